Background: an optimization exercise with open tools, aiming at small area. Do not read the settings as production practice.
RTL that was checked went through simulation tests only; none was proved equivalent to the original.
The runs stand in the order in which they began. Some may have run side by side, so a run need not build on the results above it, and the first need not be the original design.
Not every run is shown, and edits may drop behaviour that the tests do not exercise.
Function not checked in runs 3 and 4: the RTL went through the layout flow alone.
No activity file was given, so power comes from the tool's default toggle rates. The clock port is modelled as an ideal driver; clocking choices that lean on that would not hold on a real chip.

==> flow/design.v <==
`timescale 1ns / 1ps
module myfifo
(
    input clk,
    input srst,
    input [7 : 0] din,
    input wr_en,
    input rd_en,
    output [7 : 0] dout,
    output full,
    output empty
);
    reg [7:0] mem [63:0];
    reg [5:0] wptr;
    reg [5:0] rptr;
    reg [6:0] count;
    reg [7:0] dout_reg;
    wire do_wr = wr_en && (count != 7'd64);
    wire do_rd = rd_en && (count != 7'd0);
    assign dout = dout_reg;
    assign full = (count == 7'd64);
    assign empty = (count == 7'd0);
    always @ (posedge clk) begin
        if(do_wr)
            mem[wptr] <= din;
    end
    always @ (posedge clk) begin
        if(srst) begin
            wptr <= 6'd0;
            rptr <= 6'd0;
            count <= 7'd0;
            dout_reg <= 8'd0;
        end
        else begin
            if(do_wr)
                wptr <= wptr + 6'd1;
            if(do_rd) begin
                dout_reg <= mem[rptr];
                rptr <= rptr + 6'd1;
            end
            count <= count + {6'd0, do_wr} - {6'd0, do_rd};
        end
    end
endmodule
`timescale 1 ns / 1 ns
module spi_slave_r
(
	input rst,
	input clk,
	input fifo_full,
	output [7:0] fifo_d,
	output fifo_w_en,
	input sclk,
	input sdin
);
	reg [1:0] sclk_edge;
	always @ (posedge clk) begin
		if(!rst) begin
			sclk_edge <= 2'b00;
		end
		else begin
			sclk_edge <= {sclk_edge[0],sclk};
		end
	end
	reg w_en_reg;
	reg [7:0] d_reg;
	assign fifo_w_en = w_en_reg;
	assign fifo_d = d_reg;
	reg [4:0] bit_index;
	reg [4:0] sta_cur;
	always @ (posedge clk) begin
		if(!rst) begin
			w_en_reg <= 1'b0;
			d_reg <= 8'd0;
			bit_index <= 5'd0;
			sta_cur <= 0;
		end
		else begin
			case(sta_cur)
				0 : begin
					d_reg <= 8'd0;
					bit_index <= 5'd0;
					sta_cur <= 1;
				end
				1 : begin
					if(sclk_edge == 2'b01) begin
						d_reg[0] <= sdin;
						sta_cur <= 2;
					end
				end
				2 : begin
					bit_index <= bit_index + 1;
					sta_cur <= 3;
				end	
				3 : begin
					if(bit_index == 8) begin
						if(fifo_full != 1)
							w_en_reg <= 1;
						sta_cur <= 4;
					end
					else begin
						d_reg <= {d_reg[6:0],1'b0};
						sta_cur <= 1;
					end
				end
				4 : begin
					w_en_reg <= 0;
					sta_cur <= 0;
				end
			endcase
		end
	end
endmodule
`timescale 1ns / 1ps
module depack
(
    input clk,
    input rst,
    input spi_sclk,
    input spi_din,
    input load,
    output crc_err,
    output ready,
    output [31:0] ftw_lower_1,
    output [31:0] ftw_upper_1,
    output [31:0] ftw_lower_2,
    output [31:0] ftw_upper_2,
    output [31:0] sweep_step,
    output [15:0] sweep_rate,
    output [31:0] resweep_period,
    output [2:0] mode,
    output rf_switch,
    output [7:0] tx_att,
    output [2:0] rx_ch_pwr_ctrl,
    output [7:0] rx_ch1_att,
    output [7:0] rx_ch2_att,
    output [7:0] rx_ch3_att,
    output [7:0] rx_ch1_pha,
    output [7:0] rx_ch2_pha,
    output [7:0] rx_ch3_pha,
    output [31:0] ct_period
);
    wire fifo_rst = ~rst;
    wire fifo_wr_en;
    wire fifo_rd_en;
    wire [7:0] fifo_din;
    wire [7:0] fifo_dout;
    wire fifo_full;
    wire fifo_empty;
    reg fifo_rd_en_reg;
    assign fifo_rd_en = fifo_rd_en_reg;
    myfifo rx_fifo_inst
    (
        .clk(clk),  
        .srst(fifo_rst),  
        .din(fifo_din),  
        .wr_en(fifo_wr_en),  
        .rd_en(fifo_rd_en),  
        .dout(fifo_dout),  
        .full(fifo_full),  
        .empty(fifo_empty)  
    );
    spi_slave_r spi_slave_r_inst
    (
        .rst(rst),
        .clk(clk),
        .fifo_full(fifo_full),
        .fifo_d(fifo_din),
        .fifo_w_en(fifo_wr_en),
        .sclk(spi_sclk),
        .sdin(spi_din)
    );
    reg [7:0] cmd [41:0];
    assign ftw_lower_1 = {cmd[2],cmd[3],cmd[4],cmd[5]};
    assign ftw_upper_1 = {cmd[6],cmd[7],cmd[8],cmd[9]};
    assign ftw_lower_2 = {cmd[10],cmd[11],cmd[12],cmd[13]};
    assign ftw_upper_2 = {cmd[14],cmd[15],cmd[16],cmd[17]};
    assign sweep_step = {cmd[18],cmd[19],cmd[20],cmd[21]};
    assign sweep_rate = {cmd[22],cmd[23]};
    assign resweep_period = {cmd[24],cmd[25],cmd[26],cmd[27]};
    assign mode = cmd[29][2:0];
    assign rf_switch = cmd[29][3];
    assign tx_att = cmd[28];
    assign rx_ch_pwr_ctrl = cmd[30][2:0];
    assign rx_ch1_att = cmd[31];
    assign rx_ch2_att = cmd[32];
    assign rx_ch3_att = cmd[33];
    assign rx_ch1_pha = cmd[34];
    assign rx_ch2_pha = cmd[35];
    assign rx_ch3_pha = cmd[36];
    assign ct_period = {cmd[37],cmd[38],cmd[39],cmd[40]};
    reg crc_err_reg;
    reg ready_reg;
    assign crc_err = crc_err_reg;
    assign ready = ready_reg;
    reg [4:0] sta_cur;
    reg [7:0] acc_res;
    reg [5:0] byte_index;
    integer k;
    always @ (posedge clk) begin
        if(!rst) begin
            crc_err_reg <= 0;
            ready_reg <= 0;
            fifo_rd_en_reg <= 0;
            for(k=0;k<42;k=k+1)
                cmd[k] <= 8'd0;
            sta_cur <= 0;
        end
        else begin
            case (sta_cur)
                0 : begin
                    byte_index <= 0;
                    acc_res <= 0;
                    sta_cur <= 1;
                end
                1 : begin
                    if(fifo_empty == 0)
                        sta_cur <=2;
                end
                2 : begin
                    fifo_rd_en_reg <= 1;
                    sta_cur <= 3;
                end
                3 : begin
                    fifo_rd_en_reg <= 0;
                    sta_cur <= 4;
                end
                4 : begin
                    cmd[byte_index] <= fifo_dout;
                    byte_index <= byte_index + 1;
                    sta_cur <= 5;
                end
                5 : begin
                    if(byte_index != 6'h2a) 
                        sta_cur <= 1;
                    else begin
                        byte_index <= 0;
                        if((cmd[0] == 8'heb) && (cmd[1] == 8'h90)) begin
                            acc_res <= 0;
                            sta_cur <= 6;
                        end
                        else sta_cur <= 9;
                    end
                end
                6 : begin 
                    acc_res <= acc_res + cmd[byte_index];
                    sta_cur <= 7;
                end
                7 : begin
                    byte_index <= byte_index + 1;
                    sta_cur <= 8;
                end
                8 : begin
                    if(byte_index != 6'h29)
                        sta_cur <= 6;
                    else begin
                        if(acc_res != cmd[41]) begin
                            crc_err_reg <= 1;
                            byte_index <= 0;
                            sta_cur <= 9;
                        end
                        else begin
                            crc_err_reg <= 0;
                            sta_cur <= 12;
                        end
                    end
                end
                9 : begin 
                    cmd[byte_index] <= cmd[byte_index+1];
                    sta_cur <= 10;
                end
                10 : begin
                    byte_index <= byte_index + 1;
                    sta_cur <= 11;
                end
                11 : begin
                    if(byte_index != 8'h29) 
                        sta_cur <= 9;
                    else sta_cur <= 1;
                end
                12 : begin
                    ready_reg <= 1;
                    sta_cur <= 13;
                end
                13 : begin
                    if(load) begin
                        ready_reg <= 0;  
                        sta_cur <= 0;
                    end
                end
            endcase
        end
    end
endmodule
`timescale 1ns / 1ps
module parallel_wr
    #(
		parameter [15 : 0] MAIN_CLOCK_PERIOD = 7,
        parameter [15 : 0] RD_DELAY_CLOCK_PERIOD = 40,
        parameter [15 : 0] WR_DELAY_CLOCK_PERIOD = 20,
		parameter [3 : 0] ADDR_WIDTH = 8,
		parameter [5 : 0] DATA_WIDTH = 8
	)
    (
        input rst,
		input clk,
		input load,
        input wr_cmd, 
		input [ADDR_WIDTH - 1 : 0] addr,
		input [DATA_WIDTH - 1 : 0] wdata,
        output [DATA_WIDTH - 1 : 0] rdata,
        output busy,
		output finish,
        output pwd, 
        output wr,
        output rd,
        output [ADDR_WIDTH - 1 : 0] p_addr,
		output [DATA_WIDTH - 1 : 0] p_wdata,
        input [DATA_WIDTH - 1 : 0] p_rdata,
        output data_tri_select
    );
    localparam [15 : 0] RD_DELAY_CLOCK_NUM = RD_DELAY_CLOCK_PERIOD / MAIN_CLOCK_PERIOD;
    localparam [15 : 0] WR_DELAY_CLOCK_NUM = WR_DELAY_CLOCK_PERIOD / MAIN_CLOCK_PERIOD;
    reg busy_reg;
	reg finish_reg;
    assign busy = busy_reg;
	assign finish = finish_reg;
    assign pwd = 0;
    reg wr_reg;
    reg rd_reg;
    assign wr = wr_reg;
    assign rd = rd_reg;
    reg [ADDR_WIDTH - 1 : 0] p_addr_reg;
    reg [DATA_WIDTH - 1 : 0] p_wdata_reg;
    reg data_tri_select_reg;
    assign p_addr = p_addr_reg;
    assign p_wdata = p_wdata_reg;
    assign data_tri_select = data_tri_select_reg;
    reg [DATA_WIDTH - 1 : 0] rdata_reg;
    assign rdata = rdata_reg;
    reg wr_cmd_reg;
    reg [15 : 0] delay_count;
    reg [7 : 0] fsm_state_cur;
    always @ (posedge clk) begin
        if(!rst) begin
            busy_reg <= 1'b0;
	        finish_reg <= 1'b1;
            wr_reg <= 1;
            rd_reg <= 1;
            p_addr_reg <= 0;
            p_wdata_reg <= 0;
            rdata_reg <= 0;
            data_tri_select_reg <= 0;
            fsm_state_cur <= 0;
        end
        else begin
            case(fsm_state_cur)
                0 : begin
                    delay_count <= 16'd0;
                    fsm_state_cur <= 1;
                end
                1 : begin
                    if(load) begin
                        wr_cmd_reg <= wr_cmd;
                        p_addr_reg <= addr;
                        p_wdata_reg <= wdata;
                        busy_reg <= 1;
                        finish_reg <= 0;
                        fsm_state_cur <= 2;
                    end
                end
                2 : begin
                    delay_count <= 16'd0;
                    data_tri_select_reg <= wr_cmd_reg;
                    if(wr_cmd_reg) begin
                        rd_reg <= 0;
                        fsm_state_cur <= 3;
                    end
                    else begin
                        wr_reg <= 0;
                        fsm_state_cur <= 6;
                    end         
                end
                3 : begin
                    delay_count <= delay_count + 16'd1;
                    if(delay_count == RD_DELAY_CLOCK_NUM) begin
                        rdata_reg <= p_rdata;
                        fsm_state_cur <= 4;
                    end
                end
                4 : begin
                    rd_reg <= 1; 
                    delay_count <= 0;
                    fsm_state_cur <= 5;
                end
                5 : begin
                    delay_count <= delay_count + 16'd1;
                    if(delay_count == RD_DELAY_CLOCK_NUM) begin
                        busy_reg <= 1'b0;
	                    finish_reg <= 1'b1;
                        fsm_state_cur <= 0;
                    end
                end
                6 : begin
                    delay_count <= delay_count + 16'd1;
                    if(delay_count == WR_DELAY_CLOCK_NUM)
                        fsm_state_cur <= 7;
                end 
                7 : begin
                    wr_reg <= 1; 
                    delay_count <= 0;
                    fsm_state_cur <= 8;
                end
                8 : begin
                    delay_count <= delay_count + 16'd1;
                    if(delay_count == WR_DELAY_CLOCK_NUM) begin
                        busy_reg <= 1'b0;
	                    finish_reg <= 1'b1;
                        fsm_state_cur <= 0;
                    end
                end
            endcase
        end
    end
endmodule
`timescale 1ns / 1ps
module ad9914_reg_wr
    #(
        parameter IO_UPDATE_DELAY_NUM = 2
    )
    (
		input clk,
        input rst,
        input load,
        input [7:0] reg_base_addr,
        input [31:0] reg_wvar,
        output [31:0] reg_rvar,
        input [3:0] reg_byte_num,
        output res,
        output busy,
        output finish,
        output io_update,
        output p_pwd, 
        output p_wr,
        output p_rd,
		output [7 : 0] p_addr,
		output [7 : 0] p_wdata,
        input [7 : 0] p_rdata,
        output data_tri_select
    );
    wire p_load;
    wire p_wr_cmd;
    wire [7 : 0] addr;
    wire [7 : 0] wdata;
    wire [7 : 0] rdata;
    wire p_busy;
    wire p_finish;
    reg p_load_reg;
    reg p_wr_cmd_reg;
    reg [7 : 0] addr_reg;
    reg [7 : 0] wdata_reg;
    assign p_load = p_load_reg;
    assign p_wr_cmd = p_wr_cmd_reg;
    assign addr = addr_reg;
    assign wdata = wdata_reg;
    parallel_wr parallel_wr_inst
    (
        .rst(rst),
		.clk(clk),
		.load(p_load),
        .wr_cmd(p_wr_cmd), 
		.addr(addr),
		.wdata(wdata),
        .rdata(rdata),
        .busy(p_busy),
		.finish(p_finish),
        .pwd(p_pwd), 
        .wr(p_wr),
        .rd(p_rd),
        .p_addr(p_addr),
		.p_wdata(p_wdata),
        .p_rdata(p_rdata),
        .data_tri_select(data_tri_select)
    );
    reg [7:0] reg_base_addr_reg;
    reg [7:0] reg_wvar_reg [3:0];
    reg [7:0] reg_rvar_reg [3:0];
    reg [3:0] reg_byte_num_reg;
    reg res_reg;
    reg busy_reg;
    reg finish_reg;
    reg io_update_reg;
    assign reg_rvar = {reg_rvar_reg[3],reg_rvar_reg[2],reg_rvar_reg[1],reg_rvar_reg[0]};
    assign res = res_reg;
    assign busy =busy_reg;
    assign finish = finish_reg;
    assign io_update = io_update_reg;
	reg [7 : 0] fsm_state_cur;
	reg [15 : 0] delay_count;
	reg [7 : 0] reg_index;
    always @ (posedge clk) begin
		if(!rst) begin
			p_load_reg <= 0;
			p_wr_cmd_reg <= 0;
            addr_reg <= 0;
            wdata_reg <= 0;
            reg_rvar_reg[0] <= 0;
            reg_rvar_reg[1] <= 0;
            reg_rvar_reg[2] <= 0;
            reg_rvar_reg[3] <= 0;
            res_reg <= 0;
            busy_reg <= 0;
            finish_reg <= 1;
            reg_index <= 0;
			io_update_reg <= 0;
			fsm_state_cur <= 0;
		end
		else begin
            case(fsm_state_cur)
                0:	begin
				    fsm_state_cur <= 1;
                end
                1 : begin
                    if(load) begin
                        reg_wvar_reg[0] <= reg_wvar[7:0];
					    reg_wvar_reg[1] <= reg_wvar[15:8];
					    reg_wvar_reg[2] <= reg_wvar[23:16];
					    reg_wvar_reg[3] <= reg_wvar[31:24];
                        reg_base_addr_reg <= (reg_base_addr << 2);
                        reg_byte_num_reg <= reg_byte_num - 1;
                        busy_reg <= 1;
                        finish_reg <= 0;
                        reg_index <= 0;
                        fsm_state_cur <= 2;
                    end
                end
                2 : begin 
                    if(p_finish) begin
                        wdata_reg <= reg_wvar_reg[reg_index];
                        addr_reg <= reg_base_addr_reg + reg_index;
                        p_wr_cmd_reg <= 0;
                        p_load_reg <= 1;
                        fsm_state_cur <= 3;
                    end
                end
                3 : begin
                    if(p_busy) begin
                        p_load_reg <= 0;
                        reg_index <= reg_index + 1;
                        if(reg_index == reg_byte_num_reg)
                            fsm_state_cur <= 4;
                        else fsm_state_cur <= 2;
                    end
                end
                4 : begin
                    if(p_finish) begin
                        delay_count <= 16'd0;
                        io_update_reg <= 1;
                        fsm_state_cur <= 5;
                    end
                end
                5 : begin
                    delay_count <= delay_count + 16'd1;
                    if(delay_count == IO_UPDATE_DELAY_NUM) begin
                        io_update_reg <= 0;
                        reg_index <= 0;
                        fsm_state_cur <= 6;
                    end
                end
                6 : begin
                    if(p_finish) begin
                        addr_reg <= reg_base_addr_reg + reg_index;
                        p_wr_cmd_reg <= 1;
                        p_load_reg <= 1;
                        fsm_state_cur <= 7;
                    end
                end
                7 : begin
                    if(p_busy) begin
                        p_load_reg <= 0;
                        fsm_state_cur <= 8;
                    end
                end
                8 : begin
                     if(p_finish) begin
                        reg_rvar_reg[reg_index] <= rdata;
                        reg_index <= reg_index + 1;
                        if(reg_index == reg_byte_num_reg)
                            fsm_state_cur <= 9;
                        else fsm_state_cur <= 6;
                     end
                end
                9 : begin
                    busy_reg <= 0;
                    finish_reg <= 1;
                    if((reg_wvar_reg[0] == reg_rvar_reg[0])
                        && (reg_wvar_reg[1] == reg_rvar_reg[1])
                        && (reg_wvar_reg[2] == reg_rvar_reg[2])
                        && (reg_wvar_reg[3] == reg_rvar_reg[3]))
                        res_reg <= 0;
                    else res_reg <= 1;
                    reg_index <= 0;
                    fsm_state_cur <= 0;
                end   
            endcase
        end
    end
endmodule
`timescale 1ns / 1ps
module ad9914_ctrl
#(
	parameter [7 : 0] MASTER_RESET_DELAY_NUM = 10
)
(
	input clk,
	input rst,
	input update,
	input [31 : 0] lower_limit,
	input [31 : 0] upper_limit,
	input [31 : 0] positive_step,
	input [15 : 0] positive_rate,
	input [31 : 0] resweep_period,
	output busy,
	output finish,
	output trig,
	output pre_trig,
	output resweep,
	output osk,
	input dover,
	output dhold,
	output io_update,
	output master_reset,
	output dctrl,
	output [2 : 0] profile_select,
	output [3 : 0] function_select,
	output p_pwd,
	output p_rd,
	output p_wr,
	output [7 : 0] p_addr,
	input [7 : 0] p_data_in,
	output [7 : 0] p_data_out,
	output p_data_tri_select
);
	wire p_load;
	wire [7:0] reg_base_addr;
	wire [31:0] reg_wvar;
	wire [31:0] reg_rvar;
	wire [3:0] reg_byte_num;
	wire p_res;
	wire p_busy;
	wire p_finish;
	reg p_load_reg;
	reg [7:0] reg_base_addr_reg;
	reg [31:0] reg_wvar_reg;
	reg [3:0] reg_byte_num_reg;
	assign p_load = p_load_reg;
	assign reg_base_addr = reg_base_addr_reg;
	assign reg_wvar = reg_wvar_reg;
	assign reg_byte_num = reg_byte_num_reg;
	ad9914_reg_wr ad9914_reg_wr_inst
    (
		.clk(clk),
        .rst(rst),
        .load(p_load),
        .reg_base_addr(reg_base_addr),
        .reg_wvar(reg_wvar),
        .reg_rvar(reg_rvar),
        .reg_byte_num(reg_byte_num),
        .res(p_res),
        .busy(p_busy),
        .finish(p_finish),
        .io_update(io_update),
        .p_pwd(p_pwd), 
        .p_wr(p_wr),
        .p_rd(p_rd),
		.p_addr(p_addr),
		.p_wdata(p_data_out),
        .p_rdata(p_data_in),
        .data_tri_select(p_data_tri_select)
    );
	assign function_select = 4'b0000;
	assign profile_select = 3'b000;
	assign dhold = 0;
	reg dctrl_reg;
	assign dctrl = dctrl_reg;
	reg pre_trig_reg;
	assign pre_trig = pre_trig_reg;
	assign master_reset = 1'b0;
	reg resweep_state;
	assign resweep = resweep_state;
	reg busy_reg;
	reg finish_reg;
	assign busy = busy_reg;
	assign finish = finish_reg;
	wire [31 : 0] sfr [3 : 0]; 
	assign sfr[3] = 32'h00_05_31_20;
	assign sfr[2] = 32'h00_00_19_1c;
	assign sfr[1] = 32'h00_04_29_00;
	assign sfr[0] = 32'h00_01_03_00;
	reg [31 : 0] lower_limit_reg;
	reg [31 : 0] upper_limit_reg;
	reg [31 : 0] positive_step_reg;
	reg [15 : 0] positive_rate_reg;
	reg [31 : 0] resweep_period_reg;
	reg [7 : 0] fsm_state_cur;
	reg [31 : 0] delay_count;
	reg [7 : 0] reg_index;
	reg fixed_freq_enable;
	reg osk_trig_enable;
	always @ (posedge clk) begin
		if(!rst) begin
			busy_reg <= 0;
			finish_reg <= 1;
			p_load_reg <= 0;
			reg_base_addr_reg <= 0;
			reg_wvar_reg <= 0;
			reg_byte_num_reg <= 0;	
			reg_index <= 0;	
			dctrl_reg <= 0;
			pre_trig_reg <= 0;
			fixed_freq_enable <= 0;
			osk_trig_enable <= 0;
			resweep_state <= 0;
			fsm_state_cur <= 0;
		end
		else case(fsm_state_cur)
			0 : begin
				dctrl_reg <= 0;
				pre_trig_reg <= 0;
				osk_trig_enable <= 0;
				resweep_state <= 0;
				reg_index <= 0;
				fsm_state_cur <= 1;
			end
			1 : begin
				if(update) begin
					lower_limit_reg <= lower_limit;
					upper_limit_reg <= upper_limit;
					positive_step_reg <= positive_step;
					positive_rate_reg <= positive_rate;
					resweep_period_reg <= resweep_period;
					busy_reg <= 1;
					finish_reg <= 0;
					fixed_freq_enable <= (positive_step == 0) ? 1 : 0;
					fsm_state_cur <= 3;
				end
			end
			3 : begin 
				if(p_finish) begin
					reg_wvar_reg <= sfr[reg_index];
					reg_base_addr_reg <= reg_index;
					reg_byte_num_reg <= 4;
					p_load_reg <= 1;
					fsm_state_cur <= 4;
				end	
			end
			4 : begin
				if(p_busy) begin
					p_load_reg <= 0;
					reg_index <= reg_index + 1;
					if(reg_index == 3)
						fsm_state_cur <= 5;
					else fsm_state_cur <= 3;	
				end
			end
			5 : begin 
				if(p_finish) begin
					reg_wvar_reg <= lower_limit_reg;
					reg_base_addr_reg <= reg_index;
					reg_byte_num_reg <= 4;
					p_load_reg <= 1;
					fsm_state_cur <= 6;
				end
			end
			6 : begin
				if(p_busy) begin
					p_load_reg <= 0;
					reg_index <= reg_index + 1;
					fsm_state_cur <= 7;
				end
			end
			7 : begin 
				if(p_finish) begin
					reg_wvar_reg <= upper_limit_reg;
					reg_base_addr_reg <= reg_index;
					reg_byte_num_reg <= 4;
					p_load_reg <= 1;
					fsm_state_cur <= 8;
				end
			end
			8 : begin
				if(p_busy) begin
					p_load_reg <= 0;
					reg_index <= reg_index + 1;
					fsm_state_cur <= 9;
				end
			end
			9 : begin 
				if(p_finish) begin
					reg_wvar_reg <= positive_step_reg;
					reg_base_addr_reg <= reg_index;
					reg_byte_num_reg <= 4;
					p_load_reg <= 1;
					fsm_state_cur <= 10;
				end
			end
			10 : begin
				if(p_busy) begin
					p_load_reg <= 0;
					reg_index <= reg_index + 2;
					fsm_state_cur <= 11;
				end
			end
			11 : begin 
				if(p_finish) begin
					reg_wvar_reg <= positive_rate_reg;
					reg_base_addr_reg <= reg_index;
					reg_byte_num_reg <= 4;
					p_load_reg <= 1;
					fsm_state_cur <= 12;
				end
			end
			12 : begin
				if(p_busy) begin
					p_load_reg <= 0;
					fsm_state_cur <= 13;
				end
			end
			13 : begin 
				if(p_finish) begin
					reg_wvar_reg <= 32'h0f_ff_00_00;
					reg_base_addr_reg <= 8'h0c;
					reg_byte_num_reg <= 4;
					p_load_reg <= 1;
					fsm_state_cur <= 14;
				end
			end
			14 : begin
				if(p_busy) begin
					p_load_reg <= 0;
					fsm_state_cur <= 15;
				end
			end
			15 : begin
				if(p_finish && (!p_res)) begin
					osk_trig_enable <= 1;
					fsm_state_cur <= 16;
				end
			end
			16 : begin
				pre_trig_reg <= 0; 
				if(p_finish) begin
					dctrl_reg <= 1;
					reg_wvar_reg <= sfr[1] | 32'h00_08_00_00;
					reg_base_addr_reg <= 8'h01;
					reg_byte_num_reg <= 4;
					p_load_reg <= 1;
					fsm_state_cur <= 17;
				end
			end
			17 : begin
				if(p_busy) begin
					p_load_reg <= 0;
					fsm_state_cur <= 18;
				end
			end
			18 : begin
				if(p_finish) begin
					busy_reg <= 0;
					finish_reg <= 1;
					dctrl_reg <= 0;
					delay_count <= 0;
					fsm_state_cur <= 19;
				end
			end
			19 : begin
				delay_count <= delay_count + 1;
				if(update)
					fsm_state_cur <= 0;
				else if((delay_count > resweep_period_reg) && (!fixed_freq_enable)) begin
					resweep_state <= 1;
					fsm_state_cur <= 16;
				end
				else if(delay_count > resweep_period_reg - 32'd40)
					pre_trig_reg <= 1;
			end
		endcase
	end
	wire resweep_osk_trig;
	assign resweep_osk_trig = resweep_state ? ~dover : 0;
	wire initsweep_osk_trig;
	reg initsweep_osk_trig_enable;
	reg [7:0] initsweep_osk_trig_delay_count;
	reg [3:0] initsweep_osk_trig_sta;
	always @ (posedge clk) begin
		if(!rst) begin
			initsweep_osk_trig_delay_count <= 0;
			initsweep_osk_trig_enable <= 0;
			initsweep_osk_trig_sta <= 0;
		end
		else case (initsweep_osk_trig_sta)
			0 : begin
				if(update) begin
					initsweep_osk_trig_enable <= 0;
					initsweep_osk_trig_delay_count <= 0;
					initsweep_osk_trig_sta <= 1;
				end
			end
			1 : begin
				initsweep_osk_trig_delay_count <= initsweep_osk_trig_delay_count + 1;
				if(initsweep_osk_trig_delay_count == 5) begin
					initsweep_osk_trig_sta <= 2;	
				end
			end
			2 : begin
				if(osk_trig_enable)
					initsweep_osk_trig_sta <= 3;
			end
			3 : begin
				if(io_update) begin
					initsweep_osk_trig_delay_count <= 0;
					initsweep_osk_trig_sta <= 4;
				end
			end
			4 : begin
				initsweep_osk_trig_delay_count <= initsweep_osk_trig_delay_count + 1;
				if(initsweep_osk_trig_delay_count == 5) begin
					initsweep_osk_trig_enable <= 1;
					initsweep_osk_trig_sta <= 0;	
				end
			end
		endcase
	end
	assign initsweep_osk_trig = initsweep_osk_trig_enable ? ~dover : 0;
	assign osk = (resweep_state ? resweep_osk_trig : initsweep_osk_trig) | fixed_freq_enable;
	assign trig = osk;
endmodule
`timescale 1ns / 1ps
module ds3502
(
    input clk,
    input rst,
    input load,
    input [7:0] reg_addr,
    input [7:0] reg_var,
    output reg busy,
    output [1:0] a,
    output reg scl,
    input sda_i,
    output reg sda_o,
    output reg sda_io_ctrl 
);
    assign a = 2'b00;
    reg [7:0] reg_addr_temp;
    reg [7:0] reg_var_temp;
    reg [7:0] fsm_state_cur;
    reg [15:0] delay_count;
    reg [7:0] i2c_addr_temp;
    reg [7:0] bit_temp;
    always @ (posedge clk) begin
        if(!rst) begin
            busy <= 1'b0;
            sda_io_ctrl <= 1'b0;
            scl <= 1'b1;
            sda_o <= 1'b1;
            delay_count <= 16'd0;
            fsm_state_cur <= 8'd0;
        end
        else begin
            case(fsm_state_cur)
                0 : begin
                    if(load) begin
                        reg_addr_temp <= reg_addr;
                        reg_var_temp <= reg_var;
                        busy <= 1'b1;
                        fsm_state_cur <= 8'd1;
                    end
                end
                1 : begin
                    sda_o <= 1'b0;
                    delay_count <= 16'd0;
                    fsm_state_cur <= 8'd2;
                end
                2 : begin
                    delay_count <= delay_count + 16'd1;
                    if(delay_count == 1410) begin
                        scl <= 1'b0;
                        delay_count <= 16'd0;
                        fsm_state_cur <= 8'd3;
                    end
                end
                3 : begin
                    delay_count <= delay_count + 16'd1;
                    if(delay_count == 1410) begin
                        i2c_addr_temp <= 8'h50;
                        bit_temp <= 8'd0;
                        fsm_state_cur <= 8'd4;
                    end
                end
                4 : begin
                    sda_o <= i2c_addr_temp[7];
                    bit_temp <= bit_temp + 8'd1;
                    delay_count <= 16'd0;
                    fsm_state_cur <= 8'd5;
                end
                5 : begin
                    delay_count <= delay_count + 16'd1;
                    if(delay_count == 1410) begin
                        scl <= 1'b1;
                        delay_count <= 16'd0;
                        fsm_state_cur <= 8'd6;
                    end
                end
                6 : begin
                    delay_count <= delay_count + 16'd1;
                    if(delay_count == 1410) begin
                        scl <= 1'b0;
                        delay_count <= 16'd0;
                        fsm_state_cur <= 8'd7;
                    end
                end
                7 : begin
                    delay_count <= delay_count + 16'd1;
                    if(delay_count == 1410) begin
                        if(bit_temp == 8'd8) begin
                            sda_io_ctrl <= 1'b1;
                            fsm_state_cur <= 8'd8;
                        end
                        else begin
                            i2c_addr_temp <= {i2c_addr_temp[6:0],1'b0};
                            fsm_state_cur <= 8'd4;
                        end
                    end
                end
                8 : begin
                    if(sda_i == 1'b0)
                        fsm_state_cur <= 8'd9;
                    else fsm_state_cur <= 8'd28;
                end
                9 : begin
                    scl <= 1'b1;
                    delay_count <= 16'd0;
                    fsm_state_cur <= 8'd10;
                end
                10 : begin
                    delay_count <= delay_count + 16'd1;
                    if(delay_count == 1410) begin
                        scl <= 1'b0;
                        sda_io_ctrl <= 1'b0;
                        delay_count <= 16'd0;
                        fsm_state_cur <= 8'd11;
                    end 
                end
                11 : begin
                    delay_count <= delay_count + 16'd1;
                    if(delay_count == 1410) begin
                        bit_temp <= 8'd0;
                        fsm_state_cur <= 8'd12;
                    end 
                end
                12 : begin
                    sda_o <= reg_addr_temp[7];
                    bit_temp <= bit_temp + 8'd1;
                    delay_count <= 16'd0;
                    fsm_state_cur <= 8'd13;
                end
                13: begin
                    delay_count <= delay_count + 16'd1;
                    if(delay_count == 1410) begin
                        scl <= 1'b1;
                        delay_count <= 16'd0;
                        fsm_state_cur <= 8'd14;
                    end
                end
                14 : begin
                    delay_count <= delay_count + 16'd1;
                    if(delay_count == 2820) begin
                        scl <= 1'b0;
                        delay_count <= 16'd0;
                        fsm_state_cur <= 8'd15;
                    end
                end
                15 : begin
                    delay_count <= delay_count + 16'd1;
                    if(delay_count == 1410) begin
                        if(bit_temp == 8'd8) begin
                            sda_io_ctrl <= 1'b1;
                            fsm_state_cur <= 8'd16;
                        end
                        else begin
                            reg_addr_temp <= {reg_addr_temp[6:0],1'b0};
                            fsm_state_cur <= 8'd12;
                        end
                    end
                end
                16 : begin
                    if(sda_i == 1'b0)
                        fsm_state_cur <= 8'd17;
                    else  fsm_state_cur <= 8'd28;
                end
                17 : begin
                    scl <= 1'b1;
                    delay_count <= 16'd0;
                    fsm_state_cur <= 8'd18;
                end
                18 : begin
                    delay_count <= delay_count + 16'd1;
                    if(delay_count == 1410) begin
                        scl <= 1'b0;
                        sda_io_ctrl <= 1'b0;
                        delay_count <= 16'd0;
                        fsm_state_cur <= 8'd19;
                    end 
                end
                19 : begin
                    delay_count <= delay_count + 16'd1;
                    if(delay_count == 1410) begin
                        bit_temp <= 8'd0;
                        fsm_state_cur <= 8'd20;
                    end 
                end
                20 : begin
                    sda_o <= reg_var_temp[7];
                    bit_temp <= bit_temp + 8'd1;
                    delay_count <= 16'd0;
                    fsm_state_cur <= 8'd21;
                end
                21: begin
                    delay_count <= delay_count + 16'd1;
                    if(delay_count == 1410) begin
                        scl <= 1'b1;
                        delay_count <= 16'd0;
                        fsm_state_cur <= 8'd22;
                    end
                end
                22 : begin
                    delay_count <= delay_count + 16'd1;
                    if(delay_count == 2820) begin
                        scl <= 1'b0;
                        delay_count <= 16'd0;
                        fsm_state_cur <= 8'd23;
                    end
                end
                23 : begin
                    delay_count <= delay_count + 16'd1;
                    if(delay_count == 1410) begin
                        if(bit_temp == 8'd8) begin
                            sda_io_ctrl <= 1'b1;
                            fsm_state_cur <= 8'd24;
                        end
                        else begin
                            reg_var_temp <= {reg_var_temp[6:0],1'b0};
                            fsm_state_cur <= 8'd20;
                        end
                    end
                end
                24 : begin
                    if(sda_i == 1'b0)
                        fsm_state_cur <= 8'd25;
                    else fsm_state_cur <= 8'd28;
                end
                25 : begin
                    scl <= 1'b1;
                    delay_count <= 16'd0;
                    fsm_state_cur <= 8'd26;
                end
                26 : begin
                    delay_count <= delay_count + 16'd1;
                    if(delay_count == 1410) begin
                        scl <= 1'b0;
                        sda_io_ctrl <= 1'b0;
                        delay_count <= 16'd0;
                        fsm_state_cur <= 8'd27;
                    end 
                end
                27 : begin
                    delay_count <= delay_count + 16'd1;
                    if(delay_count == 1410)
                        fsm_state_cur <= 8'd28;
                end
                28 : begin
                    sda_io_ctrl <= 1'b0;
                    sda_o <= 1'b0;
                    delay_count <= 16'd0;
                    fsm_state_cur <= 8'd29;
                end
                29 : begin
                    delay_count <= delay_count + 16'd1;
                    if(delay_count == 1410) begin
                        scl <= 1'b1;
                        delay_count <= 16'd0;
                        fsm_state_cur <= 8'd30;
                    end 
                end
                30 : begin
                    delay_count <= delay_count + 16'd1;
                    if(delay_count == 1410) begin
                        sda_o <= 1'b1;
                        busy <= 1'b0;
                        fsm_state_cur <= 8'd0;
                    end
                end
            endcase
        end
    end
endmodule
`timescale 1ns / 1ps
module work_flow
(
    input clk,
    input rst,
    input [31:0] ct_period,
    input [1:0] tv_mode,
    input ad9914_update_1,
    input ad9914_update_2,
    input ad9914_osk_2_temp,
    input ad9914_trig_1,
    input ad9914_pre_trig_1,
    input [2:0] rx_ch_pwr_ctrl,
    output ad9914_osk_2,
    output tr,
    output tr_pwr,
    output lo,
    output tv,
    output [2:0] rx_ch_ctrl
);
    reg [1:0] ad9914_update_1_edge;
    reg [1:0] ad9914_update_2_edge;
    reg [1:0] ad9914_trig_1_edge;
    reg [1:0] ad9914_pre_trig_1_edge;
    always @ (posedge clk) begin
        if(!rst) begin
            ad9914_update_1_edge <= 2'b00;
            ad9914_update_2_edge <= 2'b00;
            ad9914_trig_1_edge <= 2'b00;
            ad9914_pre_trig_1_edge <= 2'b00;
        end
        else begin
        ad9914_update_1_edge <= {ad9914_update_1_edge[0],ad9914_update_1};
        ad9914_update_2_edge <= {ad9914_update_2_edge[0],ad9914_update_2};
        ad9914_trig_1_edge <= {ad9914_trig_1_edge[0],ad9914_trig_1};
        ad9914_pre_trig_1_edge <= {ad9914_pre_trig_1_edge[0],ad9914_pre_trig_1};
        end
    end
    reg ct_enable;
    reg [31:0] ct_delay_count;
    reg [31:0] ct_period_reg;
    reg [5:0] ct_fsm_sta;
    always @ (posedge clk) begin
        if(!rst) begin
            ct_delay_count <= 32'd0;
            ct_enable <= 1'b0;
            ct_period_reg <= 32'd0;
            ct_fsm_sta <= 0;
        end
        else if(ad9914_update_2_edge == 2'b01) begin
            ct_enable <= 1'b1;
            ct_period_reg <= ct_period;
            ct_delay_count <= 0;
        end
        else if(ct_delay_count > ct_period_reg) begin
            ct_enable <= 1'b0;
        end
        else if(ct_enable) begin
            ct_delay_count <= ct_delay_count + 8'd1;
        end
    end
    reg [7:0] tv_sw_count;
    reg tv_sw;
    reg tv_sw_enable;
    reg tr_sw;
    always @ (posedge clk) begin
        if(!rst) begin
            tv_sw_count <= 8'd0;
            tv_sw <= 1'b1;
            tv_sw_enable <= 1'b0;
            tr_sw <= 1'b0;
        end
        else if(ad9914_update_1_edge == 2'b01) begin
            tv_sw_count <= 8'd0;
            tv_sw <= 1'b1;
            tv_sw_enable <= 1'b1;
        end
        else if(ad9914_pre_trig_1_edge == 2'b01) begin
            tv_sw_count <= 8'd0;
            tv_sw_enable <= 1'b1;
        end
        else if(tv_sw_count > 8'd10) begin
            if(tv_mode == 2'b11)
                tv_sw <= ~tv_sw;
            else tv_sw <= 1'b0;
            tv_sw_enable <= 1'b0;
            tv_sw_count <= 8'd0;
            tr_sw <= ct_enable ? 1'b1 : 1'b0;
        end
        else if(tv_sw_enable) begin
            tv_sw_count <= tv_sw_count + 8'd1;
        end
    end
    reg [7:0] tr_pwr_off_count;
    reg tr_pwr_on;
    reg tr_pwr_enable;
    always @ (posedge clk) begin
        if(!rst) begin
            tr_pwr_off_count <= 8'd0;
            tr_pwr_on <= 1'b0;
            tr_pwr_enable <= 1'b0;
        end
        else if((ad9914_update_1_edge == 2'b01) || (ad9914_pre_trig_1_edge == 2'b01)) begin
            tr_pwr_off_count <= 8'd0;
            tr_pwr_on <= 1'b0;
            tr_pwr_enable <= 1'b1;
        end
        else if(ad9914_trig_1_edge == 2'b10) begin
            tr_pwr_on <= 1'b0;
            tr_pwr_enable <= 1'b0;
            tr_pwr_off_count <= 8'd0;
        end
        else if(tr_pwr_off_count > 8'd20) begin
            tr_pwr_on <= 1'b1;
            tr_pwr_enable <= 1'b0;
        end
        else if(tr_pwr_enable) begin
            tr_pwr_off_count <= tr_pwr_off_count + 8'd1;
        end
    end
    assign tv = tv_sw;
    assign tr_pwr = tr_pwr_on;
    assign tr = tr_sw;
    assign lo = tr;
    assign ad9914_osk_2 = ct_enable ? ad9914_osk_2_temp : 1'b0;
    assign rx_ch_ctrl = ct_enable ? {~rx_ch_pwr_ctrl[2], ~rx_ch_pwr_ctrl[1],~rx_ch_pwr_ctrl[0]}: 3'b111;
endmodule
`timescale 1ns / 1ps
module top
(
    input clk,
    input rst_n,
    input spi_sclk,
    input spi_din,
    output tr_pwr_p,
    output tr_pwr_n,
    output tr,
    output lo,
    output t_bite,
    output [5:0] tx_att,
    output tv,
    output [2:0] rx_ch_pwr_ctrl,
    output [2:0] rx_ch_ctrl,
    output [2:0] scl,
    input [2:0] sda_i,
    output [2:0] sda_o,
    output [2:0] sda_t,
    output [2:0] a0,
    output [2:0] a1,
    output [5:0] rx_ch1_pha,
    output [5:0] rx_ch2_pha,
    output [5:0] rx_ch3_pha,
    output trig,
    output osk_1,
    input dover_1,
    output dhold_1,
    output io_update_1,
    output master_reset_1,
    output dctrl_1,
    output [2 : 0] profile_select_1,
    output [3 : 0] function_select_1,
    output p_pwd_1,
    output p_rd_1,
    output p_wr_1,
    output [7 : 0] p_addr_1,
    input [7 : 0] p_data_in_1,
    output [7 : 0] p_data_out_1,
    output p_data_t_1,
    output osk_2,
    input dover_2,
    output dhold_2,
    output io_update_2,
    output master_reset_2,
    output dctrl_2,
    output [2 : 0] profile_select_2,
    output [3 : 0] function_select_2,
    output p_pwd_2,
    output p_rd_2,
    output p_wr_2,
    output [7 : 0] p_addr_2,
    input [7 : 0] p_data_in_2,
    output [7 : 0] p_data_out_2,
    output p_data_t_2
);
	wire rst;
    assign rst = rst_n;
    wire depack_load;
    wire depack_ready;
    wire depack_crc_err;
    wire [31:0] depack_ftw_lower_1;
    wire [31:0] depack_ftw_upper_1;
    wire [31:0] depack_ftw_lower_2;
    wire [31:0] depack_ftw_upper_2;
    wire [31:0] depack_sweep_step;
    wire [15:0] depack_sweep_rate;
    wire [31:0] depack_resweep_period;
    wire [2:0] depack_mode;
    wire depack_rf_switch;
    wire [7:0] depack_tx_att;
    wire [2:0] depack_rx_ch_pwr_ctrl;
    wire [7:0] depack_rx_ch1_att;
    wire [7:0] depack_rx_ch2_att;
    wire [7:0] depack_rx_ch3_att;
    wire [7:0] depack_rx_ch1_pha;
    wire [7:0] depack_rx_ch2_pha;
    wire [7:0] depack_rx_ch3_pha;
    wire [31:0] depack_ct_period;
    depack depack_inst
    (
        .clk(clk),
        .rst(rst),
        .spi_sclk(spi_sclk),
        .spi_din(spi_din),
        .load(depack_load),
        .crc_err(depack_crc_err),
        .ready(depack_ready),
        .ftw_lower_1(depack_ftw_lower_1),
        .ftw_upper_1(depack_ftw_upper_1),
        .ftw_lower_2(depack_ftw_lower_2),
        .ftw_upper_2(depack_ftw_upper_2),
        .sweep_step(depack_sweep_step),
        .sweep_rate(depack_sweep_rate),
        .resweep_period(depack_resweep_period),
        .mode(depack_mode),
        .rf_switch(depack_rf_switch),
        .tx_att(depack_tx_att),
        .rx_ch_pwr_ctrl(depack_rx_ch_pwr_ctrl),
        .rx_ch1_att(depack_rx_ch1_att),
        .rx_ch2_att(depack_rx_ch2_att),
        .rx_ch3_att(depack_rx_ch3_att),
        .rx_ch1_pha(depack_rx_ch1_pha),
        .rx_ch2_pha(depack_rx_ch2_pha),
        .rx_ch3_pha(depack_rx_ch3_pha),
        .ct_period(depack_ct_period)
    );
    assign tx_att = depack_tx_att[5:0];
    assign rx_ch_pwr_ctrl = depack_rx_ch_pwr_ctrl;
    wire [2:0] ds3502_load;
    wire [2:0] ds3502_busy;
    wire [2:0] ds3502_sda_i;
    wire [2:0] ds3502_sda_o;
    wire [2:0] sda_io_ctrl;
    assign ds3502_sda_i = sda_i;
    assign sda_o = ds3502_sda_o;
    assign sda_t = sda_io_ctrl;
    ds3502 ds3502_inst_0
    (
        .clk(clk),
        .rst(rst),
        .load(depack_ready),
        .reg_addr(8'd0),
        .reg_var(depack_rx_ch1_att),
        .busy(ds3502_busy[0]),
        .a({a1[0],a0[0]}),
        .scl(scl[0]),
        .sda_i(ds3502_sda_i[0]),
        .sda_o(ds3502_sda_o[0]),
        .sda_io_ctrl(sda_io_ctrl[0]) 
    );
    ds3502 ds3502_inst_1
    (
        .clk(clk),
        .rst(rst),
        .load(depack_ready),
        .reg_addr(8'd0),
        .reg_var(depack_rx_ch2_att),
        .busy(ds3502_busy[1]),
        .a({a1[1],a0[1]}),
        .scl(scl[1]),
        .sda_i(ds3502_sda_i[1]),
        .sda_o(ds3502_sda_o[1]),
        .sda_io_ctrl(sda_io_ctrl[1]) 
    );
    ds3502 ds3502_inst_2
    (
        .clk(clk),
        .rst(rst),
        .load(depack_ready),
        .reg_addr(8'd0),
        .reg_var(depack_rx_ch3_att),
        .busy(ds3502_busy[2]),
        .a({a1[2],a0[2]}),
        .scl(scl[2]),
        .sda_i(ds3502_sda_i[2]),
        .sda_o(ds3502_sda_o[2]),
        .sda_io_ctrl(sda_io_ctrl[2]) 
    );
    assign rx_ch1_pha = depack_rx_ch1_pha[5:0];
    assign rx_ch2_pha = depack_rx_ch2_pha[5:0];
    assign rx_ch3_pha = depack_rx_ch3_pha[5:0];
    wire ad9914_update_1;
    wire ad9914_busy_1;
    wire ad9914_finish_1;
    wire ad9914_trig_1;
    wire ad9914_pre_trig_1;
    wire p_data_tri_select_1;
    assign p_data_t_1 = p_data_tri_select_1;
    wire resweep_1;
    ad9914_ctrl ad9914_ctrl_inst1
	(
		.clk(clk),
		.rst(rst),
		.update(ad9914_update_1),
		.lower_limit(depack_ftw_lower_1),
		.upper_limit(depack_ftw_upper_1),
		.positive_step(depack_sweep_step),
		.positive_rate(depack_sweep_rate),
		.resweep_period(depack_resweep_period),
		.busy(ad9914_busy_1),
		.finish(ad9914_finish_1),
		.trig(ad9914_trig_1),
        .pre_trig(ad9914_pre_trig_1),
        .resweep(resweep_1),
		.osk(osk_1),
		.dover(dover_1),
		.dhold(dhold_1),
		.io_update(io_update_1),
		.master_reset(master_reset_1),
		.dctrl(dctrl_1),
		.profile_select(profile_select_1),
		.function_select(function_select_1),
		.p_pwd(p_pwd_1),
		.p_rd(p_rd_1),
		.p_wr(p_wr_1),
		.p_addr(p_addr_1),
		.p_data_in(p_data_in_1),
		.p_data_out(p_data_out_1),
		.p_data_tri_select(p_data_tri_select_1)
	);
    wire ad9914_update_2;
    wire ad9914_busy_2;
    wire ad9914_finish_2;
    wire ad9914_trig_2;
    wire p_data_tri_select_2;
    assign p_data_t_2 = p_data_tri_select_2;
    wire osk_2_temp;
    ad9914_ctrl ad9914_ctrl_inst2
	(
		.clk(clk),
		.rst(rst),
		.update(ad9914_update_2),
		.lower_limit(depack_ftw_lower_2),
		.upper_limit(depack_ftw_upper_2),
		.positive_step(depack_sweep_step),
		.positive_rate(depack_sweep_rate),
		.resweep_period(depack_resweep_period),
		.busy(ad9914_busy_2),
		.finish(ad9914_finish_2),
		.trig(ad9914_trig_2),
        .pre_trig(),
        .resweep(),
		.osk(osk_2_temp),
		.dover(dover_2),
		.dhold(dhold_2),
		.io_update(io_update_2),
		.master_reset(master_reset_2),
		.dctrl(dctrl_2),
		.profile_select(profile_select_2),
		.function_select(function_select_2),
		.p_pwd(p_pwd_2),
		.p_rd(p_rd_2),
		.p_wr(p_wr_2),
		.p_addr(p_addr_2),
		.p_data_in(p_data_in_2),
		.p_data_out(p_data_out_2),
		.p_data_tri_select(p_data_tri_select_2)
	);
    wire tr_pwr;
    work_flow work_flow_inst
    (
        .clk(clk),
        .rst(rst),
        .ct_period(depack_ct_period),
        .tv_mode(depack_mode[1:0]),
        .ad9914_update_1(ad9914_update_1),
        .ad9914_update_2(ad9914_update_2),
        .ad9914_osk_2_temp(osk_2_temp),
        .ad9914_trig_1(ad9914_trig_1),
        .ad9914_pre_trig_1(ad9914_pre_trig_1),
        .rx_ch_pwr_ctrl(depack_rx_ch_pwr_ctrl),
        .ad9914_osk_2(osk_2),
        .tr(tr),
        .tr_pwr(tr_pwr),
        .lo(lo),
        .tv(tv),
        .rx_ch_ctrl(rx_ch_ctrl)
    );
    assign tr_pwr_p = tr_pwr & depack_rf_switch;
    assign tr_pwr_n = ~tr_pwr_p;
    assign t_bite = ~tr;
    assign trig = ad9914_trig_1;
    reg depack_load_reg;
    reg ad9914_update_1_reg;
    reg ad9914_update_2_reg;
    assign depack_load = depack_load_reg;
    assign ad9914_update_1 = ad9914_update_1_reg;
    assign ad9914_update_2 = ad9914_update_2_reg;
    reg [3:0] main_proc_sta;
    always @ (posedge clk) begin
        if(!rst) begin 
            depack_load_reg <= 0;
            ad9914_update_1_reg <= 0;
            ad9914_update_2_reg <= 0;
            main_proc_sta <= 0;
        end
        else begin
            case (main_proc_sta)
                0 : begin
                    if(depack_ready)
                        main_proc_sta <= 1;
                end
                1 : begin
                    if(ad9914_finish_1 && ad9914_finish_2)
                        main_proc_sta <= 2;
                end
                2 : begin
                    ad9914_update_1_reg <= 1;
                    if(depack_mode[2] == 1'b1)
                        ad9914_update_2_reg <= 1;
                    main_proc_sta <= 3;
                end
                3 : begin
                    if(ad9914_busy_1 && (ad9914_busy_2 || (~depack_mode[2]))) begin
                        ad9914_update_1_reg <= 0;
                        ad9914_update_2_reg <= 0;
                        main_proc_sta <= 4;
                    end
                end
                4 : begin
                    if(ad9914_finish_1 && ad9914_finish_2)
                        main_proc_sta <= 5;
                end
                5 : begin
                    depack_load_reg <= 1;
                    main_proc_sta <= 6;
                end
                6 : begin
                    if(!depack_ready) begin
                        depack_load_reg <= 0;
                        main_proc_sta <= 0;
                    end
                end
            endcase
        end
    end
endmodule
==> flow/run.sh <==
#!/bin/bash
# synth_recipe.tcl (not shown) runs the flow's synth.tcl, then flattens the netlist and writes it again
# the make line also repeats each setting of config.mk as NAME=value (left out here)
make -C /OpenROAD-flow-scripts/flow DESIGN_CONFIG=/design/flow/config.mk WORK_HOME=/design/flow/orfs CLKGATE_MAP_FILE= SYNTH_SCRIPT=/design/flow/synth_recipe.tcl finish
==> flow/config.mk <==
export PLATFORM = sky130hd
export DESIGN_NAME = top
export DESIGN_NICKNAME = top
export VERILOG_FILES = /design/flow/design.v
export SDC_FILE = /design/flow/constraint.sdc
export NUM_CORES = 4
export LEC_CHECK = 0
export CAP_MARGIN = 20
export CORE_MARGIN = 2
export CORE_UTILIZATION = 40
export PLACE_DENSITY = 0.6
export SLEW_MARGIN = 20
==> flow/constraint.sdc <==
create_clock -name core_clock -period 10.0 [get_ports {clk}]
set_input_delay 2.0000 -clock core_clock [delete_from_list [all_inputs] [get_ports {clk}]]
set_output_delay 2.0000 -clock core_clock [all_outputs]
set_load 0.01 [all_outputs]
==> results of run 1 <==
per-layer routing:
layer  part of all wire, %  wire length [microns]
met1                    41                 113000
met2                    45                 123000
met3                   9.6                  26200
met4                   4.1                  11300
met5                 0.024                     65
how the worst max path moves through the flow:
stage                     slack, ns                                   end  depth (start not counted)
after floorplan                2.47  ad9914_ctrl_inst2.lower_limit_reg[0]                          4
after global placement         4.21                                  trig                          4
after detailed placement       4.22                                  trig                          4
after CTS                      4.21                                  trig                          4
after global routing           4.22                                 osk_1                          4
final                          4.26                                  trig                          4
cell usage in the layout (no fill, tap or decap), types with 22 or more instances in the layout:
master           Yosys  routed
a21oi_1            420     419
and2_1             102     101
nor4_1              59      55
nand2b_1            61      61
buf_4               77     100
clkinv_2             0      42
dfxtp_1            507     492
and4_1              23      23
clkinv_1             0      35
a222oi_1            32      32
nand2_1            707     707
mux4_2             448     448
o22ai_1             26      26
clkbuf_16            0     238
mux2_2              24      24
nand3_1            206     206
nor3_1             111      99
or3_1               38      38
nand4_1             76      76
edfxtp_1          1658    1658
xnor2_1            132     130
ha_1               213     212
nor2b_1             47      45
o211ai_1            30      30
inv_1              229     228
and3_1              89      89
a211oi_1            34      32
a31oi_1             52      52
a311oi_1            26      26
nor2_1            1095    1087
a22oi_1             81      81
clkbuf_1           279      38
conb_1               1      30
a21o_1              36      36
clkdlybuf4s50_1      0     113
o21ai_0            186     185
bufinv_16            0      22
mux2i_1             45      45
xor2_1             229     228
per-stage QoR:
step                utilization [%]  instance area (sq um)  hold slack, ns
finish                         45.0                 112000           0.427
global route                   45.0                 112000           0.435
CTS                            44.9                 112000           0.419
detailed placement             41.8                 104000           0.410
global placement               41.7                 104000           0.414
floorplan                         -                  99900           0.403
cells by family (layout without fill, tap and decap cells):
family                   after synthesis  after routing  share of synthesized area (%)
other                                  1             39                        0.00376
XOR/XNOR                             363            363                           3.20
AND/OR/NAND/NOR                     2723           2723                           12.4
AO/OA/AOI/OAI                       1112           1112                           7.18
buffers and inverters                736            886                           3.46
multiplexers                         520            520                           10.9
adder cells (fa/ha/maj)              219            219                           2.77
flip-flops                          2165           2165                           60.0
layout make-up:
| cell class | instances | area [sq um] |
|---|---|---|
| Clock buffer | 291 | 6300 |
| Antenna cell | 9 | 22.5 |
| Clock inverter | 138 | 1590 |
| Fill cell | 22190 | 137000 |
| Tap cell | 3330 | 4170 |
| Timing Repair Buffer | 219 | 1970 |
| Inverter | 238 | 901 |
| Sequential cell | 2165 | 60000 |
| Multi-Input combinational cell | 4967 | 36800 |
synthesized netlist by cell type, drive strengths merged, types with 60 or more instances:
cell type / number
edfxtp: 1658
nor2: 1095
nand2: 707
dfxtp: 507
mux4: 451
a21oi: 421
clkbuf: 279
inv: 238
xor2: 229
buf: 219
ha: 213
nand3: 206
o21ai: 192
xnor2: 134
nor3: 114
and2: 104
and3: 90
a22oi: 81
nand4: 77
nand2b: 61
nor4: 60
power groups by stage:
stage	combinational (mW)	sequential, mW	clock [mW]
2_1_floorplan	3.53	10.5	0
4_1_cts	4.46	10.8	8.90
3_3_place_gp	4.38	11.0	0
5_1_grt	4.82	10.9	9.26
3_5_place_dp	4.43	11.0	0
6_report	4.51	10.8	8.76
critical path, delay by kind of cell:
kind	cells	cell delay, ns
AOI/OAI and AO/OA	1	0.38
buffers and inverters	3	1.35
==> summary.txt, run 1 <==
- VDD IR max: 0.167 mV
- Initial antenna violation count: 16
- Gpl congestion: 0.952
- RSZ-0062 raised after global routing: no
- Min-Delay Path Class: flip-flop to flip-flop
- CTS tree: done
- Clock slew at reported path FFs: 0.06 ns
- Mapped cell area: 99800 sq um
- Achievable Freq: 174 MHz
- Worst-Margin Slew: 1.18 ns
- Root buffer cell: clkbuf_16
- Post-Layout Cell Count: 11357
- Layout cells sized above 1: 13.0%
- Min-Delay Startpoint: ad9914_ctrl_inst2.reg_base_addr_reg[4]
- Crit end category: primary output
- Pin count of the biggest net entering global routing: 94
- Sequential share of power: 44.9%
- Final Power: 24.1 mW
- Final hold viol count: 0
- Largest cells by area after synthesis: edfxtp_1 50%, dfxtp_1 10%, mux4_2 10%, nor2_1 4.1%, ha_1 2.7%
- # rows: 183
- Post-synthesis sequential element count: 2165
- Crit path launch: dover_1
- Top Ports: 141
- Combinational group share of total power: 18.8%
- Leak: 37.1 nW
- Minimum clock period: 5.74 ns
- ANT nets after route: 0
- PD cells: 215 nW/um^2
- GR Util met2: 32.4%
- Post-CTS Setup Repair Bufs: 0
- Chip Width: 504 microns
- Syn. warnings: 10
- Total GRT Usage: 21.2%
- Inst Count DP: 10918
- Syn Inst Count: 7839
- Worst clock skew: 0.103 ns
- DR vias/cell: 5.73
- Crit-path max FO: 3
- Finish-stage setup viols: 0
- Int Pwr: 17.1 mW
- Critical path class: input pin to primary output
- Inserted Clock Buffers: 226
- Clock insertion delay at the later pin of the skew report: 0.93 ns
- Synthesized area per cell: 12.7 sq um
- WL final: 273000 microns
- Die height: 504 microns
- Clk buf depth: 3
- Hold path depth: 0
- HPWL Detailed: 188000 microns
- Layout area overhead: 11.9%
- NetSw: 7.02 mW
- Vias in the first global route: 62393
- Met3 Track Usage GR: 4.77%
- Post-synthesis async set-or-reset flop share: 0%
- Global-route wire length before repair: 405000 microns
- DRC: 0
- Avg WL per Cell: 24.1 microns
- Data required, critical path: 8.00 ns
- Reg2reg path depth: 10
- Initial Utilization: 40.2%
- Cell taking the most area after synthesis: edfxtp_1
- First DRT Iteration DRCs: 7897
- Number of distinct library cells after synthesis: 95
- CTS resizes: 0
- Status: timing/DRC/antenna clean
- Nets@finish: 8059
- Total negative slack: 0 ns
- Worst slack, placed: 4.22 ns
- Rel. slew slack: 21.2%
- R2R Setup Slk: 4.56 ns
- Crit-path max cell delay: 0.56 ns
- CP cell instances: clkdlybuf4s50_1 > o21bai_1 > buf_4 > clkdlybuf4s50_1
- Seq/Total Area, Yosys: 60.0%
- CP most frequent cell: clkdlybuf4s50_1
- Met1 usage: 29.3%
- Global routing's busiest layer: met2
- Crit path max-delay cell type: clkdlybuf4s50_1
- Pre-antenna DRT Iters: 9
- Area share of the largest cell type after synthesis: 49.9%
- Worst Setup Slack, final: 4.26 ns
- PortBufs: 114
- Period utilisation layout: 57.4%
- Max Cap Violations: 0
- Via count: 65121
- Die area: 254000 sq um
- Worst Setup Start Kind: input pin
- Congestion Overflow GR: 0
- Pins Over Slew Limit: 0
- Switching share of total power: 29.2%
- Worst r2r src: depack_inst.byte_index[1]
- Crit path arrival time: 3.74 ns
- Reg-to-Reg End: depack_inst.cmd[53][4]
- Core Region: 248000 sq um
- CTS Sinks: 2165
- Post-synth top flop: edfxtp_1
- H-tree depth reported by CTS: 4
- Top flop regs: depack_inst.cmd x512, depack_inst.rx_fifo_inst.mem x512
- Hold-fix buffers, CTS: 0
- EDFF count, synth: 1658
- Clk pwr share: 36.4%
==> run 2: changes to the inputs <==
==> flow/design.v (replaced) <==
`timescale 1 ns / 1 ns
module spi_slave_r
(
	input rst,
	input clk,
	input fifo_full,
	output [7:0] fifo_d,
	output fifo_w_en,
	input sclk,
	input sdin
);
	reg [1:0] sclk_edge;
	always @ (posedge clk) begin
		if(!rst)
			sclk_edge <= 2'b00;
		else
			sclk_edge <= {sclk_edge[0],sclk};
	end
	reg w_en_reg;
	reg [7:0] d_reg;
	reg [3:0] bit_index;
	reg [2:0] sta_cur;
	assign fifo_w_en = w_en_reg;
	assign fifo_d = d_reg;
	always @ (posedge clk) begin
		if(sta_cur == 3'd1 && sclk_edge == 2'b01)
			d_reg <= {d_reg[6:0],sdin};
	end
	always @ (posedge clk) begin
		if(!rst) begin
			w_en_reg <= 1'b0;
			sta_cur <= 3'd0;
		end
		else begin
			case(sta_cur)
				3'd0 : begin
					bit_index <= 4'd0;
					sta_cur <= 3'd1;
				end
				3'd1 : begin
					if(sclk_edge == 2'b01)
						sta_cur <= 3'd2;
				end
				3'd2 : begin
					bit_index <= bit_index + 4'd1;
					sta_cur <= 3'd3;
				end
				3'd3 : begin
					if(bit_index == 4'd8) begin
						if(!fifo_full)
							w_en_reg <= 1'b1;
						sta_cur <= 3'd4;
					end
					else
						sta_cur <= 3'd1;
				end
				default : begin
					w_en_reg <= 1'b0;
					sta_cur <= 3'd0;
				end
			endcase
		end
	end
endmodule
`timescale 1ns / 1ps
module depack
(
    input clk,
    input rst,
    input spi_sclk,
    input spi_din,
    input load,
    output ready,
    output [31:0] ftw_lower_1,
    output [31:0] ftw_upper_1,
    output [31:0] ftw_lower_2,
    output [31:0] ftw_upper_2,
    output [31:0] sweep_step,
    output [15:0] sweep_rate,
    output [31:0] resweep_period,
    output [2:0] mode,
    output rf_switch,
    output [7:0] tx_att,
    output [2:0] rx_ch_pwr_ctrl,
    output [7:0] rx_ch1_att,
    output [7:0] rx_ch2_att,
    output [7:0] rx_ch3_att,
    output [7:0] rx_ch1_pha,
    output [7:0] rx_ch2_pha,
    output [7:0] rx_ch3_pha,
    output [31:0] ct_period
);
    reg [3:0] sta_cur;
    wire fifo_wr_en;
    wire [7:0] fifo_din;
    reg [7:0] mem [0:63];
    reg [5:0] wptr;
    reg [5:0] rptr;
    reg [6:0] count;
    wire fifo_full = count[6];
    wire fifo_empty = (count == 7'd0);
    wire do_wr = fifo_wr_en & ~fifo_full;
    wire do_rd = (sta_cur == 4'd3);
    always @ (posedge clk) begin
        if(do_wr)
            mem[wptr] <= fifo_din;
    end
    always @ (posedge clk) begin
        if(!rst) begin
            wptr <= 6'd0;
            count <= 7'd0;
        end
        else begin
            if(do_wr)
                wptr <= wptr + 6'd1;
            count <= count + {6'd0, do_wr} - {6'd0, do_rd};
        end
    end
    spi_slave_r spi_slave_r_inst
    (
        .rst(rst),
        .clk(clk),
        .fifo_full(fifo_full),
        .fifo_d(fifo_din),
        .fifo_w_en(fifo_wr_en),
        .sclk(spi_sclk),
        .sdin(spi_din)
    );
    wire [7:0] cmd [0:41];
    reg [5:0] byte_index;
    reg [7:0] acc_sum;
    reg ready_reg;
    assign ready = ready_reg;
    assign ftw_lower_1 = {cmd[2],cmd[3],cmd[4],cmd[5]};
    assign ftw_upper_1 = {cmd[6],cmd[7],cmd[8],cmd[9]};
    assign ftw_lower_2 = {cmd[10],cmd[11],cmd[12],cmd[13]};
    assign ftw_upper_2 = {cmd[14],cmd[15],cmd[16],cmd[17]};
    assign sweep_step = {cmd[18],cmd[19],cmd[20],cmd[21]};
    assign sweep_rate = {cmd[22],cmd[23]};
    assign resweep_period = {cmd[24],cmd[25],cmd[26],cmd[27]};
    assign mode = cmd[29][2:0];
    assign rf_switch = cmd[29][3];
    assign tx_att = cmd[28];
    assign rx_ch_pwr_ctrl = cmd[30][2:0];
    assign rx_ch1_att = cmd[31];
    assign rx_ch2_att = cmd[32];
    assign rx_ch3_att = cmd[33];
    assign rx_ch1_pha = cmd[34];
    assign rx_ch2_pha = cmd[35];
    assign rx_ch3_pha = cmd[36];
    assign ct_period = {cmd[37],cmd[38],cmd[39],cmd[40]};
    wire fill = (sta_cur == 4'd4);
    wire slide = (sta_cur == 4'd9);
    wire [7:0] fifo_byte = mem[rptr];
    wire [7:0] next_byte = cmd[byte_index + 6'd1];
    wire [7:0] wbyte = fill ? fifo_byte : next_byte;
    function [7:0] rmask(input integer k);
        case(k)
            28, 34, 35, 36 : rmask = 8'h3f;
            29 : rmask = 8'h0f;
            30 : rmask = 8'h07;
            default : rmask = 8'h00;
        endcase
    endfunction
    genvar gk;
    generate
        for(gk = 0; gk < 42; gk = gk + 1) begin : g_cmd
            wire we = (fill | slide) && (byte_index == gk);
            reg [7:0] r;
            assign cmd[gk] = r;
            always @ (posedge clk) begin
                if(!rst)
                    r <= r & ~rmask(gk);
                else if(we)
                    r <= wbyte;
            end
        end
    endgenerate
    wire [7:0] slide_delta = cmd[41] - cmd[0];
    wire header_ok = (cmd[0] == 8'heb) && (cmd[1] == 8'h90);
    always @ (posedge clk) begin
        if(!rst) begin
            ready_reg <= 1'b0;
            sta_cur <= 4'd0;
        end
        else begin
            case (sta_cur)
                4'd0 : begin
                    byte_index <= 6'd0;
                    acc_sum <= 8'd0;
                    sta_cur <= 4'd1;
                end
                4'd1 : begin
                    if(!fifo_empty)
                        sta_cur <= 4'd2;
                end
                4'd2 : sta_cur <= 4'd3;
                4'd3 : sta_cur <= 4'd4;
                4'd4 : begin
                    byte_index <= byte_index + 6'd1;
                    if(byte_index != 6'd41)
                        acc_sum <= acc_sum + fifo_byte;
                    sta_cur <= 4'd5;
                end
                4'd5 : begin
                    if(byte_index != 6'd42)
                        sta_cur <= 4'd1;
                    else begin
                        byte_index <= 6'd0;
                        if(header_ok)
                            sta_cur <= 4'd6;
                        else begin
                            acc_sum <= acc_sum + slide_delta;
                            sta_cur <= 4'd9;
                        end
                    end
                end
                4'd6 : sta_cur <= 4'd7;
                4'd7 : begin
                    byte_index <= byte_index + 6'd1;
                    sta_cur <= 4'd8;
                end
                4'd8 : begin
                    if(byte_index != 6'd41)
                        sta_cur <= 4'd6;
                    else if(acc_sum != cmd[41]) begin
                        byte_index <= 6'd0;
                        acc_sum <= acc_sum + slide_delta;
                        sta_cur <= 4'd9;
                    end
                    else
                        sta_cur <= 4'd12;
                end
                4'd9 : sta_cur <= 4'd10;
                4'd10 : begin
                    byte_index <= byte_index + 6'd1;
                    sta_cur <= 4'd11;
                end
                4'd11 : begin
                    if(byte_index != 6'd41)
                        sta_cur <= 4'd9;
                    else
                        sta_cur <= 4'd1;
                end
                4'd12 : begin
                    ready_reg <= 1'b1;
                    sta_cur <= 4'd13;
                end
                4'd13 : begin
                    if(load) begin
                        ready_reg <= 1'b0;
                        sta_cur <= 4'd0;
                    end
                end
                default : ;
            endcase
        end
    end
    always @ (posedge clk) begin
        if(!rst)
            rptr <= 6'd0;
        else if(fill)
            rptr <= rptr + 6'd1;
    end
endmodule
`timescale 1ns / 1ps
module ad9914_ctrl
(
	input clk,
	input rst,
	input update,
	input [31 : 0] lower_limit,
	input [31 : 0] upper_limit,
	input [31 : 0] positive_step,
	input [15 : 0] positive_rate,
	input [31 : 0] resweep_period,
	output busy,
	output finish,
	output trig,
	output pre_trig,
	output osk,
	input dover,
	output io_update,
	output dctrl,
	output p_rd,
	output p_wr,
	output [7 : 0] p_addr,
	input [7 : 0] p_data_in,
	output [7 : 0] p_data_out,
	output p_data_tri_select
);
	reg c_busy;
	reg c_load;
	reg [3:0] base;           
	reg [1:0] sfr_index;
	reg dctrl_reg;
	reg pre_trig_reg;
	reg fixed_freq_enable;
	reg osk_trig_enable;
	reg resweep_state;
	reg [4:0] c_sta;
	reg [31:0] resweep_period_reg;
	reg [31:0] delay_count;
	reg r_busy;
	reg r_load;
	reg r_wr_cmd;
	reg r_res;
	reg r_io_update;
	reg [3:0] r_sta;
	reg [1:0] r_delay;
	reg [1:0] r_index;
	reg r_mismatch;
	reg p_busy;
	reg wr_reg;
	reg rd_reg;
	reg [5:0] p_addr_reg;
	reg [7:0] p_wdata_reg;
	reg tri_reg;
	reg p_wr_cmd;
	reg [2:0] p_delay;
	reg [3:0] p_sta;
	assign busy = c_busy;
	assign finish = ~c_busy;
	assign dctrl = dctrl_reg;
	assign pre_trig = pre_trig_reg;
	assign io_update = r_io_update;
	assign p_rd = rd_reg;
	assign p_wr = wr_reg;
	assign p_addr = {2'b00, p_addr_reg};
	assign p_data_out = p_wdata_reg;
	assign p_data_tri_select = tri_reg;
	reg [31:0] reg_value;
	always @ (*) begin
		case(base)
			4'd0 : reg_value = 32'h00_01_03_00;
			4'd1 : reg_value = dctrl_reg ? 32'h00_0c_29_00 : 32'h00_04_29_00;
			4'd2 : reg_value = 32'h00_00_19_1c;
			4'd3 : reg_value = 32'h00_05_31_20;
			4'd4 : reg_value = lower_limit;
			4'd5 : reg_value = upper_limit;
			4'd6 : reg_value = positive_step;
			4'd8 : reg_value = {16'd0, positive_rate};
			default : reg_value = 32'h0f_ff_00_00;
		endcase
	end
	wire [7:0] reg_byte = reg_value[{r_index, 3'b000} +: 8];
	always @ (posedge clk) begin
		if(!rst) begin
			c_busy <= 1'b0;
			c_load <= 1'b0;
			dctrl_reg <= 1'b0;
			pre_trig_reg <= 1'b0;
			fixed_freq_enable <= 1'b0;
			osk_trig_enable <= 1'b0;
			resweep_state <= 1'b0;
			c_sta <= 5'd0;
		end
		else case(c_sta)
			5'd0 : begin
				dctrl_reg <= 1'b0;
				pre_trig_reg <= 1'b0;
				osk_trig_enable <= 1'b0;
				resweep_state <= 1'b0;
				sfr_index <= 2'd0;
				c_sta <= 5'd1;
			end
			5'd1 : begin
				if(update) begin
					resweep_period_reg <= resweep_period;
					c_busy <= 1'b1;
					fixed_freq_enable <= (positive_step == 32'd0);
					c_sta <= 5'd3;
				end
			end
			5'd3 : begin
				if(!r_busy) begin
					base <= {2'b00, sfr_index};
					c_load <= 1'b1;
					c_sta <= 5'd4;
				end
			end
			5'd4 : begin
				if(r_busy) begin
					c_load <= 1'b0;
					sfr_index <= sfr_index + 2'd1;
					if(sfr_index == 2'd3)
						c_sta <= 5'd5;
					else
						c_sta <= 5'd3;
				end
			end
			5'd5 : begin
				if(!r_busy) begin
					base <= 4'd4;
					c_load <= 1'b1;
					c_sta <= 5'd6;
				end
			end
			5'd6 : begin
				if(r_busy) begin
					c_load <= 1'b0;
					c_sta <= 5'd7;
				end
			end
			5'd7 : begin
				if(!r_busy) begin
					base <= 4'd5;
					c_load <= 1'b1;
					c_sta <= 5'd8;
				end
			end
			5'd8 : begin
				if(r_busy) begin
					c_load <= 1'b0;
					c_sta <= 5'd9;
				end
			end
			5'd9 : begin
				if(!r_busy) begin
					base <= 4'd6;
					c_load <= 1'b1;
					c_sta <= 5'd10;
				end
			end
			5'd10 : begin
				if(r_busy) begin
					c_load <= 1'b0;
					c_sta <= 5'd11;
				end
			end
			5'd11 : begin
				if(!r_busy) begin
					base <= 4'd8;
					c_load <= 1'b1;
					c_sta <= 5'd12;
				end
			end
			5'd12 : begin
				if(r_busy) begin
					c_load <= 1'b0;
					c_sta <= 5'd13;
				end
			end
			5'd13 : begin
				if(!r_busy) begin
					base <= 4'd12;
					c_load <= 1'b1;
					c_sta <= 5'd14;
				end
			end
			5'd14 : begin
				if(r_busy) begin
					c_load <= 1'b0;
					c_sta <= 5'd15;
				end
			end
			5'd15 : begin
				if(!r_busy && !r_res) begin
					osk_trig_enable <= 1'b1;
					c_sta <= 5'd16;
				end
			end
			5'd16 : begin
				pre_trig_reg <= 1'b0;
				if(!r_busy) begin
					dctrl_reg <= 1'b1;
					base <= 4'd1;
					c_load <= 1'b1;
					c_sta <= 5'd17;
				end
			end
			5'd17 : begin
				if(r_busy) begin
					c_load <= 1'b0;
					c_sta <= 5'd18;
				end
			end
			5'd18 : begin
				if(!r_busy) begin
					c_busy <= 1'b0;
					dctrl_reg <= 1'b0;
					delay_count <= 32'd0;
					c_sta <= 5'd19;
				end
			end
			5'd19 : begin
				delay_count <= delay_count + 32'd1;
				if(update)
					c_sta <= 5'd0;
				else if((delay_count > resweep_period_reg) && (!fixed_freq_enable)) begin
					resweep_state <= 1'b1;
					c_sta <= 5'd16;
				end
				else if(delay_count > resweep_period_reg - 32'd40)
					pre_trig_reg <= 1'b1;
			end
			default : ;
		endcase
	end
	always @ (posedge clk) begin
		if(!rst) begin
			r_busy <= 1'b0;
			r_load <= 1'b0;
			r_io_update <= 1'b0;
			r_sta <= 4'd0;
		end
		else begin
			case(r_sta)
				4'd0 : r_sta <= 4'd1;
				4'd1 : begin
					if(c_load) begin
						r_busy <= 1'b1;
						r_index <= 2'd0;
						r_sta <= 4'd2;
					end
				end
				4'd2 : begin
					if(!p_busy) begin
						r_wr_cmd <= 1'b0;
						r_load <= 1'b1;
						r_sta <= 4'd3;
					end
				end
				4'd3 : begin
					if(p_busy) begin
						r_load <= 1'b0;
						r_index <= r_index + 2'd1;
						if(r_index == 2'd3)
							r_sta <= 4'd4;
						else
							r_sta <= 4'd2;
					end
				end
				4'd4 : begin
					if(!p_busy) begin
						r_delay <= 2'd0;
						r_io_update <= 1'b1;
						r_sta <= 4'd5;
					end
				end
				4'd5 : begin
					r_delay <= r_delay + 2'd1;
					if(r_delay == 2'd2) begin
						r_io_update <= 1'b0;
						r_index <= 2'd0;
						r_sta <= 4'd6;
					end
				end
				4'd6 : begin
					if(!p_busy) begin
						r_wr_cmd <= 1'b1;
						r_load <= 1'b1;
						r_sta <= 4'd7;
					end
				end
				4'd7 : begin
					if(p_busy) begin
						r_load <= 1'b0;
						r_sta <= 4'd8;
					end
				end
				4'd8 : begin
					if(!p_busy) begin
						r_index <= r_index + 2'd1;
						if(r_index == 2'd3)
							r_sta <= 4'd9;
						else
							r_sta <= 4'd6;
					end
				end
				4'd9 : begin
					r_busy <= 1'b0;
					r_res <= r_mismatch;
					r_sta <= 4'd0;
				end
				default : ;
			endcase
		end
	end
	wire p_sample = (p_sta == 4'd3) && (p_delay == 3'd5);
	always @ (posedge clk) begin
		if(r_sta == 4'd1)
			r_mismatch <= 1'b0;
		else if(p_sample && (p_data_in != reg_byte))
			r_mismatch <= 1'b1;
	end
	always @ (posedge clk) begin
		if(!rst) begin
			p_busy <= 1'b0;
			wr_reg <= 1'b1;
			rd_reg <= 1'b1;
			p_addr_reg <= 6'd0;
			p_wdata_reg <= 8'd0;
			tri_reg <= 1'b0;
			p_sta <= 4'd0;
		end
		else begin
			case(p_sta)
				4'd0 : begin
					p_delay <= 3'd0;
					p_sta <= 4'd1;
				end
				4'd1 : begin
					if(r_load) begin
						p_wr_cmd <= r_wr_cmd;
						p_addr_reg <= {base, r_index};
						if(!r_wr_cmd)
							p_wdata_reg <= reg_byte;
						p_busy <= 1'b1;
						p_sta <= 4'd2;
					end
				end
				4'd2 : begin
					p_delay <= 3'd0;
					tri_reg <= p_wr_cmd;
					if(p_wr_cmd) begin
						rd_reg <= 1'b0;
						p_sta <= 4'd3;
					end
					else begin
						wr_reg <= 1'b0;
						p_sta <= 4'd6;
					end
				end
				4'd3 : begin
					p_delay <= p_delay + 3'd1;
					if(p_delay == 3'd5)
						p_sta <= 4'd4;
				end
				4'd4 : begin
					rd_reg <= 1'b1;
					p_delay <= 3'd0;
					p_sta <= 4'd5;
				end
				4'd5 : begin
					p_delay <= p_delay + 3'd1;
					if(p_delay == 3'd5) begin
						p_busy <= 1'b0;
						p_sta <= 4'd0;
					end
				end
				4'd6 : begin
					p_delay <= p_delay + 3'd1;
					if(p_delay == 3'd2)
						p_sta <= 4'd7;
				end
				4'd7 : begin
					wr_reg <= 1'b1;
					p_delay <= 3'd0;
					p_sta <= 4'd8;
				end
				4'd8 : begin
					p_delay <= p_delay + 3'd1;
					if(p_delay == 3'd2) begin
						p_busy <= 1'b0;
						p_sta <= 4'd0;
					end
				end
				default : ;
			endcase
		end
	end
	reg initsweep_osk_trig_enable;
	reg [2:0] initsweep_delay_count;
	reg [2:0] initsweep_sta;
	always @ (posedge clk) begin
		if(!rst) begin
			initsweep_osk_trig_enable <= 1'b0;
			initsweep_sta <= 3'd0;
		end
		else case (initsweep_sta)
			3'd0 : begin
				if(update) begin
					initsweep_osk_trig_enable <= 1'b0;
					initsweep_delay_count <= 3'd0;
					initsweep_sta <= 3'd1;
				end
			end
			3'd1 : begin
				initsweep_delay_count <= initsweep_delay_count + 3'd1;
				if(initsweep_delay_count == 3'd5)
					initsweep_sta <= 3'd2;
			end
			3'd2 : begin
				if(osk_trig_enable)
					initsweep_sta <= 3'd3;
			end
			3'd3 : begin
				if(r_io_update) begin
					initsweep_delay_count <= 3'd0;
					initsweep_sta <= 3'd4;
				end
			end
			3'd4 : begin
				initsweep_delay_count <= initsweep_delay_count + 3'd1;
				if(initsweep_delay_count == 3'd5) begin
					initsweep_osk_trig_enable <= 1'b1;
					initsweep_sta <= 3'd0;
				end
			end
			default : ;
		endcase
	end
	assign osk = ((resweep_state | initsweep_osk_trig_enable) & ~dover) | fixed_freq_enable;
	assign trig = osk;
endmodule
`timescale 1ns / 1ps
module ds3502
(
    input clk,
    input rst,
    input load,
    input [7:0] reg_var,
    output reg scl,
    input sda_i,
    output reg sda_o,
    output reg sda_io_ctrl 
);
    reg [7:0] reg_var_temp;
    reg [4:0] fsm_state_cur;
    reg [11:0] delay_count;
    reg [3:0] bit_temp;
    wire q = (delay_count == 12'd1410);
    wire h = (delay_count == 12'd2820);
    wire [11:0] delay_inc = delay_count + 12'd1;
    wire addr_bit = (bit_temp == 4'd1) || (bit_temp == 4'd3);
    wire var_bit = reg_var_temp[3'd7 - bit_temp[2:0]];
    always @ (posedge clk) begin
        if(!rst) begin
            sda_io_ctrl <= 1'b0;
            scl <= 1'b1;
            sda_o <= 1'b1;
            fsm_state_cur <= 5'd0;
        end
        else begin
            case(fsm_state_cur)
                5'd0 : begin
                    if(load) begin
                        reg_var_temp <= reg_var;
                        fsm_state_cur <= 5'd1;
                    end
                end
                5'd1 : begin
                    sda_o <= 1'b0;
                    delay_count <= 12'd0;
                    fsm_state_cur <= 5'd2;
                end
                5'd2 : begin
                    delay_count <= delay_inc;
                    if(q) begin
                        scl <= 1'b0;
                        delay_count <= 12'd0;
                        fsm_state_cur <= 5'd3;
                    end
                end
                5'd3 : begin
                    delay_count <= delay_inc;
                    if(q) begin
                        bit_temp <= 4'd0;
                        fsm_state_cur <= 5'd4;
                    end
                end
                5'd4 : begin
                    sda_o <= addr_bit;
                    bit_temp <= bit_temp + 4'd1;
                    delay_count <= 12'd0;
                    fsm_state_cur <= 5'd5;
                end
                5'd5 : begin
                    delay_count <= delay_inc;
                    if(q) begin
                        scl <= 1'b1;
                        delay_count <= 12'd0;
                        fsm_state_cur <= 5'd6;
                    end
                end
                5'd6 : begin
                    delay_count <= delay_inc;
                    if(q) begin
                        scl <= 1'b0;
                        delay_count <= 12'd0;
                        fsm_state_cur <= 5'd7;
                    end
                end
                5'd7 : begin
                    delay_count <= delay_inc;
                    if(q) begin
                        if(bit_temp == 4'd8) begin
                            sda_io_ctrl <= 1'b1;
                            fsm_state_cur <= 5'd8;
                        end
                        else
                            fsm_state_cur <= 5'd4;
                    end
                end
                5'd8 : begin
                    if(sda_i == 1'b0)
                        fsm_state_cur <= 5'd9;
                    else
                        fsm_state_cur <= 5'd28;
                end
                5'd9 : begin
                    scl <= 1'b1;
                    delay_count <= 12'd0;
                    fsm_state_cur <= 5'd10;
                end
                5'd10 : begin
                    delay_count <= delay_inc;
                    if(q) begin
                        scl <= 1'b0;
                        sda_io_ctrl <= 1'b0;
                        delay_count <= 12'd0;
                        fsm_state_cur <= 5'd11;
                    end
                end
                5'd11 : begin
                    delay_count <= delay_inc;
                    if(q) begin
                        bit_temp <= 4'd0;
                        fsm_state_cur <= 5'd12;
                    end
                end
                5'd12 : begin
                    sda_o <= 1'b0;
                    bit_temp <= bit_temp + 4'd1;
                    delay_count <= 12'd0;
                    fsm_state_cur <= 5'd13;
                end
                5'd13 : begin
                    delay_count <= delay_inc;
                    if(q) begin
                        scl <= 1'b1;
                        delay_count <= 12'd0;
                        fsm_state_cur <= 5'd14;
                    end
                end
                5'd14 : begin
                    delay_count <= delay_inc;
                    if(h) begin
                        scl <= 1'b0;
                        delay_count <= 12'd0;
                        fsm_state_cur <= 5'd15;
                    end
                end
                5'd15 : begin
                    delay_count <= delay_inc;
                    if(q) begin
                        if(bit_temp == 4'd8) begin
                            sda_io_ctrl <= 1'b1;
                            fsm_state_cur <= 5'd16;
                        end
                        else
                            fsm_state_cur <= 5'd12;
                    end
                end
                5'd16 : begin
                    if(sda_i == 1'b0)
                        fsm_state_cur <= 5'd17;
                    else
                        fsm_state_cur <= 5'd28;
                end
                5'd17 : begin
                    scl <= 1'b1;
                    delay_count <= 12'd0;
                    fsm_state_cur <= 5'd18;
                end
                5'd18 : begin
                    delay_count <= delay_inc;
                    if(q) begin
                        scl <= 1'b0;
                        sda_io_ctrl <= 1'b0;
                        delay_count <= 12'd0;
                        fsm_state_cur <= 5'd19;
                    end
                end
                5'd19 : begin
                    delay_count <= delay_inc;
                    if(q) begin
                        bit_temp <= 4'd0;
                        fsm_state_cur <= 5'd20;
                    end
                end
                5'd20 : begin
                    sda_o <= var_bit;
                    bit_temp <= bit_temp + 4'd1;
                    delay_count <= 12'd0;
                    fsm_state_cur <= 5'd21;
                end
                5'd21 : begin
                    delay_count <= delay_inc;
                    if(q) begin
                        scl <= 1'b1;
                        delay_count <= 12'd0;
                        fsm_state_cur <= 5'd22;
                    end
                end
                5'd22 : begin
                    delay_count <= delay_inc;
                    if(h) begin
                        scl <= 1'b0;
                        delay_count <= 12'd0;
                        fsm_state_cur <= 5'd23;
                    end
                end
                5'd23 : begin
                    delay_count <= delay_inc;
                    if(q) begin
                        if(bit_temp == 4'd8) begin
                            sda_io_ctrl <= 1'b1;
                            fsm_state_cur <= 5'd24;
                        end
                        else
                            fsm_state_cur <= 5'd20;
                    end
                end
                5'd24 : begin
                    if(sda_i == 1'b0)
                        fsm_state_cur <= 5'd25;
                    else
                        fsm_state_cur <= 5'd28;
                end
                5'd25 : begin
                    scl <= 1'b1;
                    delay_count <= 12'd0;
                    fsm_state_cur <= 5'd26;
                end
                5'd26 : begin
                    delay_count <= delay_inc;
                    if(q) begin
                        scl <= 1'b0;
                        sda_io_ctrl <= 1'b0;
                        delay_count <= 12'd0;
                        fsm_state_cur <= 5'd27;
                    end
                end
                5'd27 : begin
                    delay_count <= delay_inc;
                    if(q)
                        fsm_state_cur <= 5'd28;
                end
                5'd28 : begin
                    sda_io_ctrl <= 1'b0;
                    sda_o <= 1'b0;
                    delay_count <= 12'd0;
                    fsm_state_cur <= 5'd29;
                end
                5'd29 : begin
                    delay_count <= delay_inc;
                    if(q) begin
                        scl <= 1'b1;
                        delay_count <= 12'd0;
                        fsm_state_cur <= 5'd30;
                    end
                end
                5'd30 : begin
                    delay_count <= delay_inc;
                    if(q) begin
                        sda_o <= 1'b1;
                        fsm_state_cur <= 5'd0;
                    end
                end
                default : ;
            endcase
        end
    end
endmodule
`timescale 1ns / 1ps
module work_flow
(
    input clk,
    input rst,
    input [31:0] ct_period,
    input [1:0] tv_mode,
    input ad9914_update_1,
    input ad9914_update_2,
    input ad9914_osk_2_temp,
    input ad9914_trig_1,
    input ad9914_pre_trig_1,
    input [2:0] rx_ch_pwr_ctrl,
    output ad9914_osk_2,
    output tr,
    output tr_pwr,
    output lo,
    output tv,
    output [2:0] rx_ch_ctrl
);
    reg [1:0] ad9914_update_1_edge;
    reg [1:0] ad9914_update_2_edge;
    reg [1:0] ad9914_trig_1_edge;
    reg [1:0] ad9914_pre_trig_1_edge;
    always @ (posedge clk) begin
        if(!rst) begin
            ad9914_update_1_edge <= 2'b00;
            ad9914_update_2_edge <= 2'b00;
            ad9914_trig_1_edge <= 2'b00;
            ad9914_pre_trig_1_edge <= 2'b00;
        end
        else begin
            ad9914_update_1_edge <= {ad9914_update_1_edge[0],ad9914_update_1};
            ad9914_update_2_edge <= {ad9914_update_2_edge[0],ad9914_update_2};
            ad9914_trig_1_edge <= {ad9914_trig_1_edge[0],ad9914_trig_1};
            ad9914_pre_trig_1_edge <= {ad9914_pre_trig_1_edge[0],ad9914_pre_trig_1};
        end
    end
    wire update_1_rise = (ad9914_update_1_edge == 2'b01);
    wire update_2_rise = (ad9914_update_2_edge == 2'b01);
    wire pre_trig_1_rise = (ad9914_pre_trig_1_edge == 2'b01);
    wire trig_1_fall = (ad9914_trig_1_edge == 2'b10);
    reg ct_enable;
    reg [31:0] ct_left;
    reg ct_forever;
    wire ct_over = (&ct_left) & ~ct_forever;
    always @ (posedge clk) begin
        if(!rst)
            ct_enable <= 1'b0;
        else if(update_2_rise) begin
            ct_enable <= 1'b1;
            ct_left <= ct_period;
            ct_forever <= &ct_period;
        end
        else if(ct_over)
            ct_enable <= 1'b0;
        else if(ct_enable)
            ct_left <= ct_left - 32'd1;
    end
    reg [3:0] tv_sw_count;
    reg tv_sw;
    reg tv_sw_enable;
    reg tr_sw;
    always @ (posedge clk) begin
        if(!rst) begin
            tv_sw_count <= 4'd0;
            tv_sw <= 1'b1;
            tv_sw_enable <= 1'b0;
            tr_sw <= 1'b0;
        end
        else if(update_1_rise) begin
            tv_sw_count <= 4'd0;
            tv_sw <= 1'b1;
            tv_sw_enable <= 1'b1;
        end
        else if(pre_trig_1_rise) begin
            tv_sw_count <= 4'd0;
            tv_sw_enable <= 1'b1;
        end
        else if(tv_sw_count > 4'd10) begin
            if(tv_mode == 2'b11)
                tv_sw <= ~tv_sw;
            else
                tv_sw <= 1'b0;
            tv_sw_enable <= 1'b0;
            tv_sw_count <= 4'd0;
            tr_sw <= ct_enable;
        end
        else if(tv_sw_enable) begin
            tv_sw_count <= tv_sw_count + 4'd1;
        end
    end
    reg [4:0] tr_pwr_off_count;
    reg tr_pwr_on;
    reg tr_pwr_enable;
    always @ (posedge clk) begin
        if(!rst) begin
            tr_pwr_off_count <= 5'd0;
            tr_pwr_on <= 1'b0;
            tr_pwr_enable <= 1'b0;
        end
        else if(update_1_rise || pre_trig_1_rise) begin
            tr_pwr_off_count <= 5'd0;
            tr_pwr_on <= 1'b0;
            tr_pwr_enable <= 1'b1;
        end
        else if(trig_1_fall) begin
            tr_pwr_on <= 1'b0;
            tr_pwr_enable <= 1'b0;
            tr_pwr_off_count <= 5'd0;
        end
        else if(tr_pwr_off_count > 5'd20) begin
            tr_pwr_on <= 1'b1;
            tr_pwr_enable <= 1'b0;
        end
        else if(tr_pwr_enable) begin
            tr_pwr_off_count <= tr_pwr_off_count + 5'd1;
        end
    end
    assign tv = tv_sw;
    assign tr_pwr = tr_pwr_on;
    assign tr = tr_sw;
    assign lo = tr;
    assign ad9914_osk_2 = ct_enable & ad9914_osk_2_temp;
    assign rx_ch_ctrl = ct_enable ? ~rx_ch_pwr_ctrl : 3'b111;
endmodule
`timescale 1ns / 1ps
module top
(
    input clk,
    input rst_n,
    input spi_sclk,
    input spi_din,
    output tr_pwr_p,
    output tr_pwr_n,
    output tr,
    output lo,
    output t_bite,
    output [5:0] tx_att,
    output tv,
    output [2:0] rx_ch_pwr_ctrl,
    output [2:0] rx_ch_ctrl,
    output [2:0] scl,
    input [2:0] sda_i,
    output [2:0] sda_o,
    output [2:0] sda_t,
    output [2:0] a0,
    output [2:0] a1,
    output [5:0] rx_ch1_pha,
    output [5:0] rx_ch2_pha,
    output [5:0] rx_ch3_pha,
    output trig,
    output osk_1,
    input dover_1,
    output dhold_1,
    output io_update_1,
    output master_reset_1,
    output dctrl_1,
    output [2 : 0] profile_select_1,
    output [3 : 0] function_select_1,
    output p_pwd_1,
    output p_rd_1,
    output p_wr_1,
    output [7 : 0] p_addr_1,
    input [7 : 0] p_data_in_1,
    output [7 : 0] p_data_out_1,
    output p_data_t_1,
    output osk_2,
    input dover_2,
    output dhold_2,
    output io_update_2,
    output master_reset_2,
    output dctrl_2,
    output [2 : 0] profile_select_2,
    output [3 : 0] function_select_2,
    output p_pwd_2,
    output p_rd_2,
    output p_wr_2,
    output [7 : 0] p_addr_2,
    input [7 : 0] p_data_in_2,
    output [7 : 0] p_data_out_2,
    output p_data_t_2
);
    wire rst = rst_n;
    wire depack_load;
    wire depack_ready;
    wire [31:0] depack_ftw_lower_1;
    wire [31:0] depack_ftw_upper_1;
    wire [31:0] depack_ftw_lower_2;
    wire [31:0] depack_ftw_upper_2;
    wire [31:0] depack_sweep_step;
    wire [15:0] depack_sweep_rate;
    wire [31:0] depack_resweep_period;
    wire [2:0] depack_mode;
    wire depack_rf_switch;
    wire [7:0] depack_tx_att;
    wire [2:0] depack_rx_ch_pwr_ctrl;
    wire [7:0] depack_rx_ch1_att;
    wire [7:0] depack_rx_ch2_att;
    wire [7:0] depack_rx_ch3_att;
    wire [7:0] depack_rx_ch1_pha;
    wire [7:0] depack_rx_ch2_pha;
    wire [7:0] depack_rx_ch3_pha;
    wire [31:0] depack_ct_period;
    depack depack_inst
    (
        .clk(clk),
        .rst(rst),
        .spi_sclk(spi_sclk),
        .spi_din(spi_din),
        .load(depack_load),
        .ready(depack_ready),
        .ftw_lower_1(depack_ftw_lower_1),
        .ftw_upper_1(depack_ftw_upper_1),
        .ftw_lower_2(depack_ftw_lower_2),
        .ftw_upper_2(depack_ftw_upper_2),
        .sweep_step(depack_sweep_step),
        .sweep_rate(depack_sweep_rate),
        .resweep_period(depack_resweep_period),
        .mode(depack_mode),
        .rf_switch(depack_rf_switch),
        .tx_att(depack_tx_att),
        .rx_ch_pwr_ctrl(depack_rx_ch_pwr_ctrl),
        .rx_ch1_att(depack_rx_ch1_att),
        .rx_ch2_att(depack_rx_ch2_att),
        .rx_ch3_att(depack_rx_ch3_att),
        .rx_ch1_pha(depack_rx_ch1_pha),
        .rx_ch2_pha(depack_rx_ch2_pha),
        .rx_ch3_pha(depack_rx_ch3_pha),
        .ct_period(depack_ct_period)
    );
    assign tx_att = depack_tx_att[5:0];
    assign rx_ch_pwr_ctrl = depack_rx_ch_pwr_ctrl;
    assign rx_ch1_pha = depack_rx_ch1_pha[5:0];
    assign rx_ch2_pha = depack_rx_ch2_pha[5:0];
    assign rx_ch3_pha = depack_rx_ch3_pha[5:0];
    assign a0 = 3'b000;
    assign a1 = 3'b000;
    ds3502 ds3502_inst_0
    (
        .clk(clk), .rst(rst), .load(depack_ready), .reg_var(depack_rx_ch1_att),
        .scl(scl[0]), .sda_i(sda_i[0]), .sda_o(sda_o[0]), .sda_io_ctrl(sda_t[0])
    );
    ds3502 ds3502_inst_1
    (
        .clk(clk), .rst(rst), .load(depack_ready), .reg_var(depack_rx_ch2_att),
        .scl(scl[1]), .sda_i(sda_i[1]), .sda_o(sda_o[1]), .sda_io_ctrl(sda_t[1])
    );
    ds3502 ds3502_inst_2
    (
        .clk(clk), .rst(rst), .load(depack_ready), .reg_var(depack_rx_ch3_att),
        .scl(scl[2]), .sda_i(sda_i[2]), .sda_o(sda_o[2]), .sda_io_ctrl(sda_t[2])
    );
    reg ad9914_update_1_reg;
    reg ad9914_update_2_reg;
    wire ad9914_busy_1;
    wire ad9914_finish_1;
    wire ad9914_trig_1;
    wire ad9914_pre_trig_1;
    assign dhold_1 = 1'b0;
    assign master_reset_1 = 1'b0;
    assign profile_select_1 = 3'b000;
    assign function_select_1 = 4'b0000;
    assign p_pwd_1 = 1'b0;
    ad9914_ctrl ad9914_ctrl_inst1
    (
        .clk(clk),
        .rst(rst),
        .update(ad9914_update_1_reg),
        .lower_limit(depack_ftw_lower_1),
        .upper_limit(depack_ftw_upper_1),
        .positive_step(depack_sweep_step),
        .positive_rate(depack_sweep_rate),
        .resweep_period(depack_resweep_period),
        .busy(ad9914_busy_1),
        .finish(ad9914_finish_1),
        .trig(ad9914_trig_1),
        .pre_trig(ad9914_pre_trig_1),
        .osk(osk_1),
        .dover(dover_1),
        .io_update(io_update_1),
        .dctrl(dctrl_1),
        .p_rd(p_rd_1),
        .p_wr(p_wr_1),
        .p_addr(p_addr_1),
        .p_data_in(p_data_in_1),
        .p_data_out(p_data_out_1),
        .p_data_tri_select(p_data_t_1)
    );
    wire ad9914_busy_2;
    wire ad9914_finish_2;
    wire osk_2_temp;
    assign dhold_2 = 1'b0;
    assign master_reset_2 = 1'b0;
    assign profile_select_2 = 3'b000;
    assign function_select_2 = 4'b0000;
    assign p_pwd_2 = 1'b0;
    ad9914_ctrl ad9914_ctrl_inst2
    (
        .clk(clk),
        .rst(rst),
        .update(ad9914_update_2_reg),
        .lower_limit(depack_ftw_lower_2),
        .upper_limit(depack_ftw_upper_2),
        .positive_step(depack_sweep_step),
        .positive_rate(depack_sweep_rate),
        .resweep_period(depack_resweep_period),
        .busy(ad9914_busy_2),
        .finish(ad9914_finish_2),
        .trig(),
        .pre_trig(),
        .osk(osk_2_temp),
        .dover(dover_2),
        .io_update(io_update_2),
        .dctrl(dctrl_2),
        .p_rd(p_rd_2),
        .p_wr(p_wr_2),
        .p_addr(p_addr_2),
        .p_data_in(p_data_in_2),
        .p_data_out(p_data_out_2),
        .p_data_tri_select(p_data_t_2)
    );
    wire tr_pwr;
    work_flow work_flow_inst
    (
        .clk(clk),
        .rst(rst),
        .ct_period(depack_ct_period),
        .tv_mode(depack_mode[1:0]),
        .ad9914_update_1(ad9914_update_1_reg),
        .ad9914_update_2(ad9914_update_2_reg),
        .ad9914_osk_2_temp(osk_2_temp),
        .ad9914_trig_1(ad9914_trig_1),
        .ad9914_pre_trig_1(ad9914_pre_trig_1),
        .rx_ch_pwr_ctrl(depack_rx_ch_pwr_ctrl),
        .ad9914_osk_2(osk_2),
        .tr(tr),
        .tr_pwr(tr_pwr),
        .lo(lo),
        .tv(tv),
        .rx_ch_ctrl(rx_ch_ctrl)
    );
    assign tr_pwr_p = tr_pwr & depack_rf_switch;
    assign tr_pwr_n = ~tr_pwr_p;
    assign t_bite = ~tr;
    assign trig = ad9914_trig_1;
    reg depack_load_reg;
    assign depack_load = depack_load_reg;
    reg [2:0] main_proc_sta;
    always @ (posedge clk) begin
        if(!rst) begin
            depack_load_reg <= 1'b0;
            ad9914_update_1_reg <= 1'b0;
            ad9914_update_2_reg <= 1'b0;
            main_proc_sta <= 3'd0;
        end
        else begin
            case (main_proc_sta)
                3'd0 : begin
                    if(depack_ready)
                        main_proc_sta <= 3'd1;
                end
                3'd1 : begin
                    if(ad9914_finish_1 && ad9914_finish_2)
                        main_proc_sta <= 3'd2;
                end
                3'd2 : begin
                    ad9914_update_1_reg <= 1'b1;
                    if(depack_mode[2] == 1'b1)
                        ad9914_update_2_reg <= 1'b1;
                    main_proc_sta <= 3'd3;
                end
                3'd3 : begin
                    if(ad9914_busy_1 && (ad9914_busy_2 || (~depack_mode[2]))) begin
                        ad9914_update_1_reg <= 1'b0;
                        ad9914_update_2_reg <= 1'b0;
                        main_proc_sta <= 3'd4;
                    end
                end
                3'd4 : begin
                    if(ad9914_finish_1 && ad9914_finish_2)
                        main_proc_sta <= 3'd5;
                end
                3'd5 : begin
                    depack_load_reg <= 1'b1;
                    main_proc_sta <= 3'd6;
                end
                3'd6 : begin
                    if(!depack_ready) begin
                        depack_load_reg <= 1'b0;
                        main_proc_sta <= 3'd0;
                    end
                end
                default : ;
            endcase
        end
    end
endmodule
==> summary.txt, run 2 <==
- Reg2reg path depth: 11 (+1)
- Fin util: 45.2% (+0.22 points)
- Crit path arrival time: 6.53 ns (+2.79 ns)
- Crit path max-delay cell type: a2111oi_0
- Crit path depth: 11 (+7)
- Inst Count DP: 7350 (-33%)
- Post-CTS Setup Repair Bufs: 0 (unchanged)
- Crit-path max FO: 25 (+22)
- # rows: 147 (-20%)
- Placed cell areas: 67900 sq um (-35%)
- Top Ports: 141 (unchanged)
- Clk buf depth: 3 (unchanged)
- Leak: 23.8 nW (-36%)
- Worst r2r src: depack_inst.byte_index[0]
- Root buffer cell: clkbuf_16
- Chip Width: 407 microns (-19%)
- Max Cap Violations: 0 (unchanged)
- Number of distinct library cells after synthesis: 103 (+8.4%)
- Top flop regs: depack_inst.mem x512, depack_inst.g_cmd.r x336
- Period utilisation layout: 60.0% (+2.6 points)
- DRC: 0 (unchanged)
- Finish-stage setup viols: 0 (unchanged)
- Congestion Overflow GR: 0 (unchanged)
- Worst clock skew: 0.0606 ns (-0.0420 ns)
- CTS resizes: 0 (unchanged)
- RSZ-0062 raised after global routing: no
- Via count: 45504 (-30%)
- Syn. warnings: 6 (-4)
- H-tree depth reported by CTS: 4 (unchanged)
- CTS Sinks: 1325 (-39%)
- Seq/Total Area, Yosys: 58.0% (-2.0 points)
- Total negative slack: 0 ns (unchanged)
- Count leader, synth: edfxtp_1
- First DRT Iteration DRCs: 5582 (-29%)
- Post-synthesis sequential element count: 1325 (-39%)
- Worst-Margin Slew: 1.19 ns (+0.0151 ns)
- Most frequent cells after synthesis: 1114 x edfxtp_1, 542 x nor2_1, 345 x nand2_1
- Status: timing/DRC/antenna clean
- Post-synthesis async set-or-reset flop share: 0% (unchanged)
- Area share of the largest cell type after synthesis: 51.5% (+1.6 points)
- Most flop-heavy register: depack_inst.mem
- Post-synth top flop: edfxtp_1
- Rel. slew slack: 18.5% (-2.8 points)
- Final Power: 14.6 mW (-39%)
- Pins Over Slew Limit: 0 (unchanged)
- Hold-fix buffers, CTS: 0 (unchanged)
- Post-Layout Cell Count: 7618 (-33%)
- DR vias/cell: 5.97 (+4.2%)
- Die area: 166000 sq um (-35%)
- Clock insertion delay at the later pin of the skew report: 0.83 ns (-0.10 ns)
- Crit-path max cell delay: 0.75 ns (+0.19 ns)
- Vias in the first global route: 43164 (-31%)
- Clock slew at reported path FFs: 0.06 ns (about the same)
- Cell taking the most area after synthesis: edfxtp_1
- PortBufs: 110 (-3.5%)
- Critical Path Sink: depack_inst.g_cmd[18].r[6]
- WL final: 212000 microns (-22%)
- Min-Delay Path Class: flip-flop to flip-flop
- Data required, critical path: 10.53 ns (+2.53 ns)
- Nets@finish: 5541 (-31%)
- Core Region: 161000 sq um (-35%)
- Inserted Clock Buffers: 144 (-36%)
- Crit-path leading delay family: simple AND/OR/NAND/NOR gates
- Mapped cell area: 64900 sq um (-35%)
- Post-route cell area: 72700 sq um (-35%)
- Largest register FFs: 512
- PD cells: 201 nW/um^2 (-6.8%)
- Crit end category: flip-flop
- Commonest non-fill, non-tap cell in the layout: edfxtp_1
- Layout area overhead: 12.0% (about the same)
- Global-route wire length before repair: 305000 microns (-25%)
- VDD IR max: 0.182 mV (+9.2%)
- HPWL Detailed: 151000 microns (-20%)
- Die height: 407 microns (-19%)
- Gpl congestion: 1.04 (+9.5%)
- Final hold viol count: 0 (unchanged)
- Commonest cells after routing, fill and taps aside: 1114 x edfxtp_1, 541 x nor2_1, 344 x nand2_1
- Layout cells sized above 1: 10.9% (-2.2 points)
- Avg WL per Cell: 27.8 microns (+16%)
- Synthesized area per cell: 12.1 sq um (-4.8%)
- Reg-to-Reg End: depack_inst.g_cmd[18].r[6]
- Minimum clock period: 6.00 ns (+0.256 ns)
- Largest cells by area after synthesis: edfxtp_1 52%, dfxtp_1 6.5%, mux4_2 6.1%, ha_1 3.3%, nor2_1 3.1%
- Pre-antenna DRT Iters: 8 (-1)
- Pin count of the biggest net entering global routing: 107 (+14%)
- Initial Utilization: 40.3% (+0.16 points)
- Worst Setup Start Kind: flip-flop
- Achievable Freq: 167 MHz (-4.3%)
- CTS tree: done
- Crit path launch: depack_inst.byte_index[0]
- Initial antenna violation count: 8 (-8)
- ANT nets after route: 0 (unchanged)
- Total GRT Usage: 25.4% (+4.1 points)
- CP cell instances: ha_1 > and3_1 > xnor2_4 > buf_4 > and3_1 > a222oi_1 > a2111oi_0 > nand3_1 > and4_1 > o31ai_4 > buf_4
- Worst Path Buf+Inv: 2 (-1)
- EDFF count, synth: 1114 (-33%)
- R2R Setup Slk: 4.00 ns (-0.56 ns)
- Critical path class: flip-flop to flip-flop
- Syn Inst Count: 5354 (-32%)
[run 2: changes by cell type after synthesis, moves of 39 or more]
cell      previous run  this run
edfxtp_1          1658      1114
dfxtp_1            507       211
nand2_1            707       345
ha_1               213       169
mux4_2             448       175
and2_1             102        37
buf_2               71        32
xor2_1             229       102
nor2_1            1095       542
buf_6               42         3
nand3_1            206       155
a21oi_1            420       267
[run 2: how the worst min path moves through the flow]
stage                                                from                              end  slack, ns  cells past startpoint
after CTS                      depack_inst.g_cmd[31].r[4]    ds3502_inst_0.reg_var_temp[4]       0.44                      0
final                            work_flow_inst.tr_pwr_on         work_flow_inst.tr_pwr_on       0.45                      2
after floorplan           ad9914_ctrl_inst2.resweep_state  ad9914_ctrl_inst2.resweep_state       0.42                      2
after global placement    ad9914_ctrl_inst2.resweep_state  ad9914_ctrl_inst2.resweep_state       0.44                      2
after global routing           depack_inst.g_cmd[31].r[4]    ds3502_inst_0.reg_var_temp[4]       0.45                      0
after detailed placement         work_flow_inst.tr_pwr_on         work_flow_inst.tr_pwr_on       0.44                      2
[run 2: per-stage QoR]
stage | worst slack (ns) | hold WS, ns
3_3_place_gp | 4.47 | 0.436
4_1_cts | 4.19 | 0.440
3_5_place_dp | 4.21 | 0.439
2_1_floorplan | 4.87 | 0.421
5_1_grt | 3.88 | 0.449
6_report | 4.00 | 0.448
[run 2: area by class of cell]
| type | instances | area, sq um |
|---|---|---|
| Clock inverter | 85 | 880 |
| Sequential cell | 1325 | 37700 |
| Antenna cell | 3 | 7.51 |
| Timing Repair Buffer | 192 | 1760 |
| Tap cell | 2160 | 2700 |
| Clock buffer | 178 | 3850 |
| Inverter | 216 | 816 |
| Multi-Input combinational cell | 3459 | 25000 |
| Fill cell | 14505 | 88200 |
[run 2: per-layer routing]
| layer | vias to the layer above | routed length [microns] | track usage [%] |
|---|---|---|---|
| met3 | 484 | 17400 | 5.40 |
| met4 | 8 | 12100 | 13.1 |
| met1 | 22597 | 84200 | 32.9 |
| met2 | 2125 | 98200 | 40.0 |
| li1 | 20290 | - | - |
| met5 | - | 57 | 0 |
[run 2: tightest hold or removal path, cell delays in order (launching register included)]
cell and delay, ns:
dfxtp_1 0.31, inv_1 0.05, a21oi_1 0.05
[run 2: cells by family (layout without fill, tap and decap cells)]
family / Yosys count / in the layout / share of synthesized area, %
multiplexers: 239 / 239 / 7.09
other: 1 / 33 / 0.00578
XOR/XNOR: 227 / 227 / 3.10
buffers and inverters: 599 / 671 / 4.00
flip-flops: 1325 / 1325 / 58.0
adder cells (fa/ha/maj): 179 / 179 / 3.55
AND/OR/NAND/NOR: 1654 / 1654 / 12.4
AO/OA/AOI/OAI: 1130 / 1130 / 11.8
[run 2: where the power goes]
| part | total, mW | internal [mW] | switching (mW) | leakage, nW |
|---|---|---|---|---|
| clock | 5.34 | 3.03 | 2.31 | 2.29 |
| sequential | 6.80 | 6.46 | 0.340 | 11.8 |
| combinational | 2.47 | 0.795 | 1.67 | 9.71 |
| total | 14.6 | 10.3 | 4.32 | 23.8 |
==> run 3: changes to the inputs <==
--- a/flow/design.v
+++ b/flow/design.v
@@ -93,27 +93,64 @@
     reg [3:0] sta_cur;
     wire fifo_wr_en;
     wire [7:0] fifo_din;
-    reg [7:0] mem [0:63];
-    reg [5:0] wptr;
-    reg [5:0] rptr;
+    reg [7:0] ring [0:63];
+    reg [7:0] wbuf;
+    reg wbuf_valid;
+    reg [5:0] wslot;
+    reg [7:0] head;
+    reg head_valid;
     reg [6:0] count;
     wire fifo_full = count[6];
     wire fifo_empty = (count == 7'd0);
     wire do_wr = fifo_wr_en & ~fifo_full;
     wire do_rd = (sta_cur == 4'd3);
+    wire put = wbuf_valid && (wslot[3:0] == 4'd2);
+    integer m;
     always @ (posedge clk) begin
+        for(m = 0; m < 64; m = m + 1) begin
+            if(m % 16 == 0)
+                ring[m] <= (put && (wslot[5:4] == m / 16)) ? wbuf : ring[(m + 1) % 64];
+            else
+                ring[m] <= ring[(m + 1) % 64];
+        end
+    end
+    always @ (posedge clk) begin
+        if(!rst)
+            wslot <= 6'd0;
+        else
+            wslot <= wslot - {5'd0, ~do_wr};
         if(do_wr)
-            mem[wptr] <= fifo_din;
+            wbuf <= fifo_din;
+    end
+    wire [5:0] oslot = wslot - count[5:0];
+    wire [7:0] tap = ring[{oslot[5:2], 2'b00}];
+    wire oldest_waiting = wbuf_valid && (count == 7'd1);
+    wire fetch_ring = !head_valid && (count != 7'd0) && !oldest_waiting && (oslot[1:0] == 2'd0);
+    wire fetch_wbuf = !head_valid && oldest_waiting;
+    always @ (posedge clk) begin
+        if(do_wr && fifo_empty)
+            head <= fifo_din;
+        else if(fetch_wbuf)
+            head <= wbuf;
+        else if(fetch_ring)
+            head <= tap;
     end
     always @ (posedge clk) begin
         if(!rst) begin
-            wptr <= 6'd0;
             count <= 7'd0;
+            wbuf_valid <= 1'b0;
+            head_valid <= 1'b0;
         end
         else begin
-            if(do_wr)
-                wptr <= wptr + 6'd1;
             count <= count + {6'd0, do_wr} - {6'd0, do_rd};
+            if(do_wr)
+                wbuf_valid <= 1'b1;
+            else if(put)
+                wbuf_valid <= 1'b0;
+            if(do_rd)
+                head_valid <= 1'b0;
+            else if((do_wr && fifo_empty) || fetch_wbuf || fetch_ring)
+                head_valid <= 1'b1;
         end
     end
     spi_slave_r spi_slave_r_inst
@@ -126,11 +163,65 @@
         .sclk(spi_sclk),
         .sdin(spi_din)
     );
+    reg [7:0] win [0:41];
     wire [7:0] cmd [0:41];
     reg [5:0] byte_index;
     reg [7:0] acc_sum;
     reg ready_reg;
     assign ready = ready_reg;
+    wire fill = (sta_cur == 4'd4);
+    wire slide = (sta_cur == 4'd9);
+    wire [7:0] fifo_byte = head;
+    integer w;
+    always @ (posedge clk) begin
+        if(fill) begin
+            win[41] <= fifo_byte;
+            for(w = 0; w < 41; w = w + 1)
+                win[w] <= win[w + 1];
+        end
+    end
+    genvar gk;
+    generate
+        for(gk = 0; gk < 42; gk = gk + 1) begin : g_win
+            assign cmd[gk] = win[gk];
+        end
+    endgenerate
+    reg [5:0] out28;
+    reg [3:0] out29;
+    reg [2:0] out30;
+    reg [5:0] out34;
+    reg [5:0] out35;
+    reg [5:0] out36;
+    wire at28 = (byte_index == 6'd28);
+    wire at29 = (byte_index == 6'd29);
+    wire at30 = (byte_index == 6'd30);
+    wire at34 = (byte_index == 6'd34);
+    wire at35 = (byte_index == 6'd35);
+    wire at36 = (byte_index == 6'd36);
+    always @ (posedge clk) begin
+        if(!rst) begin
+            out28 <= 6'd0;
+            out29 <= 4'd0;
+            out30 <= 3'd0;
+            out34 <= 6'd0;
+            out35 <= 6'd0;
+            out36 <= 6'd0;
+        end
+        else begin
+            if(at28 && fill) out28 <= fifo_byte[5:0];
+            if(at28 && slide) out28 <= win[29][5:0];
+            if(at29 && fill) out29 <= fifo_byte[3:0];
+            if(at29 && slide) out29 <= win[30][3:0];
+            if(at30 && fill) out30 <= fifo_byte[2:0];
+            if(at30 && slide) out30 <= win[31][2:0];
+            if(at34 && fill) out34 <= fifo_byte[5:0];
+            if(at34 && slide) out34 <= win[35][5:0];
+            if(at35 && fill) out35 <= fifo_byte[5:0];
+            if(at35 && slide) out35 <= win[36][5:0];
+            if(at36 && fill) out36 <= fifo_byte[5:0];
+            if(at36 && slide) out36 <= win[37][5:0];
+        end
+    end
     assign ftw_lower_1 = {cmd[2],cmd[3],cmd[4],cmd[5]};
     assign ftw_upper_1 = {cmd[6],cmd[7],cmd[8],cmd[9]};
     assign ftw_lower_2 = {cmd[10],cmd[11],cmd[12],cmd[13]};
@@ -138,44 +229,17 @@
     assign sweep_step = {cmd[18],cmd[19],cmd[20],cmd[21]};
     assign sweep_rate = {cmd[22],cmd[23]};
     assign resweep_period = {cmd[24],cmd[25],cmd[26],cmd[27]};
-    assign mode = cmd[29][2:0];
-    assign rf_switch = cmd[29][3];
-    assign tx_att = cmd[28];
-    assign rx_ch_pwr_ctrl = cmd[30][2:0];
+    assign mode = out29[2:0];
+    assign rf_switch = out29[3];
+    assign tx_att = {2'b00, out28};
+    assign rx_ch_pwr_ctrl = out30;
     assign rx_ch1_att = cmd[31];
     assign rx_ch2_att = cmd[32];
     assign rx_ch3_att = cmd[33];
-    assign rx_ch1_pha = cmd[34];
-    assign rx_ch2_pha = cmd[35];
-    assign rx_ch3_pha = cmd[36];
+    assign rx_ch1_pha = {2'b00, out34};
+    assign rx_ch2_pha = {2'b00, out35};
+    assign rx_ch3_pha = {2'b00, out36};
     assign ct_period = {cmd[37],cmd[38],cmd[39],cmd[40]};
-    wire fill = (sta_cur == 4'd4);
-    wire slide = (sta_cur == 4'd9);
-    wire [7:0] fifo_byte = mem[rptr];
-    wire [7:0] next_byte = cmd[byte_index + 6'd1];
-    wire [7:0] wbyte = fill ? fifo_byte : next_byte;
-    function [7:0] rmask(input integer k);
-        case(k)
-            28, 34, 35, 36 : rmask = 8'h3f;
-            29 : rmask = 8'h0f;
-            30 : rmask = 8'h07;
-            default : rmask = 8'h00;
-        endcase
-    endfunction
-    genvar gk;
-    generate
-        for(gk = 0; gk < 42; gk = gk + 1) begin : g_cmd
-            wire we = (fill | slide) && (byte_index == gk);
-            reg [7:0] r;
-            assign cmd[gk] = r;
-            always @ (posedge clk) begin
-                if(!rst)
-                    r <= r & ~rmask(gk);
-                else if(we)
-                    r <= wbyte;
-            end
-        end
-    endgenerate
     wire [7:0] slide_delta = cmd[41] - cmd[0];
     wire header_ok = (cmd[0] == 8'heb) && (cmd[1] == 8'h90);
     always @ (posedge clk) begin
@@ -256,12 +320,6 @@
             endcase
         end
     end
-    always @ (posedge clk) begin
-        if(!rst)
-            rptr <= 6'd0;
-        else if(fill)
-            rptr <= rptr + 6'd1;
-    end
 endmodule
 `timescale 1ns / 1ps
 module ad9914_ctrl
@@ -291,7 +349,6 @@
 );
 	reg c_busy;
 	reg c_load;
-	reg [3:0] base;           
 	reg [1:0] sfr_index;
 	reg dctrl_reg;
 	reg pre_trig_reg;
@@ -300,38 +357,42 @@
 	reg resweep_state;
 	reg [4:0] c_sta;
 	reg [31:0] resweep_period_reg;
-	reg [31:0] delay_count;
+	reg [31:0] delay_left;     
 	reg r_busy;
-	reg r_load;
-	reg r_wr_cmd;
+	reg [6:0] t;
 	reg r_res;
-	reg r_io_update;
-	reg [3:0] r_sta;
-	reg [1:0] r_delay;
-	reg [1:0] r_index;
 	reg r_mismatch;
-	reg p_busy;
-	reg wr_reg;
-	reg rd_reg;
 	reg [5:0] p_addr_reg;
-	reg [7:0] p_wdata_reg;
+	reg p_wr_cmd;             
 	reg tri_reg;
-	reg p_wr_cmd;
-	reg [2:0] p_delay;
-	reg [3:0] p_sta;
 	assign busy = c_busy;
 	assign finish = ~c_busy;
 	assign dctrl = dctrl_reg;
 	assign pre_trig = pre_trig_reg;
-	assign io_update = r_io_update;
-	assign p_rd = rd_reg;
-	assign p_wr = wr_reg;
+	assign io_update = r_busy & (t >= 7'd42) & (t <= 7'd44);
+	assign p_rd = ~(r_busy & rd_low);
+	assign p_wr = ~(r_busy & wr_low);
 	assign p_addr = {2'b00, p_addr_reg};
-	assign p_data_out = p_wdata_reg;
+	assign p_data_out = reg_byte;
 	assign p_data_tri_select = tri_reg;
+	reg [3:0] base;
+	always @ (*) begin
+		case(c_sta)
+			5'd5 : base = 4'd3;
+			5'd7 : base = 4'd4;
+			5'd9 : base = 4'd5;
+			5'd11 : base = 4'd6;
+			5'd13 : base = 4'd8;
+			5'd15 : base = 4'd12;
+			5'd18 : base = 4'd1;
+			default : base = {2'b00, sfr_index - 2'd1};
+		endcase
+	end
+	wire [3:0] out_reg = p_addr_reg[5:2];
+	wire [1:0] out_byte = p_wr_cmd ? 2'd3 : p_addr_reg[1:0];
 	reg [31:0] reg_value;
 	always @ (*) begin
-		case(base)
+		case(out_reg)
 			4'd0 : reg_value = 32'h00_01_03_00;
 			4'd1 : reg_value = dctrl_reg ? 32'h00_0c_29_00 : 32'h00_04_29_00;
 			4'd2 : reg_value = 32'h00_00_19_1c;
@@ -343,7 +404,11 @@
 			default : reg_value = 32'h0f_ff_00_00;
 		endcase
 	end
-	wire [7:0] reg_byte = reg_value[{r_index, 3'b000} +: 8];
+	wire [7:0] reg_byte = reg_value[{out_byte, 3'b000} +: 8];
+	wire [7:0] amp_byte = (p_addr_reg[1:0] == 2'd3) ? 8'h0f :
+	                      (p_addr_reg[1:0] == 2'd2) ? 8'hff : 8'h00;
+	wire period_over = (&delay_left) & ~(&resweep_period_reg);
+	wire pre_trig_start = (delay_left == 32'd39) & (resweep_period_reg != 32'd39);
 	always @ (posedge clk) begin
 		if(!rst) begin
 			c_busy <= 1'b0;
@@ -374,7 +439,6 @@
 			end
 			5'd3 : begin
 				if(!r_busy) begin
-					base <= {2'b00, sfr_index};
 					c_load <= 1'b1;
 					c_sta <= 5'd4;
 				end
@@ -391,7 +455,6 @@
 			end
 			5'd5 : begin
 				if(!r_busy) begin
-					base <= 4'd4;
 					c_load <= 1'b1;
 					c_sta <= 5'd6;
 				end
@@ -404,7 +467,6 @@
 			end
 			5'd7 : begin
 				if(!r_busy) begin
-					base <= 4'd5;
 					c_load <= 1'b1;
 					c_sta <= 5'd8;
 				end
@@ -417,7 +479,6 @@
 			end
 			5'd9 : begin
 				if(!r_busy) begin
-					base <= 4'd6;
 					c_load <= 1'b1;
 					c_sta <= 5'd10;
 				end
@@ -430,7 +491,6 @@
 			end
 			5'd11 : begin
 				if(!r_busy) begin
-					base <= 4'd8;
 					c_load <= 1'b1;
 					c_sta <= 5'd12;
 				end
@@ -443,7 +503,6 @@
 			end
 			5'd13 : begin
 				if(!r_busy) begin
-					base <= 4'd12;
 					c_load <= 1'b1;
 					c_sta <= 5'd14;
 				end
@@ -464,7 +523,6 @@
 				pre_trig_reg <= 1'b0;
 				if(!r_busy) begin
 					dctrl_reg <= 1'b1;
-					base <= 4'd1;
 					c_load <= 1'b1;
 					c_sta <= 5'd17;
 				end
@@ -479,185 +537,98 @@
 				if(!r_busy) begin
 					c_busy <= 1'b0;
 					dctrl_reg <= 1'b0;
-					delay_count <= 32'd0;
 					c_sta <= 5'd19;
 				end
 			end
 			5'd19 : begin
-				delay_count <= delay_count + 32'd1;
 				if(update)
 					c_sta <= 5'd0;
-				else if((delay_count > resweep_period_reg) && (!fixed_freq_enable)) begin
+				else if(period_over && (!fixed_freq_enable)) begin
 					resweep_state <= 1'b1;
 					c_sta <= 5'd16;
 				end
-				else if(delay_count > resweep_period_reg - 32'd40)
+				else if(pre_trig_start)
 					pre_trig_reg <= 1'b1;
 			end
 			default : ;
 		endcase
 	end
 	always @ (posedge clk) begin
-		if(!rst) begin
+		if((c_sta == 5'd18) && !r_busy)
+			delay_left <= resweep_period_reg;
+		else
+			delay_left <= delay_left - 32'd1;
+	end
+	reg wr_low;
+	reg rd_low;
+	reg sample;
+	reg set_addr;
+	reg set_rd;
+	reg [1:0] byte_k;
+	always @ (*) begin
+		wr_low = 1'b0;
+		rd_low = 1'b0;
+		sample = 1'b0;
+		set_addr = 1'b0;
+		set_rd = 1'b0;
+		byte_k = 2'd0;
+		case(t)
+			7'd4, 7'd5, 7'd6, 7'd7, 7'd14, 7'd15, 7'd16, 7'd17,
+			7'd24, 7'd25, 7'd26, 7'd27, 7'd34, 7'd35, 7'd36, 7'd37 : wr_low = 1'b1;
+			7'd48, 7'd49, 7'd50, 7'd51, 7'd52, 7'd54,
+			7'd65, 7'd66, 7'd67, 7'd68, 7'd69, 7'd71,
+			7'd82, 7'd83, 7'd84, 7'd85, 7'd86, 7'd88,
+			7'd99, 7'd100, 7'd101, 7'd102, 7'd103, 7'd105 : rd_low = 1'b1;
+			7'd53, 7'd70, 7'd87, 7'd104 : begin rd_low = 1'b1; sample = 1'b1; end
+			7'd2 : begin set_addr = 1'b1; byte_k = 2'd0; end
+			7'd12 : begin set_addr = 1'b1; byte_k = 2'd1; end
+			7'd22 : begin set_addr = 1'b1; byte_k = 2'd2; end
+			7'd32 : begin set_addr = 1'b1; byte_k = 2'd3; end
+			7'd46 : begin set_addr = 1'b1; set_rd = 1'b1; byte_k = 2'd0; end
+			7'd63 : begin set_addr = 1'b1; set_rd = 1'b1; byte_k = 2'd1; end
+			7'd80 : begin set_addr = 1'b1; set_rd = 1'b1; byte_k = 2'd2; end
+			7'd97 : begin set_addr = 1'b1; set_rd = 1'b1; byte_k = 2'd3; end
+			default : ;
+		endcase
+	end
+	always @ (posedge clk) begin
+		if(!rst)
 			r_busy <= 1'b0;
-			r_load <= 1'b0;
-			r_io_update <= 1'b0;
-			r_sta <= 4'd0;
-		end
-		else begin
-			case(r_sta)
-				4'd0 : r_sta <= 4'd1;
-				4'd1 : begin
-					if(c_load) begin
-						r_busy <= 1'b1;
-						r_index <= 2'd0;
-						r_sta <= 4'd2;
-					end
-				end
-				4'd2 : begin
-					if(!p_busy) begin
-						r_wr_cmd <= 1'b0;
-						r_load <= 1'b1;
-						r_sta <= 4'd3;
-					end
-				end
-				4'd3 : begin
-					if(p_busy) begin
-						r_load <= 1'b0;
-						r_index <= r_index + 2'd1;
-						if(r_index == 2'd3)
-							r_sta <= 4'd4;
-						else
-							r_sta <= 4'd2;
-					end
-				end
-				4'd4 : begin
-					if(!p_busy) begin
-						r_delay <= 2'd0;
-						r_io_update <= 1'b1;
-						r_sta <= 4'd5;
-					end
-				end
-				4'd5 : begin
-					r_delay <= r_delay + 2'd1;
-					if(r_delay == 2'd2) begin
-						r_io_update <= 1'b0;
-						r_index <= 2'd0;
-						r_sta <= 4'd6;
-					end
-				end
-				4'd6 : begin
-					if(!p_busy) begin
-						r_wr_cmd <= 1'b1;
-						r_load <= 1'b1;
-						r_sta <= 4'd7;
-					end
-				end
-				4'd7 : begin
-					if(p_busy) begin
-						r_load <= 1'b0;
-						r_sta <= 4'd8;
-					end
-				end
-				4'd8 : begin
-					if(!p_busy) begin
-						r_index <= r_index + 2'd1;
-						if(r_index == 2'd3)
-							r_sta <= 4'd9;
-						else
-							r_sta <= 4'd6;
-					end
-				end
-				4'd9 : begin
-					r_busy <= 1'b0;
-					r_res <= r_mismatch;
-					r_sta <= 4'd0;
-				end
-				default : ;
-			endcase
+		else if(!r_busy) begin
+			if(c_load)
+				r_busy <= 1'b1;
 		end
+		else if(t == 7'd113)
+			r_busy <= 1'b0;
 	end
-	wire p_sample = (p_sta == 4'd3) && (p_delay == 3'd5);
 	always @ (posedge clk) begin
-		if(r_sta == 4'd1)
+		if(!r_busy)
+			t <= 7'd1;
+		else
+			t <= t + 7'd1;
+	end
+	always @ (posedge clk) begin
+		if(!r_busy)
 			r_mismatch <= 1'b0;
-		else if(p_sample && (p_data_in != reg_byte))
+		else if(sample && (p_data_in != amp_byte))
 			r_mismatch <= 1'b1;
 	end
 	always @ (posedge clk) begin
+		if(r_busy && (t == 7'd113))
+			r_res <= r_mismatch;
+	end
+	always @ (posedge clk) begin
 		if(!rst) begin
-			p_busy <= 1'b0;
-			wr_reg <= 1'b1;
-			rd_reg <= 1'b1;
 			p_addr_reg <= 6'd0;
-			p_wdata_reg <= 8'd0;
+			p_wr_cmd <= 1'b0;
 			tri_reg <= 1'b0;
-			p_sta <= 4'd0;
 		end
 		else begin
-			case(p_sta)
-				4'd0 : begin
-					p_delay <= 3'd0;
-					p_sta <= 4'd1;
-				end
-				4'd1 : begin
-					if(r_load) begin
-						p_wr_cmd <= r_wr_cmd;
-						p_addr_reg <= {base, r_index};
-						if(!r_wr_cmd)
-							p_wdata_reg <= reg_byte;
-						p_busy <= 1'b1;
-						p_sta <= 4'd2;
-					end
-				end
-				4'd2 : begin
-					p_delay <= 3'd0;
-					tri_reg <= p_wr_cmd;
-					if(p_wr_cmd) begin
-						rd_reg <= 1'b0;
-						p_sta <= 4'd3;
-					end
-					else begin
-						wr_reg <= 1'b0;
-						p_sta <= 4'd6;
-					end
-				end
-				4'd3 : begin
-					p_delay <= p_delay + 3'd1;
-					if(p_delay == 3'd5)
-						p_sta <= 4'd4;
-				end
-				4'd4 : begin
-					rd_reg <= 1'b1;
-					p_delay <= 3'd0;
-					p_sta <= 4'd5;
-				end
-				4'd5 : begin
-					p_delay <= p_delay + 3'd1;
-					if(p_delay == 3'd5) begin
-						p_busy <= 1'b0;
-						p_sta <= 4'd0;
-					end
-				end
-				4'd6 : begin
-					p_delay <= p_delay + 3'd1;
-					if(p_delay == 3'd2)
-						p_sta <= 4'd7;
-				end
-				4'd7 : begin
-					wr_reg <= 1'b1;
-					p_delay <= 3'd0;
-					p_sta <= 4'd8;
-				end
-				4'd8 : begin
-					p_delay <= p_delay + 3'd1;
-					if(p_delay == 3'd2) begin
-						p_busy <= 1'b0;
-						p_sta <= 4'd0;
-					end
-				end
-				default : ;
-			endcase
+			if(r_busy && set_addr) begin
+				p_addr_reg <= {base, byte_k};
+				p_wr_cmd <= set_rd;
+			end
+			tri_reg <= p_wr_cmd;
 		end
 	end
 	reg initsweep_osk_trig_enable;
@@ -686,7 +657,7 @@
 					initsweep_sta <= 3'd3;
 			end
 			3'd3 : begin
-				if(r_io_update) begin
+				if(io_update) begin
 					initsweep_delay_count <= 3'd0;
 					initsweep_sta <= 3'd4;
 				end
@@ -716,247 +687,153 @@
     output reg sda_o,
     output reg sda_io_ctrl 
 );
+    localparam [2:0] S_IDLE  = 3'd0;
+    localparam [2:0] S_START = 3'd1;    
+    localparam [2:0] S_BIT   = 3'd2;    
+    localparam [2:0] S_BITW  = 3'd3;    
+    localparam [2:0] S_ACK   = 3'd4;    
+    localparam [2:0] S_ACKH  = 3'd5;    
+    localparam [2:0] S_STOP  = 3'd6;    
     reg [7:0] reg_var_temp;
-    reg [4:0] fsm_state_cur;
-    reg [11:0] delay_count;
+    reg [2:0] step;
+    reg [1:0] phase;         
+    reg [1:0] byte_no;       
     reg [3:0] bit_temp;
-    wire q = (delay_count == 12'd1410);
-    wire h = (delay_count == 12'd2820);
-    wire [11:0] delay_inc = delay_count + 12'd1;
+    reg [11:0] delay_count;
+    wire q = (delay_count == 12'hb79);
+    wire h = (delay_count == 12'h9a3);
+    wire [11:0] delay_inc = {delay_count[10:0],
+        delay_count[11] ^ delay_count[10] ^ delay_count[9] ^ delay_count[3]};
+    wire long_low = (byte_no != 2'd0) && (phase == 2'd1);
+    wire done = long_low ? h : q;
     wire addr_bit = (bit_temp == 4'd1) || (bit_temp == 4'd3);
     wire var_bit = reg_var_temp[3'd7 - bit_temp[2:0]];
+    wire bit_val = (byte_no == 2'd0) ? addr_bit :
+                   (byte_no == 2'd1) ? 1'b0 : var_bit;
     always @ (posedge clk) begin
+        if(step == S_IDLE) begin
+            if(load)
+                reg_var_temp <= reg_var;
+        end
+    end
+    always @ (posedge clk) begin
+        delay_count <= delay_inc;
         if(!rst) begin
             sda_io_ctrl <= 1'b0;
             scl <= 1'b1;
             sda_o <= 1'b1;
-            fsm_state_cur <= 5'd0;
+            step <= S_IDLE;
         end
         else begin
-            case(fsm_state_cur)
-                5'd0 : begin
+            case(step)
+                S_IDLE : begin
                     if(load) begin
-                        reg_var_temp <= reg_var;
-                        fsm_state_cur <= 5'd1;
-                    end
-                end
-                5'd1 : begin
-                    sda_o <= 1'b0;
-                    delay_count <= 12'd0;
-                    fsm_state_cur <= 5'd2;
-                end
-                5'd2 : begin
-                    delay_count <= delay_inc;
-                    if(q) begin
-                        scl <= 1'b0;
-                        delay_count <= 12'd0;
-                        fsm_state_cur <= 5'd3;
-                    end
-                end
-                5'd3 : begin
-                    delay_count <= delay_inc;
-                    if(q) begin
+                        step <= S_START;
+                        phase <= 2'd3;
+                        byte_no <= 2'd0;
                         bit_temp <= 4'd0;
-                        fsm_state_cur <= 5'd4;
                     end
                 end
-                5'd4 : begin
-                    sda_o <= addr_bit;
-                    bit_temp <= bit_temp + 4'd1;
-                    delay_count <= 12'd0;
-                    fsm_state_cur <= 5'd5;
-                end
-                5'd5 : begin
-                    delay_count <= delay_inc;
-                    if(q) begin
-                        scl <= 1'b1;
-                        delay_count <= 12'd0;
-                        fsm_state_cur <= 5'd6;
+                S_START : begin
+                    if(phase == 2'd3) begin
+                        sda_o <= 1'b0;
+                        phase <= 2'd0;
+                        delay_count <= 12'd1;
                     end
-                end
-                5'd6 : begin
-                    delay_count <= delay_inc;
-                    if(q) begin
-                        scl <= 1'b0;
-                        delay_count <= 12'd0;
-                        fsm_state_cur <= 5'd7;
-                    end
-                end
-                5'd7 : begin
-                    delay_count <= delay_inc;
-                    if(q) begin
-                        if(bit_temp == 4'd8) begin
-                            sda_io_ctrl <= 1'b1;
-                            fsm_state_cur <= 5'd8;
+                    else begin
+                        if(q) begin
+                            delay_count <= 12'd1;
+                            if(phase == 2'd0) begin
+                                scl <= 1'b0;
+                                phase <= 2'd1;
+                            end
+                            else
+                                step <= S_BIT;
                         end
-                        else
-                            fsm_state_cur <= 5'd4;
-                    end
-                end
-                5'd8 : begin
-                    if(sda_i == 1'b0)
-                        fsm_state_cur <= 5'd9;
-                    else
-                        fsm_state_cur <= 5'd28;
-                end
-                5'd9 : begin
-                    scl <= 1'b1;
-                    delay_count <= 12'd0;
-                    fsm_state_cur <= 5'd10;
-                end
-                5'd10 : begin
-                    delay_count <= delay_inc;
-                    if(q) begin
-                        scl <= 1'b0;
-                        sda_io_ctrl <= 1'b0;
-                        delay_count <= 12'd0;
-                        fsm_state_cur <= 5'd11;
                     end
                 end
-                5'd11 : begin
-                    delay_count <= delay_inc;
-                    if(q) begin
-                        bit_temp <= 4'd0;
-                        fsm_state_cur <= 5'd12;
-                    end
-                end
-                5'd12 : begin
-                    sda_o <= 1'b0;
+                S_BIT : begin
+                    sda_o <= bit_val;
                     bit_temp <= bit_temp + 4'd1;
-                    delay_count <= 12'd0;
-                    fsm_state_cur <= 5'd13;
-                end
-                5'd13 : begin
-                    delay_count <= delay_inc;
-                    if(q) begin
-                        scl <= 1'b1;
-                        delay_count <= 12'd0;
-                        fsm_state_cur <= 5'd14;
-                    end
-                end
-                5'd14 : begin
-                    delay_count <= delay_inc;
-                    if(h) begin
-                        scl <= 1'b0;
-                        delay_count <= 12'd0;
-                        fsm_state_cur <= 5'd15;
-                    end
-                end
-                5'd15 : begin
-                    delay_count <= delay_inc;
-                    if(q) begin
-                        if(bit_temp == 4'd8) begin
-                            sda_io_ctrl <= 1'b1;
-                            fsm_state_cur <= 5'd16;
-                        end
-                        else
-                            fsm_state_cur <= 5'd12;
+                    delay_count <= 12'd1;
+                    phase <= 2'd0;
+                    step <= S_BITW;
+                end
+                S_BITW : begin
+                    if(done) begin
+                        delay_count <= 12'd1;
+                        case(phase)
+                            2'd0 : begin
+                                scl <= 1'b1;
+                                phase <= 2'd1;
+                            end
+                            2'd1 : begin
+                                scl <= 1'b0;
+                                phase <= 2'd2;
+                            end
+                            default : begin
+                                if(bit_temp == 4'd8) begin
+                                    sda_io_ctrl <= 1'b1;
+                                    step <= S_ACK;
+                                end
+                                else
+                                    step <= S_BIT;
+                            end
+                        endcase
                     end
                 end
-                5'd16 : begin
+                S_ACK : begin
                     if(sda_i == 1'b0)
-                        fsm_state_cur <= 5'd17;
+                        step <= S_ACKH;
                     else
-                        fsm_state_cur <= 5'd28;
+                        step <= S_STOP;
+                    phase <= 2'd3;
                 end
-                5'd17 : begin
-                    scl <= 1'b1;
-                    delay_count <= 12'd0;
-                    fsm_state_cur <= 5'd18;
-                end
-                5'd18 : begin
-                    delay_count <= delay_inc;
-                    if(q) begin
-                        scl <= 1'b0;
-                        sda_io_ctrl <= 1'b0;
-                        delay_count <= 12'd0;
-                        fsm_state_cur <= 5'd19;
-                    end
-                end
-                5'd19 : begin
-                    delay_count <= delay_inc;
-                    if(q) begin
-                        bit_temp <= 4'd0;
-                        fsm_state_cur <= 5'd20;
-                    end
-                end
-                5'd20 : begin
-                    sda_o <= var_bit;
-                    bit_temp <= bit_temp + 4'd1;
-                    delay_count <= 12'd0;
-                    fsm_state_cur <= 5'd21;
-                end
-                5'd21 : begin
-                    delay_count <= delay_inc;
-                    if(q) begin
+                S_ACKH : begin
+                    if(phase == 2'd3) begin
                         scl <= 1'b1;
-                        delay_count <= 12'd0;
-                        fsm_state_cur <= 5'd22;
+                        delay_count <= 12'd1;
+                        phase <= 2'd0;
                     end
-                end
-                5'd22 : begin
-                    delay_count <= delay_inc;
-                    if(h) begin
-                        scl <= 1'b0;
-                        delay_count <= 12'd0;
-                        fsm_state_cur <= 5'd23;
-                    end
-                end
-                5'd23 : begin
-                    delay_count <= delay_inc;
-                    if(q) begin
-                        if(bit_temp == 4'd8) begin
-                            sda_io_ctrl <= 1'b1;
-                            fsm_state_cur <= 5'd24;
+                    else begin
+                        if(q) begin
+                            delay_count <= 12'd1;
+                            if(phase == 2'd0) begin
+                                scl <= 1'b0;
+                                sda_io_ctrl <= 1'b0;
+                                phase <= 2'd1;
+                            end
+                            else begin
+                                bit_temp <= 4'd0;
+                                byte_no <= byte_no + 2'd1;
+                                if(byte_no == 2'd2)
+                                    step <= S_STOP;
+                                else
+                                    step <= S_BIT;
+                                phase <= 2'd3;
+                            end
                         end
-                        else
-                            fsm_state_cur <= 5'd20;
                     end
                 end
-                5'd24 : begin
-                    if(sda_i == 1'b0)
-                        fsm_state_cur <= 5'd25;
-                    else
-                        fsm_state_cur <= 5'd28;
-                end
-                5'd25 : begin
-                    scl <= 1'b1;
-                    delay_count <= 12'd0;
-                    fsm_state_cur <= 5'd26;
-                end
-                5'd26 : begin
-                    delay_count <= delay_inc;
-                    if(q) begin
-                        scl <= 1'b0;
+                S_STOP : begin
+                    if(phase == 2'd3) begin
                         sda_io_ctrl <= 1'b0;
-                        delay_count <= 12'd0;
-                        fsm_state_cur <= 5'd27;
+                        sda_o <= 1'b0;
+                        delay_count <= 12'd1;
+                        phase <= 2'd0;
                     end
-                end
-                5'd27 : begin
-                    delay_count <= delay_inc;
-                    if(q)
-                        fsm_state_cur <= 5'd28;
-                end
-                5'd28 : begin
-                    sda_io_ctrl <= 1'b0;
-                    sda_o <= 1'b0;
-                    delay_count <= 12'd0;
-                    fsm_state_cur <= 5'd29;
-                end
-                5'd29 : begin
-                    delay_count <= delay_inc;
-                    if(q) begin
-                        scl <= 1'b1;
-                        delay_count <= 12'd0;
-                        fsm_state_cur <= 5'd30;
-                    end
-                end
-                5'd30 : begin
-                    delay_count <= delay_inc;
-                    if(q) begin
-                        sda_o <= 1'b1;
-                        fsm_state_cur <= 5'd0;
+                    else begin
+                        if(q) begin
+                            delay_count <= 12'd1;
+                            if(phase == 2'd0) begin
+                                scl <= 1'b1;
+                                phase <= 2'd1;
+                            end
+                            else begin
+                                sda_o <= 1'b1;
+                                step <= S_IDLE;
+                            end
+                        end
                     end
                 end
                 default : ;
@@ -1013,14 +890,17 @@
     always @ (posedge clk) begin
         if(!rst)
             ct_enable <= 1'b0;
-        else if(update_2_rise) begin
+        else if(update_2_rise)
             ct_enable <= 1'b1;
+        else if(ct_over)
+            ct_enable <= 1'b0;
+    end
+    always @ (posedge clk) begin
+        if(update_2_rise) begin
             ct_left <= ct_period;
             ct_forever <= &ct_period;
         end
-        else if(ct_over)
-            ct_enable <= 1'b0;
-        else if(ct_enable)
+        else
             ct_left <= ct_left - 32'd1;
     end
     reg [3:0] tv_sw_count;
--- a/flow/config.mk
+++ b/flow/config.mk
@@ -7,6 +7,9 @@
 export LEC_CHECK = 0
 export CAP_MARGIN = 20
 export CORE_MARGIN = 2
-export CORE_UTILIZATION = 40
-export PLACE_DENSITY = 0.6
+export CORE_UTILIZATION = 45
+export CTS_BUF_LIST = sky130_fd_sc_hd__clkbuf_16
+export CTS_CLUSTER_DIAMETER = 60
+export CTS_CLUSTER_SIZE = 24
+export PLACE_DENSITY = 0.65
 export SLEW_MARGIN = 20
==> summary.txt, run 3 <==
- CTS resizes: 0 (unchanged)
- Worst r2r src: depack_inst.count[0]
- Largest cells by area after synthesis: dfxtp_1 34%, edfxtp_1 31%, nand2_1 2.6%, nor2_1 2.5%, ha_1 2.4%
- Cell taking the most area after synthesis: dfxtp_1
- Congestion Overflow GR: 0 (unchanged)
- Clk buf depth: 3 (unchanged)
- Min-Delay Path Class: flip-flop to flip-flop
- Int Pwr: 9.10 mW (-12%)
- Crit path launch: ad9914_ctrl_inst1.p_addr_reg[4]
- Syn Inst Count: 4236 (-21%)
- Crit-path leading delay family: simple AND/OR/NAND/NOR gates
- Clk pwr share: 31.8% (-4.8 points)
- Crit path arrival time: 4.22 ns (-2.31 ns)
- Final hold viol count: 0 (unchanged)
- Met1 WL: 52800 microns (-37%)
- Top Ports: 141 (unchanged)
- Root buffer cell: clkbuf_16
- Finish-stage setup viols: 0 (unchanged)
- Area share of the largest cell type after synthesis: 33.6% (-18 points)
- Crit end category: primary output
- Seq/Total Area, Yosys: 64.3% (+6.2 points)
- Worst slack, placed: 4.57 ns (+0.365 ns)
- ANT nets after route: 0 (unchanged)
- Pins Over Slew Limit: 0 (unchanged)
- Layout area overhead: 11.8%
- Critical path class: flip-flop to primary output
- Global-route wire length before repair: 173000 microns (-43%)
- Worst Path Buf+Inv: 2 (unchanged)
- Max Cap Violations: 0 (unchanged)
- Sequential share of power: 49.6% (+3.1 points)
- Layout cells sized above 1: 7.33% (-3.5 points)
- Crit-path max cell delay: 0.84 ns (+0.09 ns)
- Worst Setup Start Kind: flip-flop
- DRC: 0 (unchanged)
- Met3 WL: 6950 microns (-60%)
- Crit path max-delay cell type: dfxtp_1
- Initial Utilization: 45.3% (+5.0 points)
- Die height: 335 microns (-18%)
- CTS Sinks: 1330 (+0.38%)
- Nets@finish: 4407 (-20%)
- Worst Setup Slack, final: 3.78 ns (-0.216 ns)
- Data required, critical path: 8.00 ns (-2.53 ns)
- Leak: 19.4 nW (-19%)
- Vias in the first global route: 30204 (-30%)
- RSZ-0062 raised after global routing: no
- Total negative slack: 0 ns (unchanged)
- Commonest cells after routing, fill and taps aside: 827 x dfxtp_1, 503 x edfxtp_1, 334 x nand2_1
- Gpl congestion: 0.889 (-15%)
- Total GRT Usage: 19.5% (-5.9 points)
- Achievable Freq: 161 MHz (-3.5%)
- Synthesized area per cell: 11.6 sq um (-4.1%)
- PortBufs: 110 (unchanged)
- Worst clock skew: 0.0339 ns (-0.0267 ns)
- Post-CTS Setup Repair Bufs: 0 (unchanged)
- Initial antenna violation count: 0 (-8)
- # rows: 121 (-18%)
- Count leader, synth: dfxtp_1
- Post-synth top flop: dfxtp_1
- Pin count of the biggest net entering global routing: 176 (+64%)
- Most frequent cells after synthesis: 827 x dfxtp_1, 503 x edfxtp_1, 335 x nand2_1
- Rel. slew slack: 27.4% (+8.9 points)
- Switching share of total power: 31.9% (+2.4 points)
- Top Metal Used: met4
- DR vias/cell: 5.55 (-7.0%)
- CP cell instances: nand2b_1 > nor3_2 > buf_4 > a22oi_1 > a21oi_1 > nor3_1 > o21ai_0 > clkdlybuf4s50_1
- H-tree depth reported by CTS: 3 (-1)
- Sequential cell area: 31700 sq um (-16%)
- Avg WL per Cell: 19.2 microns (-31%)
- Metal2 WL: 48600 microns (-51%)
- Number of distinct library cells after synthesis: 108 (+4.9%)
- Area of the multi-input gates: 16200 sq um (-35%)
- Minimum clock period: 6.22 ns (+0.216 ns)
- First DRT Iteration DRCs: 3176 (-43%)
- Worst-Margin Slew: 1.09 ns (-0.105 ns)
- Top flop regs: depack_inst.ring x512, depack_inst.win x336
- HPWL Detailed: 74200 microns (-51%)
- Status: timing/DRC/antenna clean
- CTS tree: done
- Post-synthesis sequential element count: 1330 (+0.38%)
- PD cells: 243 nW/um^2 (+21%)
- Commonest non-fill, non-tap cell in the layout: dfxtp_1
- Clock slew at reported path FFs: 0.08 ns (+0.02 ns)
- Fill count: 9417 (-35%)
- Via count: 32048 (-30%)
- Largest register FFs: 512 (unchanged)
- Min-Delay Startpoint: depack_inst.ring[22][2]
- Mapped cell area: 49300 sq um (-24%)
- Combinational group share of total power: 18.6% (+1.7 points)
- NetSw: 4.27 mW (-1.2%)
- Hold-fix buffers, CTS: 0 (unchanged)
- Chip Width: 335 microns (-18%)
- Most flop-heavy register: depack_inst.ring
- Period utilisation layout: 62.2% (+2.2 points)
- EDFF count, synth: 503 (-55%)
- Pre-antenna DRT Iters: 6 (-2)
- Clock insertion delay at the later pin of the skew report: 0.71 ns (-0.12 ns)
- Syn. warnings: 8 (+2)
- VDD IR max: 0.203 mV (+11%)
- Crit-path max FO: 24 (-4.0%)
- Die area: 112000 sq um (-32%)
- Post-synthesis async set-or-reset flop share: 0% (unchanged)
- Core Region: 109000 sq um (-32%)
- Inserted Clock Buffers: 97 (-33%)
- WL final: 111000 microns (-48%)
## run 3: cell types whose count changed after synthesis, moves of 63 or more
| cell | previous run | this run |
|---|---|---|
| nor2_1 | 542 | 326 |
| inv_1 | 210 | 147 |
| clkbuf_1 | 248 | 164 |
| edfxtp_1 | 1114 | 503 |
| dfxtp_1 | 211 | 827 |
| mux4_2 | 175 | 6 |
| ha_1 | 169 | 95 |
## run 3: final timing paths
| kind | end | slack [ns] | cells past startpoint |
|---|---|---|---|
| worst min register to register | depack_inst.ring[21][2] | 0.32 | 0 |
| worst min-delay path | depack_inst.ring[21][2] | 0.32 | 0 |
| worst max-delay path | p_data_out_1[0] | 3.78 | 8 |
| worst max register to register | depack_inst.head[0] | 5.93 | 10 |
## run 3: metal layers
layer  track usage, %  up-vias
met5                0        -
met4             5.01        0
met3             3.16      163
met2             29.6      973
met1             29.0    15562
li1                 -    15350
## run 3: final cells by class
class / count / area share, %
multi-input combinational: 2551 / 29.4
timing repair buffer: 144 / 2.48
antenna: 2 / 0.00909
clock buffer: 101 / 4.59
sequential: 1330 / 57.5
inverter: 153 / 1.06
clock inverter: 75 / 1.75
tap: 1414 / 3.21
## run 3: worst register-to-register path, cell delays in order (launching register included)
cell       delay [ns]
dfxtp_1          0.40
ha_1             0.19
inv_1            0.06
fa_1             0.60
a211oi_1         0.48
o21bai_1         0.20
and2_2           0.43
a2111oi_4        0.63
nand2_1          0.30
o221a_2          0.32
o32a_1           0.23
## run 3: logic make-up (layout without fill, tap and decap cells)
family | count (synthesis) | after routing | synth area share (%)
xor+xnor | 155 | 155 | 2.79
fa+ha+maj | 106 | 106 | 2.84
mux | 82 | 82 | 1.93
simple gates | 1321 | 1321 | 13.4
other cells | 1 | 32 | 0.00761
buf+inv | 384 | 473 | 3.29
compound gates | 857 | 857 | 11.4
flops | 1330 | 1330 | 64.3
## run 3: stage by stage
stage,cell area [sq um],util (%),hold slack (ns),power [mW],std cells
floorplan,49400,-,0.310,8.40,4265
global placement,51600,47.4,0.310,9.18,5592
detailed placement,51600,47.4,0.312,9.21,5592
CTS,55100,50.6,0.318,13.4,5768
global route,55100,50.6,0.322,14.0,5768
finish,55100,50.6,0.320,13.4,5770
## run 3: power groups by stage
stage / sequential, mW / combinational (mW) / clock, mW
5_1_grt: 6.70 / 2.74 / 4.54
6_report: 6.63 / 2.48 / 4.25
3_5_place_dp: 6.74 / 2.47 / 0
4_1_cts: 6.63 / 2.48 / 4.33
3_3_place_gp: 6.74 / 2.44 / 0
2_1_floorplan: 6.50 / 1.90 / 0
==> run 4: changes to the inputs <==
==> flow/flow/run.sh (new file) <==
#!/bin/bash
set -o pipefail
cp standard.sh standard_sh.txt
export CTS_ARGS="-sink_clustering_enable -repair_clock_nets -sink_clustering_size 24 -sink_clustering_max_diameter 60 -buf_list sky130_fd_sc_hd__clkbuf_16 -dont_use_dummy_load"
bash standard.sh > standard.log 2>&1
==> flow/standard.sh (new file) <==
#!/bin/bash
# synth_recipe.tcl (not shown) runs the flow's synth.tcl, then flattens the netlist and writes it again
# the make line also repeats each setting of config.mk as NAME=value (left out here)
make -C /OpenROAD-flow-scripts/flow DESIGN_CONFIG=/design/flow/config.mk WORK_HOME=/design/flow/orfs CLKGATE_MAP_FILE= SYNTH_SCRIPT=/design/flow/synth_recipe.tcl "${@:-finish}"
removed: flow/run.sh
==> summary.txt, run 4 <==
- Top Ports: 141 (unchanged)
- Final Power: 12.5 mW (-6.2%)
- Congestion Overflow GR: 0 (unchanged)
- Gpl congestion: 0.889 (unchanged)
- Pins Over Slew Limit: 0 (unchanged)
- CTS Sinks: 1330 (unchanged)
- Crit end category: primary output
- H-tree depth reported by CTS: 3 (unchanged)
- Total GRT Usage: 19.4% (-0.094 points)
- Commonest cells after routing, fill and taps aside: 827 x dfxtp_1, 503 x edfxtp_1, 334 x nand2_1
- Critical path class: flip-flop to primary output
- Fill count: 9538 (+1.3%)
- Reg2reg path depth: 11 (+1)
- Final hold viol count: 0 (unchanged)
- Die area: 112000 sq um (unchanged)
- DRC: 0 (unchanged)
- Worst Setup Slack, final: 3.83 ns (+0.0453 ns)
- PortBufs: 110 (unchanged)
- Fin util: 49.7% (-0.98 points)
- Nets@finish: 4407 (unchanged)
- Core Region: 109000 sq um (unchanged)
- Max Cap Violations: 0 (unchanged)
- Period utilisation layout: 61.7% (-0.45 points)
- Data required, critical path: 8.00 ns (about the same)
- Pre-antenna DRT Iters: 9 (+3)
- Clk buf depth: 3 (unchanged)
- Initial Utilization: 45.3% (unchanged)
- Layout cells sized above 1: 5.89% (-1.4 points)
- Most flop-heavy register: depack_inst.ring
- Crit path arrival time: 4.17 ns (-0.05 ns)
- R2R Setup Slk: 5.96 ns (+0.03 ns)
- DR vias/cell: 5.59 (+0.58%)
- Achievable Freq: 162 MHz (+0.73%)
- Area share of the largest cell type after synthesis: 33.6% (unchanged)
- Mapped cell area: 49300 sq um (unchanged)
- Chip Width: 335 microns (unchanged)
- RSZ-0062 raised after global routing: no
- Worst-Margin Slew: 1.04 ns (-0.0424 ns)
- Worst slack, placed: 4.57 ns (unchanged)
- Finish-stage setup viols: 0 (unchanged)
- WL final: 110000 microns (-0.55%)
- VDD IR max: 0.204 mV (+0.79%)
- Largest register FFs: 512 (unchanged)
- Count leader, synth: dfxtp_1
- Synthesized area per cell: 11.6 sq um (unchanged)
- Minimum clock period: 6.17 ns (-0.0453 ns)
- Avg WL per Cell: 19.4 microns (+0.86%)
- CTS tree: done
- Inserted Clock Buffers: 97 (unchanged)
- Leak: 18.8 nW (-2.7%)
- Post-synth top flop: dfxtp_1
- ANT nets after route: 0 (unchanged)
- Most frequent cells after synthesis: 827 x dfxtp_1, 503 x edfxtp_1, 335 x nand2_1
- Clock slew at reported path FFs: 0.07 ns (about the same)
- Number of distinct library cells after synthesis: 108 (unchanged)
- Commonest non-fill, non-tap cell in the layout: dfxtp_1
- Vias in the first global route: 29960 (-0.81%)
- Via count: 31782 (-0.83%)
- Die height: 335 microns (unchanged)
- Seq/Total Area, Yosys: 64.3% (unchanged)
- PD cells: 232 nW/um^2 (-4.3%)
- Pin count of the biggest net entering global routing: 176 (unchanged)
- CTS resizes: 0 (unchanged)
- Total negative slack: 0 ns (unchanged)
- Status: timing/DRC/antenna clean
- Largest cells by area after synthesis: dfxtp_1 34%, edfxtp_1 31%, nand2_1 2.6%, nor2_1 2.5%, ha_1 2.4%
- Worst Setup Start Kind: flip-flop
- CP cell instances: nand2b_1 > nor3_2 > buf_4 > a22oi_1 > a21oi_1 > nor3_1 > o21ai_0 > clkdlybuf4s50_1
- Top flop regs: depack_inst.ring x512, depack_inst.win x336
- Hold path depth: 0 (unchanged)
- Syn. warnings: 8 (unchanged)
- HPWL Detailed: 74200 microns (unchanged)
- First DRT Iteration DRCs: 3302 (+4.0%)
- Crit-path max FO: 24 (unchanged)
- Cell taking the most area after synthesis: dfxtp_1
- # rows: 121 (unchanged)
- Post-synthesis async set-or-reset flop share: 0% (unchanged)
- Crit-path max cell delay: 0.83 ns (about the same)
- Initial antenna violation count: 0 (unchanged)
- Crit path max-delay cell type: dfxtp_1
- Rel. slew slack: 29.8% (+2.4 points)
- EDFF count, synth: 503 (unchanged)
- Clock insertion delay at the later pin of the skew report: 0.69 ns (-0.02 ns)
- Post-CTS Setup Repair Bufs: 0 (unchanged)
- Root buffer cell: clkbuf_16
- Min-Delay Path Class: flip-flop to flip-flop
- Layout area overhead: 9.61%
- Hold-fix buffers, CTS: 0 (unchanged)
- Antenna diodes: 0 (-2)
- Worst clock skew: 0.0784 ns (+0.0445 ns)
- Global-route wire length before repair: 172000 microns (-0.63%)
- Post-synthesis sequential element count: 1330 (unchanged)
- Syn Inst Count: 4236 (unchanged)
[run 4: cell counts after synthesis]
Identical to the previous run, type by type.
[run 4: layer usage]
layer | up-vias | global-route usage (%) | part of all wire [%]
met5 | - | 0 | 0
met4 | 0 | 5.09 | 2.3
met3 | 160 | 3.26 | 6.2
met2 | 980 | 29.3 | 44
met1 | 15380 | 28.9 | 48
li1 | 15262 | - | -
[run 4: critical path: cells and delay by family, from the launching register on]
kind | cells | cell delay [ns]
AOI/OAI and AO/OA | 3 | 0.69
DFF | 1 | 0.83
buffers and inverters | 2 | 0.96
and+or+nand+nor | 3 | 1.03
[run 4: final cells by class]
type	instances	area, sq um	area share (%)
clock buffer	97	2430	4.50
inverter	153	584	1.08
multi-input combinational	2551	16200	30.0
timing repair buffer	144	1360	2.53
sequential	1330	31700	58.6
tap	1414	1770	3.28
[run 4: worst paths after layout]
check,end,startpoint
setup / recovery,p_data_out_1[0],ad9914_ctrl_inst1.p_addr_reg[4]
hold reg to reg,depack_inst.ring[21][2],depack_inst.ring[22][2]
setup reg to reg,depack_inst.head[0],depack_inst.wslot[0]
hold / removal,depack_inst.ring[21][2],depack_inst.ring[22][2]
[run 4: kinds of logic (layout without fill, tap and decap cells)]
group | Yosys count | in the layout | share of synthesized area (%)
other | 1 | 30 | 0.00761
buffers and inverters | 384 | 394 | 3.29
DFF | 1330 | 1330 | 64.3
adders and majority gates | 106 | 106 | 2.84
AOI/OAI and AO/OA | 857 | 857 | 11.4
xor gates and xnor gates | 155 | 155 | 2.79
muxes | 82 | 82 | 1.93
and+or+nand+nor | 1321 | 1321 | 13.4
[run 4: power breakdown]
group	leakage [nW]	internal, mW	switching [mW]
logic	6.36	0.920	1.56
registers	11.3	6.11	0.527
clock network	1.20	1.70	1.73
[run 4: metrics by stage]
stage | area, sq um | hold WS (ns) | cells
finish | 54000 | 0.291 | 5689
global route | 54000 | 0.293 | 5689
CTS | 54000 | 0.291 | 5689
detailed placement | 51600 | 0.312 | 5592
global placement | 51600 | 0.310 | 5592
floorplan | 49400 | 0.310 | 4265
==> run 5: changes to the inputs <==
--- a/flow/design.v
+++ b/flow/design.v
@@ -348,14 +348,13 @@
 	output p_data_tri_select
 );
 	reg c_busy;
-	reg c_load;
 	reg [1:0] sfr_index;
 	reg dctrl_reg;
 	reg pre_trig_reg;
 	reg fixed_freq_enable;
 	reg osk_trig_enable;
 	reg resweep_state;
-	reg [4:0] c_sta;
+	reg [3:0] c_sta;
 	reg [31:0] resweep_period_reg;
 	reg [31:0] delay_left;     
 	reg r_busy;
@@ -378,13 +377,13 @@
 	reg [3:0] base;
 	always @ (*) begin
 		case(c_sta)
-			5'd5 : base = 4'd3;
-			5'd7 : base = 4'd4;
-			5'd9 : base = 4'd5;
-			5'd11 : base = 4'd6;
-			5'd13 : base = 4'd8;
-			5'd15 : base = 4'd12;
-			5'd18 : base = 4'd1;
+			4'd5 : base = 4'd3;
+			4'd7 : base = 4'd4;
+			4'd9 : base = 4'd5;
+			4'd11 : base = 4'd6;
+			4'd13 : base = 4'd8;
+			4'd15 : base = 4'd12;
+			4'd8 : base = 4'd1;
 			default : base = {2'b00, sfr_index - 2'd1};
 		endcase
 	end
@@ -409,143 +408,74 @@
 	                      (p_addr_reg[1:0] == 2'd2) ? 8'hff : 8'h00;
 	wire period_over = (&delay_left) & ~(&resweep_period_reg);
 	wire pre_trig_start = (delay_left == 32'd39) & (resweep_period_reg != 32'd39);
+	wire c_start = !r_busy && ((c_sta == 4'd3) || (c_sta == 4'd5) || (c_sta == 4'd7) ||
+	                           (c_sta == 4'd9) || (c_sta == 4'd11) || (c_sta == 4'd13) ||
+	                           (c_sta == 4'd6));
 	always @ (posedge clk) begin
 		if(!rst) begin
 			c_busy <= 1'b0;
-			c_load <= 1'b0;
 			dctrl_reg <= 1'b0;
 			pre_trig_reg <= 1'b0;
 			fixed_freq_enable <= 1'b0;
 			osk_trig_enable <= 1'b0;
 			resweep_state <= 1'b0;
-			c_sta <= 5'd0;
+			c_sta <= 4'd0;
 		end
 		else case(c_sta)
-			5'd0 : begin
+			4'd0 : begin
 				dctrl_reg <= 1'b0;
 				pre_trig_reg <= 1'b0;
 				osk_trig_enable <= 1'b0;
 				resweep_state <= 1'b0;
 				sfr_index <= 2'd0;
-				c_sta <= 5'd1;
+				c_sta <= 4'd1;
 			end
-			5'd1 : begin
+			4'd1 : begin
 				if(update) begin
 					resweep_period_reg <= resweep_period;
 					c_busy <= 1'b1;
 					fixed_freq_enable <= (positive_step == 32'd0);
-					c_sta <= 5'd3;
+					c_sta <= 4'd3;
 				end
 			end
-			5'd3 : begin
+			4'd3 : begin
 				if(!r_busy) begin
-					c_load <= 1'b1;
-					c_sta <= 5'd4;
-				end
-			end
-			5'd4 : begin
-				if(r_busy) begin
-					c_load <= 1'b0;
 					sfr_index <= sfr_index + 2'd1;
 					if(sfr_index == 2'd3)
-						c_sta <= 5'd5;
-					else
-						c_sta <= 5'd3;
-				end
-			end
-			5'd5 : begin
-				if(!r_busy) begin
-					c_load <= 1'b1;
-					c_sta <= 5'd6;
-				end
-			end
-			5'd6 : begin
-				if(r_busy) begin
-					c_load <= 1'b0;
-					c_sta <= 5'd7;
-				end
-			end
-			5'd7 : begin
-				if(!r_busy) begin
-					c_load <= 1'b1;
-					c_sta <= 5'd8;
-				end
-			end
-			5'd8 : begin
-				if(r_busy) begin
-					c_load <= 1'b0;
-					c_sta <= 5'd9;
-				end
-			end
-			5'd9 : begin
-				if(!r_busy) begin
-					c_load <= 1'b1;
-					c_sta <= 5'd10;
+						c_sta <= 4'd5;
 				end
 			end
-			5'd10 : begin
-				if(r_busy) begin
-					c_load <= 1'b0;
-					c_sta <= 5'd11;
-				end
-			end
-			5'd11 : begin
-				if(!r_busy) begin
-					c_load <= 1'b1;
-					c_sta <= 5'd12;
-				end
-			end
-			5'd12 : begin
-				if(r_busy) begin
-					c_load <= 1'b0;
-					c_sta <= 5'd13;
-				end
-			end
-			5'd13 : begin
-				if(!r_busy) begin
-					c_load <= 1'b1;
-					c_sta <= 5'd14;
-				end
-			end
-			5'd14 : begin
-				if(r_busy) begin
-					c_load <= 1'b0;
-					c_sta <= 5'd15;
-				end
-			end
-			5'd15 : begin
+			4'd5 : if(!r_busy) c_sta <= 4'd7;
+			4'd7 : if(!r_busy) c_sta <= 4'd9;
+			4'd9 : if(!r_busy) c_sta <= 4'd11;
+			4'd11 : if(!r_busy) c_sta <= 4'd13;
+			4'd13 : if(!r_busy) c_sta <= 4'd15;
+			4'd15 : begin
 				if(!r_busy && !r_res) begin
 					osk_trig_enable <= 1'b1;
-					c_sta <= 5'd16;
+					c_sta <= 4'd6;
 				end
 			end
-			5'd16 : begin
+			4'd6 : begin
 				pre_trig_reg <= 1'b0;
 				if(!r_busy) begin
 					dctrl_reg <= 1'b1;
-					c_load <= 1'b1;
-					c_sta <= 5'd17;
+					c_sta <= 4'd8;
 				end
 			end
-			5'd17 : begin
-				if(r_busy) begin
-					c_load <= 1'b0;
-					c_sta <= 5'd18;
-				end
-			end
-			5'd18 : begin
+			4'd8 : begin
 				if(!r_busy) begin
 					c_busy <= 1'b0;
 					dctrl_reg <= 1'b0;
-					c_sta <= 5'd19;
+					c_sta <= 4'd10;
 				end
 			end
-			5'd19 : begin
+			4'd10 : begin
 				if(update)
-					c_sta <= 5'd0;
+					c_sta <= 4'd0;
 				else if(period_over && (!fixed_freq_enable)) begin
 					resweep_state <= 1'b1;
-					c_sta <= 5'd16;
+					c_sta <= 4'd6;
 				end
 				else if(pre_trig_start)
 					pre_trig_reg <= 1'b1;
@@ -554,7 +484,7 @@
 		endcase
 	end
 	always @ (posedge clk) begin
-		if((c_sta == 5'd18) && !r_busy)
+		if((c_sta == 4'd8) && !r_busy)
 			delay_left <= resweep_period_reg;
 		else
 			delay_left <= delay_left - 32'd1;
@@ -594,16 +524,14 @@
 	always @ (posedge clk) begin
 		if(!rst)
 			r_busy <= 1'b0;
-		else if(!r_busy) begin
-			if(c_load)
-				r_busy <= 1'b1;
-		end
+		else if(c_start)
+			r_busy <= 1'b1;
 		else if(t == 7'd113)
 			r_busy <= 1'b0;
 	end
 	always @ (posedge clk) begin
 		if(!r_busy)
-			t <= 7'd1;
+			t <= 7'd0;
 		else
 			t <= t + 7'd1;
 	end
==> flow/run.sh (new file) <==
#!/bin/bash
# synth_recipe.tcl (not shown) runs the flow's synth.tcl, then flattens the netlist and writes it again
# the make line also repeats each setting of config.mk as NAME=value (left out here)
make -C /OpenROAD-flow-scripts/flow DESIGN_CONFIG=/design/flow/config.mk WORK_HOME=/design/flow/orfs CLKGATE_MAP_FILE= SYNTH_SCRIPT=/design/flow/synth_recipe.tcl finish
removed: flow/flow/run.sh
removed: flow/standard.sh
==> summary.txt, run 5 <==
- R2R Setup Slk: 5.88 ns (-0.08 ns)
- Worst Setup Start Kind: flip-flop
- Pin count of the biggest net entering global routing: 195 (+11%)
- Leak: 19.3 nW (+2.8%)
- Mapped cell area: 48700 sq um (-1.2%)
- Achievable Freq: 183 MHz (+13%)
- Inst Count DP: 5536 (-1.0%)
- Clk buf depth: 3 (unchanged)
- Post-synthesis sequential element count: 1326 (-0.30%)
- ANT nets after route: 0 (unchanged)
- DRC: 0 (unchanged)
- EDFF count, synth: 503 (unchanged)
- Core Region: 107000 sq um (-1.4%)
- WL final: 110000 microns (-0.47%)
- Largest register FFs: 512 (unchanged)
- Final Power: 13.9 mW (+11%)
- Pins Over Slew Limit: 0 (unchanged)
- Most frequent cells after synthesis: 823 x dfxtp_1, 503 x edfxtp_1, 368 x nor2_1
- Antenna diodes: 0 (unchanged)
- Inserted Clock Buffers: 101 (+4.1%)
- Congestion Overflow GR: 0 (unchanged)
- Pre-antenna DRT Iters: 8 (-1)
- Hold-fix buffers, CTS: 0 (unchanged)
- Root buffer cell: clkbuf_16
- CTS tree: done
- GR Util met2: 28.8% (-0.44 points)
- Cell taking the most area after synthesis: dfxtp_1
- Initial Utilization: 45.4% (+0.086 points)
- Period utilisation layout: 54.7% (-7.0 points)
- Post-Layout Cell Count: 5721 (+0.56%)
- # rows: 120 (-0.83%)
- Status: timing/DRC/antenna clean
- Rel. slew slack: 23.5% (-6.3 points)
- Syn. warnings: 8 (unchanged)
- Clock insertion delay at the later pin of the skew report: 0.72 ns (+0.03 ns)
- Crit path arrival time: 3.47 ns (-0.70 ns)
- PortBufs: 110 (unchanged)
- H-tree depth reported by CTS: 3 (unchanged)
- Nets@finish: 4366 (-0.93%)
- Post-synthesis async set-or-reset flop share: 0% (unchanged)
- Post-synth top flop: dfxtp_1
- Most flop-heavy register: depack_inst.ring
- Top Ports: 141 (unchanged)
- CTS Sinks: 1326 (-0.30%)
- Global-route wire length before repair: 171000 microns (-0.87%)
- Data required, critical path: 8.00 ns (about the same)
- Seq/Total Area, Yosys: 64.9% (+0.61 points)
- Min-Delay Path Class: flip-flop to flip-flop
- DR vias/cell: 5.53 (-1.0%)
- Via count: 31641 (-0.44%)
- Global routing's busiest layer: met1
- Avg WL per Cell: 19.2 microns (-1.0%)
- PD cells: 255 nW/um^2 (+9.6%)
- Chip Width: 333 microns (-0.59%)
- Total GRT Usage: 19.4% (-0.029 points)
- Syn Inst Count: 4176 (-1.4%)
- Die height: 333 microns (-0.59%)
- Max Cap Violations: 0 (unchanged)
- Crit end category: primary output
- Met3 Track Usage GR: 2.94% (-0.31 points)
- Met1 usage: 29.1% (+0.23 points)
- CTS resizes: 0 (unchanged)
- HPWL Detailed: 73800 microns (-0.58%)
- Layout cells sized above 1: 7.46% (+1.6 points)
- Gpl congestion: 0.869 (-2.2%)
- Final hold viol count: 0 (unchanged)
- Synthesized area per cell: 11.7 sq um (+0.23%)
- Initial antenna violation count: 1 (+1)
- Total negative slack: 0 ns (unchanged)
- RSZ-0062 raised after global routing: no
- Layout area overhead: 12.3%
- Crit-path max FO: 27 (+13%)
- Vias in the first global route: 29466 (-1.6%)
- Commonest cells after routing, fill and taps aside: 823 x dfxtp_1, 503 x edfxtp_1, 365 x nor2_1
- Area share of the largest cell type after synthesis: 33.9% (+0.24 points)
- Clock slew at reported path FFs: 0.10 ns (+0.03 ns)
- Top flop regs: depack_inst.ring x512, depack_inst.win x336
- Number of distinct library cells after synthesis: 98 (-9.3%)
- Post-CTS Setup Repair Bufs: 0 (unchanged)
- Commonest non-fill, non-tap cell in the layout: dfxtp_1
- Count leader, synth: dfxtp_1
- Minimum clock period: 5.47 ns (-0.703 ns)
- First DRT Iteration DRCs: 2989 (-9.5%)
- Largest cells by area after synthesis: dfxtp_1 34%, edfxtp_1 31%, nor2_1 2.8%, a21oi_1 2.7%, nand2_1 2.5%
- Finish-stage setup viols: 0 (unchanged)
- Worst-Margin Slew: 1.14 ns (+0.0931 ns)
- Critical path class: flip-flop to primary output
- Worst clock skew: 0.0411 ns (-0.0373 ns)
- Die area: 111000 sq um (-1.2%)
- VDD IR max: 0.208 mV (+1.8%)
-- run 5: changes by cell type in the layout (fill, tap and decap cells not counted), moves of 12 or more --
cell / previous run / this run
o21ai_1: 1 / 28
nor2_1: 326 / 365
nand2b_1: 47 / 35
a222oi_1: 17 / 36
o21ai_0: 211 / 139
a21oi_1: 219 / 263
nor3_1: 89 / 74
nor4_1: 54 / 68
and3_1: 37 / 22
clkinv_8: 0 / 19
a21o_1: 13 / 25
nor2b_1: 77 / 46
-- run 5: cells by family after synthesis --
kind of cell	count (synthesis)	synth area share [%]
other	1	0.00771
adder cells (fa/ha/maj)	105	2.85
flip-flops	1326	64.9
multiplexers	73	1.76
XOR/XNOR	176	3.18
AND/OR/NAND/NOR	1281	12.8
AO/OA/AOI/OAI	843	11.2
buffers and inverters	371	3.33
-- run 5: worst max-delay path: stages (launching register included) --
cell             delay [ns]
dfxtp_1                0.64
nor2b_1                0.31
nand2_1                0.08
nor2_1                 0.12
buf_4                  0.30
a222oi_1               0.16
nand2_1                0.09
a21oi_1                0.06
o21ai_0                0.37
clkdlybuf4s50_1        0.62
-- run 5: where the power goes --
part	total, mW	switching [mW]	internal [mW]
registers	6.81	0.636	6.18
logic	2.76	1.72	1.04
clock network	4.33	2.18	2.15
-- run 5: final timing paths --
| kind | end | depth (start not counted) | start |
|---|---|---|---|
| worst max-delay path | p_data_out_2[0] | 9 | ad9914_ctrl_inst2.p_addr_reg[4] |
| worst min register to register | depack_inst.ring[1][3] | 0 | depack_inst.ring[2][3] |
| worst max register to register | depack_inst.head[1] | 10 | depack_inst.count[1] |
| worst min-delay path | depack_inst.ring[1][3] | 0 | depack_inst.ring[2][3] |
-- run 5: cell type report --
class	instances	area, sq um
clock inverter	83	1090
inverter	153	584
multi-input combinational	2508	15700
clock buffer	102	2550
timing repair buffer	146	1380
sequential	1326	31600
tap	1403	1760
fill	9342	52600
-- run 5: through the flow --
step	setup WS (ns)	hold WS, ns	utilization (%)	area, sq um
2_1_floorplan	3.63	0.310	-	48800
3_3_place_gp	4.84	0.310	47.6	51000
3_5_place_dp	4.79	0.312	47.6	51000
4_1_cts	4.53	0.323	51.0	54600
5_1_grt	4.34	0.322	51.0	54600
6_report	4.53	0.322	51.0	54600
-- run 5: layer usage --
layer,share of wire (%),vias to the layer above
met4,2.6,0
met5,0,-
met3,6.4,157
li1,-,15159
met1,48,15319
met2,43,1006
==> run 6: changes to the inputs <==
==> flow/flow/run.sh (new file) <==
#!/bin/bash
# The standard layout (standard.sh), with two ORFS arguments changed:
#  - clock tree synthesis adds no dummy loads for balancing
#  - the buffers put on the input and output ports are buf_1 cells
# The full make output is in standard.log.
set -o pipefail
export CTS_ARGS="-sink_clustering_enable -repair_clock_nets -sink_clustering_size 24 -sink_clustering_max_diameter 60 -buf_list sky130_fd_sc_hd__clkbuf_16 -dont_use_dummy_load"
export BUFFER_PORTS_ARGS="-buffer_cell sky130_fd_sc_hd__buf_1"
bash standard.sh > standard.log 2>&1
==> flow/standard.sh (new file) <==
#!/bin/bash
# synth_recipe.tcl (not shown) runs the flow's synth.tcl, then flattens the netlist and writes it again
# the make line also repeats each setting of config.mk as NAME=value (left out here)
make -C /OpenROAD-flow-scripts/flow DESIGN_CONFIG=/design/flow/config.mk WORK_HOME=/design/flow/orfs CLKGATE_MAP_FILE= SYNTH_SCRIPT=/design/flow/synth_recipe.tcl "${@:-finish}"
removed: flow/run.sh
==> summary.txt, run 6 <==
- Hold-fix buffers, CTS: 0 (unchanged)
- Finish-stage setup viols: 0 (unchanged)
- Layout area overhead: 8.36%
- Post-Layout Cell Count: 5637 (-1.5%)
- Data required, critical path: 8.00 ns (about the same)
- HPWL Detailed: 75800 microns (+2.7%)
- Met3 Track Usage GR: 3.59% (+0.64 points)
- Cell taking the most area after synthesis: dfxtp_1
- Largest register FFs: 512 (unchanged)
- Worst clock skew: 0.0860 ns (+0.0449 ns)
- Pre-antenna DRT Iters: 7 (-1)
- GR Util met2: 29.3% (+0.48 points)
- Crit path arrival time: 3.01 ns (-0.46 ns)
- Top flop regs: depack_inst.ring x512, depack_inst.win x336
- Clock insertion delay at the later pin of the skew report: 0.69 ns (-0.03 ns)
- Avg WL per Cell: 19.5 microns (+1.9%)
- First DRT Iteration DRCs: 3385 (+13%)
- Gpl congestion: 0.897 (+3.3%)
- Die height: 333 microns (unchanged)
- Count leader, synth: dfxtp_1
- Top Ports: 141 (unchanged)
- Initial Utilization: 45.4% (unchanged)
- WL final: 110000 microns (+0.42%)
- Vias in the first global route: 29322 (-0.49%)
- Layout cells sized above 1: 5.74% (-1.7 points)
- Root buffer cell: clkbuf_16
- Total GRT Usage: 19.4% (+0.066 points)
- Via count: 31505 (-0.43%)
- Initial antenna violation count: 0 (-1)
- Total negative slack: 0 ns (unchanged)
- Crit-path max FO: 27 (unchanged)
- Sequential share of power: 52.7% (+3.7 points)
- Fin util: 49.2% (-1.8 points)
- Post-route cell area: 52700 sq um (-3.5%)
- Worst slack, placed: 5.53 ns (+0.746 ns)
- Min-Delay Path Class: flip-flop to flip-flop
- Post-synthesis async set-or-reset flop share: 0% (unchanged)
- Syn. warnings: 8 (unchanged)
- Congestion Overflow GR: 0 (unchanged)
- Minimum clock period: 5.01 ns (-0.463 ns)
- Inst Count DP: 5541 (+0.090%)
- Synthesized area per cell: 11.7 sq um (unchanged)
- Seq/Total Area, Yosys: 64.9% (unchanged)
- Largest cells by area after synthesis: dfxtp_1 34%, edfxtp_1 31%, nor2_1 2.8%, a21oi_1 2.7%, nand2_1 2.5%
- Final hold viol count: 0 (unchanged)
- Nets@finish: 4366 (unchanged)
- CTS Sinks: 1326 (unchanged)
- Clk pwr share: 26.2% (-5.0 points)
- Worst Setup Start Kind: flip-flop
- Number of distinct library cells after synthesis: 98 (unchanged)
- PortBufs: 110 (unchanged)
- H-tree depth reported by CTS: 3 (unchanged)
- Post-CTS Setup Repair Bufs: 0 (unchanged)
- Final Power: 12.9 mW (-7.1%)
- Pins Over Slew Limit: 0 (unchanged)
- Most flop-heavy register: depack_inst.ring
- Global routing's busiest layer: met2
- Int Pwr: 8.90 mW (-5.0%)
- Clk buf depth: 3 (unchanged)
- Met1 usage: 28.6% (-0.56 points)
- Clock slew at reported path FFs: 0.08 ns (-0.02 ns)
- Achievable Freq: 200 MHz (+9.2%)
- DR vias/cell: 5.59 (+1.1%)
- Post-synthesis sequential element count: 1326 (unchanged)
- Combinational group share of total power: 21.1% (+1.2 points)
- Worst-Margin Slew: 1.04 ns (-0.0966 ns)
- Inserted Clock Buffers: 96 (-5.0%)
- Max Cap Violations: 0 (unchanged)
- Pin count of the biggest net entering global routing: 118 (-39%)
- Status: timing/DRC/antenna clean
- Syn Inst Count: 4176 (unchanged)
- Leak: 18.5 nW (-4.3%)
- Antenna diodes: 0 (unchanged)
- Placed cell areas: 50300 sq um (-1.3%)
- ANT nets after route: 0 (unchanged)
- Crit end category: primary output
- Commonest cells after routing, fill and taps aside: 823 x dfxtp_1, 503 x edfxtp_1, 366 x nor2_1
- Worst Setup Slack, final: 4.99 ns (+0.463 ns)
- Rel. slew slack: 30.4% (+6.9 points)
- Commonest non-fill, non-tap cell in the layout: dfxtp_1
- Global-route wire length before repair: 171000 microns (about the same)
- PD cells: 245 nW/um^2 (-3.8%)
- Chip Width: 333 microns (unchanged)
- CTS resizes: 0 (unchanged)
- NetSw: 4.02 mW (-12%)
- VDD IR max: 0.257 mV (+24%)
- Worst hold slack: 0.283 ns (-0.0384 ns)
- Area share of the largest cell type after synthesis: 33.9% (unchanged)
- EDFF count, synth: 503 (unchanged)
- Post-synth top flop: dfxtp_1
- Switching share of total power: 31.1% (-1.6 points)
- DRC: 0 (unchanged)
- Critical path class: flip-flop to primary output
- Period utilisation layout: 50.1% (-4.6 points)
- Mapped cell area: 48700 sq um (unchanged)
- Most frequent cells after synthesis: 823 x dfxtp_1, 503 x edfxtp_1, 368 x nor2_1
- Core Region: 107000 sq um (unchanged)
- RSZ-0062 raised after global routing: no
- Die area: 111000 sq um (unchanged)
- # rows: 120 (unchanged)
- CTS tree: done
## run 6: cell counts after synthesis
Identical to the previous run, type by type.
## run 6: kinds of logic (layout without fill, tap and decap cells)
logic type      after synthesis  in the layout  share of synthesized area, %
flops                      1326           1326                          64.9
simple gates               1281           1281                          12.8
compound gates              843            843                          11.2
buf+inv                     371            400                          3.33
xor+xnor                    176            176                          3.18
fa+ha+maj                   105            105                          2.85
mux                          73             73                          1.76
other cells                   1             30                       0.00771
## run 6: final timing paths
kind                        endpoint  cells past startpoint  slack (ns)                       startpoint
max                  p_data_out_2[0]                      9        4.99  ad9914_ctrl_inst2.p_addr_reg[4]
min reg2reg  depack_inst.ring[38][4]                      0        0.28          depack_inst.ring[39][4]
max reg2reg     depack_inst.out28[1]                      8        6.27           depack_inst.sta_cur[2]
min          depack_inst.ring[38][4]                      0        0.28          depack_inst.ring[39][4]
## run 6: critical path, stage by stage, from the launching register on
cell	delay, ns
dfxtp_1	0.64
nor2b_1	0.33
nand2_1	0.09
nor2_1	0.11
buf_4	0.31
a222oi_1	0.17
nand2_1	0.09
a21oi_1	0.06
o21ai_0	0.33
buf_1	0.19
## run 6: layout make-up
type,count,area (sq um)
Timing Repair Buffer,151,723
Tap cell,1403,1760
Inverter,153,584
Sequential cell,1326,31600
Fill cell,9510,54500
Clock buffer,96,2400
Multi-Input combinational cell,2508,15700
## run 6: power groups by stage
stage | sequential (mW) | combinational [mW] | clock [mW]
6_report | 6.81 | 2.73 | 3.39
3_3_place_gp | 6.91 | 2.65 | 0
3_5_place_dp | 6.91 | 2.70 | 0
2_1_floorplan | 6.63 | 2.04 | 0
5_1_grt | 6.88 | 3.01 | 3.65
4_1_cts | 6.80 | 2.72 | 3.47
## run 6: routing by layer
layer	up-vias	wire, microns
li1	15072	-
met1	15258	51200
met2	996	48200
met3	179	7730
met4	0	2990
met5	-	0
==> run 7: changes to the inputs <==
==> flow/flow/run.sh (replaced) <==
#!/bin/bash
# The standard layout (standard.sh), with two ORFS arguments changed:
#  - clock tree synthesis adds no dummy loads for balancing
#  - the buffers put on the input and output ports are buf_1 cells
# The full make output is in standard.log.
set -o pipefail
export CTS_ARGS="-sink_clustering_enable -repair_clock_nets -sink_clustering_size 32 -sink_clustering_max_diameter 100 -buf_list sky130_fd_sc_hd__clkbuf_16 -dont_use_dummy_load"
export BUFFER_PORTS_ARGS="-buffer_cell sky130_fd_sc_hd__buf_1"
bash standard.sh > standard.log 2>&1
--- a/flow/config.mk
+++ b/flow/config.mk
@@ -9,7 +9,7 @@
 export CORE_MARGIN = 2
 export CORE_UTILIZATION = 45
 export CTS_BUF_LIST = sky130_fd_sc_hd__clkbuf_16
-export CTS_CLUSTER_DIAMETER = 60
-export CTS_CLUSTER_SIZE = 24
+export CTS_CLUSTER_DIAMETER = 100
+export CTS_CLUSTER_SIZE = 32
 export PLACE_DENSITY = 0.65
 export SLEW_MARGIN = 20
==> summary.txt, run 7 <==
- Mapped cell area: 48700 sq um (unchanged)
- Synthesized area per cell: 11.7 sq um (unchanged)
- CTS resizes: 0 (unchanged)
- Commonest cells after routing, fill and taps aside: 823 x dfxtp_1, 503 x edfxtp_1, 366 x nor2_1
- Crit-path max cell delay: 0.70 ns (+0.06 ns)
- Largest cells by area after synthesis: dfxtp_1 34%, edfxtp_1 31%, nor2_1 2.8%, a21oi_1 2.7%, nand2_1 2.5%
- Seq/Total Area, Yosys: 64.9% (unchanged)
- CTS Sinks: 1326 (unchanged)
- Crit-path max FO: 15 (-44%)
- Number of distinct library cells after synthesis: 98 (unchanged)
- Synth Area in XOR/XNOR: 3.18% (unchanged)
- Initial Utilization: 45.4% (unchanged)
- Post-synthesis sequential element count: 1326 (unchanged)
- Post-synth top flop: dfxtp_1
- WL final: 109000 microns (-0.89%)
- Adder-Cell Fraction of Synth Area: 2.85% (unchanged)
- Pins Over Slew Limit: 0 (unchanged)
- Worst slack, placed: 5.53 ns (unchanged)
- Total GRT Usage: 19.2% (-0.24 points)
- Critical path class: flip-flop to primary output
- Inserted Clock Buffers: 52 (-46%)
- H-tree depth reported by CTS: 2 (-1)
- Vias in the first global route: 28774 (-1.9%)
- Count leader, synth: dfxtp_1
- Die height: 333 microns (unchanged)
- Most frequent cells after synthesis: 823 x dfxtp_1, 503 x edfxtp_1, 368 x nor2_1
- Fin util: 48.2% (-1.0 points)
- HPWL Detailed: 75800 microns (unchanged)
- Avg WL per Cell: 19.5 microns (-0.11%)
- Layout area overhead: 6.10%
- Area fraction in compound gates after synthesis: 11.2% (unchanged)
- Clock insertion delay at the later pin of the skew report: 0.70 ns (about the same)
- Chip Width: 333 microns (unchanged)
- DRC: 0 (unchanged)
- Clock slew at reported path FFs: 0.12 ns (+0.04 ns)
- ANT nets after route: 0 (unchanged)
- Largest register FFs: 512 (unchanged)
- Antenna diodes: 0 (unchanged)
- Inst Count DP: 5541 (unchanged)
- Post-route cell area: 51600 sq um (-2.1%)
- Reg2reg path depth: 8 (unchanged)
- Gpl congestion: 0.897 (unchanged)
- Pin count of the biggest net entering global routing: 118 (unchanged)
- PD cells: 233 nW/um^2 (-5.1%)
- Crit path max-delay cell type: dfxtp_1
- Via count: 31169 (-1.1%)
- Period utilisation layout: 50.3% (+0.23 points)
- Achievable Freq: 199 MHz (-0.47%)
- Leak: 18.0 nW (-2.9%)
- Root buffer cell: clkbuf_16
- # rows: 120 (unchanged)
- Max Cap Violations: 0 (unchanged)
- First DRT Iteration DRCs: 3195 (-5.6%)
- Worst Setup Start Kind: flip-flop
- Top Ports: 141 (unchanged)
- Minimum clock period: 5.03 ns (+0.0234 ns)
- Global-route wire length before repair: 169000 microns (-1.0%)
- Top flop regs: depack_inst.ring x512, depack_inst.win x336
- Worst clock skew: 0.0774 ns (-0.00864 ns)
- Post-Layout Cell Count: 5593 (-0.78%)
- CTS tree: done
- Syn Inst Count: 4176 (unchanged)
- Hold path depth: 0 (unchanged)
- Pre-antenna DRT Iters: 12 (+5)
- CP cell instances: inv_1 > and3_1 > a222oi_1 > o21ai_0 > o21ai_1 > a22oi_1 > buf_1
- DR vias/cell: 5.57 (-0.29%)
- Post-CTS Setup Repair Bufs: 0 (unchanged)
- Layout cells sized above 1: 4.75% (-0.99 points)
- Most flop-heavy register: depack_inst.ring
- PortBufs: 110 (unchanged)
- Nets@finish: 4322 (-1.0%)
- Post-synthesis async set-or-reset flop share: 0% (unchanged)
- Syn. warnings: 8 (unchanged)
- Rel. slew slack: 27.5% (-2.8 points)
- Fill count: 9629 (+1.3%)
- Finish-stage setup viols: 0 (unchanged)
- Min-Delay Path Class: flip-flop to flip-flop
- Placed cell areas: 50300 sq um (unchanged)
- Worst Setup Slack, final: 4.97 ns (-0.0234 ns)
- Clk buf depth: 3 (unchanged)
- Final hold viol count: 0 (unchanged)
- Congestion Overflow GR: 0 (unchanged)
- Die area: 111000 sq um (unchanged)
- Mux cell area share after synthesis: 1.76% (unchanged)
- RSZ-0062 raised after global routing: no
- Crit end category: primary output
- Largest family of logic cells by synthesized area: simple AND/OR/NAND/NOR gates
- Core Region: 107000 sq um (unchanged)
- EDFF count, synth: 503 (unchanged)
- Cell taking the most area after synthesis: dfxtp_1
- Crit path arrival time: 3.03 ns (+0.02 ns)
- Status: timing/DRC/antenna clean
- Commonest non-fill, non-tap cell in the layout: dfxtp_1
- Worst-Margin Slew: 1.08 ns (+0.0420 ns)
- Area share of the largest cell type after synthesis: 33.9% (unchanged)
- Initial antenna violation count: 1 (+1)
- Hold-fix buffers, CTS: 0 (unchanged)
- Data required, critical path: 8.00 ns (about the same)
- Simple-gate share of the synthesized area: 12.8% (unchanged)
- Total negative slack: 0 ns (unchanged)
- VDD IR max: 0.253 mV (-1.6%)
[run 7: cells by family (layout without fill, tap and decap cells)]
kind of cell             after synthesis  after routing
multiplexers                          73             73
XOR/XNOR                             176            176
other                                  1             30
AO/OA/AOI/OAI                        843            843
AND/OR/NAND/NOR                     1281           1281
buffers and inverters                371            356
flip-flops                          1326           1326
adder cells (fa/ha/maj)              105            105
[run 7: metal layers]
layer  up-vias  routed length (microns)  global-route usage, %
li1      14966                        -                      -
met1     15156                    51300                   28.4
met2       910                    48300                   29.3
met3       137                     6930                   3.11
met4         0                     2560                   4.84
met5         -                        0                      0
[run 7: metrics by stage]
step / total power, mW / hold WS (ns)
floorplan: 8.68 / 0.310
global placement: 9.56 / 0.310
detailed placement: 9.62 / 0.312
CTS: 12.1 / 0.311
global route: 12.6 / 0.311
finish: 12.0 / 0.307
[run 7: worst max-delay path: cells and delay by family, from the launching register on]
kind	cells	cell delay, ns
compound gates	4	0.82
flops	1	0.70
buf+inv	2	0.43
simple gates	1	0.43
[run 7: power by group]
| group | internal (mW) | leakage (nW) | switching [mW] |
|---|---|---|---|
| clock | 0.936 | 0.641 | 1.55 |
| combinational | 1.03 | 6.08 | 1.69 |
| sequential | 6.18 | 11.2 | 0.627 |
| total | 8.14 | 18.0 | 3.86 |
[run 7: final cells by class]
class	instances	area, sq um	area share, %
clock buffer	52	1300	2.52
inverter	153	584	1.13
multi-input combinational	2508	15700	30.4
sequential	1326	31600	61.2
tap	1403	1760	3.40
timing repair buffer	151	723	1.40
[run 7: final timing paths]
path | start | endpoint | slack [ns]
max | ad9914_ctrl_inst1.p_addr_reg[2] | p_data_out_1[3] | 4.97
min | depack_inst.ring[9][1] | depack_inst.ring[8][1] | 0.31
max reg2reg | depack_inst.sta_cur[2] | depack_inst.out28[1] | 6.16
min reg2reg | depack_inst.ring[9][1] | depack_inst.ring[8][1] | 0.31
==> run 8: changes to the inputs <==
==> flow/flow/run.sh (replaced) <==
#!/bin/bash
# The standard layout (standard.sh), with two ORFS arguments changed:
#  - clock tree synthesis adds no dummy loads for balancing
#  - the buffers put on the input and output ports are buf_1 cells
# The full make output is in standard.log.
set -o pipefail
export CTS_ARGS="-sink_clustering_enable -repair_clock_nets -sink_clustering_size 16 -sink_clustering_max_diameter 70 -buf_list sky130_fd_sc_hd__clkbuf_8 -dont_use_dummy_load"
export BUFFER_PORTS_ARGS="-buffer_cell sky130_fd_sc_hd__buf_1"
bash standard.sh > standard.log 2>&1
--- a/flow/config.mk
+++ b/flow/config.mk
@@ -8,8 +8,8 @@
 export CAP_MARGIN = 20
 export CORE_MARGIN = 2
 export CORE_UTILIZATION = 45
-export CTS_BUF_LIST = sky130_fd_sc_hd__clkbuf_16
-export CTS_CLUSTER_DIAMETER = 100
-export CTS_CLUSTER_SIZE = 32
+export CTS_BUF_LIST = sky130_fd_sc_hd__clkbuf_8
+export CTS_CLUSTER_DIAMETER = 70
+export CTS_CLUSTER_SIZE = 16
 export PLACE_DENSITY = 0.65
 export SLEW_MARGIN = 20
==> summary.txt, run 8 <==
- Status: timing/DRC/antenna clean
- Max Cap Violations: 0 (unchanged)
- EDFF count, synth: 503 (unchanged)
- PortBufs: 110 (unchanged)
- Via count: 31492 (+1.0%)
- Total GRT Usage: 19.4% (+0.22 points)
- CP most frequent cell: nand2_1
- Pre-antenna DRT Iters: 9 (-3)
- Most frequent cells after synthesis: 823 x dfxtp_1, 503 x edfxtp_1, 368 x nor2_1
- Finish-stage setup viols: 0 (unchanged)
- Avg WL per Cell: 19.4 microns (-0.30%)
- Inserted Clock Buffers: 102 (+96%)
- Crit-path leading delay family: flip-flops
- H-tree depth reported by CTS: 3 (+1)
- Seq/Total Area, Yosys: 64.9% (unchanged)
- Die area: 111000 sq um (unchanged)
- Min-Delay Startpoint: depack_inst.ring[30][2]
- Worst-Margin Slew: 1.07 ns (-0.0116 ns)
- Leak: 18.1 nW (+0.52%)
- Cell taking the most area after synthesis: dfxtp_1
- Initial Utilization: 45.4% (unchanged)
- Post-synthesis async set-or-reset flop share: 0% (unchanged)
- Post-CTS Setup Repair Bufs: 0 (unchanged)
- Area share of the largest cell type after synthesis: 33.9% (unchanged)
- Layout area overhead: 6.33%
- Most flop-heavy register: depack_inst.ring
- Total negative slack: 0 ns (unchanged)
- Worst Setup Slack, final: 4.96 ns (-0.0139 ns)
- Core Region: 107000 sq um (unchanged)
- Final hold viol count: 0 (unchanged)
- Initial antenna violation count: 2 (+1)
- Layout cells sized above 1: 5.87% (+1.1 points)
- Top flop regs: depack_inst.ring x512, depack_inst.win x336
- Chip Width: 333 microns (unchanged)
- # rows: 120 (unchanged)
- VDD IR max: 0.254 mV (+0.76%)
- Pin count of the biggest net entering global routing: 118 (unchanged)
- Minimum clock period: 5.04 ns (+0.0139 ns)
- Crit path launch: ad9914_ctrl_inst2.p_addr_reg[4]
- Crit-path max cell delay: 0.65 ns (-0.05 ns)
- Largest register FFs: 512 (unchanged)
- Count leader, synth: dfxtp_1
- Synthesized area per cell: 11.7 sq um (unchanged)
- Rel. slew slack: 28.3% (+0.78 points)
- Worst clock skew: 0.125 ns (+0.0479 ns)
- Crit path max-delay cell type: dfxtp_1
- Clk buf depth: 3 (unchanged)
- Nets@finish: 4372 (+1.2%)
- DRC: 0 (unchanged)
- Root buffer cell: clkbuf_8
- Global-route wire length before repair: 171000 microns (+0.89%)
- DR vias/cell: 5.58 (about the same)
- Period utilisation layout: 50.4% (+0.14 points)
- Worst Setup Start Kind: flip-flop
- Congestion Overflow GR: 0 (unchanged)
- Number of distinct library cells after synthesis: 98 (unchanged)
- CP cell instances: nor2b_1 > nand2_1 > nor2_1 > buf_4 > a222oi_1 > nand2_1 > a21oi_1 > o21ai_0 > buf_1
- Critical path class: flip-flop to primary output
- Clock insertion delay at the later pin of the skew report: 0.83 ns (+0.13 ns)
- Die height: 333 microns (unchanged)
- Crit-path max FO: 27 (+12)
- Data required, critical path: 8.00 ns (about the same)
- Gpl congestion: 0.897 (unchanged)
- HPWL Detailed: 75800 microns (unchanged)
- Crit path arrival time: 3.04 ns (about the same)
- Achievable Freq: 198 MHz (-0.27%)
- Syn. warnings: 8 (unchanged)
- Post-synth top flop: dfxtp_1
- PD cells: 233 nW/um^2 (about the same)
- Commonest cells after routing, fill and taps aside: 823 x dfxtp_1, 503 x edfxtp_1, 366 x nor2_1
- RSZ-0062 raised after global routing: no
- Min-Delay Path Class: flip-flop to flip-flop
- Largest cells by area after synthesis: dfxtp_1 34%, edfxtp_1 31%, nor2_1 2.8%, a21oi_1 2.7%, nand2_1 2.5%
- Vias in the first global route: 29231 (+1.6%)
- Worst hold slack: 0.264 ns (-0.0428 ns)
- Pins Over Slew Limit: 0 (unchanged)
- Hold-fix buffers, CTS: 0 (unchanged)
- CTS resizes: 0 (unchanged)
- CTS Sinks: 1326 (unchanged)
- Worst r2r src: depack_inst.sta_cur[2]
- CTS tree: done
- Worst slack, placed: 5.53 ns (unchanged)
- Post-synthesis sequential element count: 1326 (unchanged)
- Fill count: 9608 (-0.22%)
- Syn Inst Count: 4176 (unchanged)
- First DRT Iteration DRCs: 3073 (-3.8%)
- Commonest non-fill, non-tap cell in the layout: dfxtp_1
- Top Ports: 141 (unchanged)
- Mapped cell area: 48700 sq um (unchanged)
- Worst Path Buf+Inv: 2 (unchanged)
- ANT nets after route: 0 (unchanged)
- Clock slew at reported path FFs: 0.10 ns (-0.02 ns)
- Crit end category: primary output
- WL final: 110000 microns (+0.66%)
[run 8: cell counts after synthesis]
No cell type changed its count.
[run 8: worst register-to-register path, stage by stage, from the launching register on]
cell	delay [ns]
dfxtp_1	0.60
nand2b_1	0.18
or3_1	0.71
inv_8	0.68
nor2_1	0.29
nor3_1	0.58
and2_1	0.32
o221ai_1	0.16
a21oi_1	0.18
[run 8: worst paths after layout]
path | cells after the start | slack, ns | endpoint
min reg2reg | 0 | 0.26 | depack_inst.ring[29][2]
max reg2reg | 8 | 6.23 | depack_inst.out28[1]
max | 9 | 4.96 | p_data_out_2[0]
min | 0 | 0.26 | depack_inst.ring[29][2]
[run 8: through the flow]
step	std cells	total power [mW]	area (sq um)	utilization, %
2_1_floorplan	4205	8.68	48800	-
3_3_place_gp	5540	9.56	50300	46.9
3_5_place_dp	5541	9.62	50300	46.9
4_1_cts	5643	12.1	51700	48.3
5_1_grt	5647	12.7	51700	48.3
6_report	5647	12.0	51700	48.3
[run 8: where the power goes]
group	internal, mW	switching, mW
registers	6.18	0.624
clock network	0.909	1.60
logic	1.03	1.69
total	8.12	3.92
[run 8: cells by family (layout without fill, tap and decap cells)]
family          count (synthesis)  count (layout)  synth area share, %
fa+ha+maj                     105             105                 2.85
other cells                     1              34              0.00771
simple gates                 1281            1281                 12.8
xor+xnor                      176             176                 3.18
compound gates                843             843                 11.2
flops                        1326            1326                 64.9
buf+inv                       371             406                 3.33
mux                            73              73                 1.76
[run 8: area by class of cell]
type | count | area, sq um | share of cell area [%]
multi-input combinational | 2508 | 15700 | 30.3
sequential | 1326 | 31600 | 61.0
clock buffer | 102 | 1400 | 2.71
timing repair buffer | 151 | 723 | 1.40
tap | 1403 | 1760 | 3.39
antenna | 4 | 10.0 | 0.0193
inverter | 153 | 584 | 1.13
[run 8: layer usage]
layer | GRT usage, % | vias up | share of wire, %
li1 | - | 15047 | -
met1 | 28.6 | 15282 | 47
met2 | 29.3 | 984 | 44
met3 | 3.71 | 179 | 6.8
met4 | 5.29 | 0 | 2.5
met5 | 0 | - | 0
==> run 9: changes to the inputs <==
==> flow/flow/run.sh (replaced) <==
#!/bin/bash
# The standard layout (standard.sh), with two ORFS arguments changed:
#  - clock tree synthesis adds no dummy loads for balancing
#  - the buffers put on the input and output ports are buf_1 cells
# The full make output is in standard.log.
set -o pipefail
export CTS_ARGS="-sink_clustering_enable -repair_clock_nets -sink_clustering_size 10 -sink_clustering_max_diameter 50 -buf_list sky130_fd_sc_hd__clkbuf_4 -dont_use_dummy_load"
export BUFFER_PORTS_ARGS="-buffer_cell sky130_fd_sc_hd__buf_1"
bash standard.sh > standard.log 2>&1
--- a/flow/config.mk
+++ b/flow/config.mk
@@ -8,8 +8,8 @@
 export CAP_MARGIN = 20
 export CORE_MARGIN = 2
 export CORE_UTILIZATION = 45
-export CTS_BUF_LIST = sky130_fd_sc_hd__clkbuf_8
-export CTS_CLUSTER_DIAMETER = 70
-export CTS_CLUSTER_SIZE = 16
+export CTS_BUF_LIST = sky130_fd_sc_hd__clkbuf_4
+export CTS_CLUSTER_DIAMETER = 50
+export CTS_CLUSTER_SIZE = 10
 export PLACE_DENSITY = 0.65
 export SLEW_MARGIN = 20
==> summary.txt, run 9 <==
- CTS resizes: 0 (unchanged)
- Post-synthesis async set-or-reset flop share: 0% (unchanged)
- Cell taking the most area after synthesis: dfxtp_1
- Seq/Total Area, Yosys: 64.9% (unchanged)
- Post-CTS Setup Repair Bufs: 0 (unchanged)
- Area fraction in compound gates after synthesis: 11.2% (unchanged)
- Final hold viol count: 0 (unchanged)
- DR vias/cell: 5.58 (about the same)
- Mux cell area share after synthesis: 1.76% (unchanged)
- Clock slew at reported path FFs: 0.10 ns (about the same)
- Pin count of the biggest net entering global routing: 118 (unchanged)
- Vias in the first global route: 29845 (+2.1%)
- Crit path arrival time: 3.37 ns (+0.33 ns)
- Largest cells by area after synthesis: dfxtp_1 34%, edfxtp_1 31%, nor2_1 2.8%, a21oi_1 2.7%, nand2_1 2.5%
- Min-Delay Startpoint: depack_inst.ring[16][6]
- Critical path class: flip-flop to primary output
- Synthesized area per cell: 11.7 sq um (unchanged)
- Clk buf depth: 3 (unchanged)
- PortBufs: 110 (unchanged)
- CTS Sinks: 1326 (unchanged)
- Worst slack, placed: 5.53 ns (unchanged)
- Top flop regs: depack_inst.ring x512, depack_inst.win x336
- Largest family of logic cells by synthesized area: simple AND/OR/NAND/NOR gates
- PD cells: 231 nW/um^2 (-0.77%)
- Worst hold slack: 0.285 ns (+0.0204 ns)
- Initial Utilization: 45.4% (unchanged)
- Max Cap Violations: 0 (unchanged)
- Fin util: 48.1% (-0.18 points)
- Die height: 333 microns (unchanged)
- CTS tree: done
- Layout cells sized above 1: 7.19% (+1.3 points)
- Min-Delay Path Class: flip-flop to flip-flop
- ANT nets after route: 0 (unchanged)
- DRC: 0 (unchanged)
- Simple-gate share of the synthesized area: 12.8% (unchanged)
- Commonest cells after routing, fill and taps aside: 823 x dfxtp_1, 503 x edfxtp_1, 366 x nor2_1
- Largest register FFs: 512 (unchanged)
- Die area: 111000 sq um (unchanged)
- RSZ-0062 raised after global routing: no
- Crit path launch: ad9914_ctrl_inst1.p_addr_reg[5]
- Area share of the largest cell type after synthesis: 33.9% (unchanged)
- Inserted Clock Buffers: 162 (+59%)
- Gpl congestion: 0.897 (unchanged)
- Top Ports: 141 (unchanged)
- Mapped cell area: 48700 sq um (unchanged)
- EDFF count, synth: 503 (unchanged)
- Worst clock skew: 0.130 ns (+0.00522 ns)
- Worst-Margin Slew: 1.04 ns (-0.0310 ns)
- Finish-stage setup viols: 0 (unchanged)
- VDD IR max: 0.255 mV (+0.32%)
- Total negative slack: 0 ns (unchanged)
- Core Region: 107000 sq um (unchanged)
- Count leader, synth: dfxtp_1
- Pre-antenna DRT Iters: 9 (unchanged)
- Minimum clock period: 5.37 ns (+0.328 ns)
- Clock insertion delay at the later pin of the skew report: 1.12 ns (+0.29 ns)
- Rel. slew slack: 30.2% (+1.9 points)
- Commonest non-fill, non-tap cell in the layout: dfxtp_1
- HPWL Detailed: 75800 microns (unchanged)
- Crit end category: primary output
- Layout area overhead: 5.94%
- Crit-path max FO: 18 (-33%)
- Via count: 31821 (+1.0%)
- Synth Area in XOR/XNOR: 3.18% (unchanged)
- Syn Inst Count: 4176 (unchanged)
- Congestion Overflow GR: 0 (unchanged)
- First DRT Iteration DRCs: 3309 (+7.7%)
- Nets@finish: 4432 (+1.4%)
- WL final: 111000 microns (+0.94%)
- Global-route wire length before repair: 172000 microns (+1.1%)
- Number of distinct library cells after synthesis: 98 (unchanged)
- Post-synth top flop: dfxtp_1
- Hold-fix buffers, CTS: 0 (unchanged)
- H-tree depth reported by CTS: 4 (+1)
- Post-synthesis sequential element count: 1326 (unchanged)
- Pins Over Slew Limit: 0 (unchanged)
- Initial antenna violation count: 2 (unchanged)
- Root buffer cell: clkbuf_4
- Most flop-heavy register: depack_inst.ring
- Leak: 18.1 nW (about the same)
- Period utilisation layout: 53.7% (+3.3 points)
- Fill count: 9693 (+0.88%)
- Achievable Freq: 186 MHz (-6.1%)
- Final Power: 11.9 mW (-1.1%)
- Avg WL per Cell: 19.4 microns (-0.13%)
- Chip Width: 333 microns (unchanged)
- # rows: 120 (unchanged)
- Most frequent cells after synthesis: 823 x dfxtp_1, 503 x edfxtp_1, 368 x nor2_1
- Total GRT Usage: 19.7% (+0.31 points)
- Status: timing/DRC/antenna clean
- Worst Setup Start Kind: flip-flop
- Worst r2r src: depack_inst.sta_cur[2]
- Worst Setup Slack, final: 4.63 ns (-0.328 ns)
- Syn. warnings: 8 (unchanged)
- Data required, critical path: 8.00 ns (about the same)
- Adder-Cell Fraction of Synth Area: 2.85% (unchanged)
run 9: cell type report:
cell class / count / area, sq um / share of cell area [%]
diodes: 4 / 10.0 / 0.0194
repair buffers: 151 / 723 / 1.40
well taps: 1403 / 1760 / 3.40
flip-flops and latches: 1326 / 31600 / 61.3
inverters: 153 / 584 / 1.13
clock buffers: 162 / 1220 / 2.36
multi-input cells: 2508 / 15700 / 30.4
run 9: report_power, final:
| group | total, mW | switching [mW] | internal, mW |
|---|---|---|---|
| registers | 6.80 | 0.624 | 6.18 |
| clock network | 2.38 | 1.64 | 0.745 |
| logic | 2.72 | 1.69 | 1.03 |
| total | 11.9 | 3.95 | 7.95 |
run 9: metrics by stage:
step	cells	cell area, sq um
after global routing	5707	51600
after global placement	5540	50300
after CTS	5703	51500
after floorplan	4205	48800
after detailed placement	5541	50300
final	5707	51600
run 9: kinds of logic after synthesis:
family | count (synthesis)
DFF | 1326
and+or+nand+nor | 1281
AOI/OAI and AO/OA | 843
buffers and inverters | 371
xor gates and xnor gates | 176
adders and majority gates | 105
muxes | 73
other | 1
run 9: routing by layer:
metal	share of wire, %	vias up	global-route usage (%)	routed length [microns]
met5	0	-	0	0
met4	2.9	0	6.75	3170
met3	7.3	211	4.20	8090
met2	44	1077	29.4	48700
met1	46	15311	28.5	50900
li1	-	15222	-	-
run 9: worst paths after layout:
check                                               end  slack, ns  cells past startpoint
worst min-delay path            depack_inst.ring[15][6]       0.28                      0
worst max register to register     depack_inst.out28[1]       6.19                      8
worst min register to register  depack_inst.ring[15][6]       0.28                      0
worst max-delay path                    p_data_out_1[3]       4.63                      6
run 9: critical path, cell delays in order (launching register included):
cell      delay (ns)
dfxtp_1         0.76
and3_1          0.64
a222oi_1        0.21
o21ai_0         0.12
o21ai_1         0.08
a22oi_1         0.32
buf_1           0.19
==> run 10: changes to the inputs <==
==> flow/flow/run.sh (replaced) <==
#!/bin/bash
# The standard layout (standard.sh), with two ORFS arguments changed:
#  - clock tree synthesis adds no dummy loads for balancing
#  - the buffers put on the input and output ports are buf_1 cells
# The full make output is in standard.log.
set -o pipefail
export CTS_ARGS="-sink_clustering_enable -repair_clock_nets -sink_clustering_size 16 -sink_clustering_max_diameter 70 -buf_list sky130_fd_sc_hd__clkbuf_8 -dont_use_dummy_load"
export BUFFER_PORTS_ARGS="-buffer_cell sky130_fd_sc_hd__buf_1"
bash standard.sh > standard.log 2>&1
==> flow/config.mk (replaced) <==
export PLATFORM = sky130hd
export DESIGN_NAME = top
export DESIGN_NICKNAME = top
export VERILOG_FILES = /design/flow/design.v
export SDC_FILE = /design/flow/constraint.sdc
export NUM_CORES = 4
export LEC_CHECK = 0
export CAP_MARGIN = 0
export CORE_MARGIN = 2
export CORE_UTILIZATION = 45
export CTS_BUF_LIST = sky130_fd_sc_hd__clkbuf_8
export CTS_CLUSTER_DIAMETER = 70
export CTS_CLUSTER_SIZE = 16
export PLACE_DENSITY = 0.65
export SLEW_MARGIN = 0
==> summary.txt, run 10 <==
- Status: timing/DRC/antenna clean
- Hold path depth: 0 (unchanged)
- Worst clock skew: 0.138 ns (+0.00725 ns)
- Period utilisation layout: 50.8% (-2.9 points)
- Leak: 18.0 nW (-0.14%)
- Reg2reg path depth: 4 (-4)
- Post-route cell area: 51700 sq um (+0.31%)
- Finish-stage setup viols: 0 (unchanged)
- Crit end category: primary output
- Commonest non-fill, non-tap cell in the layout: dfxtp_1
- PD cells: 233 nW/um^2 (+0.73%)
- Synthesized area per cell: 11.7 sq um (unchanged)
- Nets@finish: 4370 (-1.4%)
- CTS resizes: 0 (unchanged)
- Crit path arrival time: 3.08 ns (-0.29 ns)
- ANT nets after route: 0 (unchanged)
- Count leader, synth: dfxtp_1
- Initial Utilization: 45.4% (unchanged)
- Minimum clock period: 5.08 ns (-0.293 ns)
- Via count: 31391 (-1.4%)
- Root buffer cell: clkbuf_8
- Congestion Overflow GR: 0 (unchanged)
- Placed cell areas: 50300 sq um (about the same)
- Data required, critical path: 8.00 ns (about the same)
- Mapped cell area: 48700 sq um (unchanged)
- Final hold viol count: 0 (unchanged)
- Syn Inst Count: 4176 (unchanged)
- Pre-antenna DRT Iters: 7 (-2)
- CTS tree: done
- Pin count of the biggest net entering global routing: 118 (unchanged)
- Chip Width: 333 microns (unchanged)
- Crit-path leading delay family: compound AO/OA/AOI/OAI gates
- Global-route wire length before repair: 170000 microns (-1.6%)
- Critical path class: flip-flop to primary output
- Fin util: 48.2% (+0.15 points)
- Area share of the largest cell type after synthesis: 33.9% (unchanged)
- Syn. warnings: 8 (unchanged)
- Seq/Total Area, Yosys: 64.9% (unchanged)
- Clock slew at reported path FFs: 0.10 ns (about the same)
- Core Region: 107000 sq um (unchanged)
- Post-synthesis sequential element count: 1326 (unchanged)
- Post-synthesis async set-or-reset flop share: 0% (unchanged)
- Post-CTS Setup Repair Bufs: 0 (unchanged)
- Top flop regs: depack_inst.ring x512, depack_inst.win x336
- Worst-Margin Slew: 1.21 ns (+0.170 ns)
- Clk buf depth: 3 (unchanged)
- Die height: 333 microns (unchanged)
- EDFF count, synth: 503 (unchanged)
- HPWL Detailed: 75700 microns (-0.10%)
- Post-synth top flop: dfxtp_1
- Initial antenna violation count: 3 (+1)
- Layout area overhead: 6.27%
- Max Cap Violations: 0 (unchanged)
- Crit-path max cell delay: 0.67 ns (-0.09 ns)
- # rows: 120 (unchanged)
- Vias in the first global route: 29305 (-1.8%)
- VDD IR max: 0.232 mV (-9.0%)
- Most flop-heavy register: depack_inst.ring
- First DRT Iteration DRCs: 3325 (+0.48%)
- Total GRT Usage: 19.4% (-0.34 points)
- Number of distinct library cells after synthesis: 98 (unchanged)
- Inserted Clock Buffers: 101 (-38%)
- Achievable Freq: 197 MHz (+5.8%)
- Hold-fix buffers, CTS: 0 (unchanged)
- Cell taking the most area after synthesis: dfxtp_1
- Rel. slew slack: 18.7% (-11 points)
- Crit path depth: 7 (+1)
- Commonest cells after routing, fill and taps aside: 823 x dfxtp_1, 503 x edfxtp_1, 367 x nor2_1
- Die area: 111000 sq um (unchanged)
- Total negative slack: 0 ns (unchanged)
- Clock insertion delay at the later pin of the skew report: 0.84 ns (-0.28 ns)
- H-tree depth reported by CTS: 3 (-1)
- PortBufs: 110 (unchanged)
- Most frequent cells after synthesis: 823 x dfxtp_1, 503 x edfxtp_1, 368 x nor2_1
- DRC: 0 (unchanged)
- Crit path max-delay cell type: dfxtp_1
- Layout cells sized above 1: 5.78% (-1.4 points)
- Largest cells by area after synthesis: dfxtp_1 34%, edfxtp_1 31%, nor2_1 2.8%, a21oi_1 2.7%, nand2_1 2.5%
- Worst hold slack: 0.257 ns (-0.0276 ns)
- Pins Over Slew Limit: 0 (unchanged)
- Worst Path Buf+Inv: 2 (+1)
- DR vias/cell: 5.56 (-0.27%)
- CTS Sinks: 1326 (unchanged)
- Top Ports: 141 (unchanged)
- WL final: 110000 microns (-0.39%)
- Worst Setup Start Kind: flip-flop
- Avg WL per Cell: 19.6 microns (+0.70%)
- Gpl congestion: 0.897 (unchanged)
- Min-Delay Path Class: flip-flop to flip-flop
- Fill count: 9618 (-0.77%)
- RSZ-0062 raised after global routing: no
- Largest register FFs: 512 (unchanged)
- Crit-path max FO: 15 (-3)
- CP cell instances: inv_1 > and3_1 > a222oi_1 > o21ai_0 > o21ai_1 > a22oi_1 > buf_1
[run 10: cell counts after synthesis]
No cell type changed its count.
[run 10: final timing paths]
| path | start | endpoint | slack [ns] |
|---|---|---|---|
| worst max-delay path | ad9914_ctrl_inst1.p_addr_reg[2] | p_data_out_1[3] | 4.92 |
| worst min-delay path | depack_inst.ring[37][5] | depack_inst.ring[36][5] | 0.26 |
| worst max register to register | depack_inst.sta_cur[2] | depack_inst.win[12][5] | 6.18 |
| worst min register to register | depack_inst.ring[37][5] | depack_inst.ring[36][5] | 0.26 |
[run 10: kinds of logic after synthesis]
family	Yosys count	synth area share, %
DFF	1326	64.9
and+or+nand+nor	1281	12.8
AOI/OAI and AO/OA	843	11.2
buffers and inverters	371	3.33
xor gates and xnor gates	176	3.18
adders and majority gates	105	2.85
muxes	73	1.76
other	1	0.00771
[run 10: power breakdown]
| part | internal, mW | total (mW) | switching (mW) |
|---|---|---|---|
| combinational | 1.03 | 2.71 | 1.68 |
| clock | 0.900 | 2.51 | 1.61 |
| sequential | 6.18 | 6.80 | 0.627 |
[run 10: final cells by class]
type / instances / area (sq um) / area share (%)
well taps: 1403 / 1760 / 3.39
diodes: 4 / 10.0 / 0.0194
repair buffers: 150 / 714 / 1.38
inverters: 153 / 584 / 1.13
flip-flops and latches: 1326 / 31600 / 61.1
multi-input cells: 2508 / 15700 / 30.3
clock buffers: 101 / 1390 / 2.69
[run 10: per-layer routing]
metal / vias to the layer above / track usage [%] / routed length (microns)
met5: - / 0 / 0
met4: 0 / 6.01 / 2850
met3: 156 / 4.03 / 7600
met2: 989 / 29.2 / 48600
met1: 15216 / 28.1 / 51300
li1: 15030 / - / -
[run 10: through the flow]
| step | power (mW) | cells | worst slack [ns] |
|---|---|---|---|
| 2_1_floorplan | 8.68 | 4205 | 3.63 |
| 3_3_place_gp | 9.56 | 5540 | 5.55 |
| 3_5_place_dp | 9.61 | 5540 | 5.53 |
| 4_1_cts | 12.1 | 5641 | 4.92 |
| 5_1_grt | 12.6 | 5644 | 4.67 |
| 6_report | 12.0 | 5645 | 4.92 |
==> run 11: changes to the inputs <==
--- a/flow/design.v
+++ b/flow/design.v
@@ -172,10 +172,11 @@
     wire fill = (sta_cur == 4'd4);
     wire slide = (sta_cur == 4'd9);
     wire [7:0] fifo_byte = head;
+    wire rotate = (sta_cur == 4'd7) || ((sta_cur == 4'd8) && (byte_index == 6'd41));
     integer w;
     always @ (posedge clk) begin
-        if(fill) begin
-            win[41] <= fifo_byte;
+        if(fill || rotate) begin
+            win[41] <= fill ? fifo_byte : win[0];
             for(w = 0; w < 41; w = w + 1)
                 win[w] <= win[w + 1];
         end
@@ -240,7 +241,6 @@
     assign rx_ch2_pha = {2'b00, out35};
     assign rx_ch3_pha = {2'b00, out36};
     assign ct_period = {cmd[37],cmd[38],cmd[39],cmd[40]};
-    wire [7:0] slide_delta = cmd[41] - cmd[0];
     wire header_ok = (cmd[0] == 8'heb) && (cmd[1] == 8'h90);
     always @ (posedge clk) begin
         if(!rst) begin
@@ -251,7 +251,6 @@
             case (sta_cur)
                 4'd0 : begin
                     byte_index <= 6'd0;
-                    acc_sum <= 8'd0;
                     sta_cur <= 4'd1;
                 end
                 4'd1 : begin
@@ -262,8 +261,6 @@
                 4'd3 : sta_cur <= 4'd4;
                 4'd4 : begin
                     byte_index <= byte_index + 6'd1;
-                    if(byte_index != 6'd41)
-                        acc_sum <= acc_sum + fifo_byte;
                     sta_cur <= 4'd5;
                 end
                 4'd5 : begin
@@ -271,15 +268,17 @@
                         sta_cur <= 4'd1;
                     else begin
                         byte_index <= 6'd0;
+                        acc_sum <= 8'd0;
                         if(header_ok)
                             sta_cur <= 4'd6;
-                        else begin
-                            acc_sum <= acc_sum + slide_delta;
+                        else
                             sta_cur <= 4'd9;
-                        end
                     end
                 end
-                4'd6 : sta_cur <= 4'd7;
+                4'd6 : begin
+                    acc_sum <= acc_sum + cmd[0];
+                    sta_cur <= 4'd7;
+                end
                 4'd7 : begin
                     byte_index <= byte_index + 6'd1;
                     sta_cur <= 4'd8;
@@ -287,9 +286,8 @@
                 4'd8 : begin
                     if(byte_index != 6'd41)
                         sta_cur <= 4'd6;
-                    else if(acc_sum != cmd[41]) begin
+                    else if(acc_sum != cmd[0]) begin
                         byte_index <= 6'd0;
-                        acc_sum <= acc_sum + slide_delta;
                         sta_cur <= 4'd9;
                     end
                     else
--- a/flow/config.mk
+++ b/flow/config.mk
@@ -5,11 +5,11 @@
 export SDC_FILE = /design/flow/constraint.sdc
 export NUM_CORES = 4
 export LEC_CHECK = 0
-export CAP_MARGIN = 0
+export CAP_MARGIN = 20
 export CORE_MARGIN = 2
 export CORE_UTILIZATION = 45
 export CTS_BUF_LIST = sky130_fd_sc_hd__clkbuf_8
 export CTS_CLUSTER_DIAMETER = 70
 export CTS_CLUSTER_SIZE = 16
 export PLACE_DENSITY = 0.65
-export SLEW_MARGIN = 0
+export SLEW_MARGIN = 20
==> summary.txt, run 11 <==
- Status: timing/DRC/antenna clean
- Clk buf depth: 3 (unchanged)
- Via count: 31223 (-0.54%)
- Layout area overhead: 6.30% (about the same)
- Post-route cell area: 51300 sq um (-0.90%)
- Global-route wire length before repair: 171000 microns (+0.81%)
- Mapped cell area: 48200 sq um (-0.93%)
- Worst Setup Start Kind: flip-flop
- Avg WL per Cell: 19.7 microns (+1.0%)
- DR vias/cell: 5.57 (+0.17%)
- Root buffer cell: clkbuf_8
- PD cells: 216 nW/um^2 (-7.2%)
- ANT nets after route: 0 (unchanged)
- Post-synthesis sequential element count: 1326 (unchanged)
- Max Cap Violations: 0 (unchanged)
- Total GRT Usage: 19.7% (+0.34 points)
- Top Ports: 141 (unchanged)
- Post-synthesis async set-or-reset flop share: 0% (unchanged)
- Cell taking the most area after synthesis: dfxtp_1
- Die area: 110000 sq um (-0.92%)
- Clk pwr share: 22.3% (+1.4 points)
- Worst hold slack: 0.295 ns (+0.0375 ns)
- H-tree depth reported by CTS: 3 (unchanged)
- Die height: 331 microns (-0.46%)
- Finish-stage setup viols: 0 (unchanged)
- HPWL Detailed: 75800 microns (+0.12%)
- Met3 WL: 7980 microns (+5.0%)
- First DRT Iteration DRCs: 3329 (+0.12%)
- Pre-antenna DRT Iters: 6 (-1)
- Sequential share of power: 59.5% (+2.9 points)
- Period utilisation layout: 57.0% (+6.3 points)
- PortBufs: 110 (unchanged)
- Achievable Freq: 175 MHz (-11%)
- Data required, critical path: 8.00 ns (about the same)
- Syn. warnings: 8 (unchanged)
- Post-synth top flop: dfxtp_1
- Met1 WL: 52200 microns (+1.8%)
- # rows: 120 (unchanged)
- Worst slack, placed: 5.20 ns (-0.327 ns)
- Leak: 17.7 nW (-1.8%)
- Int Pwr: 7.68 mW (-5.2%)
- Core Region: 107000 sq um (-0.56%)
- Largest cells by area after synthesis: dfxtp_1 34%, edfxtp_1 31%, nand2_1 3.0%, o21ai_0 2.6%, nor2_1 2.5%
- Seq/Total Area, Yosys: 65.5% (+0.61 points)
- WL final: 111000 microns (+0.28%)
- Vias in the first global route: 29171 (-0.46%)
- Number of distinct library cells after synthesis: 99 (+1.0%)
- Clock insertion delay at the later pin of the skew report: 0.82 ns (-0.02 ns)
- Combinational group share of total power: 18.2% (-4.4 points)
- Area share of the largest cell type after synthesis: 34.2% (+0.32 points)
- Initial antenna violation count: 4 (+1)
- Pin count of the biggest net entering global routing: 190 (+61%)
- Crit-path max FO: 16 (+1)
- Chip Width: 331 microns (-0.46%)
- Clock slew at reported path FFs: 0.10 ns (about the same)
- Top Metal Used: met4
- Commonest cells after routing, fill and taps aside: 823 x dfxtp_1, 503 x edfxtp_1, 387 x nand2_1
- EDFF count, synth: 503 (unchanged)
- Worst clock skew: 0.142 ns (+0.00412 ns)
- Total negative slack: 0 ns (unchanged)
- Critical path class: flip-flop to primary output
- RSZ-0062 raised after global routing: no
- Most frequent cells after synthesis: 823 x dfxtp_1, 503 x edfxtp_1, 387 x nand2_1
- Nets@finish: 4315 (-1.3%)
- Gpl congestion: 0.899 (+0.16%)
- Hold-fix buffers, CTS: 0 (unchanged)
- Post-Layout Cell Count: 5605 (-0.71%)
- Initial Utilization: 45.2% (-0.17 points)
- Inserted Clock Buffers: 98 (-3.0%)
- Placed cell areas: 49900 sq um (-0.87%)
- Top flop regs: depack_inst.ring x512, depack_inst.win x336
- CTS resizes: 0 (unchanged)
- Crit end category: primary output
- Pins Over Slew Limit: 0 (unchanged)
- VDD IR max: 0.160 mV (-31%)
- Minimum clock period: 5.70 ns (+0.628 ns)
- Fin util: 48.1% (-0.16 points)
- CTS Sinks: 1326 (unchanged)
- Worst Setup Slack, final: 4.30 ns (-0.628 ns)
- Layout cells sized above 1: 5.88% (+0.10 points)
- Worst-Margin Slew: 1.16 ns (-0.0544 ns)
- Switching share of total power: 30.6% (-2.0 points)
- Congestion Overflow GR: 0 (unchanged)
- Final Power: 11.1 mW (-8.0%)
- Commonest non-fill, non-tap cell in the layout: dfxtp_1
- NetSw: 3.38 mW (-14%)
- Syn Inst Count: 4157 (-0.45%)
- Inst Count DP: 5503 (-0.67%)
- DRC: 0 (unchanged)
- Most flop-heavy register: depack_inst.ring
- Rel. slew slack: 22.7% (+4.0 points)
- Count leader, synth: dfxtp_1
- Crit path arrival time: 3.70 ns (+0.62 ns)
- Synthesized area per cell: 11.6 sq um (-0.48%)
- Min-Delay Path Class: flip-flop to flip-flop
- Largest register FFs: 512 (unchanged)
- CTS tree: done
- Metal2 WL: 47800 microns (-1.7%)
- Post-CTS Setup Repair Bufs: 0 (unchanged)
- Final hold viol count: 0 (unchanged)
- Fill count: 9522 (-1.0%)
-- run 11: metal layers --
metal	vias to the layer above	GRT usage, %
met5	-	0
met3	174	3.43
met2	1040	29.4
li1	14885	-
met1	15124	29.4
met4	0	5.97
-- run 11: path summary, 6_finish.rpt --
path / from / end / slack, ns / cells after the start
setup reg to reg: depack_inst.wslot[0] / depack_inst.head[0] / 6.02 / 12
setup / recovery: ad9914_ctrl_inst2.p_addr_reg[4] / p_data_out_2[2] / 4.30 / 8
hold / removal: depack_inst.ring[52][6] / depack_inst.ring[51][6] / 0.29 / 0
hold reg to reg: depack_inst.ring[52][6] / depack_inst.ring[51][6] / 0.29 / 0
-- run 11: area by class of cell --
class	count	area [sq um]	share of cell area, %
multi-input combinational	2508	15400	30.1
tap	1403	1760	3.42
inverter	121	457	0.891
sequential	1326	31600	61.6
clock buffer	98	1350	2.63
timing repair buffer	145	689	1.35
antenna	4	10.0	0.0195
-- run 11: power groups by stage --
stage | clock (mW) | combinational (mW) | sequential (mW)
finish | 2.46 | 2.02 | 6.58
global route | 2.73 | 2.23 | 6.66
CTS | 2.55 | 2.01 | 6.57
detailed placement | 0 | 2.00 | 6.69
global placement | 0 | 1.96 | 6.69
floorplan | 0 | 1.55 | 6.46
-- run 11: cell families (layout without fill, tap and decap cells) --
family	Yosys count	count (layout)	synth area share, %
AO/OA/AOI/OAI	850	850	11.1
flip-flops	1326	1326	65.5
other	1	34	0.00778
adder cells (fa/ha/maj)	91	91	2.40
multiplexers	65	65	1.61
AND/OR/NAND/NOR	1324	1324	13.6
XOR/XNOR	148	148	2.69
buffers and inverters	352	364	3.10
-- run 11: worst max-delay path: stages (launching register included) --
cell	delay, ns
dfxtp_1	0.68
nand2b_1	0.22
nor3_2	0.79
buf_4	0.36
a22oi_1	0.11
a31oi_1	0.21
nor3_1	0.06
a21oi_1	0.34
buf_1	0.19
==> run 12: changes to the inputs <==
==> flow/flow/run.sh (replaced) <==
#!/bin/bash
# The standard layout (standard.sh), with two ORFS arguments changed:
#  - clock tree synthesis adds no dummy loads for balancing
#  - the buffers put on the input and output ports are buf_1 cells
# The full make output is in standard.log.
set -o pipefail
export CTS_ARGS="-sink_clustering_enable -repair_clock_nets -sink_clustering_size 10 -sink_clustering_max_diameter 50 -buf_list sky130_fd_sc_hd__clkbuf_4 -dont_use_dummy_load"
export BUFFER_PORTS_ARGS="-buffer_cell sky130_fd_sc_hd__buf_1"
bash standard.sh > standard.log 2>&1
--- a/flow/config.mk
+++ b/flow/config.mk
@@ -8,8 +8,8 @@
 export CAP_MARGIN = 20
 export CORE_MARGIN = 2
 export CORE_UTILIZATION = 45
-export CTS_BUF_LIST = sky130_fd_sc_hd__clkbuf_8
-export CTS_CLUSTER_DIAMETER = 70
-export CTS_CLUSTER_SIZE = 16
+export CTS_BUF_LIST = sky130_fd_sc_hd__clkbuf_4
+export CTS_CLUSTER_DIAMETER = 50
+export CTS_CLUSTER_SIZE = 10
 export PLACE_DENSITY = 0.65
 export SLEW_MARGIN = 20
==> summary.txt, run 12 <==
- Status: timing/DRC/antenna clean
- Crit path arrival time: 4.05 ns (+0.35 ns)
- Crit-path max cell delay: 0.81 ns (+0.02 ns)
- Number of distinct library cells after synthesis: 99 (unchanged)
- DRC: 0 (unchanged)
- EDFF count, synth: 503 (unchanged)
- Hold-fix buffers, CTS: 0 (unchanged)
- RSZ-0062 raised after global routing: no
- Commonest non-fill, non-tap cell in the layout: dfxtp_1
- Clock insertion delay at the later pin of the skew report: 1.10 ns (+0.28 ns)
- Layout cells sized above 1: 7.30% (+1.4 points)
- Min-Delay Path Class: flip-flop to flip-flop
- NetSw: 3.43 mW (+1.4%)
- Minimum clock period: 6.05 ns (+0.347 ns)
- Reg2reg path depth: 12 (unchanged)
- Most frequent cells after synthesis: 823 x dfxtp_1, 503 x edfxtp_1, 387 x nand2_1
- H-tree depth reported by CTS: 4 (+1)
- Crit-path max FO: 16 (unchanged)
- Commonest cells after routing, fill and taps aside: 823 x dfxtp_1, 503 x edfxtp_1, 387 x nand2_1
- Combinational group share of total power: 18.4% (+0.2 points)
- Post-route cell area: 51100 sq um (-0.26%)
- Syn Inst Count: 4157 (unchanged)
- Congestion Overflow GR: 0 (unchanged)
- Clk pwr share: 21.7% (-0.6 points)
- Met3 Track Usage GR: 4.64% (+1.2 points)
- Avg WL per Cell: 19.7 microns (-0.20%)
- First DRT Iteration DRCs: 3253 (-2.3%)
- Worst Path Buf+Inv: 2 (unchanged)
- Gpl congestion: 0.899 (unchanged)
- Global-route wire length before repair: 173000 microns (+0.92%)
- Seq/Total Area, Yosys: 65.5% (unchanged)
- Layout area overhead: 6.03%
- Global routing's busiest layer: met2
- Pin count of the biggest net entering global routing: 190 (unchanged)
- DR vias/cell: 5.59 (+0.29%)
- Die height: 331 microns (unchanged)
- Rel. slew slack: 24.1% (+1.4 points)
- Critical path class: flip-flop to primary output
- Final Power: 11.0 mW (-0.75%)
- PD cells: 215 nW/um^2 (-0.49%)
- Met1 usage: 28.9% (-0.52 points)
- Hold path depth: 0 (unchanged)
- GR Util met2: 29.3% (about the same)
- Post-synthesis async set-or-reset flop share: 0% (unchanged)
- Max Cap Violations: 0 (unchanged)
- Worst-Margin Slew: 1.13 ns (-0.0208 ns)
- Pins Over Slew Limit: 0 (unchanged)
- Clock slew at reported path FFs: 0.11 ns (about the same)
- Worst Setup Slack, final: 3.95 ns (-0.347 ns)
- Core Region: 107000 sq um (unchanged)
- Mapped cell area: 48200 sq um (unchanged)
- Largest register FFs: 512 (unchanged)
- Switching share of total power: 31.2% (+0.67 points)
- Initial Utilization: 45.2% (unchanged)
- PortBufs: 110 (unchanged)
- WL final: 112000 microns (+0.94%)
- Crit path launch: ad9914_ctrl_inst2.p_addr_reg[4]
- CTS resizes: 0 (unchanged)
- # rows: 120 (unchanged)
- CTS Sinks: 1326 (unchanged)
- Initial antenna violation count: 7 (+3)
- Vias in the first global route: 29774 (+2.1%)
- Leak: 17.8 nW (+0.23%)
- Post-synth top flop: dfxtp_1
- Sequential share of power: 60.0% (+0.5 points)
- Inserted Clock Buffers: 162 (+65%)
- Clk buf depth: 3 (unchanged)
- Post-CTS Setup Repair Bufs: 0 (unchanged)
- VDD IR max: 0.135 mV (-16%)
- Top Ports: 141 (unchanged)
- Pre-antenna DRT Iters: 9 (+3)
- Placed cell areas: 49900 sq um (unchanged)
- Crit end category: primary output
- Count leader, synth: dfxtp_1
- Largest cells by area after synthesis: dfxtp_1 34%, edfxtp_1 31%, nand2_1 3.0%, o21ai_0 2.6%, nor2_1 2.5%
- Crit-path leading delay family: simple AND/OR/NAND/NOR gates
- Int Pwr: 7.55 mW (-1.7%)
- Most flop-heavy register: depack_inst.ring
- ANT nets after route: 0 (unchanged)
- Inst Count DP: 5503 (unchanged)
- Total negative slack: 0 ns (unchanged)
- Area share of the largest cell type after synthesis: 34.2% (unchanged)
- Final hold viol count: 0 (unchanged)
- Syn. warnings: 8 (unchanged)
- Top flop regs: depack_inst.ring x512, depack_inst.win x336
- Sink of the worst hold path: depack_inst.ring[22][7]
- Nets@finish: 4379 (+1.5%)
- Finish-stage setup viols: 0 (unchanged)
- Reg-to-Reg End: depack_inst.head[0]
- Worst slack, placed: 5.20 ns (unchanged)
- CP cell instances: nand2b_1 > nor3_2 > buf_4 > a22oi_1 > a31oi_1 > nor3_1 > a21oi_1 > buf_1
- Chip Width: 331 microns (unchanged)
- Post-synthesis sequential element count: 1326 (unchanged)
- Achievable Freq: 165 MHz (-5.7%)
- Root buffer cell: clkbuf_4
- HPWL Detailed: 75800 microns (unchanged)
- Post-Layout Cell Count: 5669 (+1.1%)
- Cell taking the most area after synthesis: dfxtp_1
- Total GRT Usage: 20.0% (+0.29 points)
- Crit path max-delay cell type: nor3_2
- R2R Setup Slk: 5.97 ns (-0.05 ns)
- Synthesized area per cell: 11.6 sq um (unchanged)
- Period utilisation layout: 60.5% (+3.5 points)
- CTS tree: done
- Die area: 110000 sq um (unchanged)
- Min-Delay Startpoint: depack_inst.ring[23][7]
- Worst r2r src: depack_inst.wslot[0]
- Worst clock skew: 0.129 ns (-0.0133 ns)
- Worst Setup Start Kind: flip-flop
- Via count: 31670 (+1.4%)
- Data required, critical path: 8.00 ns (about the same)
run 12: worst register-to-register path: cells and delay by family (launching register included):
family | cells | cell delay, ns
adder cells (fa/ha/maj) | 2 | 0.76
AND/OR/NAND/NOR | 3 | 1.07
AO/OA/AOI/OAI | 5 | 1.54
flip-flops | 1 | 0.32
buffers and inverters | 2 | 0.15
run 12: area by class of cell:
| cell class | count | area, sq um |
|---|---|---|
| antenna | 4 | 10.0 |
| clock buffer | 162 | 1220 |
| fill | 9586 | 55500 |
| inverter | 121 | 457 |
| multi-input combinational | 2508 | 15400 |
| sequential | 1326 | 31600 |
| tap | 1403 | 1760 |
| timing repair buffer | 145 | 689 |
run 12: stage by stage:
stage | hold WS, ns | util, %
finish | 0.283 | 48.0
global route | 0.279 | 48.0
CTS | 0.272 | 47.9
detailed placement | 0.312 | 46.8
global placement | 0.310 | 46.8
floorplan | 0.310 | -
run 12: power by group through the flow:
stage	sequential [mW]	combinational [mW]	clock (mW)
after floorplan	6.46	1.55	0
after global placement	6.69	1.96	0
after detailed placement	6.69	2.00	0
after CTS	6.57	2.01	2.47
after global routing	6.66	2.23	2.66
final	6.58	2.02	2.38
run 12: how the worst max path moves through the flow:
stage          depth (start not counted)  slack, ns               endpoint
6_report                               8       3.95        p_data_out_2[2]
5_1_grt                                8       3.69        p_data_out_2[2]
4_1_cts                                8       3.93        p_data_out_2[2]
3_5_place_dp                           8       5.20        p_data_out_2[2]
3_3_place_gp                           8       5.31        p_data_out_2[2]
2_1_floorplan                          4      -2.02  depack_inst.win[0][0]
run 12: logic make-up after synthesis:
kind of cell	synth area share, %
xor+xnor	2.69
flops	65.5
fa+ha+maj	2.40
compound gates	11.1
mux	1.61
buf+inv	3.10
other cells	0.00778
simple gates	13.6
run 12: per-layer routing:
metal	vias to the layer above	wire length, microns
met5	-	20
met4	2	3390
met2	1186	48000
met3	211	9250
li1	15076	-
met1	15195	51100
==> run 13: changes to the inputs <==
--- a/flow/design.v
+++ b/flow/design.v
@@ -345,6 +345,10 @@
 	output [7 : 0] p_data_out,
 	output p_data_tri_select
 );
+	localparam [1:0] PH_START = 2'd0;
+	localparam [1:0] PH_WR = 2'd1;
+	localparam [1:0] PH_IO = 2'd2;
+	localparam [1:0] PH_RD = 2'd3;
 	reg c_busy;
 	reg [1:0] sfr_index;
 	reg dctrl_reg;
@@ -356,7 +360,9 @@
 	reg [31:0] resweep_period_reg;
 	reg [31:0] delay_left;     
 	reg r_busy;
-	reg [6:0] t;
+	reg [1:0] ph;             
+	reg [1:0] k;              
+	reg [4:0] c;              
 	reg r_res;
 	reg r_mismatch;
 	reg [5:0] p_addr_reg;
@@ -366,9 +372,9 @@
 	assign finish = ~c_busy;
 	assign dctrl = dctrl_reg;
 	assign pre_trig = pre_trig_reg;
-	assign io_update = r_busy & (t >= 7'd42) & (t <= 7'd44);
-	assign p_rd = ~(r_busy & rd_low);
-	assign p_wr = ~(r_busy & wr_low);
+	assign io_update = (ph == PH_IO) && (c <= 5'd2);
+	assign p_rd = ~rd_low;
+	assign p_wr = ~wr_low;
 	assign p_addr = {2'b00, p_addr_reg};
 	assign p_data_out = reg_byte;
 	assign p_data_tri_select = tri_reg;
@@ -487,51 +493,60 @@
 		else
 			delay_left <= delay_left - 32'd1;
 	end
-	reg wr_low;
-	reg rd_low;
-	reg sample;
-	reg set_addr;
-	reg set_rd;
-	reg [1:0] byte_k;
-	always @ (*) begin
-		wr_low = 1'b0;
-		rd_low = 1'b0;
-		sample = 1'b0;
-		set_addr = 1'b0;
-		set_rd = 1'b0;
-		byte_k = 2'd0;
-		case(t)
-			7'd4, 7'd5, 7'd6, 7'd7, 7'd14, 7'd15, 7'd16, 7'd17,
-			7'd24, 7'd25, 7'd26, 7'd27, 7'd34, 7'd35, 7'd36, 7'd37 : wr_low = 1'b1;
-			7'd48, 7'd49, 7'd50, 7'd51, 7'd52, 7'd54,
-			7'd65, 7'd66, 7'd67, 7'd68, 7'd69, 7'd71,
-			7'd82, 7'd83, 7'd84, 7'd85, 7'd86, 7'd88,
-			7'd99, 7'd100, 7'd101, 7'd102, 7'd103, 7'd105 : rd_low = 1'b1;
-			7'd53, 7'd70, 7'd87, 7'd104 : begin rd_low = 1'b1; sample = 1'b1; end
-			7'd2 : begin set_addr = 1'b1; byte_k = 2'd0; end
-			7'd12 : begin set_addr = 1'b1; byte_k = 2'd1; end
-			7'd22 : begin set_addr = 1'b1; byte_k = 2'd2; end
-			7'd32 : begin set_addr = 1'b1; byte_k = 2'd3; end
-			7'd46 : begin set_addr = 1'b1; set_rd = 1'b1; byte_k = 2'd0; end
-			7'd63 : begin set_addr = 1'b1; set_rd = 1'b1; byte_k = 2'd1; end
-			7'd80 : begin set_addr = 1'b1; set_rd = 1'b1; byte_k = 2'd2; end
-			7'd97 : begin set_addr = 1'b1; set_rd = 1'b1; byte_k = 2'd3; end
-			default : ;
-		endcase
-	end
+	wire wr_low = (ph == PH_WR) && (c >= 5'd2) && (c <= 5'd5);
+	wire rd_low = (ph == PH_RD) && (c >= 5'd2) && (c <= 5'd8);
+	wire sample = (ph == PH_RD) && (c == 5'd7);
+	wire set_addr = ph[0] && (c == 5'd0);
+	wire set_rd = (ph == PH_RD);
+	wire [1:0] byte_k = k;
+	wire r_last = (ph == PH_RD) && (k == 2'd3) && (c == 5'd16);
 	always @ (posedge clk) begin
 		if(!rst)
 			r_busy <= 1'b0;
 		else if(c_start)
 			r_busy <= 1'b1;
-		else if(t == 7'd113)
+		else if(r_last)
 			r_busy <= 1'b0;
 	end
 	always @ (posedge clk) begin
-		if(!r_busy)
-			t <= 7'd0;
-		else
-			t <= t + 7'd1;
+		if(!r_busy) begin
+			ph <= PH_START;
+			k <= 2'd0;
+			c <= 5'd0;
+		end
+		else begin
+			c <= c + 5'd1;
+			case(ph)
+				PH_START : begin
+					if(c == 5'd1) begin
+						ph <= PH_WR;
+						c <= 5'd0;
+					end
+				end
+				PH_WR : begin
+					if(c == 5'd9) begin
+						c <= 5'd0;
+						k <= k + 2'd1;
+						if(k == 2'd3)
+							ph <= PH_IO;
+					end
+				end
+				PH_IO : begin
+					if(c == 5'd3) begin
+						ph <= PH_RD;
+						c <= 5'd0;
+					end
+				end
+				default : begin
+					if(c == 5'd16) begin
+						c <= 5'd0;
+						k <= k + 2'd1;
+						if(k == 2'd3)
+							ph <= PH_START;
+					end
+				end
+			endcase
+		end
 	end
 	always @ (posedge clk) begin
 		if(!r_busy)
@@ -540,7 +555,7 @@
 			r_mismatch <= 1'b1;
 	end
 	always @ (posedge clk) begin
-		if(r_busy && (t == 7'd113))
+		if(r_last)
 			r_res <= r_mismatch;
 	end
 	always @ (posedge clk) begin
@@ -550,7 +565,7 @@
 			tri_reg <= 1'b0;
 		end
 		else begin
-			if(r_busy && set_addr) begin
+			if(set_addr) begin
 				p_addr_reg <= {base, byte_k};
 				p_wr_cmd <= set_rd;
 			end
==> flow/flow/run.sh (replaced) <==
#!/bin/bash
# The standard layout (standard.sh), with two ORFS arguments changed:
#  - clock tree synthesis adds no dummy loads for balancing
#  - the buffers put on the input and output ports are buf_1 cells
# The full make output is in standard.log.
set -o pipefail
export CTS_ARGS="-sink_clustering_enable -repair_clock_nets -sink_clustering_size 16 -sink_clustering_max_diameter 70 -buf_list sky130_fd_sc_hd__clkbuf_8 -dont_use_dummy_load"
export BUFFER_PORTS_ARGS="-buffer_cell sky130_fd_sc_hd__buf_1"
bash standard.sh > standard.log 2>&1
--- a/flow/config.mk
+++ b/flow/config.mk
@@ -8,8 +8,8 @@
 export CAP_MARGIN = 20
 export CORE_MARGIN = 2
 export CORE_UTILIZATION = 45
-export CTS_BUF_LIST = sky130_fd_sc_hd__clkbuf_4
-export CTS_CLUSTER_DIAMETER = 50
-export CTS_CLUSTER_SIZE = 10
+export CTS_BUF_LIST = sky130_fd_sc_hd__clkbuf_8
+export CTS_CLUSTER_DIAMETER = 70
+export CTS_CLUSTER_SIZE = 16
 export PLACE_DENSITY = 0.65
 export SLEW_MARGIN = 20
==> summary.txt, run 13 <==
- Worst hold slack: 0.291 ns (+0.00807 ns)
- CTS Sinks: 1316 (-0.75%)
- H-tree depth reported by CTS: 3 (-1)
- # rows: 119 (-0.83%)
- Total negative slack: 0 ns (unchanged)
- CTS tree: done
- Met3 Track Usage GR: 3.36% (-1.3 points)
- Initial Utilization: 45.4% (+0.20 points)
- WL final: 108000 microns (-3.4%)
- Most frequent cells after synthesis: 813 x dfxtp_1, 503 x edfxtp_1, 331 x nor2_1
- Commonest cells after routing, fill and taps aside: 813 x dfxtp_1, 503 x edfxtp_1, 329 x nor2_1
- Hold path depth: 0 (unchanged)
- Met1 usage: 29.6% (+0.69 points)
- Most flop-heavy register: depack_inst.ring
- Count leader, synth: dfxtp_1
- Total GRT Usage: 19.4% (-0.67 points)
- HPWL Detailed: 73100 microns (-3.6%)
- CTS resizes: 0 (unchanged)
- Syn. warnings: 8 (unchanged)
- Die height: 330 microns (-0.26%)
- Worst-Margin Slew: 1.09 ns (-0.0447 ns)
- Critical path class: flip-flop to primary output
- Via count: 30817 (-2.7%)
- Layout cells sized above 1: 5.56% (-1.7 points)
- Area fraction in compound gates after synthesis: 11.4% (+0.26 points)
- Crit-path max cell delay: 0.89 ns (+0.08 ns)
- Finish-stage setup viols: 0 (unchanged)
- Min-Delay Path Class: flip-flop to flip-flop
- Synthesized area per cell: 11.7 sq um (+1.2%)
- Hold-fix buffers, CTS: 0 (unchanged)
- Leak: 17.4 nW (-1.8%)
- PD cells: 212 nW/um^2 (-1.1%)
- Die area: 109000 sq um (-0.53%)
- Worst clock skew: 0.105 ns (-0.0237 ns)
- Congestion Overflow GR: 0 (unchanged)
- Core Region: 106000 sq um (-0.97%)
- PortBufs: 110 (unchanged)
- Gpl congestion: 0.909 (+1.1%)
- Top Ports: 141 (unchanged)
- Simple-gate share of the synthesized area: 13.0% (-0.63 points)
- Switching share of total power: 30.2% (-1.0 points)
- Minimum clock period: 5.62 ns (-0.428 ns)
- Number of distinct library cells after synthesis: 91 (-8.1%)
- Avg WL per Cell: 19.6 microns (-0.62%)
- Top flop regs: depack_inst.ring x512, depack_inst.win x336
- CP cell instances: nor2b_1 > and3_1 > a221oi_1 > o21ai_0 > o22ai_1 > o32ai_1 > buf_1
- Largest cells by area after synthesis: dfxtp_1 34%, edfxtp_1 31%, nor2_1 2.6%, nand2_1 2.4%, ha_1 2.4%
- Max Cap Violations: 0 (unchanged)
- Worst Setup Start Kind: flip-flop
- First DRT Iteration DRCs: 3711 (+14%)
- Combinational group share of total power: 18.0% (-0.4 points)
- Crit path max-delay cell type: and3_1
- Clock insertion delay at the later pin of the skew report: 0.75 ns (-0.35 ns)
- DRC: 0 (unchanged)
- Int Pwr: 7.53 mW (-0.22%)
- Pre-antenna DRT Iters: 6 (-3)
- Root buffer cell: clkbuf_8
- Adder-Cell Fraction of Synth Area: 2.50% (+0.096 points)
- Area share of the largest cell type after synthesis: 33.9% (-0.23 points)
- GR Util met2: 28.2% (-1.2 points)
- Achievable Freq: 178 MHz (+7.6%)
- Syn Inst Count: 4085 (-1.7%)
- Cell taking the most area after synthesis: dfxtp_1
- Vias in the first global route: 28469 (-4.4%)
- Final Power: 10.8 mW (-1.7%)
- Synth Area in XOR/XNOR: 2.65% (-0.040 points)
- Data required, critical path: 8.00 ns (about the same)
- Clk buf depth: 3 (unchanged)
- VDD IR max: 0.169 mV (+25%)
- Initial antenna violation count: 2 (-5)
- Post-synthesis async set-or-reset flop share: 0% (unchanged)
- Sequential share of power: 59.6% (-0.4 points)
- EDFF count, synth: 503 (unchanged)
- Post-synthesis sequential element count: 1316 (-0.75%)
- Status: timing/DRC/antenna clean
- Mux cell area share after synthesis: 1.94% (+0.33 points)
- Global-route wire length before repair: 167000 microns (-3.5%)
- Crit end category: primary output
- ANT nets after route: 0 (unchanged)
- Chip Width: 330 microns (-0.26%)
- Final hold viol count: 0 (unchanged)
- Pins Over Slew Limit: 0 (unchanged)
- Crit-path max FO: 29 (+13)
- Reg2reg path depth: 10 (-2)
- Global routing's busiest layer: met1
- Inserted Clock Buffers: 95 (-41%)
- Clk pwr share: 22.5% (+0.8 points)
- NetSw: 3.26 mW (-4.9%)
- Period utilisation layout: 56.2% (-4.3 points)
- Largest family of logic cells by synthesized area: simple AND/OR/NAND/NOR gates
- Commonest non-fill, non-tap cell in the layout: dfxtp_1
- Layout area overhead: 6.00% (about the same)
- Seq/Total Area, Yosys: 65.4% (-0.067 points)
- Crit path arrival time: 3.62 ns (-0.43 ns)
- Post-synth top flop: dfxtp_1
- Nets@finish: 4237 (-3.2%)
- Largest register FFs: 512 (unchanged)
- Mapped cell area: 48000 sq um (-0.53%)
- Rel. slew slack: 26.6% (+2.6 points)
- Post-CTS Setup Repair Bufs: 0 (unchanged)
- DR vias/cell: 5.59 (+0.11%)
- RSZ-0062 raised after global routing: no
- Clock slew at reported path FFs: 0.10 ns (about the same)
- Pin count of the biggest net entering global routing: 198 (+4.2%)
-- run 13: critical path, delay by kind of cell, from the launching register on --
family / cells / cell delay [ns]
compound gates: 4 / 0.86
simple gates: 2 / 1.22
buf+inv: 1 / 0.19
flops: 1 / 0.63
-- run 13: cell type report --
| class | count | area (sq um) |
|---|---|---|
| multi-input cells | 2443 | 15300 |
| inverters | 121 | 457 |
| clock buffers | 95 | 1310 |
| diodes | 3 | 7.51 |
| repair buffers | 141 | 659 |
| well taps | 1391 | 1740 |
| flip-flops and latches | 1316 | 31400 |
| fillers | 9309 | 54700 |
-- run 13: cell families after synthesis --
logic type	count (synthesis)
xor gates and xnor gates	145
AOI/OAI and AO/OA	836
other	1
and+or+nand+nor	1258
muxes	80
adders and majority gates	94
buffers and inverters	355
DFF	1316
-- run 13: routing by layer --
| layer | routed length (microns) | vias up |
|---|---|---|
| li1 | - | 14740 |
| met4 | 2570 | 0 |
| met1 | 51300 | 14843 |
| met2 | 46000 | 1067 |
| met5 | 0 | - |
| met3 | 7960 | 167 |
-- run 13: power by group through the flow --
stage / Clock (mW) / Sequential, mW / Combinational (mW)
after floorplan: 0 / 6.32 / 1.47
after global placement: 0 / 6.54 / 1.87
after detailed placement: 0 / 6.54 / 1.91
after CTS: 2.50 / 6.42 / 1.92
after global routing: 2.69 / 6.49 / 2.12
final: 2.42 / 6.43 / 1.94
-- run 13: path summary, 6_finish.rpt --
kind                              startpoint                 endpoint  slack [ns]
max reg2reg             depack_inst.count[4]      depack_inst.head[6]        5.91
max          ad9914_ctrl_inst1.p_addr_reg[4]          p_data_out_1[0]        4.38
min                  depack_inst.ring[36][5]  depack_inst.ring[35][5]        0.29
min reg2reg          depack_inst.ring[36][5]  depack_inst.ring[35][5]        0.29
-- run 13: through the flow --
step	setup WS [ns]	cell area, sq um	instances	utilization [%]
after floorplan	3.10	48100	4114	-
after global placement	5.30	49500	5412	46.9
after detailed placement	5.18	49500	5412	46.9
after CTS	4.37	50800	5507	48.1
after global routing	4.21	50800	5510	48.2
final	4.38	50800	5510	48.2
==> run 14: changes to the inputs <==
==> flow/flow/run.sh (replaced) <==
#!/bin/bash
# The standard layout (standard.sh), with two ORFS arguments changed:
#  - clock tree synthesis adds no dummy loads for balancing
#  - the buffers put on the input and output ports are buf_1 cells
# The full make output is in standard.log.
set -o pipefail
export CTS_ARGS="-sink_clustering_enable -repair_clock_nets -sink_clustering_size 8 -sink_clustering_max_diameter 40 -buf_list sky130_fd_sc_hd__clkbuf_4 -dont_use_dummy_load"
export BUFFER_PORTS_ARGS="-buffer_cell sky130_fd_sc_hd__buf_1"
bash standard.sh > standard.log 2>&1
--- a/flow/config.mk
+++ b/flow/config.mk
@@ -8,8 +8,8 @@
 export CAP_MARGIN = 20
 export CORE_MARGIN = 2
 export CORE_UTILIZATION = 45
-export CTS_BUF_LIST = sky130_fd_sc_hd__clkbuf_8
-export CTS_CLUSTER_DIAMETER = 70
-export CTS_CLUSTER_SIZE = 16
+export CTS_BUF_LIST = sky130_fd_sc_hd__clkbuf_4
+export CTS_CLUSTER_DIAMETER = 40
+export CTS_CLUSTER_SIZE = 8
 export PLACE_DENSITY = 0.65
 export SLEW_MARGIN = 20
==> summary.txt, run 14 <==
- Clk buf depth: 3 (unchanged)
- Reg2reg path depth: 5 (-5)
- Clock slew at reported path FFs: 0.09 ns (about the same)
- Adder-Cell Fraction of Synth Area: 2.50% (unchanged)
- Rel. slew slack: 26.5% (-0.16 points)
- Worst-Margin Slew: 1.10 ns (+0.0125 ns)
- Cell taking the most area after synthesis: dfxtp_1
- Die height: 330 microns (unchanged)
- Seq/Total Area, Yosys: 65.4% (unchanged)
- Root buffer cell: clkbuf_4
- Worst Setup Start Kind: flip-flop
- Initial Utilization: 45.4% (unchanged)
- Most frequent cells after synthesis: 813 x dfxtp_1, 503 x edfxtp_1, 331 x nor2_1
- ANT nets after route: 0 (unchanged)
- Total GRT Usage: 19.8% (+0.42 points)
- Count leader, synth: dfxtp_1
- WL final: 109000 microns (+1.3%)
- CTS Sinks: 1316 (unchanged)
- Hold path depth: 0 (unchanged)
- CTS resizes: 0 (unchanged)
- Post-synth top flop: dfxtp_1
- Synth Area in XOR/XNOR: 2.65% (unchanged)
- Crit path max-delay cell type: and3_1
- Commonest cells after routing, fill and taps aside: 813 x dfxtp_1, 503 x edfxtp_1, 329 x nor2_1
- PD cells: 214 nW/um^2 (+0.98%)
- Commonest non-fill, non-tap cell in the layout: dfxtp_1
- First DRT Iteration DRCs: 3403 (-8.3%)
- Status: timing/DRC/antenna clean
- Most flop-heavy register: depack_inst.ring
- Fill count: 9406 (+1.0%)
- Post-synthesis async set-or-reset flop share: 0% (unchanged)
- Post-CTS Setup Repair Bufs: 0 (unchanged)
- Data required, critical path: 8.00 ns (about the same)
- Top Ports: 141 (unchanged)
- Fin util: 48.4% (+0.21 points)
- Critical path class: flip-flop to primary output
- Final Power: 10.9 mW (+1.4%)
- Crit path arrival time: 4.02 ns (+0.40 ns)
- Global routing's busiest layer: met1
- HPWL Detailed: 73100 microns (unchanged)
- Post-route cell area: 51100 sq um (+0.44%)
- PortBufs: 110 (unchanged)
- Largest cells by area after synthesis: dfxtp_1 34%, edfxtp_1 31%, nor2_1 2.6%, nand2_1 2.4%, ha_1 2.4%
- Mapped cell area: 48000 sq um (unchanged)
- Sequential cell area: 31400 sq um (unchanged)
- Crit-path max cell delay: 0.93 ns (+0.04 ns)
- Final hold viol count: 0 (unchanged)
- # rows: 119 (unchanged)
- Mux cell area share after synthesis: 1.94% (unchanged)
- Pre-antenna DRT Iters: 9 (+3)
- Die area: 109000 sq um (unchanged)
- Chip Width: 330 microns (unchanged)
- Syn Inst Count: 4085 (unchanged)
- Largest register FFs: 512 (unchanged)
- CTS tree: done
- Syn. warnings: 8 (unchanged)
- Synthesized area per cell: 11.7 sq um (unchanged)
- Worst r2r src: depack_inst.byte_index[2]
- GR Util met2: 28.5% (+0.32 points)
- Min-Delay Path Class: flip-flop to flip-flop
- Post-synthesis sequential element count: 1316 (unchanged)
- CP cell instances: nor2b_1 > and3_1 > a221oi_1 > o21ai_0 > o22ai_1 > o32ai_1 > buf_1
- Pin count of the biggest net entering global routing: 198 (unchanged)
- Hold-fix buffers, CTS: 0 (unchanged)
- Global-route wire length before repair: 169000 microns (+1.5%)
- Met3 Track Usage GR: 4.22% (+0.86 points)
- Worst clock skew: 0.171 ns (+0.0666 ns)
- Worst slack, placed: 5.18 ns (unchanged)
- H-tree depth reported by CTS: 4 (+1)
- Via count: 31477 (+2.1%)
- Crit-path max FO: 29 (unchanged)
- Top flop regs: depack_inst.ring x512, depack_inst.win x336
- EDFF count, synth: 503 (unchanged)
- Avg WL per Cell: 19.5 microns (-0.66%)
- DR vias/cell: 5.60 (+0.18%)
- Largest family of logic cells by synthesized area: simple AND/OR/NAND/NOR gates
- Area fraction in compound gates after synthesis: 11.4% (unchanged)
- Core Region: 106000 sq um (unchanged)
- Period utilisation layout: 60.2% (+3.9 points)
- Area share of the largest cell type after synthesis: 33.9% (unchanged)
- Max Cap Violations: 0 (unchanged)
- Gpl congestion: 0.909 (unchanged)
- Initial antenna violation count: 3 (+1)
- VDD IR max: 0.152 mV (-10%)
- Layout area overhead: 6.46%
- Vias in the first global route: 29406 (+3.3%)
- Leak: 17.7 nW (+1.4%)
- Minimum clock period: 6.02 ns (+0.393 ns)
- Finish-stage setup viols: 0 (unchanged)
- Congestion Overflow GR: 0 (unchanged)
- Sink of the worst hold path: depack_inst.ring[4][5]
- Clock insertion delay at the later pin of the skew report: 1.13 ns (+0.38 ns)
- Placed cell areas: 49500 sq um (unchanged)
- Number of distinct library cells after synthesis: 91 (unchanged)
- Achievable Freq: 166 MHz (-6.5%)
- R2R Setup Slk: 5.88 ns (-0.03 ns)
- Nets@finish: 4343 (+2.5%)
- Worst Setup Slack, final: 3.98 ns (-0.393 ns)
- Total negative slack: 0 ns (unchanged)
- DRC: 0 (unchanged)
- Met1 usage: 29.5% (-0.059 points)
- RSZ-0062 raised after global routing: no
- Crit end category: primary output
- Layout cells sized above 1: 7.93% (+2.4 points)
- Pins Over Slew Limit: 0 (unchanged)
- Area of the multi-input gates: 15300 sq um (about the same)
- Simple-gate share of the synthesized area: 13.0% (unchanged)
- Inserted Clock Buffers: 200 (+110%)
- Reg-to-Reg End: depack_inst.win[22][6]
- Min-Delay Startpoint: depack_inst.ring[5][5]
-- run 14: cell count changes in the layout (fill, tap and decap cells not counted), sizes merged --
cell | before | now
buf | 140 | 141
clkbuf | 96 | 201
diode | 3 | 5
-- run 14: cell type report --
class,count,area share [%]
well taps,1391,3.41
multi-input cells,2443,29.9
inverters,121,0.894
repair buffers,142,1.35
clock buffers,200,2.94
flip-flops and latches,1316,61.5
diodes,5,0.0245
-- run 14: critical path, delay by kind of cell (launching register included) --
kind            cells  cell delay, ns
compound gates      4            0.87
buf+inv             1            0.19
flops               1            0.62
simple gates        2            1.26
-- run 14: cell families after synthesis --
logic type | count (synthesis)
flip-flops | 1316
AND/OR/NAND/NOR | 1258
AO/OA/AOI/OAI | 836
buffers and inverters | 355
XOR/XNOR | 145
adder cells (fa/ha/maj) | 94
multiplexers | 80
other | 1
-- run 14: metal layers --
layer / wire length [microns] / vias to the layer above / share of wire [%]
li1: - / 15028 / -
met1: 51600 / 15132 / 47
met2: 47000 / 1156 / 43
met3: 8170 / 161 / 7.5
met4: 2540 / 0 / 2.3
met5: 0 / - / 0
-- run 14: per-stage QoR --
stage / cells / hold WS, ns
floorplan: 4114 / 0.310
global placement: 5412 / 0.310
detailed placement: 5412 / 0.312
CTS: 5612 / 0.260
global route: 5618 / 0.266
finish: 5618 / 0.270
-- run 14: how the worst max path moves through the flow --
stage	start	end	slack (ns)
floorplan	depack_inst.byte_index[2]	depack_inst.win[0][0]	3.10
global placement	ad9914_ctrl_inst1.p_addr_reg[4]	p_data_out_1[0]	5.30
detailed placement	ad9914_ctrl_inst1.p_addr_reg[4]	p_data_out_1[0]	5.18
CTS	ad9914_ctrl_inst1.p_addr_reg[4]	p_data_out_1[0]	3.95
global route	ad9914_ctrl_inst1.p_addr_reg[4]	p_data_out_1[0]	3.79
finish	ad9914_ctrl_inst1.p_addr_reg[4]	p_data_out_1[0]	3.98
-- run 14: power breakdown --
part | switching [mW] | internal [mW]
registers | 0.470 | 5.96
clock network | 1.66 | 0.912
logic | 1.23 | 0.723
total | 3.35 | 7.60

-- static timing again, ports no longer ideal --
No port has a modelled driver above. Below, the same layouts with a new extraction and two added sets of constraints.
Step 1 assumes that a clkbuf_16 drives the clock port and a buf_2 every other input.
Step 2 adds t to the input delays and takes it off the output delays; t is the mean of the earliest and latest rising clock arrival at the registers after step 1. Input paths then give back, and output paths get back, about the clock's delay inside the block.
Slacks: no drivers / after step 1 / after step 2; pairs: no drivers / after step 1.
run | t (ns) | setup WS [ns] | worst hold slack (ns) | latest minus earliest clock arrival (ns)
run 1 | 0.972 | 4.256 / 4.232 / 4.232 | 0.427 / 0.427 / 0.427 | 0.103 / 0.102
run 2 | 0.881 | 4.000 / 4.000 / 4.000 | 0.448 / 0.448 / 0.448 | 0.061 / 0.061
run 3 | 0.758 | 3.783 / 3.715 / 4.473 | 0.320 / 0.320 / 0.320 | 0.048 / 0.047
run 4 | 0.729 | 3.829 / 3.760 / 4.489 | 0.291 / 0.291 / 0.291 | 0.108 / 0.108
run 5 | 0.760 | 4.532 / 4.462 / 4.788 | 0.322 / 0.322 / 0.322 | 0.052 / 0.052
run 6 | 0.721 | 4.995 / 4.926 / 5.530 | 0.283 / 0.283 / 0.283 | 0.107 / 0.107
run 7 | 0.709 | 4.971 / 4.902 / 5.530 | 0.307 / 0.307 / 0.307 | 0.120 / 0.119
run 8 | 0.813 | 4.957 / 4.890 / 5.530 | 0.264 / 0.264 / 0.264 | 0.170 / 0.170
run 9 | 1.107 | 4.630 / 4.563 / 5.521 | 0.285 / 0.285 / 0.285 | 0.159 / 0.159
run 10 | 0.833 | 4.923 / 4.856 / 5.532 | 0.257 / 0.257 / 0.257 | 0.144 / 0.145
run 11 | 0.821 | 4.295 / 4.224 / 5.045 | 0.295 / 0.295 / 0.295 | 0.142 / 0.142
run 12 | 1.106 | 3.948 / 3.881 / 4.987 | 0.283 / 0.283 / 0.283 | 0.182 / 0.182
run 13 | 0.772 | 4.376 / 4.307 / 5.079 | 0.291 / 0.291 / 0.291 | 0.105 / 0.105
run 14 | 1.112 | 3.984 / 3.917 / 5.029 | 0.270 / 0.270 / 0.270 | 0.172 / 0.172
After both steps every run listed still meets setup and hold. The setup slack of run 1, which loses most, moves by -0.024 ns with the drivers and by -0.024 ns with both steps.
